Source: an optimization exercise on an open RTL-to-GDS flow (aim: small area). Production flows keep margins and buffers that such runs may drop. RTL that was checked went through simulation tests only; none was proved equivalent to the original. The runs stand in the order in which they began. Some may have run side by side, so a run need not build on the results above it, and the first need not be the original design. Some runs may be left out. An edit can pass the tests and still lose a function that they never use. Only the layout flow was run in runs 3 to 10 and 14; the RTL was not checked for function there. No activity file was given, so power comes from the tool's default toggle rates. The clock port is modelled as an ideal driver; clocking choices that lean on that would not hold on a real chip.

===== flow/constraint.sdc =====
create_clock -name core_clock -period 5.0 [get_ports {clk}]
set_input_delay 1.0000 -clock core_clock [delete_from_list [all_inputs] [get_ports {clk}]]
set_output_delay 1.0000 -clock core_clock [all_outputs]
set_load 0.01 [all_outputs]

===== flow/run.sh =====
#!/bin/bash
# synth_recipe.tcl (not shown) runs the flow's synth.tcl, then flattens the netlist and writes it again
# the make line also repeats each setting of config.mk as NAME=value (left out here)
make -C /OpenROAD-flow-scripts/flow DESIGN_CONFIG=/design/flow/config.mk WORK_HOME=/design/flow/orfs CLKGATE_MAP_FILE= SYNTH_SCRIPT=/design/flow/synth_recipe.tcl finish

===== flow/design.v =====
`timescale 1ns / 1ps
module Comparator #(parameter WORD_WIDTH = 8)
						 (input [2*WORD_WIDTH-1: 0] A, B,
						  output reg equal);
	integer i;
	always @(*) begin
			equal = 1'b1;
			for (i = 0; i < WORD_WIDTH; i=i+1)
				equal = equal & (!A[WORD_WIDTH + i] || !B[WORD_WIDTH + i] || A[i] == B[i]);
	end
endmodule
`timescale 1ns / 1ps
module TCAM #(parameter WORD_WIDTH = 16, parameter MEMORY_SIZE = 32)
				 (input [WORD_WIDTH-1: 0] A, K,
				  input [$clog2(MEMORY_SIZE)-1: 0] write_addr,
				  input read, write, reset, clk,
				  output reg [MEMORY_SIZE-1: 0] matched);
	reg [2*WORD_WIDTH-1: 0] memory [MEMORY_SIZE-1: 0];
	wire [MEMORY_SIZE-1: 0] equal;
	genvar i;
	integer j;
	generate
		for (i = 0 ; i < MEMORY_SIZE; i=i+1)
			Comparator #(.WORD_WIDTH(WORD_WIDTH)) comparator (memory[i], {K, A}, equal[i]);
	endgenerate
	always @(posedge clk or negedge reset) begin
		if (!reset) begin
			for (j = 0; j < MEMORY_SIZE; j=j+1)
				memory[j] <= {{WORD_WIDTH{1'b1}}, {WORD_WIDTH{1'b0}}};
		end else if (read)	;
			 else if (write)	begin
				memory[write_addr] <= {K, A};
			 end
	end
	always @(posedge clk) begin
		if (reset && read) matched <= equal;
	end
endmodule

===== flow/config.mk =====
export PLATFORM = sky130hd
export DESIGN_NAME = TCAM
export DESIGN_NICKNAME = TCAM
export VERILOG_FILES = /design/flow/design.v
export SDC_FILE = /design/flow/constraint.sdc
export NUM_CORES = 4
export LEC_CHECK = 0
export CAP_MARGIN = 20
export CORE_MARGIN = 2
export CORE_UTILIZATION = 45
export SLEW_MARGIN = 20

==> results.ini, run 1 <==
[synthesis]
synthTopCellsByArea = dfstp_2 (28%), dfrtp_1 (26%), mux2_2 (23%)
netlist-cell-type-count = 30
yosysTopAreaCellShare_pct = 27.7
synth_top_flop_cell = dfstp_2
synth.largest_area_cell = dfstp_2
synth_cells = 3638
synth_common_cells = mux2_2 (1001), nand3_1 (515), dfrtp_1 (512), dfstp_2 (512), xor2_1 (512)
seq_area_frac_synth_pct = 56.0
synth_edf_count = 32
post-synth-top-count-cell = mux2_2
avgSynthCellArea_um2 = 13.4
ys_seq_elements = 1056
syn-num-nets = 3679
synth_area_um2 = 48600
async_flop_share_pct = 97.0
yosys_warnings = 4

[cells_and_area]
diodes = 0
drive_gt1_share_pct = 49.7
nFillCells = 9349
multi_input_area_um2 = 19900
synthToLayoutAreaGrowth_pct = 11.3
utilization_pct = 50.5
seq_area_um2 = 27200
nets = 3635

[setup_path]
crit_path_start = read
worstPathRequired_ns = 5.57
cp-start-kind = input port
r2r_setup_slack_ns = 3.17
critPathSlowestCell = or3_1
worstPathMaxFanout = 24
endpoint_kind = register
r2r-end = matched[0]
crit_chain = clkdlybuf4s50_1, and3b_1, nand3b_1, or3_1, buf_4, mux2_2
crit_type = in2reg
r2r-start = memory[0][3]
max_stage_delay_ns = 0.91
reg2regPathDepth = 4
arrival_ns = 3.74

[clock_network]
clockBufferDepth = 3
cts_buffers = 113
cts_tree = built
cts-root-buf = clkbuf_16
clk-insertion-delay-late_ns = 0.68
ctsHoldBuffers = 0
cts_resized = 0
htreeDepth = 3
postCtsSetupRepairBufs = 0
cts.sinks = 1056
clk_pin_slew_ns = 0.06

[floorplan]
die_h_um = 333
core_area_um2 = 107000
io-pin-count = 73
dieArea_um2 = 111000
rows = 120
start_util_pct = 45.4
die_w_um = 333

[sta]
clock-skew-final_ns = 0.0179
maxSlewHeadroom_pct = 31.1
fin_tns_setup_ns = 0
setup_viol_count_final = 0
worst_slew_pin_slew_ns = 1.03
rsz0062_at_grt = false
hold_viol = 0
maxSlewViolCount = 0
fin_crit_sh_pct = 63.4
clock.fmax_ghz = 0.315
min_period_ns = 3.17
setup_ws_ns = 1.83
hold_ws_ns = 0.234

[run]
max_cap_violations = 0

[worst_hold_path]
hp-class = in2async

[placement]
gp_congestion = 0.740
pre_cts_slack_ns = 1.15
portBuffers = 72
dpl.hpwl_mm = 65.5

[global_routing]
grtUsageTotal_pct = 20.4
grt_overflow_total = 0
grt_pass1_vias = 28111
grt_max_degree = 177
grt_pass1_wl_mm = 173
grt_antenna_before_repair = 2

[route]
drtPass1Iterations = 5
postRouteAntennaNets = 0
vias = 27683
drtIter0Drc = 1606
avgViaCountPerCell = 5.43
drc_errors = 0
routedWlPerCell_um = 22.0
wirelength_mm = 112

[power_and_ir_drop]
pwr_density_cell_nw_per_um2 = 403
ir_drop_mv = 0.310
cellLeakagePower_uw = 0.0241

[status]
status = timing/DRC/antenna clean

==> report_power, final <==
part	switching [uW]	internal (uW)
clock	3430	4820
combinational	1360	1380
sequential	621	10200
total	5410	16400
==> cell families (layout without fill, tap and decap cells) <==
group                  after synthesis  count (layout)  synth area share [%]
AND/OR/NAND/NOR                    722             722                  7.97
multiplexers                      1024            1024                  23.7
XOR/XNOR                           512             512                  9.22
buffers and inverters              324             379                  3.08
flip-flops                        1056            1056                  56.0
==> layout by cell type (no fill, tap or decap), types with 7 or more instances in the layout <==
master / count
mux2_2: 1001
nand3_1: 515
xor2_1: 512
dfrtp_1: 512
dfstp_2: 512
nand4_1: 128
clkbuf_16: 116
buf_4: 114
clkdlybuf4s50_1: 39
clkbuf_1: 33
nor4_1: 32
edfxtp_1: 32
clkinv_2: 25
clkbuf_8: 25
mux2_1: 23
nand2_1: 14
buf_12: 11
nor2_2: 8
clkinv_1: 7
==> state kept, by name, summed over array words and instances, names as in the netlist <==
register  count
memory     1024
matched      32
==> critical path, delay by kind of cell <==
kind | cells | cell delay, ns
and+or+nand+nor | 3 | 1.64
buffers and inverters | 2 | 0.82
muxes | 1 | 0.27
==> final cells by class <==
cell class / instances / share of cell area [%]
clock buffers: 174 / 6.23
clock inverters: 40 / 0.578
multi-input cells: 2258 / 36.9
flip-flops and latches: 1056 / 50.3
well taps: 1403 / 3.25
repair buffers: 165 / 2.74
==> stage by stage <==
stage / area (um^2) / std cells / total power (uW)
3_3_place_gp: 50400 / 4882 / 13600
2_1_floorplan: 48600 / 3638 / 12700
4_1_cts: 54100 / 5096 / 22100
6_report: 54100 / 5096 / 21800
3_5_place_dp: 50400 / 4882 / 13700
5_1_grt: 54100 / 5096 / 22800
==> worst max path at each step <==
stage                     endpoint  slack, ns  cells after the start
global route        memory[12][11]       1.76                      6
finish              memory[12][11]       1.83                      6
CTS                  memory[12][6]       1.90                      6
global placement     memory[12][7]       1.16                      6
floorplan           memory[20][10]       2.44                      5
detailed placement   memory[12][6]       1.15                      6
==> routing by layer <==
| layer | part of all wire [%] | GRT usage, % |
|---|---|---|
| met5 | 0 | 0 |
| met4 | 2.1 | 4.88 |
| met3 | 2.6 | 2.62 |
| met2 | 48 | 33.4 |
| met1 | 48 | 28.9 |
==> inputs of run 2 (changes only) <==
==> flow/design.v (replaced) <==
`timescale 1ns / 1ps
module Comparator #(parameter WORD_WIDTH = 16)
						 (input [WORD_WIDTH-1: 0] hit,
						  output equal);
	assign equal = &hit;
endmodule
`timescale 1ns / 1ps
module TCAM #(parameter WORD_WIDTH = 16, parameter MEMORY_SIZE = 32)
				 (input [WORD_WIDTH-1: 0] A, K,
				  input [$clog2(MEMORY_SIZE)-1: 0] write_addr,
				  input read, write, reset, clk,
				  output reg [MEMORY_SIZE-1: 0] matched);
	wire wr = write & ~read;
	wire [WORD_WIDTH-1: 0] dx = K & ~A;
	wire [WORD_WIDTH-1: 0] dy = K & A;
	wire [WORD_WIDTH-1: 0] ka1 = K & A;
	wire [WORD_WIDTH-1: 0] ka0 = K & ~A;
	wire [MEMORY_SIZE-1: 0] equal;
	genvar i, b;
	generate
		for (i = 0; i < MEMORY_SIZE; i = i + 1) begin : entry
			reg [WORD_WIDTH-1: 0] mx, my;
			wire [WORD_WIDTH-1: 0] mx_d, my_d, hit;
			wire sel  = wr & (write_addr == i);
			wire ldx = sel | ~reset;
			wire kpx = ~sel | ~reset;
			wire ldy = sel & reset;
			wire kpy = ~sel & reset;
			for (b = 0; b < WORD_WIDTH; b = b + 1) begin : col
				BitCell bitcell (.ldx(ldx), .kpx(kpx), .ldy(ldy), .kpy(kpy),
				              .dx(dx[b]), .dy(dy[b]), .qx(mx[b]), .qy(my[b]),
				              .ka1(ka1[b]), .ka0(ka0[b]),
				              .nx(mx_d[b]), .ny(my_d[b]), .hit(hit[b]));
			end
			always @(posedge clk) begin
				mx <= mx_d;
				my <= my_d;
			end
			Comparator #(.WORD_WIDTH(WORD_WIDTH)) comparator (.hit(hit), .equal(equal[i]));
		end
	endgenerate
	always @(posedge clk) begin
		if (reset && read) matched <= equal;
	end
endmodule
module BitCell (input ldx, kpx, ldy, kpy, dx, dy, qx, qy, ka1, ka0,
                output nx, ny, hit);
	assign nx = (ldx | qx) & (kpx | dx);
	assign ny = (ldy & dy) | (kpy & qy);
	assign hit = ~((qx & ka1) | (qy & ka0));
endmodule
--- a/flow/config.mk
+++ b/flow/config.mk
@@ -11 +11,3 @@
 export SLEW_MARGIN = 20
+export SYNTH_HIERARCHICAL = 1
+export SYNTH_MINIMUM_KEEP_SIZE = 0
==> run 2 against run 1 <==
  * Still clean
  * Fmax is 6.6% lower
  * Power fell by 19%
  * Sequential share of layout area shrank 0.97 points
  * Flip-flop and latch count unchanged
  * Clock power shrank 3.6%
  * Setup slack got worse by 0.22 ns
  * Die area fell by 24%
  * First-iteration DRC count rose by 95%
  * Area after synthesis shrank 24%
  * Critical endpoint is now entry[20].my[13]
  * Highest routed layer is now met5
==> results.ini, run 2 <==
[route]
drc_errors = 0  ; unchanged
vias = 30115  ; was 27683
routedWlPerCell_um = 28.1  ; was 22.0 um
drtPass1Iterations = 6  ; was 5
drtIter0Drc = 3138  ; was 1606
postRouteAntennaNets = 0  ; unchanged
wirelength_mm = 123  ; was 112 mm
avgViaCountPerCell = 6.86  ; was 5.43

[global_routing]
grt_antenna_before_repair = 4  ; was 2
grtUsageTotal_pct = 28.3  ; was 20.4%
grt_pass1_wl_mm = 185  ; was 173 mm
grt_overflow_total = 0  ; unchanged
grt_max_degree = 65  ; was 177
grt_pass1_vias = 29637  ; was 28111

[setup_path]
endpoint_kind = register  ; unchanged
critPathTopFamily = simple AND/OR/NAND/NOR gates  ; unchanged
worstPathRequired_ns = 5.58  ; was 5.57 ns
r2r_setup_slack_ns = 3.47  ; was 3.17 ns
arrival_ns = 3.98  ; was 3.74 ns
r2r-end = matched[25]  ; was matched[0]
crit_chain = clkdlybuf4s50_1, or4b_1, nor2_1, a22o_1  ; was clkdlybuf4s50_1, and3b_1, nand3b_1, or3_1, buf_4, mux2_2
max_stage_delay_ns = 0.90  ; was 0.91 ns
cp-start-kind = input port  ; unchanged
critPathSlowestCell = nor2_1  ; was or3_1
worst-path-buf-inv = 1  ; was 2
crit_type = in2reg  ; unchanged
r2r-start = entry[25].mx[14]  ; was memory[0][3]
worstPathMaxFanout = 27  ; was 24
reg2regPathDepth = 3  ; was 4
cp.depth = 4  ; was 6

[sta]
fin_crit_sh_pct = 67.9  ; was 63.4%
clock-skew-final_ns = 0.0196  ; was 0.0179 ns
fin_tns_setup_ns = 0  ; unchanged
min_period_ns = 3.40  ; was 3.17 ns
maxSlewHeadroom_pct = 24.7  ; was 31.1%
maxSlewViolCount = 0  ; unchanged
clock.fmax_ghz = 0.294  ; was 0.315 GHz
rsz0062_at_grt = false  ; unchanged
hold_viol = 0  ; unchanged
worst_slew_pin_slew_ns = 1.13  ; was 1.03 ns
setup_viol_count_final = 0  ; unchanged

[power_and_ir_drop]
cellLeakagePower_uw = 0.0149  ; was 0.0241 uW
sw_frac_of_total_pct = 23.3  ; was 24.8%
seqPwrFrac_pct = 48.2  ; was 49.5%
ir_drop_mv = 0.325  ; was 0.310 mV
p_comb_share_pct = 6.7  ; was 12.6%
clkPwrFrac_pct = 45.1  ; was 37.9%
switchingPower_uw = 4110  ; was 5410 uW
p_int_uw = 13500  ; was 16400 uW
pwr_density_cell_nw_per_um2 = 406  ; was 403 nW/um^2

[cells_and_area]
multi_input_area_um2 = 15400  ; was 19900 um^2
mostFrequentLayoutCells = dfxtp_1 (1024), o22a_1 (512), a22oi_1 (512), a22o_1 (512), nand4_1 (129)  ; was mux2_2 (1001), nand3_1 (515), xor2_1 (512), dfrtp_1 (512), dfstp_2 (512)
seq_area_um2 = 21500  ; was 27200 um^2
top_regs = entry.mx (512), entry.my (512), matched (32)  ; was memory (1024), matched (32)
diodes = 0  ; unchanged
utilization_pct = 53.8  ; was 50.5%
nets = 3282  ; was 3635
drive_gt1_share_pct = 11.1  ; was 49.7%
stdcell_area_um2 = 43500  ; was 54100 um^2
final_common_cell = dfxtp_1  ; was mux2_2
synthToLayoutAreaGrowth_pct = 18.1  ; was 11.3%
nFillCells = 6732  ; was 9349

[worst_hold_path]
hp-class = reg2reg  ; was in2async
whs_endpoint = entry[13].mx[4]
min_path_cells = 1
hold_start = entry[13].mx[4]

[run]
max_cap_violations = 0  ; unchanged

[clock_network]
clk_pin_slew_ns = 0.06  ; about the same
cts_buffers = 107  ; was 113
postCtsSetupRepairBufs = 0  ; unchanged
cts-root-buf = clkbuf_16  ; unchanged
cts.sinks = 1056  ; unchanged
cts_resized = 0  ; unchanged
cts_tree = built  ; unchanged
clk-insertion-delay-late_ns = 0.66  ; was 0.68 ns
clockBufferDepth = 3  ; unchanged
ctsHoldBuffers = 0  ; unchanged
htreeDepth = 3  ; unchanged

[synthesis]
yosys_warnings = 7  ; was 4
synth.largest_area_cell = dfxtp_1  ; was dfstp_2
yosys.area_share.simple_pct = 5.40  ; was 7.97%
netlist-cell-type-count = 31  ; was 30
ys_seq_elements = 1056  ; unchanged
synth_top_flop_cell = dfxtp_1  ; was dfstp_2
synth_area_um2 = 36800  ; was 48600 um^2
seq_area_frac_synth_pct = 58.3  ; was 56.0%
synth_common_cells = dfxtp_1 (1024), a22o_1 (512), a22oi_1 (512), o22a_1 (512), nand4_1 (129)  ; was mux2_2 (1001), nand3_1 (515), dfrtp_1 (512), dfstp_2 (512), xor2_1 (512)
synth_compound_area_share_pct = 35.9  ; was 0%
yosysTopAreaCellShare_pct = 55.7  ; was 27.7%
synth_edf_count = 32  ; unchanged
async_flop_share_pct = 0  ; was 97.0%
synth_cells = 2980  ; was 3638
syn-num-nets = 3021  ; was 3679
synthMuxAreaShare_pct = 0  ; was 23.7%
avgSynthCellArea_um2 = 12.4  ; was 13.4 um^2
synthXorXnorAreaFrac_pct = 0  ; was 9.22%
synth-adder-area-share_pct = 0  ; unchanged
post-synth-top-count-cell = dfxtp_1  ; was mux2_2
synthTopCellsByArea = dfxtp_1 (56%), a22o_1 (12%), o22a_1 (12%)  ; was dfstp_2 (28%), dfrtp_1 (26%), mux2_2 (23%)
synth_top_family_by_area = compound AO/OA/AOI/OAI gates  ; was multiplexers

[floorplan]
die_w_um = 290  ; was 333 um
start_util_pct = 45.6  ; was 45.4%
dieArea_um2 = 84100  ; was 111000 um^2
core_area_um2 = 80800  ; was 107000 um^2
rows = 104  ; was 120
io-pin-count = 73  ; unchanged
die_h_um = 290  ; was 333 um

[status]
status = timing/DRC/antenna clean  ; unchanged

[placement]
portBuffers = 72  ; unchanged
gp_congestion = 0.813  ; was 0.740
dpl.hpwl_mm = 68.6  ; was 65.5 mm
placed_area_um2 = 39900  ; was 50400 um^2

run 2: area by class of cell:
| class | count | area share, % |
|---|---|---|
| Sequential cell | 1056 | 49.4 |
| Multi-Input combinational cell | 1890 | 35.5 |
| Clock buffer | 174 | 7.60 |
| Clock inverter | 26 | 0.544 |
| Tap cell | 1060 | 3.05 |
| Timing Repair Buffer | 186 | 3.94 |
run 2: logic make-up after synthesis:
| family | count (synthesis) |
|---|---|
| AOI/OAI and AO/OA | 1600 |
| DFF | 1056 |
| and+or+nand+nor | 290 |
| buffers and inverters | 34 |
run 2: worst max-delay path by stage:
| stage | slack, ns | to | startpoint |
|---|---|---|---|
| 2_1_floorplan | 1.18 | matched[0] | A[14] |
| 3_3_place_gp | 0.98 | entry[27].mx[15] | write_addr[3] |
| 3_5_place_dp | 0.81 | entry[27].mx[13] | write_addr[3] |
| 4_1_cts | 1.52 | entry[27].mx[13] | write_addr[3] |
| 5_1_grt | 1.51 | entry[30].mx[7] | write_addr[1] |
| 6_report | 1.60 | entry[20].my[13] | write_addr[1] |
run 2: power groups by stage:
stage / clock (uW) / sequential (uW) / combinational [uW]
after floorplan: 0 / 8700 / 613
after global placement: 0 / 8700 / 1140
after detailed placement: 0 / 8700 / 1160
after CTS: 8070 / 8520 / 1160
after global routing: 8410 / 8520 / 1230
final: 7960 / 8520 / 1180
run 2: per-stage QoR:
step	instances	power, uW	hold slack, ns	worst slack (ns)
2_1_floorplan	2980	9320	0.443	1.18
3_3_place_gp	4189	9840	0.453	0.976
3_5_place_dp	4192	9860	0.455	0.810
4_1_cts	4392	17700	0.474	1.52
5_1_grt	4392	18200	0.481	1.51
6_report	4392	17700	0.471	1.60
run 2: modules after synthesis, one instance, submodules excluded, a selection:
| module | cells inside | flip-flops and latches |
|---|---|---|
| TCAM | 1284 | 1056 |
| BitCell | 3 | 0 |
run 2: metal layers:
layer  share of wire, %  GRT usage [%]
met5              0.037              0
met4                3.1           10.5
met3                7.5           3.78
met2                 46           45.3
met1                 43           39.0
==> inputs of run 3 (changes only) <==
--- a/flow/design.v
+++ b/flow/design.v
@@ -2,5 +2,25 @@
 module Comparator #(parameter WORD_WIDTH = 16)
-						 (input [WORD_WIDTH-1: 0] hit,
+						 (input [WORD_WIDTH-1: 0] mx, my, ka1, ka0,
 						  output equal);
+	localparam NP = 2 * WORD_WIDTH;
+	localparam N3 = NP / 3;
+	localparam NR = NP - 3 * N3;
+	wire [NP-1: 0] f = {my, mx};
+	wire [NP-1: 0] k = {ka0, ka1};
+	wire [N3: 0] hit;
+	genvar g;
+	generate
+		for (g = 0; g < N3; g = g + 1) begin : grp
+			NoHit #(.N(3)) nh (.f(f[3*g +: 3]), .k(k[3*g +: 3]), .y(hit[g]));
+		end
+		if (NR > 0) begin : rest
+			NoHit #(.N(NR)) nh (.f(f[NP-1: 3*N3]), .k(k[NP-1: 3*N3]), .y(hit[N3]));
+		end else begin : none
+			assign hit[N3] = 1'b1;
+		end
+	endgenerate
 	assign equal = &hit;
+endmodule
+module NoHit #(parameter N = 3) (input [N-1: 0] f, k, output y);
+	assign y = ~|(f & k);
 endmodule
@@ -22,3 +42,3 @@
 			reg [WORD_WIDTH-1: 0] mx, my;
-			wire [WORD_WIDTH-1: 0] mx_d, my_d, hit;
+			wire [WORD_WIDTH-1: 0] mx_d, my_d;
 			wire sel  = wr & (write_addr == i);
@@ -29,6 +49,5 @@
 			for (b = 0; b < WORD_WIDTH; b = b + 1) begin : col
-				BitCell bitcell (.ldx(ldx), .kpx(kpx), .ldy(ldy), .kpy(kpy),
-				              .dx(dx[b]), .dy(dy[b]), .qx(mx[b]), .qy(my[b]),
-				              .ka1(ka1[b]), .ka0(ka0[b]),
-				              .nx(mx_d[b]), .ny(my_d[b]), .hit(hit[b]));
+				FlagHold hold (.ldx(ldx), .kpx(kpx), .ldy(ldy), .kpy(kpy),
+				               .dx(dx[b]), .dy(dy[b]), .qx(mx[b]), .qy(my[b]),
+				               .nx(mx_d[b]), .ny(my_d[b]));
 			end
@@ -38,3 +57,3 @@
 			end
-			Comparator #(.WORD_WIDTH(WORD_WIDTH)) comparator (.hit(hit), .equal(equal[i]));
+			Comparator #(.WORD_WIDTH(WORD_WIDTH)) comparator (.mx(mx), .my(my), .ka1(ka1), .ka0(ka0), .equal(equal[i]));
 		end
@@ -45,7 +64,6 @@
 endmodule
-module BitCell (input ldx, kpx, ldy, kpy, dx, dy, qx, qy, ka1, ka0,
-                output nx, ny, hit);
+module FlagHold (input ldx, kpx, ldy, kpy, dx, dy, qx, qy,
+                 output nx, ny);
 	assign nx = (ldx | qx) & (kpx | dx);
 	assign ny = (ldy & dy) | (kpy & qy);
-	assign hit = ~((qx & ka1) | (qy & ka0));
 endmodule
==> run 3 against run 2 <==
  * Still clean on timing, DRC and antenna
  * Final cell count is 4.2% lower
  * Clock power increased by 2%
  * Via count is 0.24% lower
  * Largest cell class unchanged
  * Highest routed layer is now met4
==> results.ini, run 3 <==
[cells_and_area]
nFillCells = 6793  ; was 6732
diodes = 0  ; unchanged
seq_area_um2 = 21500  ; unchanged
final_common_cell = dfxtp_1  ; unchanged
nets = 3098  ; was 3282
synthToLayoutAreaGrowth_pct = 18.7  ; was 18.1%
top_regs = entry.mx (512), entry.my (512), matched (32)  ; unchanged
drive_gt1_share_pct = 12.6  ; was 11.1%
layout.cells.non_filler = 4206  ; was 4392
multi_input_area_um2 = 14800  ; was 15400 um^2
mostFrequentLayoutCells = dfxtp_1 (1024), o22a_1 (512), a22o_1 (512)  ; was dfxtp_1 (1024), o22a_1 (512), a22oi_1 (512), a22o_1 (512), nand4_1 (129)

[sta]
setup_viol_count_final = 0  ; unchanged
maxSlewHeadroom_pct = 19.9  ; was 24.7%
maxSlewViolCount = 0  ; unchanged
fin_crit_sh_pct = 71.5  ; was 67.9%
fin_tns_setup_ns = 0  ; unchanged
rsz0062_at_grt = false  ; unchanged
min_period_ns = 3.57  ; was 3.40 ns
hold_ws_ns = 0.472  ; was 0.471 ns
worst_slew_pin_slew_ns = 1.20  ; was 1.13 ns
hold_viol = 0  ; unchanged
clock-skew-final_ns = 0.0177  ; was 0.0196 ns
clock.fmax_ghz = 0.280  ; was 0.294 GHz

[synthesis]
netlist-cell-type-count = 33  ; was 31
async_flop_share_pct = 0  ; unchanged
yosys_warnings = 7  ; unchanged
synth_top_flop_cell = dfxtp_1  ; unchanged
syn-num-nets = 2829  ; was 3021
ys_seq_elements = 1056  ; unchanged
synth.largest_area_cell = dfxtp_1  ; unchanged
synth_cells = 2788  ; was 2980
synth_edf_count = 32  ; unchanged
seq_area_frac_synth_pct = 59.2  ; was 58.3%
yosysTopAreaCellShare_pct = 56.6  ; was 55.7%
synthTopCellsByArea = dfxtp_1 (57%), a22o_1 (12%), o22a_1 (12%)  ; was dfxtp_1 (56%), a22o_1 (12%), o22a_1 (12%)
post-synth-top-count-cell = dfxtp_1  ; unchanged
avgSynthCellArea_um2 = 13.0  ; was 12.4 um^2
synth_common_cells = dfxtp_1 (1024), a22o_1 (512), o22a_1 (512), a222oi_1 (320), nand4_1 (65)  ; was dfxtp_1 (1024), a22o_1 (512), a22oi_1 (512), o22a_1 (512), nand4_1 (129)
synth_area_um2 = 36200  ; was 36800 um^2

[clock_network]
htreeDepth = 3  ; unchanged
cts.sinks = 1056  ; unchanged
ctsHoldBuffers = 0  ; unchanged
clk-insertion-delay-late_ns = 0.67  ; was 0.66 ns
cts-root-buf = clkbuf_16  ; unchanged
cts_resized = 0  ; unchanged
postCtsSetupRepairBufs = 0  ; unchanged
clk_pin_slew_ns = 0.06  ; about the same
clockBufferDepth = 3  ; unchanged
cts_tree = built  ; unchanged
cts_buffers = 106  ; was 107

[setup_path]
worstPathRequired_ns = 5.61  ; was 5.58 ns
crit_type = in2reg  ; unchanged
crit_path_start = write_addr[2]  ; was write_addr[1]
cp-start-kind = input port  ; unchanged
worstPathMaxFanout = 27  ; unchanged
arrival_ns = 4.18  ; was 3.98 ns
endpoint_kind = register  ; unchanged
r2r-start = entry[22].mx[0]  ; was entry[25].mx[14]

[route]
vias = 30043  ; was 30115
drtPass1Iterations = 9  ; was 6
wirelength_mm = 129  ; was 123 mm
postRouteAntennaNets = 0  ; unchanged
routed.top_layer = met4  ; was met5
avgViaCountPerCell = 7.14  ; was 6.86
drt-met1-wl_mm = 54.3  ; was 53.6 mm
dr_wl_met3_mm = 12.4  ; was 9.26 mm
drtIter0Drc = 4534  ; was 3138
routedWlPerCell_um = 30.8  ; was 28.1 um
wl_met2_mm = 58.7  ; was 56.6 mm
drc_errors = 0  ; unchanged

[power_and_ir_drop]
cellLeakagePower_uw = 0.0148  ; was 0.0149 uW
pwr_density_cell_nw_per_um2 = 414  ; was 406 nW/um^2
ir_drop_mv = 0.262  ; was 0.325 mV

[floorplan]
die_h_um = 288  ; was 290 um
start_util_pct = 45.2  ; was 45.6%
core_area_um2 = 80200  ; was 80800 um^2
dieArea_um2 = 82800  ; was 84100 um^2
rows = 104  ; unchanged
io-pin-count = 73  ; unchanged
die_w_um = 288  ; was 290 um

[worst_hold_path]
hold_start = entry[12].my[0]  ; was entry[13].mx[4]
hp-class = reg2reg  ; unchanged

[global_routing]
grt_pass1_wl_mm = 191  ; was 185 mm
grtUsageTotal_pct = 30.3  ; was 28.3%
grt_max_degree = 69  ; was 65
grt_pass1_vias = 29495  ; was 29637
grt_overflow_total = 0  ; unchanged
grt_antenna_before_repair = 0  ; was 4

[run]
max_cap_violations = 0  ; unchanged

[status]
status = timing/DRC/antenna clean  ; unchanged

[placement]
place_inst = 4008  ; was 4192
gp_congestion = 0.780  ; was 0.813
portBuffers = 72  ; unchanged
dpl.hpwl_mm = 69.3  ; was 68.6 mm

==> run 3: cell count changes after synthesis, sizes merged <==
cell | before | now
nor3 | 0 | 32
nand4 | 129 | 65
a22oi | 512 | 32
nor4 | 33 | 1
nand3 | 0 | 32
a222oi | 0 | 320
==> run 3: worst max-delay path, cell delays in order <==
cell and delay, ns:
clkdlybuf4s50_1 1.23, nand4b_1 0.64, nor2_1 1.01, a22o_1 0.28
==> run 3: cell type report <==
type,count,area share [%]
multi-input cells,1698,34.5
well taps,1060,3.08
clock inverters,31,0.916
clock buffers,166,7.42
repair buffers,195,4.19
flip-flops and latches,1056,49.9
==> run 3: metal layers <==
metal	vias to the layer above	GRT usage (%)
li1	12820	-
met1	15404	41.7
met2	1554	48.1
met3	265	5.13
met4	0	10.7
met5	-	0
==> run 3: cells by family (layout without fill, tap and decap cells) <==
family,count (synthesis),count (layout),synth area share [%]
AO/OA/AOI/OAI,1440,1440,35.8
buffers and inverters,34,392,0.414
flip-flops,1056,1056,59.2
AND/OR/NAND/NOR,258,258,4.60
==> run 3: final timing paths <==
kind | slack (ns) | endpoint | cells after the start
worst min-delay path | 0.47 | entry[12].my[0] | 1
worst min register to register | 0.47 | entry[12].my[0] | 1
worst max-delay path | 1.43 | entry[14].my[6] | 4
worst max register to register | 3.41 | matched[22] | 3
==> run 3: report_power, final <==
group	internal (uW)	switching (uW)	leakage, uW	total [uW]
sequential	8500	21.4	0.00858	8520
clock	4790	3330	0.00176	8120
combinational	305	855	0.00451	1160
==> run 3: through the flow <==
step	setup WS (ns)	power, uW	area [um^2]	utilization [%]
2_1_floorplan	0.324	9230	36200	-
4_1_cts	1.62	17900	43000	53.6
3_5_place_dp	0.910	9830	39400	49.2
3_3_place_gp	1.06	9810	39400	49.2
5_1_grt	1.30	18300	43000	53.7
6_report	1.43	17800	43000	53.7
==> run 3: Yosys stat by module (local to each module, per instance), a selection <==
module,flops+latches,cells
TCAM,1056,1284
FlagHold,0,2
==> inputs of run 4 (changes only) <==
--- a/flow/config.mk
+++ b/flow/config.mk
@@ -9,3 +9,5 @@
 export CORE_MARGIN = 2
-export CORE_UTILIZATION = 45
+export CORE_UTILIZATION = 60
+export CTS_CLUSTER_DIAMETER = 150
+export CTS_CLUSTER_SIZE = 30
 export SLEW_MARGIN = 20
==> run 4 against run 3 <==
  * Core utilization up 14 points
  * Clock power down 49%
  * Flip-flop and latch count unchanged
  * Final cell count down 10%
  * Power down 22%
  * Clock skew up 0.012 ns
  * Fmax up 2.6%
  * Die area down 25%
  * Sequential share of layout area up 3.3 points
  * Count of clock-buffer cells in the layout down 100
  * Area after synthesis unchanged
  * Critical path type unchanged
  * Largest cell class unchanged
==> results.ini, run 4 <==
[clock_network]
ctsHoldBuffers = 0  ; unchanged
clk_pin_slew_ns = 0.11  ; was 0.06 ns
cts_resized = 0  ; unchanged
postCtsSetupRepairBufs = 0  ; unchanged
clk-insertion-delay-late_ns = 0.62  ; was 0.67 ns
cts_tree = built  ; unchanged
cts_buffers = 41  ; was 106
cts-root-buf = clkbuf_16  ; unchanged
clockBufferDepth = 3  ; unchanged
cts.sinks = 1056  ; unchanged
htreeDepth = 2  ; was 3

[sta]
clock.fmax_ghz = 0.287  ; was 0.280 GHz
rsz0062_at_grt = false  ; unchanged
setup_viol_count_final = 0  ; unchanged
worst_slew_pin_slew_ns = 1.10  ; was 1.20 ns
maxSlewViolCount = 0  ; unchanged
maxSlewHeadroom_pct = 26.1  ; was 19.9%
fin_crit_sh_pct = 69.7  ; was 71.5%
min_period_ns = 3.49  ; was 3.57 ns
hold_viol = 0  ; unchanged
fin_tns_setup_ns = 0  ; unchanged
clock-skew-final_ns = 0.0299  ; was 0.0177 ns

[route]
drc_errors = 0  ; unchanged
vias = 29746  ; was 30043
postRouteAntennaNets = 0  ; unchanged
routedWlPerCell_um = 32.3  ; was 30.8 um
avgViaCountPerCell = 7.88  ; was 7.14
wirelength_mm = 122  ; was 129 mm
drtPass1Iterations = 7  ; was 9
drtIter0Drc = 4689  ; was 4534

[placement]
dpl.hpwl_mm = 64.5  ; was 69.3 mm
placed_area_um2 = 39100  ; was 39400 um^2
portBuffers = 72  ; unchanged
gp_congestion = 0.792  ; was 0.780

[synthesis]
synth_cells = 2788  ; unchanged
post-synth-top-count-cell = dfxtp_1  ; unchanged
synth_common_cells = dfxtp_1 (1024), a22o_1 (512), o22a_1 (512), a222oi_1 (320), nand4_1 (65)  ; unchanged
synth_area_um2 = 36200  ; unchanged
seq_area_frac_synth_pct = 59.2  ; unchanged
synth.largest_area_cell = dfxtp_1  ; unchanged
avgSynthCellArea_um2 = 13.0  ; unchanged
netlist-cell-type-count = 33  ; unchanged
ys_seq_elements = 1056  ; unchanged
async_flop_share_pct = 0  ; unchanged
synthTopCellsByArea = dfxtp_1 (57%), a22o_1 (12%), o22a_1 (12%)  ; unchanged
syn-num-nets = 2829  ; unchanged
yosysTopAreaCellShare_pct = 56.6  ; unchanged
yosys_warnings = 7  ; unchanged
synth_top_flop_cell = dfxtp_1  ; unchanged
synth_edf_count = 32  ; unchanged

[cells_and_area]
nFillCells = 4399  ; was 6793
stdcell_area_um2 = 40300  ; was 43000 um^2
top_regs = entry.mx (512), entry.my (512), matched (32)  ; unchanged
synthToLayoutAreaGrowth_pct = 11.3  ; was 18.7%
drive_gt1_share_pct = 8.68  ; was 12.6%
utilization_pct = 67.2  ; was 53.7%
final_common_cell = dfxtp_1  ; unchanged
mostFrequentLayoutCells = dfxtp_1 (1024), o22a_1 (512), a22o_1 (512)  ; unchanged
diodes = 0  ; unchanged
nets = 3012  ; was 3098

[floorplan]
core_area_um2 = 60000  ; was 80200 um^2
dieArea_um2 = 62400  ; was 82800 um^2
start_util_pct = 60.4  ; was 45.2%
die_h_um = 250  ; was 288 um
rows = 90  ; was 104
die_w_um = 250  ; was 288 um
io-pin-count = 73  ; unchanged

[setup_path]
cp-start-kind = input port  ; unchanged
reg2regPathDepth = 3  ; unchanged
crit_type = in2reg  ; unchanged
worstPathMaxFanout = 27  ; unchanged
r2r-start = entry[16].mx[15]  ; was entry[22].mx[0]
r2r_setup_slack_ns = 3.57  ; was 3.41 ns
arrival_ns = 4.06  ; was 4.18 ns
endpoint_kind = register  ; unchanged
r2r-end = matched[16]  ; was matched[22]
worstPathRequired_ns = 5.57  ; was 5.61 ns

[power_and_ir_drop]
sw_frac_of_total_pct = 24.8  ; was 23.6%
seqPwrFrac_pct = 61.6  ; was 47.9%
p_int_uw = 10400  ; was 13600 uW
clkPwrFrac_pct = 30.1  ; was 45.6%
ir_drop_mv = 0.312  ; was 0.262 mV
switchingPower_uw = 3430  ; was 4210 uW
cellLeakagePower_uw = 0.0136  ; was 0.0148 uW
p_comb_share_pct = 8.3  ; was 6.5%
pwr_density_cell_nw_per_um2 = 343  ; was 414 nW/um^2

[worst_hold_path]
whs_endpoint = entry[26].my[3]  ; was entry[12].my[0]
hold_start = entry[26].my[3]  ; was entry[12].my[0]
hp-class = reg2reg  ; unchanged
min_path_cells = 1  ; unchanged

[global_routing]
grt_pass1_vias = 28603  ; was 29495
grt_max_degree = 65  ; was 69
grt_antenna_before_repair = 0  ; unchanged
grt_overflow_total = 0  ; unchanged
grt_pass1_wl_mm = 180  ; was 191 mm
grtUsageTotal_pct = 37.5  ; was 30.3%

[status]
status = timing/DRC/antenna clean  ; unchanged

[run]
max_cap_violations = 0  ; unchanged

[run 4: cell counts after synthesis]
No cell type changed its count.
[run 4: kinds of logic (layout without fill, tap and decap cells)]
group	after synthesis	after routing	share of synthesized area (%)
buffers and inverters	34	241	0.414
and+or+nand+nor	258	258	4.60
AOI/OAI and AO/OA	1440	1440	35.8
DFF	1056	1056	59.2
[run 4: power groups by stage]
| stage | combinational, uW | clock, uW | sequential (uW) |
|---|---|---|---|
| 4_1_cts | 1110 | 4170 | 8510 |
| 3_5_place_dp | 1100 | 0 | 8700 |
| 6_report | 1150 | 4150 | 8510 |
| 3_3_place_gp | 1090 | 0 | 8700 |
| 2_1_floorplan | 529 | 0 | 8700 |
| 5_1_grt | 1160 | 4460 | 8520 |
[run 4: Yosys stat by module, one instance, submodules excluded, excerpt]
module	area (um^2)	times used
FlagHold	17.5	512
TCAM	22800	1
[run 4: critical path, stage by stage]
cell and delay [ns]:
clkdlybuf4s50_1 0.90, or4b_1 0.94, nor2_1 0.91, a22o_1 0.29
[run 4: area by class of cell]
type	instances	area (um^2)	area share, %
flip-flops and latches	1056	21500	53.2
multi-input cells	1698	14900	36.8
clock buffers	66	1120	2.78
well taps	782	978	2.43
clock inverters	1	30.0	0.0745
repair buffers	174	1880	4.67
[run 4: how the worst max path moves through the flow]
stage,start,to,cells after the start
after floorplan,A[14],matched[0],4
after global placement,read,entry[2].mx[14],5
after detailed placement,write_addr[3],entry[11].mx[6],4
after CTS,write_addr[3],entry[11].mx[6],4
after global routing,write_addr[1],entry[17].my[14],4
final,write_addr[2],entry[1].my[9],4
[run 4: metal layers]
layer / wire (um) / up-vias / track usage [%]
met3: 12600 / 342 / 5.66
met2: 57700 / 1794 / 61.7
li1: - / 12598 / -
met4: 4590 / 0 / 14.9
met5: 0 / - / 0
met1: 47000 / 15012 / 49.7
[run 4: through the flow]
stage | std cells | total power [uW] | setup slack (ns) | hold slack, ns
detailed placement | 3708 | 9810 | 0.875 | 0.453
finish | 3777 | 13800 | 1.51 | 0.485
global placement | 3708 | 9790 | 1.09 | 0.451
CTS | 3775 | 13800 | 1.52 | 0.484
floorplan | 2788 | 9230 | 0.324 | 0.439
global route | 3777 | 14100 | 1.41 | 0.494
==> inputs of run 5 (changes only) <==
==> flow/flow/run.sh (new file) <==
#!/bin/bash
# Standard ORFS layout with a few of its own settings changed:
#  - port buffers are buf_1 cells
#  - CTS clusters sinks into larger groups and inserts no dummy loads
#  - after global routing, cells on paths with slack are downsized
bash standard.sh \
  BUFFER_PORTS_ARGS="-buffer_cell sky130_fd_sc_hd__buf_1" \
  RECOVER_POWER=100 \
  CTS_ARGS="-sink_clustering_enable -repair_clock_nets -sink_clustering_size 30 -sink_clustering_max_diameter 150 -dont_use_dummy_load" \
  finish > standard.log 2>&1
==> flow/standard.sh (new file) <==
#!/bin/bash
# synth_recipe.tcl (not shown) runs the flow's synth.tcl, then flattens the netlist and writes it again
# the make line also repeats each setting of config.mk as NAME=value (left out here)
make -C /OpenROAD-flow-scripts/flow DESIGN_CONFIG=/design/flow/config.mk WORK_HOME=/design/flow/orfs CLKGATE_MAP_FILE= SYNTH_SCRIPT=/design/flow/synth_recipe.tcl "${@:-finish}"
removed: flow/run.sh
==> run 5 against run 4 <==
  * Sequential power about the same
  * Routed wire length up 1.3%
  * Setup slack worse by 0.54 ns
  * Register-to-register slack worse by 0.42 ns
  * Clock skew up 0.024 ns
  * The layout now fails its checks (max-capacitance violations, max-slew violations)
  * Critical path type unchanged
  * Critical endpoint is now matched[11]
  * Global-route usage up 0.53 points
  * Area after synthesis unchanged
  * Largest power group unchanged
==> results.ini, run 5 <==
[status]
status = complete, but fails checks  ; was timing/DRC/antenna clean
failed_checks = max-capacitance violations, max-slew violations

[synthesis]
yosys_warnings = 7  ; unchanged
yosysTopAreaCellShare_pct = 56.6  ; unchanged
ys_seq_elements = 1056  ; unchanged
async_flop_share_pct = 0  ; unchanged
seq_area_frac_synth_pct = 59.2  ; unchanged
synth.largest_area_cell = dfxtp_1  ; unchanged
post-synth-top-count-cell = dfxtp_1  ; unchanged
synth_cells = 2788  ; unchanged
avgSynthCellArea_um2 = 13.0  ; unchanged
synthTopCellsByArea = dfxtp_1 (57%), a22o_1 (12%), o22a_1 (12%)  ; unchanged
netlist-cell-type-count = 33  ; unchanged
synth_common_cells = dfxtp_1 (1024), a22o_1 (512), o22a_1 (512), a222oi_1 (320), nand4_1 (65)  ; unchanged
synth_top_flop_cell = dfxtp_1  ; unchanged
synth_area_um2 = 36200  ; unchanged
synth_edf_count = 32  ; unchanged
syn-num-nets = 2829  ; unchanged

[sta]
worst_slew_pin_slew_ns = 3.11  ; was 1.10 ns
rsz0062_at_grt = false  ; unchanged
maxSlewViolCount = 92  ; was 0
min_period_ns = 4.02  ; was 3.49 ns
clock.fmax_ghz = 0.248  ; was 0.287 GHz
maxSlewHeadroom_pct = -108  ; was 26.1%
hold_viol = 0  ; unchanged
fin_crit_sh_pct = 80.5  ; was 69.7%
clock-skew-final_ns = 0.0544  ; was 0.0299 ns
setup_viol_count_final = 0  ; unchanged
fin_tns_setup_ns = 0  ; unchanged

[floorplan]
die_h_um = 250  ; unchanged
io-pin-count = 73  ; unchanged
dieArea_um2 = 62400  ; unchanged
die_w_um = 250  ; unchanged
start_util_pct = 60.4  ; unchanged
rows = 90  ; unchanged
core_area_um2 = 60000  ; unchanged

[route]
drtPass1Iterations = 10  ; was 7
wirelength_mm = 123  ; was 122 mm
avgViaCountPerCell = 7.95  ; was 7.88
drtIter0Drc = 5007  ; was 4689
drc_errors = 0  ; unchanged
postRouteAntennaNets = 0  ; unchanged
routedWlPerCell_um = 33.0  ; was 32.3 um
vias = 29724  ; was 29746

[clock_network]
cts_resized = 0  ; unchanged
cts.sinks = 1056  ; unchanged
clk-insertion-delay-late_ns = 0.61  ; was 0.62 ns
cts_tree = built  ; unchanged
clk_pin_slew_ns = 0.11  ; about the same
htreeDepth = 2  ; unchanged
cts-root-buf = clkbuf_16  ; unchanged
clockBufferDepth = 3  ; unchanged
ctsHoldBuffers = 0  ; unchanged
cts_buffers = 41  ; unchanged
postCtsSetupRepairBufs = 0  ; unchanged

[global_routing]
grtUsageTotal_pct = 38.0  ; was 37.5%
grt_overflow_total = 0  ; unchanged
grt_max_degree = 65  ; unchanged
grt_antenna_before_repair = 2  ; was 0
grt_pass1_vias = 28682  ; was 28603
grt_pass1_wl_mm = 182  ; was 180 mm

[setup_path]
crit_type = in2reg  ; unchanged
arrival_ns = 4.41  ; was 4.06 ns
crit_path_start = A[2]  ; was write_addr[2]
r2r-start = entry[0].my[5]  ; was entry[16].mx[15]
worstPathMaxFanout = 45  ; was 27
r2r-end = matched[0]  ; was matched[16]
r2r_setup_slack_ns = 3.15  ; was 3.57 ns
reg2regPathDepth = 3  ; unchanged
setup.worst_path.end = matched[11]  ; was entry[1].my[9]
cp-start-kind = input port  ; unchanged
worstPathRequired_ns = 5.39  ; was 5.57 ns
endpoint_kind = register  ; unchanged

[placement]
dpl.hpwl_mm = 65.8  ; was 64.5 mm
portBuffers = 72  ; unchanged
gp_congestion = 0.808  ; was 0.792

[cells_and_area]
top_regs = entry.mx (512), entry.my (512), matched (32)  ; unchanged
drive_gt1_share_pct = 7.68  ; was 8.68%
mostFrequentLayoutCells = dfxtp_1 (1024), o22a_1 (512), a22o_1 (512)  ; unchanged
nets = 2999  ; was 3012
synthToLayoutAreaGrowth_pct = 8.60  ; was 11.3%
final_common_cell = dfxtp_1  ; unchanged

[worst_hold_path]
hp-class = reg2reg  ; unchanged

[power_and_ir_drop]
cellLeakagePower_uw = 0.0132  ; was 0.0136 uW
pwr_density_cell_nw_per_um2 = 346  ; was 343 nW/um^2
ir_drop_mv = 0.263  ; was 0.312 mV
power_uw = 13600  ; was 13800 uW

[run]
max_cap_violations = 3  ; was 0

-- run 5: cell types whose count changed in the layout (fill, tap and decap cells not counted), moves of 3 or more --
cell / delta
buf_1: +68
buf_12: -15
buf_4: -3
clkbuf_1: -19
clkdlybuf4s50_1: -71
nor3_1: +25
nor3_2: -25
o21ai_1: -12
o21ai_2: +10
-- run 5: area by class of cell --
type | count | area (um^2)
repair buffers | 161 | 1140
fillers | 4603 | 20700
diodes | 1 | 2.50
well taps | 782 | 978
clock buffers | 41 | 1030
multi-input cells | 1698 | 14800
flip-flops and latches | 1056 | 21500
-- run 5: how the worst min path moves through the flow --
stage / from / endpoint / depth (start not counted)
detailed placement: entry[9].my[8] / entry[9].my[8] / 1
CTS: entry[26].mx[7] / entry[26].mx[7] / 1
global route: entry[26].mx[7] / entry[26].mx[7] / 1
finish: entry[26].mx[7] / entry[26].mx[7] / 1
floorplan: entry[0].my[11] / entry[0].my[11] / 1
global placement: entry[23].my[2] / entry[23].my[2] / 1
-- run 5: metrics by stage --
step           area (um^2)  util (%)  std cells  setup slack, ns  hold WS [ns]
2_1_floorplan        36200         -       2788            0.324         0.439
6_report             39400      65.6       3739            0.975         0.482
4_1_cts              39400      65.6       3731             2.21         0.481
3_3_place_gp         38400      63.9       3690            0.986         0.451
5_1_grt              39400      65.6       3738             1.04         0.490
3_5_place_dp         38400      63.9       3690             1.57         0.452
-- run 5: critical path, cell delays in order --
cell	delay (ns)
buf_1	0.14
and2_1	2.28
buf_4	0.53
a222oi_1	0.17
nand4_1	0.17
nor3_1	0.08
-- run 5: logic make-up (layout without fill, tap and decap cells) --
group | count (synthesis) | count (layout) | share of synthesized area (%)
other cells | 0 | 1 | 0
simple gates | 258 | 258 | 4.60
buf+inv | 34 | 202 | 0.414
compound gates | 1440 | 1440 | 35.8
flops | 1056 | 1056 | 59.2
-- run 5: report_power, final --
group	internal, uW	switching (uW)	total, uW	leakage, uW
combinational	266	837	1100	0.00415
sequential	8490	22.4	8510	0.00858
clock	1490	2520	4010	0.000505
total	10200	3380	13600	0.0132
-- run 5: layer usage --
metal / vias up / track usage, % / wire length (um)
li1: 12521 / - / -
met1: 15045 / 50.4 / 47600
met4: 4 / 18.5 / 5760
met2: 1802 / 61.2 / 57200
met3: 352 / 5.50 / 12900
met5: - / 0 / 27
-- run 5: per-module statistics from Yosys (local to each module, per instance), excerpt --
| module | flops+latches | times used |
|---|---|---|
| FlagHold | 0 | 512 |
| TCAM | 1056 | 1 |
==> inputs of run 6 (changes only) <==
==> flow/design.v (replaced) <==
`timescale 1ns / 1ps
module Comparator #(parameter WORD_WIDTH = 16)
						 (input [WORD_WIDTH-1: 0] miss,
						  input rd, nrd, q,
						  output d);
	assign d = (rd & ~|miss) | (nrd & q);
endmodule
`timescale 1ns / 1ps
module TCAM #(parameter WORD_WIDTH = 16, parameter MEMORY_SIZE = 32)
				 (input [WORD_WIDTH-1: 0] A, K,
				  input [$clog2(MEMORY_SIZE)-1: 0] write_addr,
				  input read, write, reset, clk,
				  output [MEMORY_SIZE-1: 0] matched);
	wire wr = write & ~read;
	wire [WORD_WIDTH-1: 0] nk1 = ~(K & A);
	wire [WORD_WIDTH-1: 0] nk0 = ~(K & ~A);
	wire [WORD_WIDTH-1: 0] wx = nk0 & {WORD_WIDTH{reset}};
	wire [WORD_WIDTH-1: 0] wy = nk1 | {WORD_WIDTH{~reset}};
	wire rd = reset & read;
	genvar i, b;
	generate
		for (i = 0; i < MEMORY_SIZE; i = i + 1) begin : entry
			reg [WORD_WIDTH-1: 0] nx, ny;
			wire [WORD_WIDTH-1: 0] nx_d, ny_d, miss;
			wire ld = ~reset | (wr & (write_addr == i));
			wire kp = ~ld;
			for (b = 0; b < WORD_WIDTH; b = b + 1) begin : col
				BitCell bitcell (.ld(ld), .kp(kp), .wx(wx[b]), .wy(wy[b]),
				                 .qx(nx[b]), .qy(ny[b]), .nk1(nk1[b]), .nk0(nk0[b]),
				                 .nx(nx_d[b]), .ny(ny_d[b]), .miss(miss[b]));
			end
			always @(posedge clk) begin
				nx <= nx_d;
				ny <= ny_d;
			end
			Comparator #(.WORD_WIDTH(WORD_WIDTH)) comparator (.miss(miss), .rd(rd), .nrd(~rd),
			                                                  .q(matched[i]), .d(match_d[i]));
		end
	endgenerate
	wire [MEMORY_SIZE-1: 0] match_d;
	reg [MEMORY_SIZE-1: 0] match_q;
	assign matched = match_q;
	always @(posedge clk)
		match_q <= match_d;
endmodule
module BitCell (input ld, kp, wx, wy, qx, qy, nk1, nk0,
                output nx, ny, miss);
	assign nx = (ld & wx) | (kp & qx);
	assign ny = (ld & wy) | (kp & qy);
	assign miss = ~((qx | nk1) & (qy | nk0));
endmodule
--- a/flow/config.mk
+++ b/flow/config.mk
@@ -9,5 +9,3 @@
 export CORE_MARGIN = 2
-export CORE_UTILIZATION = 60
-export CTS_CLUSTER_DIAMETER = 150
-export CTS_CLUSTER_SIZE = 30
+export CORE_UTILIZATION = 50
 export SLEW_MARGIN = 20
==> run 6 against run 5 <==
  * Still fails the layout checks on max-capacitance violations, max-slew violations
  * Sequential share of layout area fell by 1.7 points
  * Combinational power is 110% higher
  * Count of clock-buffer cells in the layout unchanged
  * Sequential power is 14% higher
  * Fmax shrank 0.26%
  * Critical path depth did not move
  * Cell area rose by 1.7%
  * Clock power up 2%
  * Critical endpoint is now entry[20].nx[9]
==> results.ini, run 6 <==
[synthesis]
syn-num-nets = 3061  ; was 2829
netlist-cell-type-count = 22  ; was 33
post-synth-top-count-cell = dfxtp_1  ; unchanged
yosys_warnings = 7  ; unchanged
synth_common_cells = dfxtp_1 (1056), a22o_1 (1024), o22ai_1 (512), nor4_1 (96), nand2_1 (51)  ; was dfxtp_1 (1024), a22o_1 (512), o22a_1 (512), a222oi_1 (320), nand4_1 (65)
synth_top_flop_cell = dfxtp_1  ; unchanged
synth_edf_count = 0  ; was 32
synth_cells = 3020  ; was 2788
seq_area_frac_synth_pct = 58.6  ; was 59.2%
yosysTopAreaCellShare_pct = 58.6  ; was 56.6%
synthTopCellsByArea = dfxtp_1 (59%), a22o_1 (25%), o22ai_1 (8.9%)  ; was dfxtp_1 (57%), a22o_1 (12%), o22a_1 (12%)
async_flop_share_pct = 0  ; unchanged
ys_seq_elements = 1056  ; unchanged
avgSynthCellArea_um2 = 11.9  ; was 13.0 um^2
synth.largest_area_cell = dfxtp_1  ; unchanged
synth_area_um2 = 36100  ; was 36200 um^2

[route]
vias = 31208  ; was 29724
avgViaCountPerCell = 7.43  ; was 7.95
wirelength_mm = 139  ; was 123 mm
postRouteAntennaNets = 0  ; unchanged
drtIter0Drc = 4046  ; was 5007
drc_errors = 0  ; unchanged
routedWlPerCell_um = 33.0  ; about the same
drtPass1Iterations = 7  ; was 10

[sta]
rsz0062_at_grt = false  ; unchanged
maxSlewHeadroom_pct = -70.9  ; was -108%
fin_crit_sh_pct = 80.7  ; was 80.5%
fin_tns_setup_ns = 0  ; unchanged
maxSlewViolCount = 344  ; was 92
clock.fmax_ghz = 0.248  ; about the same
worst_slew_pin_slew_ns = 2.56  ; was 3.11 ns
setup_ws_ns = 0.965  ; was 0.975 ns
clock-skew-final_ns = 0.0602  ; was 0.0544 ns
setup_viol_count_final = 0  ; unchanged
hold_viol = 0  ; unchanged
min_period_ns = 4.04  ; was 4.02 ns

[setup_path]
arrival_ns = 4.60  ; was 4.41 ns
worst-path-buf-inv = 3  ; was 2
worstPathMaxFanout = 13  ; was 45
reg2regPathDepth = 4  ; was 3
critPathSlowestCell = and2_0  ; was and2_1
worstPathRequired_ns = 5.56  ; was 5.39 ns
cp-start-kind = input port  ; unchanged
crit_chain = buf_1, nand2b_1, clkbuf_1, and2_0, buf_4, a22o_1  ; was buf_1, and2_1, buf_4, a222oi_1, nand4_1, nor3_1
endpoint_kind = register  ; unchanged
cp.depth = 6  ; unchanged
max_stage_delay_ns = 1.10  ; was 2.28 ns
critPathTopFamily = simple AND/OR/NAND/NOR gates  ; unchanged
crit_type = in2reg  ; unchanged

[global_routing]
grtUsageTotal_pct = 35.8  ; was 38.0%
grt_pass1_wl_mm = 200  ; was 182 mm
grt_antenna_before_repair = 3  ; was 2
grt_pass1_vias = 29235  ; was 28682
grt_overflow_total = 0  ; unchanged
grt_max_degree = 33  ; was 65

[clock_network]
clockBufferDepth = 3  ; unchanged
cts.sinks = 1056  ; unchanged
htreeDepth = 2  ; unchanged
cts-root-buf = clkbuf_16  ; unchanged
postCtsSetupRepairBufs = 0  ; unchanged
cts_resized = 0  ; unchanged
cts_tree = built  ; unchanged
cts_buffers = 41  ; unchanged
clk_pin_slew_ns = 0.11  ; about the same
ctsHoldBuffers = 0  ; unchanged
clk-insertion-delay-late_ns = 0.62  ; was 0.61 ns

[floorplan]
die_h_um = 273  ; was 250 um
die_w_um = 273  ; was 250 um
dieArea_um2 = 74300  ; was 62400 um^2
core_area_um2 = 71500  ; was 60000 um^2
start_util_pct = 50.5  ; was 60.4%
io-pin-count = 73  ; unchanged
rows = 98  ; was 90

[power_and_ir_drop]
ir_drop_mv = 0.284  ; was 0.263 mV
pwr_density_cell_nw_per_um2 = 401  ; was 346 nW/um^2
cellLeakagePower_uw = 0.0155  ; was 0.0132 uW

[cells_and_area]
synthToLayoutAreaGrowth_pct = 10.9  ; was 8.60%
drive_gt1_share_pct = 8.30  ; was 7.68%
top_regs = entry.nx (512), entry.ny (512), match_q (32)  ; was entry.mx (512), entry.my (512), matched (32)
nets = 3295  ; was 2999
nFillCells = 6148  ; was 4603
diodes = 0  ; was 1
final_common_cell = dfxtp_1  ; unchanged
mostFrequentLayoutCells = dfxtp_1 (1056), a22o_1 (1024), o22ai_1 (512)  ; was dfxtp_1 (1024), o22a_1 (512), a22o_1 (512)

[placement]
dpl.hpwl_mm = 79.7  ; was 65.8 mm
portBuffers = 72  ; unchanged
pre_cts_slack_ns = 1.38  ; was 1.57 ns
gp_congestion = 0.845  ; was 0.808

[status]
status = complete, but fails checks  ; unchanged
failed_checks = max-capacitance violations, max-slew violations  ; unchanged

[run]
max_cap_violations = 15  ; was 3

[worst_hold_path]
min_path_cells = 2  ; was 1
hp-class = reg2reg  ; unchanged

run 6: worst paths after layout:
kind,from,slack (ns),to
setup / recovery,A[9],0.96,entry[20].nx[9]
hold / removal,match_q[2],0.46,match_q[2]
setup reg to reg,entry[12].ny[1],3.28,match_q[12]
hold reg to reg,match_q[2],0.46,match_q[2]
run 6: Yosys stat by module (local to each module, per instance), excerpt:
module   cells inside  copies in the design
BitCell             3                   512
TCAM             1228                     1
run 6: worst register-to-register path, stage by stage, from the launching register on:
cell	delay, ns
dfxtp_1	0.36
o22ai_1	0.10
nor4_1	0.71
nand4_1	0.18
o41ai_1	0.26
run 6: where the power goes:
| part | total [uW] | switching (uW) | internal, uW |
|---|---|---|---|
| clock | 4080 | 2580 | 1490 |
| combinational | 2310 | 1370 | 943 |
| sequential | 9670 | 450 | 9220 |
| total | 16100 | 4400 | 11700 |
run 6: metal layers:
layer  GRT usage, %  wire, um  up-vias
li1               -         -    13165
met5              0        30        -
met3           8.02     14400      389
met4           15.9      6890        4
met2           55.2     61300     1980
met1           48.2     56000    15670
run 6: per-stage QoR:
step                power (uW)  util (%)  std cells  instance area [um^2]  hold WS [ns]
floorplan                11100         -       3020                 36100         0.441
global placement         12000      54.6       4143                 39100         0.435
detailed placement       12100      54.8       4150                 39200         0.437
CTS                      16000      56.2       4191                 40200         0.472
global route             16500      56.0       4202                 40000         0.484
finish                   16100      56.0       4202                 40000         0.461
run 6: cell families (layout without fill, tap and decap cells):
logic type      count (synthesis)  count (layout)  share of synthesized area (%)
buf+inv                        65             297                          0.787
compound gates               1632            1632                           36.6
simple gates                  267             267                           4.01
flops                        1056            1056                           58.6
run 6: cell type report:
type	instances	area [um^2]	area share (%)
multi-input cells	1899	15100	37.6
flip-flops and latches	1056	21100	52.8
inverters	33	124	0.309
repair buffers	223	1490	3.72
clock buffers	41	1030	2.56
well taps	950	1190	2.97
==> inputs of run 7 (changes only) <==
==> flow/flow/run.sh (replaced) <==
#!/bin/bash
# Standard ORFS layout with a few of its own settings changed:
#  - port buffers are buf_1 cells
#  - CTS clusters sinks into larger groups and inserts no dummy loads
bash standard.sh \
  BUFFER_PORTS_ARGS="-buffer_cell sky130_fd_sc_hd__buf_1" \
  CTS_ARGS="-sink_clustering_enable -repair_clock_nets -sink_clustering_size 30 -sink_clustering_max_diameter 150 -dont_use_dummy_load" \
  finish > standard.log 2>&1
==> run 7 against run 6 <==
  * The run now finishes clean
  * Die area unchanged
  * Power about the same
  * Non-clock buffer count unchanged
  * First-iteration DRC count increased by 0.12%
  * Global-route usage unchanged
  * Core utilization increased by 0.47 points
  * Critical path type unchanged
  * Largest power group unchanged
  * Highest routed layer unchanged
==> results.ini, run 7 <==
[cells_and_area]
mostFrequentLayoutCells = dfxtp_1 (1056), a22o_1 (1024), o22ai_1 (512)  ; unchanged
seq_area_um2 = 21100  ; unchanged
multi_input_area_um2 = 15300  ; was 15100 um^2
final_common_cell = dfxtp_1  ; unchanged
nFillCells = 6076  ; was 6148
layout.cells.non_filler = 4202  ; unchanged
synthToLayoutAreaGrowth_pct = 11.9  ; was 10.9%
drive_gt1_share_pct = 10.7  ; was 8.30%
top_regs = entry.nx (512), entry.ny (512), match_q (32)  ; unchanged
nets = 3295  ; unchanged
diodes = 0  ; unchanged

[sta]
fin_tns_setup_ns = 0  ; unchanged
hold_viol = 0  ; unchanged
maxSlewHeadroom_pct = 27.1  ; was -70.9%
worst_slew_pin_slew_ns = 1.09  ; was 2.56 ns
clock.fmax_ghz = 0.343  ; was 0.248 GHz
setup_ws_ns = 2.08  ; was 0.965 ns
maxSlewViolCount = 0  ; was 344
min_period_ns = 2.92  ; was 4.04 ns
clock-skew-final_ns = 0.0583  ; was 0.0602 ns
rsz0062_at_grt = false  ; unchanged
fin_crit_sh_pct = 58.3  ; was 80.7%
setup_viol_count_final = 0  ; unchanged

[synthesis]
synth_top_flop_cell = dfxtp_1  ; unchanged
yosys_warnings = 7  ; unchanged
syn-num-nets = 3061  ; unchanged
yosysTopAreaCellShare_pct = 58.6  ; unchanged
synth.largest_area_cell = dfxtp_1  ; unchanged
ys_seq_elements = 1056  ; unchanged
post-synth-top-count-cell = dfxtp_1  ; unchanged
synthTopCellsByArea = dfxtp_1 (59%), a22o_1 (25%), o22ai_1 (8.9%)  ; unchanged
synth_edf_count = 0  ; unchanged
synth_common_cells = dfxtp_1 (1056), a22o_1 (1024), o22ai_1 (512), nor4_1 (96), nand2_1 (51)  ; unchanged
netlist-cell-type-count = 22  ; unchanged
async_flop_share_pct = 0  ; unchanged
avgSynthCellArea_um2 = 11.9  ; unchanged
synth_area_um2 = 36100  ; unchanged
seq_area_frac_synth_pct = 58.6  ; unchanged
synth_cells = 3020  ; unchanged

[floorplan]
die_w_um = 273  ; unchanged
io-pin-count = 73  ; unchanged
dieArea_um2 = 74300  ; unchanged
rows = 98  ; unchanged
core_area_um2 = 71500  ; unchanged
die_h_um = 273  ; unchanged
start_util_pct = 50.5  ; unchanged

[power_and_ir_drop]
cellLeakagePower_uw = 0.0158  ; was 0.0155 uW
clkPwrFrac_pct = 25.3  ; was 25.4%
p_comb_share_pct = 14.5  ; was 14.4%
seqPwrFrac_pct = 60.2  ; about the same
power_uw = 16100  ; about the same
ir_drop_mv = 0.288  ; was 0.284 mV
switchingPower_uw = 4400  ; about the same
sw_frac_of_total_pct = 27.4  ; about the same
p_int_uw = 11700  ; about the same
pwr_density_cell_nw_per_um2 = 398  ; was 401 nW/um^2

[setup_path]
max_stage_delay_ns = 0.90  ; was 1.10 ns
arrival_ns = 3.43  ; was 4.60 ns
endpoint_kind = register  ; unchanged
crit_chain = clkbuf_4, nand3_2, buf_4, a22o_1  ; was buf_1, nand2b_1, clkbuf_1, and2_0, buf_4, a22o_1
worstPathRequired_ns = 5.51  ; was 5.56 ns
worstPathMaxFanout = 29  ; was 13
crit_type = in2reg  ; unchanged
cp-start-kind = input port  ; unchanged
critPathSlowestCell = nand3_2  ; was and2_0

[route]
vias = 31178  ; was 31208
wirelength_mm = 138  ; was 139 mm
avgViaCountPerCell = 7.42  ; was 7.43
postRouteAntennaNets = 0  ; unchanged
drtPass1Iterations = 5  ; was 7
drtIter0Drc = 4051  ; was 4046
routedWlPerCell_um = 32.9  ; was 33.0 um
drc_errors = 0  ; unchanged

[global_routing]
grt_max_degree = 33  ; unchanged
grt_pass1_wl_mm = 200  ; unchanged
grtUsageTotal_pct = 35.8  ; unchanged
grt_overflow_total = 0  ; unchanged
grt_antenna_before_repair = 3  ; unchanged
grt_pass1_vias = 29235  ; unchanged

[clock_network]
cts-root-buf = clkbuf_16  ; unchanged
cts.sinks = 1056  ; unchanged
clk_pin_slew_ns = 0.11  ; about the same
clk-insertion-delay-late_ns = 0.62  ; about the same
cts_buffers = 41  ; unchanged
htreeDepth = 2  ; unchanged
postCtsSetupRepairBufs = 0  ; unchanged
cts_resized = 0  ; unchanged
clockBufferDepth = 3  ; unchanged
cts_tree = built  ; unchanged
ctsHoldBuffers = 0  ; unchanged

[placement]
dpl.hpwl_mm = 79.7  ; unchanged
portBuffers = 72  ; unchanged
gp_congestion = 0.845  ; unchanged
pre_cts_slack_ns = 1.38  ; unchanged
place_inst = 4150  ; unchanged

[run]
max_cap_violations = 0  ; was 15

[worst_hold_path]
hp-class = reg2reg  ; unchanged

[status]
status = timing/DRC/antenna clean  ; was complete, but fails checks

## run 7: power by group through the flow
stage	Clock (uW)	Sequential (uW)	Combinational, uW
after global placement	0	9800	2170
after global routing	4380	9750	2430
after detailed placement	0	9830	2240
final	4070	9670	2330
after CTS	4100	9650	2250
after floorplan	0	9720	1430
## run 7: layout make-up
| type | instances | share of cell area (%) |
|---|---|---|
| Multi-Input combinational cell | 1899 | 37.9 |
| Sequential cell | 1056 | 52.4 |
| Tap cell | 950 | 2.94 |
| Timing Repair Buffer | 223 | 3.90 |
| Inverter | 33 | 0.307 |
| Clock buffer | 41 | 2.54 |
## run 7: kinds of logic (layout without fill, tap and decap cells)
logic type,count (synthesis),in the layout,synth area share (%)
AO/OA/AOI/OAI,1632,1632,36.6
buffers and inverters,65,297,0.787
flip-flops,1056,1056,58.6
AND/OR/NAND/NOR,267,267,4.01
## run 7: per-stage QoR
stage / utilization [%] / instance area, um^2 / hold slack (ns)
after floorplan: - / 36100 / 0.441
after global placement: 54.6 / 39100 / 0.435
final: 56.5 / 40400 / 0.468
after CTS: 56.2 / 40200 / 0.472
after detailed placement: 54.8 / 39200 / 0.437
after global routing: 56.5 / 40400 / 0.484
## run 7: worst paths after layout
path,from,cells past startpoint,to,slack (ns)
max,reset,4,entry[29].ny[3],2.08
min,match_q[2],2,match_q[2],0.47
max reg2reg,entry[12].nx[1],4,match_q[12],3.33
min reg2reg,match_q[2],2,match_q[2],0.47
## run 7: worst max-delay path: cells and delay by family
kind | cells | cell delay, ns
AO/OA/AOI/OAI | 1 | 0.28
AND/OR/NAND/NOR | 1 | 0.90
buffers and inverters | 2 | 1.17
## run 7: per-layer routing
metal / global-route usage [%] / up-vias / wire length (um)
li1: - / 13158 / -
met1: 48.2 / 15675 / 55800
met2: 55.2 / 1933 / 60900
met3: 8.02 / 408 / 14500
met4: 15.9 / 4 / 7150
met5: 0 / - / 30
## run 7: modules after synthesis, one instance, submodules excluded, a selection
module   flip-flops and latches  copies in the design  area [um^2]  cells
TCAM                       1056                     1        22200   1228
BitCell                       0                   512         23.8      3
==> inputs of run 8 (changes only) <==
--- a/flow/design.v
+++ b/flow/design.v
@@ -5,3 +5,18 @@
 						  output d);
-	assign d = (rd & ~|miss) | (nrd & q);
+	localparam NG = (WORD_WIDTH + 3) / 4;
+	wire [4*NG-1: 0] m = {{(4*NG-WORD_WIDTH){1'b0}}, miss};
+	wire [NG-1: 0] none;
+	genvar g;
+	generate
+		for (g = 0; g < NG; g = g + 1) begin : grp
+			NoMiss nm (.miss(m[4*g +: 4]), .none(none[g]));
+		end
+	endgenerate
+	ResultHold hold (.none(none), .rd(rd), .nrd(nrd), .q(q), .d(d));
+endmodule
+module NoMiss (input [3: 0] miss, output none);
+	assign none = ~|miss;
+endmodule
+module ResultHold #(parameter N = 4) (input [N-1: 0] none, input rd, nrd, q, output d);
+	assign d = (rd & &none) | (nrd & q);
 endmodule
==> flow/flow/run.sh (replaced) <==
#!/bin/bash
# The standard ORFS layout with a few changes:
#  - after the standard synthesis, combinational cells are reset to drive
#    strength 1 (flow/downsize.py); the placer's repair sizes up what needs it
#  - port buffers are buf_1 cells
#  - CTS clusters sinks into larger groups and inserts no dummy loads
# Each step's output goes to a log of its own here; ORFS keeps its own logs
# under orfs/logs.
set -euo pipefail
R=orfs/results/$FLOW_PLATFORM/TCAM/base
LIB=$FLOW_HOME/platforms/$FLOW_PLATFORM/lib/sky130_fd_sc_hd__tt_025C_1v80.lib

bash standard.sh synth > synth.log 2>&1
python3 flow/downsize.py "$LIB" "$R/1_2_yosys.v" > downsize.log 2>&1
rm -f "$R/1_synth.odb" "$R/1_synth.sdc"
bash standard.sh \
  BUFFER_PORTS_ARGS="-buffer_cell sky130_fd_sc_hd__buf_1" \
  CTS_ARGS="-sink_clustering_enable -repair_clock_nets -sink_clustering_size 30 -sink_clustering_max_diameter 80 -dont_use_dummy_load" \
  finish > standard.log 2>&1
==> flow/flow/downsize.py (new file) <==
#!/usr/bin/env python3
"""Replace each combinational cell of a mapped netlist by the drive-strength-1
variant of the same cell, where the library has one. Flip-flops are left
alone. The placer's repair steps size cells up again where slew, load or
timing need it.

usage: downsize.py LIBERTY NETLIST  (the netlist is rewritten in place)
"""
import re
import sys

lib, path = sys.argv[1], sys.argv[2]
cells = set(re.findall(r'cell\s*\(\s*"?(\w+)"?\s*\)', open(lib).read()))
keep = re.compile(r'sky130_fd_sc_hd__(s?e?df|dl|clk|conb|tap|fill|decap|diode)')
count = {}


def sub(m):
    name, base = m.group(0), m.group(1)
    if keep.match(name):
        return name
    small = base + '_1'
    if small == name or small not in cells:
        return name
    count[name] = count.get(name, 0) + 1
    return small


text = open(path).read()
text = re.sub(r'\b(sky130_fd_sc_hd__\w+?)_\d+\b(?=\s)', sub, text)
open(path, 'w').write(text)
for k in sorted(count):
    print(f'{k}: {count[k]} replaced')
--- a/flow/config.mk
+++ b/flow/config.mk
@@ -9,3 +9,3 @@
 export CORE_MARGIN = 2
-export CORE_UTILIZATION = 50
+export CORE_UTILIZATION = 55
 export SLEW_MARGIN = 20
==> run 8 against run 7 <==
  * Sequential share of layout area up 0.88 points
  * Highest routed layer is now met4
  * Sequential power about the same
  * Final cell count down 4.4%
  * Via count about the same
  * Largest cell class unchanged
  * Clock power up 1%
  * Area after synthesis down 1.1%
  * Still clean
==> results.ini, run 8 <==
[status]
status = timing/DRC/antenna clean  ; unchanged

[power_and_ir_drop]
clkPwrFrac_pct = 25.7  ; was 25.3%
seqPwrFrac_pct = 60.2  ; about the same
ir_drop_mv = 0.294  ; was 0.288 mV
pwr_density_cell_nw_per_um2 = 405  ; was 398 nW/um^2
sw_frac_of_total_pct = 27.1  ; was 27.4%
p_int_uw = 11700  ; about the same
p_comb_share_pct = 14.2  ; was 14.5%
switchingPower_uw = 4360  ; was 4400 uW
cellLeakagePower_uw = 0.0155  ; was 0.0158 uW

[floorplan]
rows = 93  ; was 98
die_w_um = 259  ; was 273 um
die_h_um = 259  ; was 273 um
dieArea_um2 = 66900  ; was 74300 um^2
io-pin-count = 73  ; unchanged
start_util_pct = 55.5  ; was 50.5%
core_area_um2 = 64300  ; was 71500 um^2

[global_routing]
grtUsageTotal_pct = 38.3  ; was 35.8%
grt_max_degree = 63  ; was 33
grt_antenna_before_repair = 1  ; was 3
grt_overflow_total = 0  ; unchanged
grt_pass1_vias = 28545  ; was 29235
grt_pass1_wl_mm = 192  ; was 200 mm

[worst_hold_path]
min_path_cells = 1  ; was 2
hold_start = entry[22].ny[15]  ; was match_q[2]
whs_endpoint = entry[22].ny[15]  ; was match_q[2]
hp-class = reg2reg  ; unchanged

[sta]
worst_slew_pin_slew_ns = 1.22  ; was 1.09 ns
min_period_ns = 3.12  ; was 2.92 ns
rsz0062_at_grt = false  ; unchanged
maxSlewViolCount = 0  ; unchanged
maxSlewHeadroom_pct = 18.4  ; was 27.1%
fin_tns_setup_ns = 0  ; unchanged
setup_ws_ns = 1.88  ; was 2.08 ns
hold_viol = 0  ; unchanged
clock.fmax_ghz = 0.321  ; was 0.343 GHz
setup_viol_count_final = 0  ; unchanged
hold_ws_ns = 0.478  ; was 0.468 ns
fin_crit_sh_pct = 62.4  ; was 58.3%
clock-skew-final_ns = 0.0309  ; was 0.0583 ns

[clock_network]
ctsHoldBuffers = 0  ; unchanged
cts_resized = 0  ; unchanged
cts.sinks = 1056  ; unchanged
cts_tree = built  ; unchanged
clk-insertion-delay-late_ns = 0.63  ; was 0.62 ns
htreeDepth = 2  ; unchanged
postCtsSetupRepairBufs = 0  ; unchanged
cts_buffers = 43  ; was 41
clockBufferDepth = 3  ; unchanged
cts-root-buf = clkbuf_16  ; unchanged
clk_pin_slew_ns = 0.09  ; was 0.11 ns

[cells_and_area]
nets = 3205  ; was 3295
mostFrequentLayoutCells = dfxtp_1 (1056), a22o_1 (1024), o22ai_1 (512)  ; unchanged
final_common_cell = dfxtp_1  ; unchanged
top_regs = entry.nx (512), entry.ny (512), match_q (32)  ; unchanged
nFillCells = 5138  ; was 6076
multi_input_area_um2 = 15100  ; was 15300 um^2
seq_area_um2 = 21100  ; unchanged
drive_gt1_share_pct = 8.92  ; was 10.7%
synthToLayoutAreaGrowth_pct = 11.2  ; was 11.9%

[setup_path]
critPathTopFamily = buffers and inverters  ; unchanged
worstPathRequired_ns = 5.50  ; was 5.51 ns
cp-start-kind = input port  ; unchanged
worst-path-buf-inv = 4  ; was 2
crit_top_cell = buf_4
cp.depth = 7  ; was 4
reg2regPathDepth = 4  ; unchanged
critPathSlowestCell = buf_4  ; was nand3_2
r2r_setup_slack_ns = 3.57  ; was 3.33 ns
crit_type = in2reg  ; unchanged
crit_chain = clkbuf_4, nand2_2, buf_4, inv_1, buf_4, and3_1, a32o_1  ; was clkbuf_4, nand3_2, buf_4, a22o_1
arrival_ns = 3.62  ; was 3.43 ns
r2r-end = match_q[22]  ; was match_q[12]
endpoint_kind = register  ; unchanged
max_stage_delay_ns = 0.63  ; was 0.90 ns
r2r-start = entry[22].nx[1]  ; was entry[12].nx[1]
worstPathMaxFanout = 33  ; was 29

[placement]
gp_congestion = 0.848  ; was 0.845
dpl.hpwl_mm = 71.3  ; was 79.7 mm
pre_cts_slack_ns = 1.26  ; was 1.38 ns
portBuffers = 72  ; unchanged

[route]
drc_errors = 0  ; unchanged
drtIter0Drc = 4615  ; was 4051
avgViaCountPerCell = 7.76  ; was 7.42
routedWlPerCell_um = 33.4  ; was 32.9 um
vias = 31175  ; was 31178
drtPass1Iterations = 5  ; unchanged
postRouteAntennaNets = 0  ; unchanged
wirelength_mm = 134  ; was 138 mm

[synthesis]
syn-num-nets = 2997  ; was 3061
avgSynthCellArea_um2 = 12.1  ; was 11.9 um^2
yosys_warnings = 7  ; unchanged
synth_cells = 2956  ; was 3020
synth_area_um2 = 35700  ; was 36100 um^2

[run]
max_cap_violations = 0  ; unchanged

==> run 8: power by group through the flow <==
stage / sequential [uW] / clock (uW) / combinational [uW]
2_1_floorplan: 9720 / 0 / 1410
3_3_place_gp: 9800 / 0 / 2110
3_5_place_dp: 9830 / 0 / 2170
4_1_cts: 9650 / 4140 / 2180
5_1_grt: 9750 / 4400 / 2370
6_report: 9670 / 4120 / 2280
==> run 8: cell type report <==
type,count,share of cell area (%)
clock buffer,43,2.71
sequential,1056,53.3
tap,855,2.69
multi-input combinational,1867,38.0
antenna,1,0.00630
inverter,1,0.00946
timing repair buffer,195,3.31
==> run 8: per-layer routing <==
metal | vias up | global-route usage (%) | part of all wire, %
li1 | 12989 | - | -
met1 | 15557 | 56.0 | 41
met2 | 2273 | 53.2 | 40
met3 | 356 | 11.1 | 14
met4 | 0 | 14.5 | 4.3
met5 | - | 0 | 0
==> run 8: worst max path at each step <==
stage / start / end
floorplan: read / entry[18].ny[0]
global placement: read / entry[0].ny[6]
detailed placement: read / entry[0].ny[5]
CTS: read / entry[0].ny[5]
global route: reset / match_q[22]
finish: reset / match_q[22]
==> run 8: metrics by stage <==
step	cell area [um^2]	cells	util [%]	power, uW
floorplan	35700	2956	-	11100
global placement	38400	3959	59.6	11900
detailed placement	38400	3959	59.7	12000
CTS	39500	4002	61.3	16000
global route	39700	4017	61.7	16500
finish	39700	4018	61.7	16100
==> inputs of run 9 (changes only) <==
==> flow/design.v (replaced) <==
`timescale 1ns / 1ps
module Comparator #(parameter WORD_WIDTH = 16)
						 (input [WORD_WIDTH-1: 0] mx, my, ka1, ka0,
						  output equal);
	localparam NP = 2 * WORD_WIDTH;
	localparam N3 = NP / 3;
	localparam NR = NP - 3 * N3;
	wire [NP-1: 0] f = {my, mx};
	wire [NP-1: 0] k = {ka0, ka1};
	wire [N3: 0] hit;
	genvar g;
	generate
		for (g = 0; g < N3; g = g + 1) begin : grp
			NoHit #(.N(3)) nh (.f(f[3*g +: 3]), .k(k[3*g +: 3]), .y(hit[g]));
		end
		if (NR > 0) begin : rest
			NoHit #(.N(NR)) nh (.f(f[NP-1: 3*N3]), .k(k[NP-1: 3*N3]), .y(hit[N3]));
		end else begin : none
			assign hit[N3] = 1'b1;
		end
	endgenerate
	assign equal = &hit;
endmodule
module NoHit #(parameter N = 3) (input [N-1: 0] f, k, output y);
	assign y = ~|(f & k);
endmodule
`timescale 1ns / 1ps
module TCAM #(parameter WORD_WIDTH = 16, parameter MEMORY_SIZE = 32)
				 (input [WORD_WIDTH-1: 0] A, K,
				  input [$clog2(MEMORY_SIZE)-1: 0] write_addr,
				  input read, write, reset, clk,
				  output reg [MEMORY_SIZE-1: 0] matched);
	wire wr = write & ~read;
	wire [WORD_WIDTH-1: 0] dx = K & ~A;
	wire [WORD_WIDTH-1: 0] dy = K & A;
	wire [WORD_WIDTH-1: 0] ka1 = K & A;
	wire [WORD_WIDTH-1: 0] ka0 = K & ~A;
	wire [MEMORY_SIZE-1: 0] equal;
	genvar i, b;
	generate
		for (i = 0; i < MEMORY_SIZE; i = i + 1) begin : entry
			reg [WORD_WIDTH-1: 0] mx, my;
			wire [WORD_WIDTH-1: 0] mx_d, my_d;
			wire sel  = wr & (write_addr == i);
			wire ldx = sel | ~reset;
			wire kpx = ~sel | ~reset;
			wire ldy = sel & reset;
			wire kpy = ~sel & reset;
			for (b = 0; b < WORD_WIDTH; b = b + 1) begin : col
				FlagHold hold (.ldx(ldx), .kpx(kpx), .ldy(ldy), .kpy(kpy),
				               .dx(dx[b]), .dy(dy[b]), .qx(mx[b]), .qy(my[b]),
				               .nx(mx_d[b]), .ny(my_d[b]));
			end
			always @(posedge clk) begin
				mx <= mx_d;
				my <= my_d;
			end
			Comparator #(.WORD_WIDTH(WORD_WIDTH)) comparator (.mx(mx), .my(my), .ka1(ka1), .ka0(ka0), .equal(equal[i]));
		end
	endgenerate
	always @(posedge clk) begin
		if (reset && read) matched <= equal;
	end
endmodule
module FlagHold (input ldx, kpx, ldy, kpy, dx, dy, qx, qy,
                 output nx, ny);
	assign nx = (ldx | qx) & (kpx | dx);
	assign ny = (ldy & dy) | (kpy & qy);
endmodule
==> run 9 against run 8 <==
  * Setup slack got worse by 0.15 ns
  * Flip-flop and latch count is the same
  * Largest power group unchanged
  * Power down 14%
==> results.ini, run 9 <==
[status]
status = timing/DRC/antenna clean  ; unchanged

[route]
drtPass1Iterations = 7  ; was 5
wirelength_mm = 126  ; was 134 mm
postRouteAntennaNets = 0  ; unchanged
drc_errors = 0  ; unchanged
vias = 29725  ; was 31175
drtIter0Drc = 4530  ; was 4615
avgViaCountPerCell = 7.79  ; was 7.76
routedWlPerCell_um = 33.0  ; was 33.4 um

[placement]
dpl.hpwl_mm = 65.3  ; was 71.3 mm
place_inst = 3768  ; was 3959
gp_congestion = 0.802  ; was 0.848
pre_cts_slack_ns = 1.34  ; was 1.26 ns
portBuffers = 72  ; unchanged

[setup_path]
max_stage_delay_ns = 0.84  ; was 0.63 ns
worst-path-buf-inv = 2  ; was 4
crit_chain = buf_1, buf_4, nor4bb_1, nand2_1, o22a_1  ; was clkbuf_4, nand2_2, buf_4, inv_1, buf_4, and3_1, a32o_1
critPathSlowestCell = nor4bb_1  ; was buf_4
arrival_ns = 3.78  ; was 3.62 ns
endpoint_kind = register  ; unchanged
critPathTopFamily = simple AND/OR/NAND/NOR gates  ; was buffers and inverters
worstPathMaxFanout = 16  ; was 33
crit_type = in2reg  ; unchanged
cp-start-kind = input port  ; unchanged
worstPathRequired_ns = 5.51  ; was 5.50 ns

[clock_network]
clk_pin_slew_ns = 0.10  ; was 0.09 ns
cts_resized = 0  ; unchanged
clk-insertion-delay-late_ns = 0.64  ; was 0.63 ns
cts_buffers = 44  ; was 43
clockBufferDepth = 3  ; unchanged
ctsHoldBuffers = 0  ; unchanged
htreeDepth = 2  ; unchanged
cts-root-buf = clkbuf_16  ; unchanged
cts_tree = built  ; unchanged
cts.sinks = 1056  ; unchanged
postCtsSetupRepairBufs = 0  ; unchanged

[cells_and_area]
top_regs = entry.mx (512), entry.my (512), matched (32)  ; was entry.nx (512), entry.ny (512), match_q (32)
nFillCells = 5193  ; was 5138
layout.cells.non_filler = 3814  ; was 4018
multi_input_area_um2 = 14600  ; was 15100 um^2
synthToLayoutAreaGrowth_pct = 9.52  ; was 11.2%
final_common_cell = dfxtp_1  ; unchanged
drive_gt1_share_pct = 6.63  ; was 8.92%
nets = 3001  ; was 3205
mostFrequentLayoutCells = dfxtp_1 (1024), o22a_1 (512), a22o_1 (512)  ; was dfxtp_1 (1056), a22o_1 (1024), o22ai_1 (512)
seq_area_um2 = 21500  ; was 21100 um^2

[power_and_ir_drop]
cellLeakagePower_uw = 0.0133  ; was 0.0155 uW
pwr_density_cell_nw_per_um2 = 350  ; was 405 nW/um^2
ir_drop_mv = 0.311  ; was 0.294 mV

[synthesis]
synth_area_um2 = 35900  ; was 35700 um^2
yosys_warnings = 7  ; unchanged
synth_edf_count = 32
seq_area_frac_synth_pct = 59.2
synthTopCellsByArea = dfxtp_1 (57%), a22o_1 (12%), o22a_1 (12%)
ys_seq_elements = 1056
yosysTopAreaCellShare_pct = 56.6
synth.largest_area_cell = dfxtp_1
synth_cells = 2788  ; was 2956
synth_common_cells = dfxtp_1 (1024), a22o_1 (512), o22a_1 (512), a222oi_1 (320), nand4_1 (65)
avgSynthCellArea_um2 = 12.9  ; was 12.1 um^2
syn-num-nets = 2829  ; was 2997
async_flop_share_pct = 0
netlist-cell-type-count = 33
post-synth-top-count-cell = dfxtp_1
synth_top_flop_cell = dfxtp_1
yosys_area_um2 = 36200

[global_routing]
grt_pass1_vias = 28535  ; was 28545
grt_max_degree = 65  ; was 63
grt_pass1_wl_mm = 183  ; was 192 mm
grtUsageTotal_pct = 35.9  ; was 38.3%
grt_overflow_total = 0  ; unchanged
grt_antenna_before_repair = 0  ; was 1

[floorplan]
start_util_pct = 55.7  ; was 55.5%
core_area_um2 = 64500  ; was 64300 um^2
dieArea_um2 = 67300  ; was 66900 um^2
die_w_um = 260  ; was 259 um
rows = 93  ; unchanged
io-pin-count = 73  ; unchanged
die_h_um = 260  ; was 259 um

[sta]
rsz0062_at_grt = false  ; unchanged
fin_crit_sh_pct = 65.4  ; was 62.4%
maxSlewHeadroom_pct = 18.5  ; was 18.4%
hold_viol = 0  ; unchanged
worst_slew_pin_slew_ns = 1.22  ; about the same
fin_tns_setup_ns = 0  ; unchanged
clock-skew-final_ns = 0.0329  ; was 0.0309 ns
setup_ws_ns = 1.73  ; was 1.88 ns
setup_viol_count_final = 0  ; unchanged
min_period_ns = 3.27  ; was 3.12 ns
maxSlewViolCount = 0  ; unchanged
clock.fmax_ghz = 0.306  ; was 0.321 GHz

[worst_hold_path]
hp-class = reg2reg  ; unchanged

[run]
max_cap_violations = 0  ; unchanged

## run 9: worst reg2reg max path, delay by kind of cell (launching register included)
| kind | cells | cell delay, ns |
|---|---|---|
| and+or+nand+nor | 2 | 0.64 |
| AOI/OAI and AO/OA | 1 | 0.49 |
| DFF | 1 | 0.33 |
## run 9: logic make-up after synthesis
kind of cell,Yosys count,synth area share (%)
buf+inv,34,0.414
flops,1056,59.2
compound gates,1440,35.8
simple gates,258,4.60
## run 9: routing by layer
| layer | part of all wire (%) | GRT usage (%) | routed length [um] |
|---|---|---|---|
| met5 | 0 | 0 | 0 |
| met4 | 3.7 | 13.9 | 4610 |
| met3 | 11 | 6.70 | 13500 |
| met2 | 46 | 57.3 | 57600 |
| met1 | 40 | 48.3 | 50100 |
## run 9: worst paths after layout
path         cells after the start             from  slack, ns               end
max                              5    write_addr[0]       1.73  entry[19].mx[12]
min reg2reg                      1  entry[26].my[5]       0.48   entry[26].my[5]
min                              1  entry[26].my[5]       0.48   entry[26].my[5]
max reg2reg                      3  entry[16].mx[0]       3.30       matched[16]
## run 9: final cells by class
class / instances / share of cell area [%]
multi-input cells: 1698 / 37.1
diodes: 1 / 0.00636
well taps: 855 / 2.72
clock buffers: 44 / 2.80
flip-flops and latches: 1056 / 54.6
repair buffers: 160 / 2.82
## run 9: report_power, final
part,switching [uW],leakage [uW],internal (uW)
clock,2550,0.000542,1590
sequential,22.0,0.00858,8490
combinational,844,0.00414,260
total,3420,0.0133,10300
## run 9: per-module statistics from Yosys (local to each module, per instance), a selection
module,cell area (um^2),cells inside,times used,flops+latches
FlagHold,17.5,2,512,0
TCAM,22800,1284,1,1056
## run 9: through the flow
step,hold WS (ns),util (%),cell area [um^2],power (uW)
after floorplan,0.439,-,35900,9210
after global placement,0.451,59.1,38100,9740
after detailed placement,0.453,59.1,38100,9760
after CTS,0.481,60.8,39200,13700
after global routing,0.493,61.0,39300,14100
final,0.479,61.0,39300,13800
==> inputs of run 10 (changes only) <==
==> flow/design.v (replaced) <==
`timescale 1ns / 1ps
module Comparator #(parameter WORD_WIDTH = 16)
						 (input [WORD_WIDTH-1: 0] miss,
						  input rd, nrd, q,
						  output d);
	localparam NG = (WORD_WIDTH + 3) / 4;
	wire [4*NG-1: 0] m = {{(4*NG-WORD_WIDTH){1'b0}}, miss};
	wire [NG-1: 0] none;
	genvar g;
	generate
		for (g = 0; g < NG; g = g + 1) begin : grp
			NoMiss nm (.miss(m[4*g +: 4]), .none(none[g]));
		end
	endgenerate
	ResultHold hold (.none(none), .rd(rd), .nrd(nrd), .q(q), .d(d));
endmodule
module NoMiss (input [3: 0] miss, output none);
	assign none = ~|miss;
endmodule
module ResultHold #(parameter N = 4) (input [N-1: 0] none, input rd, nrd, q, output d);
	assign d = (rd & &none) | (nrd & q);
endmodule
`timescale 1ns / 1ps
module TCAM #(parameter WORD_WIDTH = 16, parameter MEMORY_SIZE = 32)
				 (input [WORD_WIDTH-1: 0] A, K,
				  input [$clog2(MEMORY_SIZE)-1: 0] write_addr,
				  input read, write, reset, clk,
				  output [MEMORY_SIZE-1: 0] matched);
	wire wr = write & ~read;
	wire [WORD_WIDTH-1: 0] nk1 = ~(K & A);
	wire [WORD_WIDTH-1: 0] nk0 = ~(K & ~A);
	wire [WORD_WIDTH-1: 0] wx = nk0 & {WORD_WIDTH{reset}};
	wire [WORD_WIDTH-1: 0] wy = nk1 | {WORD_WIDTH{~reset}};
	wire rd = reset & read;
	genvar i, b;
	generate
		for (i = 0; i < MEMORY_SIZE; i = i + 1) begin : entry
			reg [WORD_WIDTH-1: 0] nx, ny;
			wire [WORD_WIDTH-1: 0] nx_d, ny_d, miss;
			wire ld = ~reset | (wr & (write_addr == i));
			wire kp = ~ld;
			for (b = 0; b < WORD_WIDTH; b = b + 1) begin : col
				BitCell bitcell (.ld(ld), .kp(kp), .wx(wx[b]), .wy(wy[b]),
				                 .qx(nx[b]), .qy(ny[b]), .nk1(nk1[b]), .nk0(nk0[b]),
				                 .nx(nx_d[b]), .ny(ny_d[b]), .miss(miss[b]));
			end
			always @(posedge clk) begin
				nx <= nx_d;
				ny <= ny_d;
			end
			Comparator #(.WORD_WIDTH(WORD_WIDTH)) comparator (.miss(miss), .rd(rd), .nrd(~rd),
			                                                  .q(matched[i]), .d(match_d[i]));
		end
	endgenerate
	wire [MEMORY_SIZE-1: 0] match_d;
	reg [MEMORY_SIZE-1: 0] match_q;
	assign matched = match_q;
	always @(posedge clk)
		match_q <= match_d;
endmodule
module BitCell (input ld, kp, wx, wy, qx, qy, nk1, nk0,
                output nx, ny, miss);
	assign nx = (ld & wx) | (kp & qx);
	assign ny = (ld & wy) | (kp & qy);
	assign miss = ~((qx | nk1) & (qy | nk0));
endmodule
--- a/flow/config.mk
+++ b/flow/config.mk
@@ -7,6 +7,6 @@
 export LEC_CHECK = 0
-export CAP_MARGIN = 20
+export CAP_MARGIN = 5
 export CORE_MARGIN = 2
 export CORE_UTILIZATION = 55
-export SLEW_MARGIN = 20
+export SLEW_MARGIN = 5
 export SYNTH_HIERARCHICAL = 1
==> run 10 against run 9 <==
  * Non-clock buffer count rose by 20
  * Fmax rose by 2.4%
  * Synthesized cell count rose by 6.0%
  * Sequential share of layout area fell by 1.0 points
  * Register-to-register slack improved by 0.21 ns
  * Clock power barely moved
  * Setup slack improved by 0.076 ns
  * Critical path type unchanged
  * Critical endpoint is now entry[0].ny[5]
  * Highest routed layer unchanged
==> results.ini, run 10 <==
[status]
status = timing/DRC/antenna clean  ; unchanged

[clock_network]
postCtsSetupRepairBufs = 0  ; unchanged
clockBufferDepth = 3  ; unchanged
htreeDepth = 2  ; unchanged
cts_resized = 0  ; unchanged
clk-insertion-delay-late_ns = 0.62  ; was 0.64 ns
ctsHoldBuffers = 0  ; unchanged
cts-root-buf = clkbuf_16  ; unchanged
cts_tree = built  ; unchanged
cts_buffers = 43  ; was 44
cts.sinks = 1056  ; unchanged
clk_pin_slew_ns = 0.09  ; was 0.10 ns

[sta]
maxSlewViolCount = 0  ; unchanged
fin_crit_sh_pct = 63.9  ; was 65.4%
clock-skew-final_ns = 0.0309  ; was 0.0329 ns
clock.fmax_ghz = 0.313  ; was 0.306 GHz
setup_viol_count_final = 0  ; unchanged
min_period_ns = 3.19  ; was 3.27 ns
maxSlewHeadroom_pct = 6.80  ; was 18.5%
rsz0062_at_grt = false  ; unchanged
hold_viol = 0  ; unchanged
worst_slew_pin_slew_ns = 1.39  ; was 1.22 ns
fin_tns_setup_ns = 0  ; unchanged

[placement]
dpl.hpwl_mm = 71.1  ; was 65.3 mm
place_inst = 3959  ; was 3768
gp_congestion = 0.848  ; was 0.802
portBuffers = 72  ; unchanged
placed_area_um2 = 38400  ; was 38100 um^2

[global_routing]
grt_overflow_total = 0  ; unchanged
grt_pass1_wl_mm = 192  ; was 183 mm
grt_pass1_vias = 28511  ; was 28535
grt_antenna_before_repair = 0  ; unchanged
grtUsageTotal_pct = 38.3  ; was 35.9%
grt_max_degree = 63  ; was 65

[run]
max_cap_violations = 0  ; unchanged

[setup_path]
reg2regPathDepth = 4  ; was 3
endpoint_kind = register  ; unchanged
worstPathRequired_ns = 5.56  ; was 5.51 ns
r2r-end = match_q[19]  ; was matched[16]
cp-start-kind = input port  ; unchanged
r2r_setup_slack_ns = 3.51  ; was 3.30 ns
worstPathMaxFanout = 32  ; was 16
arrival_ns = 3.76  ; was 3.78 ns
r2r-start = entry[19].nx[1]  ; was entry[16].mx[0]
crit_type = in2reg  ; unchanged

[cells_and_area]
final_common_cell = dfxtp_1  ; unchanged
layout.cells.non_filler = 4003  ; was 3814
stdcell_area_um2 = 39500  ; was 39300 um^2
synthToLayoutAreaGrowth_pct = 10.6  ; was 9.52%
nFillCells = 5148  ; was 5193
mostFrequentLayoutCells = dfxtp_1 (1056), a22o_1 (1024), o22ai_1 (512)  ; was dfxtp_1 (1024), o22a_1 (512), a22o_1 (512)
top_regs = entry.nx (512), entry.ny (512), match_q (32)  ; was entry.mx (512), entry.my (512), matched (32)
nets = 3190  ; was 3001
drive_gt1_share_pct = 7.94  ; was 6.63%

[synthesis]
avgSynthCellArea_um2 = 12.1  ; was 12.9 um^2
syn-num-nets = 2997  ; was 2829
yosys_warnings = 7  ; unchanged
synth_area_um2 = 35700  ; was 35900 um^2
synth_cells = 2956  ; was 2788

[route]
routedWlPerCell_um = 33.4  ; was 33.0 um
vias = 31049  ; was 29725
drtPass1Iterations = 5  ; was 7
drtIter0Drc = 4253  ; was 4530
avgViaCountPerCell = 7.76  ; was 7.79
wirelength_mm = 134  ; was 126 mm
drc_errors = 0  ; unchanged
postRouteAntennaNets = 0  ; unchanged

[floorplan]
dieArea_um2 = 66900  ; was 67300 um^2
core_area_um2 = 64300  ; was 64500 um^2
die_h_um = 259  ; was 260 um
io-pin-count = 73  ; unchanged
die_w_um = 259  ; was 260 um
rows = 93  ; unchanged
start_util_pct = 55.5  ; was 55.7%

[worst_hold_path]
whs_endpoint = entry[26].ny[13]  ; was entry[26].my[5]
hp-class = reg2reg  ; unchanged
min_path_cells = 1  ; unchanged
hold_start = entry[26].ny[13]  ; was entry[26].my[5]

[power_and_ir_drop]
power_uw = 16000  ; was 13800 uW
cellLeakagePower_uw = 0.0154  ; was 0.0133 uW
ir_drop_mv = 0.279  ; was 0.311 mV
pwr_density_cell_nw_per_um2 = 407  ; was 350 nW/um^2

-- run 10: layer usage --
metal,track usage (%),routed length [um],up-vias
met4,14.5,6060,0
met3,10.9,19300,376
met2,52.6,53000,2188
met1,56.6,55500,15534
li1,-,-,12951
met5,0,0,-
-- run 10: stage by stage --
step,setup WS (ns),hold WS (ns),utilization (%)
2_1_floorplan,1.04,0.441,-
3_3_place_gp,1.38,0.453,59.6
3_5_place_dp,1.25,0.454,59.6
4_1_cts,1.88,0.478,61.3
5_1_grt,1.70,0.485,61.3
6_report,1.81,0.477,61.3
-- run 10: worst max path at each step --
stage | startpoint | end | slack [ns] | cells past startpoint
2_1_floorplan | read | entry[18].ny[0] | 1.04 | 5
3_5_place_dp | read | entry[0].ny[5] | 1.25 | 5
6_report | read | entry[0].ny[5] | 1.81 | 5
4_1_cts | read | entry[0].ny[5] | 1.88 | 5
5_1_grt | read | entry[0].ny[5] | 1.70 | 5
3_3_place_gp | read | entry[0].ny[6] | 1.38 | 5
-- run 10: power by group --
part	internal, uW	total, uW	switching, uW
Clock	1560	4110	2550
Combinational	924	2270	1340
Sequential	9220	9670	447
Total	11700	16000	4340
-- run 10: layout make-up --
class                      count  area [um^2]  area share, %
clock buffer                  43         1080           2.73
antenna                        1         2.50        0.00634
sequential                  1056        21100           53.6
inverter                       1         3.75        0.00951
multi-input combinational   1867        15100           38.2
timing repair buffer         180         1110           2.81
tap                          855         1070           2.71
-- run 10: worst max-delay path: stages --
cell and delay, ns:
buf_1 0.11, or3b_2 0.85, buf_4 0.35, o31ai_4 1.08, a22o_1 0.31
==> inputs of run 11 (changes only) <==
==> flow/design.v (replaced) <==
`timescale 1ns / 1ps
module Comparator #(parameter WORD_WIDTH = 16)
						 (input [WORD_WIDTH-1: 0] mx, my, ka1, ka0,
						  input rd, nrd, q,
						  output d);
	localparam NP = 2 * WORD_WIDTH;
	localparam N3 = NP / 3;
	localparam NR = NP - 3 * N3;
	localparam NH = N3 + (NR > 0);
	localparam NA = (NH + 3) / 4;
	wire [NP-1: 0] f = {my, mx};
	wire [NP-1: 0] k = {ka0, ka1};
	wire [4*NA-1: 0] hit;
	wire [NA-1: 0] any;
	genvar g;
	generate
		for (g = 0; g < N3; g = g + 1) begin : grp
			NoHit #(.N(3)) nh (.f(f[3*g +: 3]), .k(k[3*g +: 3]), .y(hit[g]));
		end
		if (NR > 0) begin : rest
			NoHit #(.N(NR)) nh (.f(f[NP-1: 3*N3]), .k(k[NP-1: 3*N3]), .y(hit[N3]));
		end
		if (4*NA > NH) begin : pad
			assign hit[4*NA-1: NH] = {(4*NA-NH){1'b1}};
		end
		for (g = 0; g < NA; g = g + 1) begin : tree
			if (g < NA - 1 || NH % 4 == 0) begin : full
				AnyHit #(.N(4)) ah (.nohit(hit[4*g +: 4]), .any(any[g]));
			end else begin : part
				AnyHit #(.N(NH % 4)) ah (.nohit(hit[4*g +: (NH % 4)]), .any(any[g]));
			end
		end
	endgenerate
	ResultHold #(.N(NA)) hold (.any(any), .rd(rd), .nrd(nrd), .q(q), .d(d));
endmodule
module NoHit #(parameter N = 3) (input [N-1: 0] f, k, output y);
	assign y = ~|(f & k);
endmodule
module AnyHit #(parameter N = 4) (input [N-1: 0] nohit, output any);
	assign any = ~&nohit;
endmodule
module ResultHold #(parameter N = 3) (input [N-1: 0] any, input rd, nrd, q, output d);
	assign d = (rd & ~|any) | (nrd & q);
endmodule
`timescale 1ns / 1ps
module TCAM #(parameter WORD_WIDTH = 16, parameter MEMORY_SIZE = 32)
				 (input [WORD_WIDTH-1: 0] A, K,
				  input [$clog2(MEMORY_SIZE)-1: 0] write_addr,
				  input read, write, reset, clk,
				  output [MEMORY_SIZE-1: 0] matched);
	wire wr = write & ~read;
	wire [WORD_WIDTH-1: 0] dx = K & ~A;
	wire [WORD_WIDTH-1: 0] dy = K & A;
	wire [WORD_WIDTH-1: 0] ka1 = K & A;
	wire [WORD_WIDTH-1: 0] ka0 = K & ~A;
	wire rd = reset & read;
	wire [MEMORY_SIZE-1: 0] match_d;
	reg [MEMORY_SIZE-1: 0] match_q;
	assign matched = match_q;
	genvar i, b;
	generate
		for (i = 0; i < MEMORY_SIZE; i = i + 1) begin : entry
			reg [WORD_WIDTH-1: 0] mx, my;
			wire [WORD_WIDTH-1: 0] mx_d, my_d;
			wire sel  = wr & (write_addr == i);
			wire ldx = sel | ~reset;
			wire kpx = ~sel | ~reset;
			wire ldy = sel & reset;
			wire kpy = ~sel & reset;
			for (b = 0; b < WORD_WIDTH; b = b + 1) begin : col
				FlagHold hold (.ldx(ldx), .kpx(kpx), .ldy(ldy), .kpy(kpy),
				               .dx(dx[b]), .dy(dy[b]), .qx(mx[b]), .qy(my[b]),
				               .nx(mx_d[b]), .ny(my_d[b]));
			end
			always @(posedge clk) begin
				mx <= mx_d;
				my <= my_d;
			end
			Comparator #(.WORD_WIDTH(WORD_WIDTH)) comparator (.mx(mx), .my(my), .ka1(ka1), .ka0(ka0),
			                                                  .rd(rd), .nrd(~rd), .q(matched[i]), .d(match_d[i]));
		end
	endgenerate
	always @(posedge clk)
		match_q <= match_d;
endmodule
module FlagHold (input ldx, kpx, ldy, kpy, dx, dy, qx, qy,
                 output nx, ny);
	assign nx = (ldx | qx) & (kpx | dx);
	assign ny = (ldy & dy) | (kpy & qy);
endmodule
--- a/flow/config.mk
+++ b/flow/config.mk
@@ -7,6 +7,6 @@
 export LEC_CHECK = 0
-export CAP_MARGIN = 5
+export CAP_MARGIN = 0
 export CORE_MARGIN = 2
 export CORE_UTILIZATION = 55
-export SLEW_MARGIN = 5
+export SLEW_MARGIN = 0
 export SYNTH_HIERARCHICAL = 1
==> run 11 against run 10 <==
  * Global-route usage fell by 1.5 points
  * Area after synthesis rose by 0.72%
  * Synthesized cell count fell by 3.5%
  * Worst hold slack worse by 0.012 ns
  * Highest routed layer is now met5
  * Routed wire length shrank 3.9%
  * Die area up 0.70%
  * Count of clock-buffer cells in the layout is 2 higher
  * Core utilization down 0.77 points
  * Largest cell class unchanged
  * First-iteration DRC count is 14% higher
  * Register-to-register slack is essentially flat
==> results.ini, run 11 <==
[status]
status = timing/DRC/antenna clean  ; unchanged

[sta]
setup_viol_count_final = 0  ; unchanged
min_period_ns = 3.42  ; was 3.19 ns
rsz0062_at_grt = false  ; unchanged
clock-skew-final_ns = 0.0317  ; was 0.0309 ns
maxSlewHeadroom_pct = 20.4  ; was 6.80%
fin_tns_setup_ns = 0  ; unchanged
fin_crit_sh_pct = 68.3  ; was 63.9%
hold_viol = 0  ; unchanged
maxSlewViolCount = 0  ; unchanged
worst_slew_pin_slew_ns = 1.19  ; was 1.39 ns
clock.fmax_ghz = 0.293  ; was 0.313 GHz

[clock_network]
clk_pin_slew_ns = 0.12  ; was 0.09 ns
cts-root-buf = clkbuf_16  ; unchanged
cts_buffers = 45  ; was 43
cts_tree = built  ; unchanged
ctsHoldBuffers = 0  ; unchanged
cts_resized = 0  ; unchanged
clk-insertion-delay-late_ns = 0.63  ; was 0.62 ns
postCtsSetupRepairBufs = 0  ; unchanged
cts.sinks = 1056  ; unchanged
htreeDepth = 2  ; unchanged
clockBufferDepth = 3  ; unchanged

[cells_and_area]
mostFrequentLayoutCells = dfxtp_1 (1056), o22a_1 (512), a22o_1 (512)  ; was dfxtp_1 (1056), a22o_1 (1024), o22ai_1 (512)
final_common_cell = dfxtp_1  ; unchanged
synthToLayoutAreaGrowth_pct = 8.79  ; was 10.6%
multi_input_area_um2 = 14700  ; was 15100 um^2
top_regs = entry.mx (512), entry.my (512), match_q (32)  ; was entry.nx (512), entry.ny (512), match_q (32)
nFillCells = 5180  ; was 5148
stdcell_area_um2 = 39100  ; was 39500 um^2
nets = 3042  ; was 3190
drive_gt1_share_pct = 4.80  ; was 7.94%
seq_area_um2 = 21100  ; unchanged

[route]
drc_errors = 0  ; unchanged
wirelength_mm = 129  ; was 134 mm
routedWlPerCell_um = 33.4  ; about the same
avgViaCountPerCell = 7.80  ; was 7.76
postRouteAntennaNets = 0  ; unchanged
drtIter0Drc = 4829  ; was 4253
drtPass1Iterations = 10  ; was 5
vias = 30071  ; was 31049

[power_and_ir_drop]
power_uw = 13700  ; was 16000 uW
cellLeakagePower_uw = 0.0134  ; was 0.0154 uW
ir_drop_mv = 0.252  ; was 0.279 mV
pwr_density_cell_nw_per_um2 = 350  ; was 407 nW/um^2

[worst_hold_path]
hp-class = reg2reg  ; unchanged
hold_start = match_q[10]  ; was entry[26].ny[13]
min_path_cells = 2  ; was 1

[floorplan]
core_area_um2 = 64600  ; was 64300 um^2
io-pin-count = 73  ; unchanged
dieArea_um2 = 67400  ; was 66900 um^2
die_w_um = 260  ; was 259 um
die_h_um = 260  ; was 259 um
rows = 93  ; unchanged
start_util_pct = 55.7  ; was 55.5%

[global_routing]
grtUsageTotal_pct = 36.8  ; was 38.3%
grt_antenna_before_repair = 4  ; was 0
grt_overflow_total = 0  ; unchanged
grt_max_degree = 65  ; was 63
grt_pass1_vias = 28999  ; was 28511
grt_pass1_wl_mm = 188  ; was 192 mm

[setup_path]
r2r-start = entry[5].mx[0]  ; was entry[19].nx[1]
crit_path_start = write_addr[3]  ; was read
crit_type = in2reg  ; unchanged
worstPathRequired_ns = 5.58  ; was 5.56 ns
reg2regPathDepth = 3  ; was 4
worstPathMaxFanout = 27  ; was 32
arrival_ns = 3.99  ; was 3.76 ns
cp-start-kind = input port  ; unchanged
endpoint_kind = register  ; unchanged

[synthesis]
avgSynthCellArea_um2 = 12.6  ; was 12.1 um^2
synth_area_um2 = 35900  ; was 35700 um^2
syn-num-nets = 2894  ; was 2997
yosys_warnings = 7  ; unchanged
synth_cells = 2853  ; was 2956

[placement]
portBuffers = 72  ; unchanged
placed_area_um2 = 38000  ; was 38400 um^2
dpl.hpwl_mm = 64.4  ; was 71.1 mm
gp_congestion = 0.779  ; was 0.848

[run]
max_cap_violations = 0  ; unchanged

run 11: power breakdown:
group	leakage (uW)	internal, uW	total (uW)	switching [uW]
sequential	0.00853	8440	8470	21.7
combinational	0.00428	238	1070	837
clock	0.000555	1620	4170	2540
total	0.0134	10300	13700	3400
run 11: area by class of cell:
cell class	instances	share of cell area, %
sequential	1056	54.1
multi-input combinational	1730	37.7
clock buffer	45	2.88
tap	855	2.74
timing repair buffer	135	2.35
inverter	33	0.317
antenna	1	0.00640
run 11: routing by layer:
layer | part of all wire, % | global-route usage (%) | wire length (um)
met2 | 47 | 60.6 | 60100
met3 | 10 | 5.33 | 12800
met1 | 39 | 48.1 | 49700
met5 | 0.027 | 0 | 35
met4 | 4.6 | 16.4 | 5920
run 11: final timing paths:
check,to,slack (ns)
worst min-delay path,match_q[10],0.47
worst max register to register,match_q[5],3.50
worst max-delay path,entry[11].mx[9],1.58
worst min register to register,match_q[10],0.47
run 11: critical path, cell delays in order:
cell and delay (ns):
buf_1 0.72, nand4b_1 0.85, o21ai_1 1.16, o22a_1 0.25
run 11: per-stage QoR:
step / utilization (%) / std cells / worst slack [ns] / hold WS [ns]
finish: 60.6 / 3855 / 1.58 / 0.465
global route: 60.6 / 3854 / 1.43 / 0.485
CTS: 60.6 / 3854 / 1.79 / 0.463
detailed placement: 58.8 / 3809 / 1.11 / 0.442
global placement: 58.8 / 3809 / 1.30 / 0.438
floorplan: - / 2853 / 1.18 / 0.439
==> inputs of run 12 (changes only) <==
--- a/flow/config.mk
+++ b/flow/config.mk
@@ -7,6 +7,6 @@
 export LEC_CHECK = 0
-export CAP_MARGIN = 0
+export CAP_MARGIN = 5
 export CORE_MARGIN = 2
-export CORE_UTILIZATION = 55
-export SLEW_MARGIN = 0
+export CORE_UTILIZATION = 65
+export SLEW_MARGIN = 5
 export SYNTH_HIERARCHICAL = 1
==> run 12 against run 11 <==
  * Still clean on timing, DRC and antenna
  * Register-to-register slack gained 0.03 ns
  * Area after synthesis is the same
  * Routed wire length shrank 4.5%
  * Non-clock buffer count grew 14
  * Critical path type unchanged
  * Critical endpoint is now entry[3].mx[15]
  * Largest cell class unchanged
==> results.ini, run 12 <==
[global_routing]
grt_overflow_total = 0  ; unchanged
grt_pass1_wl_mm = 180  ; was 188 mm
grt_antenna_before_repair = 3  ; was 4
grt_pass1_vias = 29022  ; was 28999
grtUsageTotal_pct = 41.5  ; was 36.8%
grt_max_degree = 65  ; unchanged

[route]
postRouteAntennaNets = 0  ; unchanged
drtPass1Iterations = 8  ; was 10
drtIter0Drc = 5342  ; was 4829
avgViaCountPerCell = 8.20  ; was 7.80
wirelength_mm = 123  ; was 129 mm
vias = 30495  ; was 30071
drc_errors = 0  ; unchanged
routedWlPerCell_um = 33.0  ; was 33.4 um

[sta]
fin_tns_setup_ns = 0  ; unchanged
hold_viol = 0  ; unchanged
maxSlewHeadroom_pct = 11.0  ; was 20.4%
fin_crit_sh_pct = 69.4  ; was 68.3%
min_period_ns = 3.47  ; was 3.42 ns
clock.fmax_ghz = 0.288  ; was 0.293 GHz
maxSlewViolCount = 0  ; unchanged
setup_viol_count_final = 0  ; unchanged
rsz0062_at_grt = false  ; unchanged
worst_slew_pin_slew_ns = 1.33  ; was 1.19 ns
clock-skew-final_ns = 0.0352  ; was 0.0317 ns

[floorplan]
core_area_um2 = 54900  ; was 64600 um^2
rows = 86  ; was 93
start_util_pct = 65.5  ; was 55.7%
die_h_um = 239  ; was 260 um
dieArea_um2 = 57200  ; was 67400 um^2
die_w_um = 239  ; was 260 um
io-pin-count = 73  ; unchanged

[setup_path]
cp-start-kind = input port  ; unchanged
setup.worst_path.end = entry[3].mx[15]  ; was entry[11].mx[9]
r2r-start = entry[17].mx[0]  ; was entry[5].mx[0]
critPathSlowestCell = o21ai_1  ; unchanged
worstPathMaxFanout = 27  ; unchanged
reg2regPathDepth = 3  ; unchanged
endpoint_kind = register  ; unchanged
crit_type = in2reg  ; unchanged
worstPathRequired_ns = 5.58  ; about the same
r2r-end = match_q[17]  ; was match_q[5]
max_stage_delay_ns = 1.18  ; was 1.16 ns
crit_path_start = write_addr[0]  ; was write_addr[3]
crit_chain = buf_1, nand4bb_1, o21ai_1, o22a_1  ; was buf_1, nand4b_1, o21ai_1, o22a_1
arrival_ns = 4.05  ; was 3.99 ns
r2r_setup_slack_ns = 3.53  ; was 3.50 ns

[power_and_ir_drop]
ir_drop_mv = 0.380  ; was 0.252 mV
cellLeakagePower_uw = 0.0134  ; about the same
pwr_density_cell_nw_per_um2 = 349  ; was 350 nW/um^2

[cells_and_area]
layout.cells.non_filler = 3718  ; was 3855
final_common_cell = dfxtp_1  ; unchanged
mostFrequentLayoutCells = dfxtp_1 (1056), o22a_1 (512), a22o_1 (512)  ; unchanged
nFillCells = 3931  ; was 5180
top_regs = entry.mx (512), entry.my (512), match_q (32)  ; unchanged
drive_gt1_share_pct = 5.18  ; was 4.80%
synthToLayoutAreaGrowth_pct = 8.43  ; was 8.79%
nets = 3054  ; was 3042

[clock_network]
postCtsSetupRepairBufs = 0  ; unchanged
clockBufferDepth = 3  ; unchanged
clk_pin_slew_ns = 0.11  ; was 0.12 ns
cts.sinks = 1056  ; unchanged
cts_buffers = 43  ; was 45
ctsHoldBuffers = 0  ; unchanged
cts-root-buf = clkbuf_16  ; unchanged
cts_tree = built  ; unchanged
htreeDepth = 2  ; unchanged
clk-insertion-delay-late_ns = 0.63  ; about the same
cts_resized = 0  ; unchanged

[placement]
portBuffers = 72  ; unchanged
place_inst = 3672  ; was 3809
gp_congestion = 0.811  ; was 0.779
dpl.hpwl_mm = 62.6  ; was 64.4 mm

[status]
status = timing/DRC/antenna clean  ; unchanged

[synthesis]
avgSynthCellArea_um2 = 12.6  ; unchanged
syn-num-nets = 2894  ; unchanged
synth_area_um2 = 35900  ; unchanged
synth_cells = 2853  ; unchanged
yosys_warnings = 7  ; unchanged

[worst_hold_path]
min_path_cells = 2  ; unchanged
hp-class = reg2reg  ; unchanged

[run]
max_cap_violations = 0  ; unchanged

run 12: how the worst min path moves through the flow:
stage	startpoint	end	slack [ns]
global route	match_q[4]	match_q[4]	0.48
CTS	match_q[1]	match_q[1]	0.46
detailed placement	match_q[1]	match_q[1]	0.44
global placement	match_q[24]	match_q[24]	0.44
finish	match_q[1]	match_q[1]	0.47
floorplan	entry[0].my[11]	entry[0].my[11]	0.44
run 12: metal layers:
layer,vias up,track usage [%],part of all wire [%]
li1,12718,-,-
met1,15199,56.2,38
met2,2132,64.9,45
met3,446,7.21,13
met4,0,19.7,5.0
met5,-,0,0
run 12: layout make-up:
type | instances | area (um^2) | area share [%]
Sequential cell | 1056 | 21100 | 54.2
Timing Repair Buffer | 149 | 1020 | 2.63
Clock buffer | 43 | 1080 | 2.76
Inverter | 33 | 124 | 0.318
Antenna cell | 3 | 7.51 | 0.0193
Multi-Input combinational cell | 1730 | 14700 | 37.8
Tap cell | 704 | 881 | 2.26
run 12: critical path, delay by kind of cell:
kind,cells,cell delay [ns]
AOI/OAI and AO/OA,2,1.42
buffers and inverters,1,0.78
and+or+nand+nor,1,0.84
run 12: where the power goes:
part           leakage [uW]  switching, uW  total (uW)  internal [uW]
sequential          0.00853           21.9        8470           8450
clock              0.000530           2530        4090           1560
combinational       0.00436            819        1060            239
run 12: metrics by stage:
step | cell area, um^2 | worst slack (ns) | hold WS [ns] | power (uW) | util (%)
2_1_floorplan | 35900 | 1.18 | 0.439 | 9160 | -
3_3_place_gp | 37900 | 1.25 | 0.439 | 9640 | 69.1
3_5_place_dp | 37900 | 1.11 | 0.440 | 9660 | 69.1
4_1_cts | 39000 | 1.76 | 0.460 | 13500 | 71.0
5_1_grt | 39000 | 1.46 | 0.480 | 13900 | 71.0
6_report | 39000 | 1.53 | 0.467 | 13600 | 71.0
==> inputs of run 13 (changes only) <==
--- a/flow/config.mk
+++ b/flow/config.mk
@@ -7,6 +7,6 @@
 export LEC_CHECK = 0
-export CAP_MARGIN = 5
+export CAP_MARGIN = 0
 export CORE_MARGIN = 2
 export CORE_UTILIZATION = 65
-export SLEW_MARGIN = 5
+export SLEW_MARGIN = 0
 export SYNTH_HIERARCHICAL = 1
==> run 13 against run 12 <==
  * Clock power barely moved
  * Core utilization did not move
  * Still clean
  * Global-route usage did not move
  * Largest power group unchanged
  * Area after synthesis did not move
  * Critical endpoint unchanged
==> results.ini, run 13 <==
[status]
status = timing/DRC/antenna clean  ; unchanged

[cells_and_area]
mostFrequentLayoutCells = dfxtp_1 (1056), o22a_1 (512), a22o_1 (512)  ; unchanged
stdcell_area_um2 = 39000  ; unchanged
drive_gt1_share_pct = 5.18  ; unchanged
top_regs = entry.mx (512), entry.my (512), match_q (32)  ; unchanged
synthToLayoutAreaGrowth_pct = 8.43  ; unchanged
nets = 3054  ; unchanged
final_common_cell = dfxtp_1  ; unchanged

[route]
drtPass1Iterations = 8  ; unchanged
wirelength_mm = 123  ; unchanged
drc_errors = 0  ; unchanged
routedWlPerCell_um = 33.0  ; unchanged
avgViaCountPerCell = 8.20  ; unchanged
vias = 30495  ; unchanged
drtIter0Drc = 5342  ; unchanged
postRouteAntennaNets = 0  ; unchanged

[run]
max_cap_violations = 0  ; unchanged

[worst_hold_path]
hold_start = match_q[1]  ; unchanged
whs_endpoint = match_q[1]  ; unchanged
hp-class = reg2reg  ; unchanged
min_path_cells = 2  ; unchanged

[setup_path]
arrival_ns = 4.05  ; about the same
crit_path_start = write_addr[0]  ; unchanged
worstPathMaxFanout = 27  ; unchanged
endpoint_kind = register  ; unchanged
r2r-start = entry[17].mx[0]  ; unchanged
worstPathRequired_ns = 5.58  ; about the same
r2r-end = match_q[17]  ; unchanged
r2r_setup_slack_ns = 3.53  ; about the same
reg2regPathDepth = 3  ; unchanged
cp-start-kind = input port  ; unchanged
crit_type = in2reg  ; unchanged

[clock_network]
postCtsSetupRepairBufs = 0  ; unchanged
cts_tree = built  ; unchanged
clk_pin_slew_ns = 0.11  ; about the same
cts.sinks = 1056  ; unchanged
htreeDepth = 2  ; unchanged
ctsHoldBuffers = 0  ; unchanged
cts_buffers = 43  ; unchanged
clk-insertion-delay-late_ns = 0.63  ; about the same
cts-root-buf = clkbuf_16  ; unchanged
cts_resized = 0  ; unchanged
clockBufferDepth = 3  ; unchanged

[floorplan]
rows = 86  ; unchanged
dieArea_um2 = 57200  ; unchanged
die_h_um = 239  ; unchanged
die_w_um = 239  ; unchanged
core_area_um2 = 54900  ; unchanged
io-pin-count = 73  ; unchanged
start_util_pct = 65.5  ; unchanged

[placement]
dpl.hpwl_mm = 62.6  ; unchanged
placed_area_um2 = 37900  ; unchanged
portBuffers = 72  ; unchanged
gp_congestion = 0.811  ; unchanged
pre_cts_slack_ns = 1.11  ; unchanged

[power_and_ir_drop]
pwr_density_cell_nw_per_um2 = 349  ; unchanged
ir_drop_mv = 0.380  ; unchanged
cellLeakagePower_uw = 0.0134  ; unchanged

[synthesis]
avgSynthCellArea_um2 = 12.6  ; unchanged
synth_area_um2 = 35900  ; unchanged
syn-num-nets = 2894  ; unchanged
yosys_warnings = 7  ; unchanged
synth_cells = 2853  ; unchanged

[sta]
worst_slew_pin_slew_ns = 1.33  ; unchanged
hold_ws_ns = 0.467  ; unchanged
min_period_ns = 3.47  ; unchanged
clock.fmax_ghz = 0.288  ; unchanged
setup_viol_count_final = 0  ; unchanged
setup_ws_ns = 1.53  ; unchanged
maxSlewViolCount = 0  ; unchanged
fin_crit_sh_pct = 69.4  ; unchanged
rsz0062_at_grt = false  ; unchanged
fin_tns_setup_ns = 0  ; unchanged
clock-skew-final_ns = 0.0352  ; unchanged
maxSlewHeadroom_pct = 11.0  ; unchanged
hold_viol = 0  ; unchanged

[global_routing]
grt_pass1_vias = 29022  ; unchanged
grt_overflow_total = 0  ; unchanged
grt_antenna_before_repair = 3  ; unchanged
grt_max_degree = 65  ; unchanged
grt_pass1_wl_mm = 180  ; unchanged
grtUsageTotal_pct = 41.5  ; unchanged

## run 13: layout make-up
cell class	count	area, um^2
clock buffer	43	1080
antenna	3	7.51
timing repair buffer	149	1020
tap	704	881
sequential	1056	21100
inverter	33	124
multi-input combinational	1730	14700
fill	3931	15900
## run 13: worst max-delay path by stage
stage	endpoint	slack [ns]	depth (start not counted)
after floorplan	match_q[0]	1.18	4
after global placement	entry[19].mx[10]	1.25	4
after detailed placement	entry[3].mx[15]	1.11	4
after CTS	entry[3].mx[15]	1.76	4
after global routing	entry[19].mx[1]	1.46	4
final	entry[3].mx[15]	1.53	4
## run 13: critical path, cell delays in order
cell and delay [ns]:
buf_1 0.78, nand4bb_1 0.84, o21ai_1 1.18, o22a_1 0.24
## run 13: routing by layer
layer	vias up	global-route usage, %	routed length [um]
met5	-	0	0
met4	0	19.7	6100
met3	446	7.21	15400
met2	2132	64.9	55200
met1	15199	56.2	46200
li1	12718	-	-
## run 13: power breakdown
group	switching (uW)	total (uW)	internal [uW]
sequential	21.9	8470	8450
clock	2530	4090	1560
combinational	819	1060	239
total	3370	13600	10200
## run 13: stage by stage
| stage | utilization [%] | cells | power (uW) |
|---|---|---|---|
| floorplan | - | 2853 | 9160 |
| global route | 71.0 | 3715 | 13900 |
| global placement | 69.1 | 3672 | 9640 |
| finish | 71.0 | 3718 | 13600 |
| detailed placement | 69.1 | 3672 | 9660 |
| CTS | 71.0 | 3715 | 13500 |
==> inputs of run 14 (changes only) <==
--- a/flow/design.v
+++ b/flow/design.v
@@ -3,3 +3,3 @@
 						 (input [WORD_WIDTH-1: 0] mx, my, ka1, ka0,
-						  input rd, nrd, q,
+						  input valid, match_rst, rd, nrd, q,
 						  output d);
@@ -33,3 +33,4 @@
 	endgenerate
-	ResultHold #(.N(NA)) hold (.any(any), .rd(rd), .nrd(nrd), .q(q), .d(d));
+	wire match = valid ? ~|any : match_rst;
+	ResultHold hold (.match(match), .rd(rd), .nrd(nrd), .q(q), .d(d));
 endmodule
@@ -41,4 +42,4 @@
 endmodule
-module ResultHold #(parameter N = 3) (input [N-1: 0] any, input rd, nrd, q, output d);
-	assign d = (rd & ~|any) | (nrd & q);
+module ResultHold (input match, rd, nrd, q, output d);
+	assign d = (rd & match) | (nrd & q);
 endmodule
@@ -51,6 +52,5 @@
 	wire wr = write & ~read;
-	wire [WORD_WIDTH-1: 0] dx = K & ~A;
-	wire [WORD_WIDTH-1: 0] dy = K & A;
 	wire [WORD_WIDTH-1: 0] ka1 = K & A;
 	wire [WORD_WIDTH-1: 0] ka0 = K & ~A;
+	wire match_rst = ~|ka1;
 	wire rd = reset & read;
@@ -63,12 +63,8 @@
 			reg [WORD_WIDTH-1: 0] mx, my;
+			reg valid;
 			wire [WORD_WIDTH-1: 0] mx_d, my_d;
-			wire sel  = wr & (write_addr == i);
-			wire ldx = sel | ~reset;
-			wire kpx = ~sel | ~reset;
-			wire ldy = sel & reset;
-			wire kpy = ~sel & reset;
+			wire ld = wr & (write_addr == i);
 			for (b = 0; b < WORD_WIDTH; b = b + 1) begin : col
-				FlagHold hold (.ldx(ldx), .kpx(kpx), .ldy(ldy), .kpy(kpy),
-				               .dx(dx[b]), .dy(dy[b]), .qx(mx[b]), .qy(my[b]),
-				               .nx(mx_d[b]), .ny(my_d[b]));
+				FlagHold hold (.ld(ld), .kp(~ld), .dx(ka0[b]), .dy(ka1[b]),
+				               .qx(mx[b]), .qy(my[b]), .nx(mx_d[b]), .ny(my_d[b]));
 			end
@@ -78,3 +74,8 @@
 			end
+			always @(posedge clk or negedge reset) begin
+				if (!reset) valid <= 1'b0;
+				else if (ld) valid <= 1'b1;
+			end
 			Comparator #(.WORD_WIDTH(WORD_WIDTH)) comparator (.mx(mx), .my(my), .ka1(ka1), .ka0(ka0),
+			                                                  .valid(valid), .match_rst(match_rst),
 			                                                  .rd(rd), .nrd(~rd), .q(matched[i]), .d(match_d[i]));
@@ -85,6 +86,5 @@
 endmodule
-module FlagHold (input ldx, kpx, ldy, kpy, dx, dy, qx, qy,
-                 output nx, ny);
-	assign nx = (ldx | qx) & (kpx | dx);
-	assign ny = (ldy & dy) | (kpy & qy);
+module FlagHold (input ld, kp, dx, dy, qx, qy, output nx, ny);
+	assign nx = (ld & dx) | (kp & qx);
+	assign ny = (ld & dy) | (kp & qy);
 endmodule
==> run 14 against run 13 <==
  * Sequential share of layout area is 0.68 points higher
  * Power is 17% higher
  * Count of clock-buffer cells in the layout fell by 1
  * Area after synthesis grew 1.7%
  * Setup slack gained 0.57 ns
  * Largest cell class unchanged
  * Sequential power increased by 17%
  * Flip-flop and latch count is 32 higher
  * Via count decreased by 1.9%
==> results.ini, run 14 <==
[synthesis]
avgSynthCellArea_um2 = 13.0  ; was 12.6 um^2
synth.largest_area_cell = dfxtp_1
syn-num-nets = 2852  ; was 2894
ys_seq_elements = 1088
synth_common_cells = a22o_1 (1056), dfxtp_1 (1056), a222oi_1 (320), nand4_1 (64)
yosys_area_um2 = 36700
async_flop_share_pct = 2.94
yosysTopAreaCellShare_pct = 57.5
synth_top_flop_cell = dfxtp_1
yosys_warnings = 7  ; unchanged
synthTopCellsByArea = dfxtp_1 (58%), a22o_1 (25%), a222oi_1 (8.7%)
seq_area_frac_synth_pct = 59.7
netlist-cell-type-count = 25
synth_area_um2 = 36600  ; was 35900 um^2
synth_edf_count = 0
synth_cells = 2811  ; was 2853

[cells_and_area]
top_regs = entry.mx (512), entry.my (512)  ; was entry.mx (512), entry.my (512), match_q (32)
mostFrequentLayoutCells = a22o_1 (1056), dfxtp_1 (1056), a222oi_1 (320)  ; was dfxtp_1 (1056), o22a_1 (512), a22o_1 (512)
synthToLayoutAreaGrowth_pct = 9.29  ; was 8.43%
layout.cells.non_filler = 3761  ; was 3718
nets = 3055  ; was 3054
drive_gt1_share_pct = 6.08  ; was 5.18%
nFillCells = 3905  ; was 3931

[setup_path]
r2r_setup_slack_ns = 3.38  ; was 3.53 ns
worst-path-buf-inv = 3  ; was 1
worstPathRequired_ns = 5.51  ; was 5.58 ns
max_stage_delay_ns = 0.53  ; was 1.18 ns
crit_chain = buf_1, nand3b_1, nor3_2, buf_4, inv_1, a22o_1  ; was buf_1, nand4bb_1, o21ai_1, o22a_1
crit_type = in2reg  ; unchanged
endpoint_kind = register  ; unchanged
critPathTopFamily = buffers and inverters  ; was compound AO/OA/AOI/OAI gates
worstPathMaxFanout = 34  ; was 27
cp-start-kind = input port  ; unchanged
arrival_ns = 3.41  ; was 4.05 ns
critPathSlowestCell = nand3b_1  ; was o21ai_1

[worst_hold_path]
hp-class = reg2reg  ; unchanged

[route]
drc_errors = 0  ; unchanged
postRouteAntennaNets = 0  ; unchanged
vias = 29918  ; was 30495
drtPass1Iterations = 10  ; was 8
drtIter0Drc = 5263  ; was 5342
routedWlPerCell_um = 31.3  ; was 33.0 um
wirelength_mm = 118  ; was 123 mm
avgViaCountPerCell = 7.95  ; was 8.20

[floorplan]
rows = 86  ; unchanged
die_h_um = 241  ; was 239 um
start_util_pct = 66.1  ; was 65.5%
die_w_um = 241  ; was 239 um
core_area_um2 = 55300  ; was 54900 um^2
io-pin-count = 73  ; unchanged
dieArea_um2 = 58200  ; was 57200 um^2

[global_routing]
grt_pass1_wl_mm = 176  ; was 180 mm
grt_max_degree = 65  ; unchanged
grtUsageTotal_pct = 39.3  ; was 41.5%
grt_pass1_vias = 28547  ; was 29022
grt_antenna_before_repair = 3  ; unchanged
grt_overflow_total = 0  ; unchanged

[sta]
rsz0062_at_grt = false  ; unchanged
maxSlewViolCount = 0  ; unchanged
clock.fmax_ghz = 0.345  ; was 0.288 GHz
maxSlewHeadroom_pct = 13.5  ; was 11.0%
min_period_ns = 2.89  ; was 3.47 ns
hold_viol = 0  ; unchanged
clock-skew-final_ns = 0.0184  ; was 0.0352 ns
worst_slew_pin_slew_ns = 1.30  ; was 1.33 ns
fin_crit_sh_pct = 57.9  ; was 69.4%
fin_tns_setup_ns = 0  ; unchanged
setup_viol_count_final = 0  ; unchanged

[placement]
dpl.hpwl_mm = 59.9  ; was 62.6 mm
gp_congestion = 0.811  ; about the same
place_inst = 3718  ; was 3672
portBuffers = 72  ; unchanged

[clock_network]
cts.sinks = 1088  ; was 1056
postCtsSetupRepairBufs = 0  ; unchanged
cts_buffers = 42  ; was 43
cts_tree = built  ; unchanged
clk-insertion-delay-late_ns = 0.63  ; about the same
cts-root-buf = clkbuf_16  ; unchanged
ctsHoldBuffers = 0  ; unchanged
cts_resized = 0  ; unchanged
clk_pin_slew_ns = 0.11  ; about the same
clockBufferDepth = 3  ; unchanged
htreeDepth = 2  ; unchanged

[power_and_ir_drop]
cellLeakagePower_uw = 0.0156  ; was 0.0134 uW
pwr_density_cell_nw_per_um2 = 397  ; was 349 nW/um^2
ir_drop_mv = 0.418  ; was 0.380 mV

[status]
status = timing/DRC/antenna clean  ; unchanged

[run]
max_cap_violations = 0  ; unchanged

==> run 14: kinds of logic (layout without fill, tap and decap cells) <==
kind of cell    after synthesis  after routing  share of synthesized area (%)
compound gates             1408           1408                           35.0
buf+inv                      35            236                          0.364
flops                      1088           1088                           59.7
mux                          32             32                          0.981
other cells                   0              1                              0
simple gates                248            248                           3.94
==> run 14: final cells by class <==
class	count	area, um^2	area share [%]
Antenna cell	1	2.50	0.00626
Clock buffer	42	1050	2.63
Inverter	33	124	0.310
Multi-Input combinational cell	1688	14700	36.9
Sequential cell	1088	21900	54.9
Tap cell	748	936	2.34
Timing Repair Buffer	161	1160	2.92
==> run 14: path summary, 6_finish.rpt <==
check	start	end	cells past startpoint
worst min register to register	match_q[21]	match_q[21]	1
min in group asynchronous	reset	entry[23].valid	2
worst max-delay path	write	entry[13].my[12]	6
worst min-delay path	match_q[21]	match_q[21]	1
worst max register to register	entry[16].mx[3]	match_q[16]	5
max in group asynchronous	reset	entry[7].valid	2
==> run 14: through the flow <==
| step | setup slack (ns) | instance area [um^2] | util, % | hold WS [ns] | power [uW] |
|---|---|---|---|---|---|
| floorplan | 0.322 | 36600 | - | 0.439 | 11100 |
| global placement | 1.67 | 38900 | 70.3 | 0.451 | 11800 |
| CTS | 2.23 | 39900 | 72.2 | 0.484 | 15800 |
| detailed placement | 1.56 | 38900 | 70.3 | 0.452 | 11900 |
| finish | 2.11 | 40000 | 72.2 | 0.482 | 15900 |
| global route | 2.05 | 39900 | 72.2 | 0.494 | 16300 |
==> run 14: power breakdown <==
part           internal (uW)  switching [uW]
Combinational            858             993
Clock                   1520            2550
Sequential              9460             478
Total                  11800            4020
==> run 14: per-module statistics from Yosys, one instance, submodules excluded, excerpt <==
module      times used  cells inside
ResultHold          32             1
FlagHold           512             2
TCAM                 1          1243
==> run 14: routing by layer <==
layer / part of all wire [%] / GRT usage, %
met1: 39 / 55.9
met2: 44 / 59.5
met3: 13 / 7.95
met4: 3.8 / 14.3
met5: 0.021 / 0
==> inputs of run 15 (changes only) <==
--- a/flow/design.v
+++ b/flow/design.v
@@ -3,3 +3,3 @@
 						 (input [WORD_WIDTH-1: 0] mx, my, ka1, ka0,
-						  input valid, match_rst, rd, nrd, q,
+						  input rd, nrd, q,
 						  output d);
@@ -33,4 +33,3 @@
 	endgenerate
-	wire match = valid ? ~|any : match_rst;
-	ResultHold hold (.match(match), .rd(rd), .nrd(nrd), .q(q), .d(d));
+	ResultHold #(.N(NA)) hold (.any(any), .rd(rd), .nrd(nrd), .q(q), .d(d));
 endmodule
@@ -42,4 +41,4 @@
 endmodule
-module ResultHold (input match, rd, nrd, q, output d);
-	assign d = (rd & match) | (nrd & q);
+module ResultHold #(parameter N = 3) (input [N-1: 0] any, input rd, nrd, q, output d);
+	assign d = (rd & ~|any) | (nrd & q);
 endmodule
@@ -52,5 +51,6 @@
 	wire wr = write & ~read;
+	wire [WORD_WIDTH-1: 0] dx = K & ~A;
+	wire [WORD_WIDTH-1: 0] dy = K & A;
 	wire [WORD_WIDTH-1: 0] ka1 = K & A;
 	wire [WORD_WIDTH-1: 0] ka0 = K & ~A;
-	wire match_rst = ~|ka1;
 	wire rd = reset & read;
@@ -63,8 +63,12 @@
 			reg [WORD_WIDTH-1: 0] mx, my;
-			reg valid;
 			wire [WORD_WIDTH-1: 0] mx_d, my_d;
-			wire ld = wr & (write_addr == i);
+			wire sel  = wr & (write_addr == i);
+			wire ldx = sel | ~reset;
+			wire kpx = ~sel | ~reset;
+			wire ldy = sel & reset;
+			wire kpy = ~sel & reset;
 			for (b = 0; b < WORD_WIDTH; b = b + 1) begin : col
-				FlagHold hold (.ld(ld), .kp(~ld), .dx(ka0[b]), .dy(ka1[b]),
-				               .qx(mx[b]), .qy(my[b]), .nx(mx_d[b]), .ny(my_d[b]));
+				FlagHold hold (.ldx(ldx), .kpx(kpx), .ldy(ldy), .kpy(kpy),
+				               .dx(dx[b]), .dy(dy[b]), .qx(mx[b]), .qy(my[b]),
+				               .nx(mx_d[b]), .ny(my_d[b]));
 			end
@@ -74,8 +78,3 @@
 			end
-			always @(posedge clk or negedge reset) begin
-				if (!reset) valid <= 1'b0;
-				else if (ld) valid <= 1'b1;
-			end
 			Comparator #(.WORD_WIDTH(WORD_WIDTH)) comparator (.mx(mx), .my(my), .ka1(ka1), .ka0(ka0),
-			                                                  .valid(valid), .match_rst(match_rst),
 			                                                  .rd(rd), .nrd(~rd), .q(matched[i]), .d(match_d[i]));
@@ -86,5 +85,6 @@
 endmodule
-module FlagHold (input ld, kp, dx, dy, qx, qy, output nx, ny);
-	assign nx = (ld & dx) | (kp & qx);
-	assign ny = (ld & dy) | (kp & qy);
+module FlagHold (input ldx, kpx, ldy, kpy, dx, dy, qx, qy,
+                 output nx, ny);
+	assign nx = (ldx | qx) & (kpx | dx);
+	assign ny = (ldy & dy) | (kpy & qy);
 endmodule
--- a/flow/config.mk
+++ b/flow/config.mk
@@ -9,3 +9,4 @@
 export CORE_MARGIN = 2
-export CORE_UTILIZATION = 65
+export CORE_UTILIZATION = 60
+export PLACE_DENSITY = 0.85
 export SLEW_MARGIN = 0
==> run 15 against run 14 <==
  * Still clean on timing, DRC and antenna
  * Routed wire length increased by 3.9%
  * Critical path depth is 2 lower
  * Setup slack lost 0.48 ns
  * Synthesized cell count increased by 1.5%
  * Combinational power down 43%
  * Clock skew about the same
  * Sequential power shrank 15%
  * Non-clock buffer count shrank 16
  * Via count increased by 3.5%
  * Fmax fell by 14%
  * Flip-flop and latch count decreased by 32
  * Cell area shrank 2.4%
==> results.ini, run 15 <==
[cells_and_area]
drive_gt1_share_pct = 4.99  ; was 6.08%
nets = 3048  ; was 3055
nFillCells = 4189  ; was 3905
top_regs = entry.mx (512), entry.my (512), match_q (32)  ; was entry.mx (512), entry.my (512)
seq_area_um2 = 21100  ; was 21900 um^2
multi_input_area_um2 = 14700  ; about the same
utilization_pct = 65.9  ; was 72.2%
mostFrequentLayoutCells = dfxtp_1 (1056), o22a_1 (512), a22o_1 (512)  ; was a22o_1 (1056), dfxtp_1 (1056), a222oi_1 (320)
layout.cells.non_filler = 3780  ; was 3761
final_common_cell = dfxtp_1
synthToLayoutAreaGrowth_pct = 8.46  ; was 9.29%

[setup_path]
crit_chain = buf_1, nand4bb_1, o21ai_1, o22a_1  ; was buf_1, nand3b_1, nor3_2, buf_4, inv_1, a22o_1
max_stage_delay_ns = 1.14  ; was 0.53 ns
worst-path-buf-inv = 1  ; was 3
worstPathRequired_ns = 5.57  ; was 5.51 ns
worstPathMaxFanout = 27  ; was 34
critPathTopFamily = compound AO/OA/AOI/OAI gates  ; was buffers and inverters
endpoint_kind = register  ; unchanged
cp-start-kind = input port  ; unchanged
critPathSlowestCell = o21ai_1  ; was nand3b_1
arrival_ns = 3.95  ; was 3.41 ns
crit_type = in2reg  ; unchanged

[power_and_ir_drop]
seqPwrFrac_pct = 62.6  ; was 62.7%
p_int_uw = 10200  ; was 11800 uW
cellLeakagePower_uw = 0.0134  ; was 0.0156 uW
p_comb_share_pct = 7.8  ; was 11.7%
pwr_density_cell_nw_per_um2 = 347  ; was 397 nW/um^2
sw_frac_of_total_pct = 24.7  ; was 25.4%
clkPwrFrac_pct = 29.5  ; was 25.7%
ir_drop_mv = 0.227  ; was 0.418 mV
switchingPower_uw = 3350  ; was 4020 uW

[route]
vias = 30967  ; was 29918
routedWlPerCell_um = 32.3  ; was 31.3 um
avgViaCountPerCell = 8.19  ; was 7.95
wirelength_mm = 122  ; was 118 mm
drc_errors = 0  ; unchanged
drtPass1Iterations = 8  ; was 10
postRouteAntennaNets = 0  ; unchanged
drtIter0Drc = 6057  ; was 5263

[floorplan]
dieArea_um2 = 61900  ; was 58200 um^2
start_util_pct = 60.8  ; was 66.1%
io-pin-count = 73  ; unchanged
die_h_um = 249  ; was 241 um
core_area_um2 = 59100  ; was 55300 um^2
die_w_um = 249  ; was 241 um
rows = 89  ; was 86

[global_routing]
grt_pass1_vias = 30157  ; was 28547
grt_overflow_total = 0  ; unchanged
grtUsageTotal_pct = 37.4  ; was 39.3%
grt_antenna_before_repair = 3  ; unchanged
grt_pass1_wl_mm = 182  ; was 176 mm
grt_max_degree = 65  ; unchanged

[placement]
portBuffers = 72  ; unchanged
dpl.hpwl_mm = 62.4  ; was 59.9 mm
gp_congestion = 0.829  ; was 0.811
place_inst = 3737  ; was 3718

[sta]
maxSlewHeadroom_pct = 20.2  ; was 13.5%
rsz0062_at_grt = false  ; unchanged
maxSlewViolCount = 0  ; unchanged
hold_viol = 0  ; unchanged
fin_crit_sh_pct = 67.4  ; was 57.9%
fin_tns_setup_ns = 0  ; unchanged
min_period_ns = 3.37  ; was 2.89 ns
setup_viol_count_final = 0  ; unchanged
worst_slew_pin_slew_ns = 1.19  ; was 1.30 ns
clock-skew-final_ns = 0.0181  ; was 0.0184 ns
clock.fmax_ghz = 0.297  ; was 0.345 GHz

[synthesis]
syn-num-nets = 2894  ; was 2852
avgSynthCellArea_um2 = 12.6  ; was 13.0 um^2
synth_area_um2 = 35900  ; was 36600 um^2
yosys_warnings = 7  ; unchanged
synth_cells = 2853  ; was 2811

[clock_network]
clk-insertion-delay-late_ns = 0.62  ; was 0.63 ns
cts_resized = 0  ; unchanged
cts_buffers = 41  ; was 42
htreeDepth = 2  ; unchanged
cts-root-buf = clkbuf_16  ; unchanged
clk_pin_slew_ns = 0.11  ; about the same
postCtsSetupRepairBufs = 0  ; unchanged
ctsHoldBuffers = 0  ; unchanged
clockBufferDepth = 3  ; unchanged
cts.sinks = 1056  ; was 1088
cts_tree = built  ; unchanged

[status]
status = timing/DRC/antenna clean  ; unchanged

[run]
max_cap_violations = 0  ; unchanged

[worst_hold_path]
hp-class = reg2reg  ; unchanged

[run 15: power groups by stage]
stage	Combinational [uW]	Clock (uW)	Sequential, uW
floorplan	503	0	8660
global placement	973	0	8660
global route	1050	4270	8480
CTS	993	3970	8470
detailed placement	990	0	8660
finish	1060	3990	8470
[run 15: layout make-up]
| class | instances | area share [%] |
|---|---|---|
| Antenna cell | 2 | 0.0128 |
| Clock buffer | 41 | 2.63 |
| Inverter | 33 | 0.318 |
| Multi-Input combinational cell | 1730 | 37.8 |
| Sequential cell | 1056 | 54.2 |
| Tap cell | 773 | 2.48 |
| Timing Repair Buffer | 145 | 2.55 |
[run 15: tightest hold or removal path, cell delays in order (launching register included)]
cell and delay [ns]:
dfxtp_1 0.33, nand2_1 0.05, o41ai_1 0.06
[run 15: per-stage QoR]
step / total power [uW] / area [um^2] / setup WS (ns) / hold slack, ns
after detailed placement: 9650 / 38000 / 1.21 / 0.452
final: 13500 / 39000 / 1.63 / 0.470
after global routing: 13800 / 39000 / 1.51 / 0.489
after global placement: 9630 / 38000 / 1.39 / 0.442
after floorplan: 9160 / 35900 / 1.18 / 0.439
after CTS: 13400 / 39000 / 1.85 / 0.473
[run 15: path summary, 6_finish.rpt]
kind | to | cells past startpoint | startpoint | slack [ns]
setup / recovery | entry[28].mx[3] | 4 | write_addr[3] | 1.63
hold / removal | match_q[5] | 2 | match_q[5] | 0.47
setup reg to reg | match_q[14] | 3 | entry[14].mx[9] | 3.52
hold reg to reg | match_q[5] | 2 | match_q[5] | 0.47
[run 15: metal layers]
layer,wire length [um],global-route usage (%)
met3,17500,8.34
met2,53200,57.6
met4,7970,22.3
met1,43500,48.6
met5,16,0
==> inputs of run 16 (changes only) <==
--- a/flow/design.v
+++ b/flow/design.v
@@ -51,2 +51,13 @@
 	wire wr = write & ~read;
+	wire [3: 0] pa;
+	wire [MEMORY_SIZE/4-1: 0] pb;
+	genvar j;
+	generate
+		for (j = 0; j < 4; j = j + 1) begin : pdec_a
+			assign pa[j] = wr & (write_addr[1: 0] == j);
+		end
+		for (j = 0; j < MEMORY_SIZE/4; j = j + 1) begin : pdec_b
+			assign pb[j] = (write_addr[$clog2(MEMORY_SIZE)-1: 2] == j);
+		end
+	endgenerate
 	wire [WORD_WIDTH-1: 0] dx = K & ~A;
@@ -64,7 +75,5 @@
 			wire [WORD_WIDTH-1: 0] mx_d, my_d;
-			wire sel  = wr & (write_addr == i);
-			wire ldx = sel | ~reset;
-			wire kpx = ~sel | ~reset;
-			wire ldy = sel & reset;
-			wire kpy = ~sel & reset;
+			wire ldx, kpx, ldy, kpy;
+			RowCtl row (.pa(pa[i % 4]), .pb(pb[i / 4]), .reset(reset), .nrst(~reset),
+			            .ldx(ldx), .kpx(kpx), .ldy(ldy), .kpy(kpy));
 			for (b = 0; b < WORD_WIDTH; b = b + 1) begin : col
@@ -85,2 +94,9 @@
 endmodule
+module RowCtl (input pa, pb, reset, nrst, output ldx, kpx, ldy, kpy);
+	wire sel = pa & pb;
+	assign ldx = sel | nrst;
+	assign kpx = ~(sel & reset);
+	assign ldy = sel & reset;
+	assign kpy = ~(sel | nrst);
+endmodule
 module FlagHold (input ldx, kpx, ldy, kpy, dx, dy, qx, qy,
==> run 16 against run 15 <==
  * Now fails the layout checks on max-capacitance violations, max-slew violations
  * Fmax up 2.8%
  * Critical path depth unchanged
  * Clock skew up 0.0034 ns
  * Largest cell class unchanged
  * Largest power group unchanged
  * Count of clock-buffer cells in the layout unchanged
  * Final cell count down 0.87%
  * Synthesized cell count down 1.9%
  * Via count down 1.2%
==> results.ini, run 16 <==
[cells_and_area]
mostFrequentLayoutCells = dfxtp_1 (1056), o22a_1 (512), a22o_1 (512)  ; unchanged
nets = 3017  ; was 3048
top_regs = entry.mx (512), entry.my (512), match_q (32)  ; unchanged
final_common_cell = dfxtp_1  ; unchanged
nFillCells = 4244  ; was 4189
drive_gt1_share_pct = 4.88  ; was 4.99%
synthToLayoutAreaGrowth_pct = 8.65  ; was 8.46%
diodes = 0  ; was 2
stdcell_area_um2 = 38800  ; was 39000 um^2

[power_and_ir_drop]
ir_drop_mv = 0.362  ; was 0.227 mV
switchingPower_uw = 3330  ; was 3350 uW
seqPwrFrac_pct = 62.8  ; was 62.6%
sw_frac_of_total_pct = 24.6  ; was 24.7%
p_comb_share_pct = 7.7  ; was 7.8%
p_int_uw = 10200  ; about the same
pwr_density_cell_nw_per_um2 = 348  ; was 347 nW/um^2
cellLeakagePower_uw = 0.0137  ; was 0.0134 uW
clkPwrFrac_pct = 29.5  ; about the same

[setup_path]
r2r_setup_slack_ns = 3.54  ; was 3.52 ns
cp-start-kind = input port  ; unchanged
worstPathRequired_ns = 5.51  ; was 5.57 ns
endpoint_kind = register  ; unchanged
reg2regPathDepth = 3  ; unchanged
r2r-start = entry[5].mx[15]  ; was entry[14].mx[9]
worstPathMaxFanout = 16  ; was 27
arrival_ns = 3.79  ; was 3.95 ns
crit_path_start = write_addr[4]  ; was write_addr[3]
crit_type = in2reg  ; unchanged

[placement]
placed_area_um2 = 37800  ; was 38000 um^2
dpl.hpwl_mm = 60.6  ; was 62.4 mm
gp_congestion = 0.803  ; was 0.829
portBuffers = 72  ; unchanged

[clock_network]
cts.sinks = 1056  ; unchanged
cts-root-buf = clkbuf_16  ; unchanged
clk_pin_slew_ns = 0.11  ; about the same
clockBufferDepth = 3  ; unchanged
postCtsSetupRepairBufs = 0  ; unchanged
clk-insertion-delay-late_ns = 0.62  ; about the same
cts_buffers = 41  ; unchanged
cts_tree = built  ; unchanged
htreeDepth = 2  ; unchanged
cts_resized = 0  ; unchanged
ctsHoldBuffers = 0  ; unchanged

[run]
max_cap_violations = 1  ; was 0

[global_routing]
grtUsageTotal_pct = 37.3  ; was 37.4%
grt_antenna_before_repair = 1  ; was 3
grt_overflow_total = 0  ; unchanged
grt_max_degree = 65  ; unchanged
grt_pass1_wl_mm = 177  ; was 182 mm
grt_pass1_vias = 29676  ; was 30157

[sta]
worst_slew_pin_slew_ns = 1.52  ; was 1.19 ns
maxSlewViolCount = 17  ; was 0
min_period_ns = 3.28  ; was 3.37 ns
clock-skew-final_ns = 0.0215  ; was 0.0181 ns
fin_crit_sh_pct = 65.6  ; was 67.4%
maxSlewHeadroom_pct = -1.94  ; was 20.2%
fin_tns_setup_ns = 0  ; unchanged
rsz0062_at_grt = false  ; unchanged
setup_viol_count_final = 0  ; unchanged
clock.fmax_ghz = 0.305  ; was 0.297 GHz
hold_viol = 0  ; unchanged

[route]
drc_errors = 0  ; unchanged
vias = 30606  ; was 30967
wirelength_mm = 119  ; was 122 mm
routedWlPerCell_um = 31.7  ; was 32.3 um
drtIter0Drc = 6167  ; was 6057
drtPass1Iterations = 8  ; unchanged
postRouteAntennaNets = 0  ; unchanged
avgViaCountPerCell = 8.17  ; was 8.19

[synthesis]
synth_area_um2 = 35700  ; was 35900 um^2
avgSynthCellArea_um2 = 12.8  ; was 12.6 um^2
syn-num-nets = 2840  ; was 2894
synth_cells = 2799  ; was 2853
yosys_warnings = 7  ; unchanged

[worst_hold_path]
hold_start = match_q[29]  ; was match_q[5]
hp-class = reg2reg  ; unchanged
min_path_cells = 2  ; unchanged

[floorplan]
die_w_um = 248  ; was 249 um
die_h_um = 248  ; was 249 um
core_area_um2 = 58900  ; was 59100 um^2
io-pin-count = 73  ; unchanged
start_util_pct = 60.6  ; was 60.8%
rows = 89  ; unchanged
dieArea_um2 = 61500  ; was 61900 um^2

[status]
status = complete, but fails checks  ; was timing/DRC/antenna clean
failed_checks = max-capacitance violations, max-slew violations

==> run 16: area by class of cell <==
class / count / area (um^2) / share of cell area [%]
flip-flops and latches: 1056 / 21100 / 54.5
well taps: 773 / 967 / 2.49
inverters: 33 / 125 / 0.322
clock buffers: 41 / 1030 / 2.64
multi-input cells: 1710 / 14600 / 37.7
repair buffers: 134 / 912 / 2.35
==> run 16: through the flow <==
| stage | std cells | util (%) | setup slack, ns | hold slack [ns] | power, uW |
|---|---|---|---|---|---|
| after floorplan | 2799 | - | 0.311 | 0.439 | 9140 |
| after global placement | 3706 | 64.1 | 1.58 | 0.446 | 9610 |
| after detailed placement | 3706 | 64.1 | 1.28 | 0.445 | 9630 |
| after CTS | 3747 | 65.9 | 1.95 | 0.471 | 13400 |
| after global routing | 3747 | 65.9 | 1.77 | 0.480 | 13800 |
| final | 3747 | 65.9 | 1.72 | 0.472 | 13500 |
==> run 16: critical path, cell delays in order <==
cell	delay (ns)
buf_1	0.24
nor3b_2	1.23
nand3_1	0.89
o22a_1	0.40
==> run 16: final timing paths <==
path,end
min,match_q[29]
min reg2reg,match_q[29]
max reg2reg,match_q[5]
max,entry[18].mx[3]
==> run 16: power by group through the flow <==
stage / logic [uW] / registers [uW] / clock network, uW
after floorplan: 488 / 8660 / 0
after global placement: 955 / 8660 / 0
after detailed placement: 974 / 8660 / 0
after CTS: 976 / 8470 / 3970
after global routing: 1040 / 8480 / 4250
final: 1040 / 8470 / 3990
==> run 16: per-layer routing <==
layer | routed length, um | vias to the layer above | global-route usage, %
li1 | - | 12600 | -
met3 | 16900 | 537 | 7.42
met1 | 43800 | 15004 | 50.3
met5 | 0 | - | 0
met4 | 6120 | 0 | 18.2
met2 | 52000 | 2465 | 57.4
==> inputs of run 17 (changes only) <==
--- a/flow/design.v
+++ b/flow/design.v
@@ -3,3 +3,3 @@
 						 (input [WORD_WIDTH-1: 0] mx, my, ka1, ka0,
-						  input rd, nrd, q,
+						  input valid, match_rst, rd, nrd, q,
 						  output d);
@@ -33,3 +33,4 @@
 	endgenerate
-	ResultHold #(.N(NA)) hold (.any(any), .rd(rd), .nrd(nrd), .q(q), .d(d));
+	ResultHold #(.N(NA)) hold (.any(any), .valid(valid), .match_rst(match_rst),
+	                           .rd(rd), .nrd(nrd), .q(q), .d(d));
 endmodule
@@ -41,4 +42,6 @@
 endmodule
-module ResultHold #(parameter N = 3) (input [N-1: 0] any, input rd, nrd, q, output d);
-	assign d = (rd & ~|any) | (nrd & q);
+module ResultHold #(parameter N = 3) (input [N-1: 0] any, input valid, match_rst, rd, nrd, q,
+                                      output d);
+	wire match = valid ? ~|any : match_rst;
+	assign d = (rd & match) | (nrd & q);
 endmodule
@@ -62,6 +65,5 @@
 	endgenerate
-	wire [WORD_WIDTH-1: 0] dx = K & ~A;
-	wire [WORD_WIDTH-1: 0] dy = K & A;
 	wire [WORD_WIDTH-1: 0] ka1 = K & A;
 	wire [WORD_WIDTH-1: 0] ka0 = K & ~A;
+	wire match_rst = ~|ka1;
 	wire rd = reset & read;
@@ -74,10 +76,9 @@
 			reg [WORD_WIDTH-1: 0] mx, my;
+			reg valid;
 			wire [WORD_WIDTH-1: 0] mx_d, my_d;
-			wire ldx, kpx, ldy, kpy;
-			RowCtl row (.pa(pa[i % 4]), .pb(pb[i / 4]), .reset(reset), .nrst(~reset),
-			            .ldx(ldx), .kpx(kpx), .ldy(ldy), .kpy(kpy));
+			wire ld, kp;
+			RowCtl row (.pa(pa[i % 4]), .pb(pb[i / 4]), .ld(ld), .kp(kp));
 			for (b = 0; b < WORD_WIDTH; b = b + 1) begin : col
-				FlagHold hold (.ldx(ldx), .kpx(kpx), .ldy(ldy), .kpy(kpy),
-				               .dx(dx[b]), .dy(dy[b]), .qx(mx[b]), .qy(my[b]),
-				               .nx(mx_d[b]), .ny(my_d[b]));
+				FlagHold hold (.ld(ld), .kp(kp), .dx(ka0[b]), .dy(ka1[b]),
+				               .qx(mx[b]), .qy(my[b]), .nx(mx_d[b]), .ny(my_d[b]));
 			end
@@ -87,3 +88,8 @@
 			end
+			always @(posedge clk or negedge reset) begin
+				if (!reset) valid <= 1'b0;
+				else if (ld) valid <= 1'b1;
+			end
 			Comparator #(.WORD_WIDTH(WORD_WIDTH)) comparator (.mx(mx), .my(my), .ka1(ka1), .ka0(ka0),
+			                                                  .valid(valid), .match_rst(match_rst),
 			                                                  .rd(rd), .nrd(~rd), .q(matched[i]), .d(match_d[i]));
@@ -94,13 +100,9 @@
 endmodule
-module RowCtl (input pa, pb, reset, nrst, output ldx, kpx, ldy, kpy);
-	wire sel = pa & pb;
-	assign ldx = sel | nrst;
-	assign kpx = ~(sel & reset);
-	assign ldy = sel & reset;
-	assign kpy = ~(sel | nrst);
+module RowCtl (input pa, pb, output ld, kp);
+	assign ld = pa & pb;
+	assign kp = ~(pa & pb);
 endmodule
-module FlagHold (input ldx, kpx, ldy, kpy, dx, dy, qx, qy,
-                 output nx, ny);
-	assign nx = (ldx | qx) & (kpx | dx);
-	assign ny = (ldy & dy) | (kpy & qy);
+module FlagHold (input ld, kp, dx, dy, qx, qy, output nx, ny);
+	assign nx = (ld & dx) | (kp & qx);
+	assign ny = (ld & dy) | (kp & qy);
 endmodule
==> run 17 against run 16 <==
  * Area after synthesis grew 2.5%
  * Sequential power grew 17%
  * Worst hold slack gained 0.0011 ns
  * The run now finishes clean
  * Non-clock buffer count shrank 8
  * Sequential share of layout area grew 0.83 points
  * Critical path type unchanged
  * Fmax grew 1.3%
  * Setup slack gained 0.043 ns
  * First-iteration DRC count shrank 4.0%
  * Clock skew grew 0.0099 ns
==> results.ini, run 17 <==
[cells_and_area]
final_common_cell = dfxtp_1  ; unchanged
nFillCells = 4372  ; was 4244
synthToLayoutAreaGrowth_pct = 8.32  ; was 8.65%
drive_gt1_share_pct = 4.51  ; was 4.88%
top_regs = entry.mx (512), entry.my (512)  ; was entry.mx (512), entry.my (512), match_q (32)
nets = 3080  ; was 3017
multi_input_area_um2 = 14800  ; was 14600 um^2
seq_area_um2 = 21900  ; was 21100 um^2
mostFrequentLayoutCells = dfxtp_1 (1056), a22o_1 (1024), a222oi_1 (320)  ; was dfxtp_1 (1056), o22a_1 (512), a22o_1 (512)
stdcell_area_um2 = 39700  ; was 38800 um^2

[synthesis]
seq_area_frac_synth_pct = 59.6
synth_area_um2 = 36600  ; was 35700 um^2
ys_seq_elements = 1088
synth_top_flop_cell = dfxtp_1
yosysTopAreaCellShare_pct = 57.5
synth.largest_area_cell = dfxtp_1
avgSynthCellArea_um2 = 12.8  ; about the same
synth_edf_count = 0
syn-num-nets = 2909  ; was 2840
synth_common_cells = dfxtp_1 (1056), a22o_1 (1024), a222oi_1 (320), nand3_1 (64), nand4_1 (64)
yosys_warnings = 7  ; unchanged
netlist-cell-type-count = 26
synth_cells = 2868  ; was 2799
yosys_area_um2 = 36800
synthTopCellsByArea = dfxtp_1 (57%), a22o_1 (24%), a222oi_1 (8.7%)
async_flop_share_pct = 2.94
post-synth-top-count-cell = dfxtp_1

[global_routing]
grt_overflow_total = 0  ; unchanged
grt_max_degree = 65  ; unchanged
grtUsageTotal_pct = 35.8  ; was 37.3%
grt_pass1_wl_mm = 177  ; about the same
grt_pass1_vias = 29125  ; was 29676
grt_antenna_before_repair = 1  ; unchanged

[sta]
clock-skew-final_ns = 0.0314  ; was 0.0215 ns
min_period_ns = 3.24  ; was 3.28 ns
setup_ws_ns = 1.76  ; was 1.72 ns
maxSlewViolCount = 0  ; was 17
worst_slew_pin_slew_ns = 1.26  ; was 1.52 ns
fin_tns_setup_ns = 0  ; unchanged
fin_crit_sh_pct = 64.7  ; was 65.6%
clock.fmax_ghz = 0.309  ; was 0.305 GHz
setup_viol_count_final = 0  ; unchanged
hold_ws_ns = 0.473  ; was 0.472 ns
maxSlewHeadroom_pct = 15.8  ; was -1.94%
rsz0062_at_grt = false  ; unchanged
hold_viol = 0  ; unchanged

[floorplan]
core_area_um2 = 60400  ; was 58900 um^2
dieArea_um2 = 63000  ; was 61500 um^2
rows = 90  ; was 89
die_w_um = 251  ; was 248 um
start_util_pct = 60.7  ; was 60.6%
io-pin-count = 73  ; unchanged
die_h_um = 251  ; was 248 um

[clock_network]
cts.sinks = 1088  ; was 1056
cts_buffers = 43  ; was 41
htreeDepth = 2  ; unchanged
postCtsSetupRepairBufs = 0  ; unchanged
cts-root-buf = clkbuf_16  ; unchanged
cts_resized = 0  ; unchanged
ctsHoldBuffers = 0  ; unchanged
cts_tree = built  ; unchanged
clk_pin_slew_ns = 0.10  ; was 0.11 ns
clk-insertion-delay-late_ns = 0.64  ; was 0.62 ns
clockBufferDepth = 3  ; unchanged

[placement]
dpl.hpwl_mm = 57.9  ; was 60.6 mm
portBuffers = 72  ; unchanged
placed_area_um2 = 38600  ; was 37800 um^2
pre_cts_slack_ns = 1.27  ; was 1.28 ns
gp_congestion = 0.806  ; was 0.803

[route]
drtIter0Drc = 5921  ; was 6167
wirelength_mm = 117  ; was 119 mm
avgViaCountPerCell = 7.95  ; was 8.17
postRouteAntennaNets = 0  ; unchanged
routedWlPerCell_um = 30.7  ; was 31.7 um
vias = 30386  ; was 30606
drtPass1Iterations = 8  ; unchanged
drc_errors = 0  ; unchanged

[power_and_ir_drop]
seqPwrFrac_pct = 62.8  ; about the same
p_comb_share_pct = 11.3  ; was 7.7%
pwr_density_cell_nw_per_um2 = 399  ; was 348 nW/um^2
cellLeakagePower_uw = 0.0153  ; was 0.0137 uW
sw_frac_of_total_pct = 25.5  ; was 24.6%
ir_drop_mv = 0.293  ; was 0.362 mV
switchingPower_uw = 4030  ; was 3330 uW
clkPwrFrac_pct = 25.8  ; was 29.5%
p_int_uw = 11800  ; was 10200 uW

[setup_path]
worstPathRequired_ns = 5.52  ; was 5.51 ns
endpoint_kind = register  ; unchanged
arrival_ns = 3.75  ; was 3.79 ns
crit_chain = buf_1, nor3b_1, nand2_1, a22o_1  ; was buf_1, nor3b_2, nand3_1, o22a_1
critPathSlowestCell = nor3b_1  ; was nor3b_2
crit_type = in2reg  ; unchanged
worstPathMaxFanout = 32  ; was 16
cp-start-kind = input port  ; unchanged
max_stage_delay_ns = 1.04  ; was 1.23 ns

[worst_hold_path]
hp-class = reg2reg  ; unchanged

[status]
status = timing/DRC/antenna clean  ; was complete, but fails checks

[run]
max_cap_violations = 0  ; was 1

-- run 17: path summary, 6_finish.rpt --
path,from,endpoint,slack (ns),cells after the start
worst min register to register,entry[10].my[15],entry[10].my[15],0.47,1
worst max-delay path,write_addr[4],entry[19].my[5],1.76,4
max in group asynchronous,reset,entry[10].valid,3.69,2
worst min-delay path,entry[10].my[15],entry[10].my[15],0.47,1
worst max register to register,entry[4].my[2],match_q[4],3.50,5
min in group asynchronous,reset,entry[1].valid,0.72,2
-- run 17: power by group through the flow --
stage                     clock network [uW]  registers, uW  logic, uW
final                                   4090           9950       1800
after global routing                    4410          10000       1890
after CTS                               4110           9920       1750
after detailed placement                   0          10100       1730
after global placement                     0          10100       1670
after floorplan                            0          10000       1110
-- run 17: routing by layer --
| layer | vias up | routed length (um) | global-route usage, % |
|---|---|---|---|
| met1 | 14940 | 44100 | 49.0 |
| met4 | 0 | 5980 | 16.9 |
| met2 | 2250 | 51300 | 54.2 |
| li1 | 12751 | - | - |
| met5 | - | 0 | 0 |
| met3 | 445 | 15800 | 7.77 |
-- run 17: cell type report --
cell class              instances  area share, %
repair buffers                126           1.99
flip-flops and latches       1088           55.3
inverters                      33          0.312
clock buffers                  43           2.71
multi-input cells            1747           37.2
well taps                     782           2.47
diodes                          1        0.00631
-- run 17: cell families after synthesis --
logic type | count (synthesis) | share of synthesized area (%)
AO/OA/AOI/OAI | 1440 | 35.4
AND/OR/NAND/NOR | 307 | 4.65
buffers and inverters | 33 | 0.337
flip-flops | 1088 | 59.6
-- run 17: critical path: cells and delay by family --
kind,cells,cell delay [ns]
AO/OA/AOI/OAI,1,0.47
AND/OR/NAND/NOR,2,2.03
buffers and inverters,1,0.25
-- run 17: per-module statistics from Yosys (local to each module, per instance), a selection --
module    cell area, um^2  times used  cells inside
FlagHold             17.5         512             2
RowCtl               10.0          32             2
TCAM                22500           1          1172
-- run 17: through the flow --
step	std cells	utilization [%]	power [uW]
floorplan	2868	-	11100
global placement	3776	63.9	11700
detailed placement	3776	63.9	11800
CTS	3819	65.7	15800
global route	3819	65.7	16300
finish	3820	65.7	15800
==> inputs of run 18 (changes only) <==
==> flow/design.v: back to that of run 16 <==
--- a/flow/config.mk
+++ b/flow/config.mk
@@ -7,3 +7,3 @@
 export LEC_CHECK = 0
-export CAP_MARGIN = 0
+export CAP_MARGIN = 10
 export CORE_MARGIN = 2
@@ -11,3 +11,3 @@
 export PLACE_DENSITY = 0.85
-export SLEW_MARGIN = 0
+export SLEW_MARGIN = 10
 export SYNTH_HIERARCHICAL = 1
==> run 18 against run 17 <==
  * Clock power shrank 2%
  * Register-to-register slack gained 0.05 ns
  * Non-clock buffer count grew 8
  * Still clean on timing, DRC and antenna
==> results.ini, run 18 <==
[setup_path]
critPathSlowestCell = and4bb_2  ; was nor3b_1
critPathTopFamily = simple AND/OR/NAND/NOR gates  ; unchanged
endpoint_kind = register  ; unchanged
max_stage_delay_ns = 1.04  ; about the same
crit_type = in2reg  ; unchanged
crit_path_start = read  ; was write_addr[4]
worst-path-buf-inv = 1  ; unchanged
worstPathMaxFanout = 32  ; unchanged
worstPathRequired_ns = 5.51  ; was 5.52 ns
r2r-start = entry[5].mx[0]  ; was entry[4].my[2]
cp-start-kind = input port  ; unchanged
crit_chain = buf_1, and4bb_2, nand3_1, o22a_1  ; was buf_1, nor3b_1, nand2_1, a22o_1
arrival_ns = 3.43  ; was 3.75 ns

[cells_and_area]
nFillCells = 4243  ; was 4372
diodes = 0  ; was 1
utilization_pct = 65.9  ; was 65.7%
final_common_cell = dfxtp_1  ; unchanged
nets = 3017  ; was 3080
drive_gt1_share_pct = 4.94  ; was 4.51%
synthToLayoutAreaGrowth_pct = 8.69  ; was 8.32%
top_regs = entry.mx (512), entry.my (512), match_q (32)  ; was entry.mx (512), entry.my (512)
mostFrequentLayoutCells = dfxtp_1 (1056), o22a_1 (512), a22o_1 (512)  ; was dfxtp_1 (1056), a22o_1 (1024), a222oi_1 (320)

[clock_network]
cts_resized = 0  ; unchanged
ctsHoldBuffers = 0  ; unchanged
cts-root-buf = clkbuf_16  ; unchanged
clk_pin_slew_ns = 0.11  ; was 0.10 ns
clk-insertion-delay-late_ns = 0.62  ; was 0.64 ns
cts.sinks = 1056  ; was 1088
clockBufferDepth = 3  ; unchanged
postCtsSetupRepairBufs = 0  ; unchanged
htreeDepth = 2  ; unchanged
cts_buffers = 41  ; was 43
cts_tree = built  ; unchanged

[floorplan]
rows = 89  ; was 90
io-pin-count = 73  ; unchanged
core_area_um2 = 58900  ; was 60400 um^2
die_h_um = 248  ; was 251 um
start_util_pct = 60.6  ; was 60.7%
die_w_um = 248  ; was 251 um
dieArea_um2 = 61500  ; was 63000 um^2

[power_and_ir_drop]
power_uw = 13500  ; was 15800 uW
pwr_density_cell_nw_per_um2 = 348  ; was 399 nW/um^2
sw_frac_of_total_pct = 24.6  ; was 25.5%
p_int_uw = 10200  ; was 11800 uW
p_comb_share_pct = 7.7  ; was 11.3%
cellLeakagePower_uw = 0.0137  ; was 0.0153 uW
seqPwrFrac_pct = 62.8  ; about the same
ir_drop_mv = 0.359  ; was 0.293 mV
clkPwrFrac_pct = 29.5  ; was 25.8%
switchingPower_uw = 3320  ; was 4030 uW

[global_routing]
grt_antenna_before_repair = 1  ; unchanged
grt_pass1_wl_mm = 177  ; about the same
grt_overflow_total = 0  ; unchanged
grt_max_degree = 65  ; unchanged
grtUsageTotal_pct = 37.3  ; was 35.8%
grt_pass1_vias = 29676  ; was 29125

[route]
postRouteAntennaNets = 0  ; unchanged
avgViaCountPerCell = 8.16  ; was 7.95
wirelength_mm = 119  ; was 117 mm
drc_errors = 0  ; unchanged
drtIter0Drc = 5793  ; was 5921
drtPass1Iterations = 14  ; was 8
routedWlPerCell_um = 31.7  ; was 30.7 um
vias = 30581  ; was 30386

[synthesis]
synth_area_um2 = 35700  ; was 36600 um^2
syn-num-nets = 2840  ; was 2909
yosys_warnings = 7  ; unchanged
synth_cells = 2799  ; was 2868
avgSynthCellArea_um2 = 12.8  ; about the same

[placement]
portBuffers = 72  ; unchanged
dpl.hpwl_mm = 60.6  ; was 57.9 mm
gp_congestion = 0.803  ; was 0.806

[sta]
worst_slew_pin_slew_ns = 1.25  ; was 1.26 ns
clock-skew-final_ns = 0.0208  ; was 0.0314 ns
maxSlewViolCount = 0  ; unchanged
rsz0062_at_grt = false  ; unchanged
setup_viol_count_final = 0  ; unchanged
min_period_ns = 2.92  ; was 3.24 ns
fin_tns_setup_ns = 0  ; unchanged
hold_viol = 0  ; unchanged
maxSlewHeadroom_pct = 16.4  ; was 15.8%
clock.fmax_ghz = 0.343  ; was 0.309 GHz
fin_crit_sh_pct = 58.3  ; was 64.7%

[worst_hold_path]
hp-class = reg2reg  ; unchanged
hold_start = match_q[29]  ; was entry[10].my[15]

[status]
status = timing/DRC/antenna clean  ; unchanged

[run]
max_cap_violations = 0  ; unchanged

==> run 18: worst paths after layout <==
kind                     to  slack [ns]  cells after the start
max reg2reg      match_q[5]        3.55                      3
max          entry[2].mx[7]        2.08                      4
min             match_q[29]        0.47                      2
min reg2reg     match_q[29]        0.47                      2
==> run 18: cell type report <==
cell class	instances	area, um^2	share of cell area (%)
timing repair buffer	134	912	2.35
multi-input combinational	1710	14600	37.7
inverter	33	125	0.322
clock buffer	41	1030	2.64
sequential	1056	21100	54.5
tap	773	967	2.49
==> run 18: tightest hold or removal path: cells and delay by family (launching register included) <==
kind            cells  cell delay, ns
compound gates      1            0.05
simple gates        1            0.05
flops               1            0.33
==> run 18: power by group through the flow <==
stage	Sequential [uW]	Clock (uW)	Combinational, uW
3_3_place_gp	8660	0	955
5_1_grt	8480	4250	1040
2_1_floorplan	8660	0	488
6_report	8470	3990	1040
3_5_place_dp	8660	0	974
4_1_cts	8470	3970	976
==> run 18: routing by layer <==
metal	vias to the layer above	track usage (%)	share of wire, %
met4	0	18.2	5.2
li1	12604	-	-
met5	-	0	0
met2	2449	57.4	44
met1	14992	50.3	36
met3	536	7.42	14
==> run 18: per-stage QoR <==
stage	instance area [um^2]	cells	setup slack [ns]	hold slack [ns]
4_1_cts	38800	3747	1.95	0.471
6_report	38800	3747	2.08	0.470
5_1_grt	38800	3747	2.11	0.480
3_5_place_dp	37800	3706	1.28	0.445
2_1_floorplan	35700	2799	0.311	0.439
3_3_place_gp	37800	3706	1.58	0.446
==> inputs of run 19 (changes only) <==
==> flow/design.v: back to that of run 17 <==
==> run 19 against run 18 <==
  * Sequential power up 17%
  * Worst hold slack better by 0.0097 ns
  * Clock power up 3%
  * Largest cell class unchanged
  * Largest power group unchanged
==> results.ini, run 19 <==
[sta]
maxSlewHeadroom_pct = 16.6  ; was 16.4%
fin_crit_sh_pct = 64.0  ; was 58.3%
hold_viol = 0  ; unchanged
rsz0062_at_grt = false  ; unchanged
setup_viol_count_final = 0  ; unchanged
worst_slew_pin_slew_ns = 1.25  ; about the same
fin_tns_setup_ns = 0  ; unchanged
hold_ws_ns = 0.479  ; was 0.470 ns
clock-skew-final_ns = 0.0306  ; was 0.0208 ns
maxSlewViolCount = 0  ; unchanged
min_period_ns = 3.20  ; was 2.92 ns
clock.fmax_ghz = 0.313  ; was 0.343 GHz

[cells_and_area]
mostFrequentLayoutCells = dfxtp_1 (1056), a22o_1 (1024), a222oi_1 (320)  ; was dfxtp_1 (1056), o22a_1 (512), a22o_1 (512)
final_common_cell = dfxtp_1  ; unchanged
top_regs = entry.mx (512), entry.my (512)  ; was entry.mx (512), entry.my (512), match_q (32)
layout.cells.non_filler = 3821  ; was 3747
drive_gt1_share_pct = 4.54  ; was 4.94%
nets = 3080  ; was 3017
synthToLayoutAreaGrowth_pct = 8.34  ; was 8.69%
stdcell_area_um2 = 39700  ; was 38800 um^2

[synthesis]
synth_cells = 2868  ; was 2799
seq_area_frac_synth_pct = 59.6
synth_area_um2 = 36600  ; was 35700 um^2
yosysTopAreaCellShare_pct = 57.5
synth-adder-area-share_pct = 0
yosys.area_share.simple_pct = 4.65
synthTopCellsByArea = dfxtp_1 (57%), a22o_1 (24%), a222oi_1 (8.7%)
yosys_area_um2 = 36800
synthMuxAreaShare_pct = 0
synth_top_flop_cell = dfxtp_1
synth_edf_count = 0
synth.largest_area_cell = dfxtp_1
ys_seq_elements = 1088
post-synth-top-count-cell = dfxtp_1
synth_common_cells = dfxtp_1 (1056), a22o_1 (1024), a222oi_1 (320), nand3_1 (64), nand4_1 (64)
avgSynthCellArea_um2 = 12.8  ; about the same
synthXorXnorAreaFrac_pct = 0
netlist-cell-type-count = 26
synth_compound_area_share_pct = 35.4
synth_top_family_by_area = compound AO/OA/AOI/OAI gates
syn-num-nets = 2909  ; was 2840
yosys_warnings = 7  ; unchanged
async_flop_share_pct = 2.94

[power_and_ir_drop]
pwr_density_cell_nw_per_um2 = 400  ; was 348 nW/um^2
clkPwrFrac_pct = 25.9  ; was 29.5%
switchingPower_uw = 4050  ; was 3320 uW
seqPwrFrac_pct = 62.7  ; was 62.8%
cellLeakagePower_uw = 0.0153  ; was 0.0137 uW
power_uw = 15900  ; was 13500 uW
ir_drop_mv = 0.293  ; was 0.359 mV
p_comb_share_pct = 11.4  ; was 7.7%
sw_frac_of_total_pct = 25.6  ; was 24.6%
p_int_uw = 11800  ; was 10200 uW

[placement]
place_inst = 3776  ; was 3706
portBuffers = 72  ; unchanged
placed_area_um2 = 38600  ; was 37800 um^2
gp_congestion = 0.806  ; was 0.803
dpl.hpwl_mm = 57.9  ; was 60.6 mm

[floorplan]
rows = 90  ; was 89
core_area_um2 = 60400  ; was 58900 um^2
die_w_um = 251  ; was 248 um
start_util_pct = 60.7  ; was 60.6%
dieArea_um2 = 63000  ; was 61500 um^2
io-pin-count = 73  ; unchanged
die_h_um = 251  ; was 248 um

[worst_hold_path]
hp-class = reg2reg  ; unchanged
min_path_cells = 1  ; was 2
whs_endpoint = entry[6].my[3]  ; was match_q[29]
hold_start = entry[6].my[3]  ; was match_q[29]

[status]
status = timing/DRC/antenna clean  ; unchanged

[setup_path]
cp-start-kind = input port  ; unchanged
r2r-start = entry[4].my[2]  ; was entry[5].mx[0]
r2r_setup_slack_ns = 3.52  ; was 3.55 ns
worstPathMaxFanout = 32  ; unchanged
worstPathRequired_ns = 5.52  ; was 5.51 ns
arrival_ns = 3.72  ; was 3.43 ns
crit_chain = buf_1, and4b_1, nand2_1, a22o_1  ; was buf_1, and4bb_2, nand3_1, o22a_1
crit_type = in2reg  ; unchanged
r2r-end = match_q[4]  ; was match_q[5]
critPathSlowestCell = and4b_1  ; was and4bb_2
max_stage_delay_ns = 1.09  ; was 1.04 ns
endpoint_kind = register  ; unchanged
reg2regPathDepth = 5  ; was 3

[clock_network]
cts-root-buf = clkbuf_16  ; unchanged
clockBufferDepth = 3  ; unchanged
clk_pin_slew_ns = 0.10  ; was 0.11 ns
ctsHoldBuffers = 0  ; unchanged
htreeDepth = 2  ; unchanged
cts_buffers = 43  ; was 41
cts.sinks = 1088  ; was 1056
cts_resized = 0  ; unchanged
cts_tree = built  ; unchanged
clk-insertion-delay-late_ns = 0.64  ; was 0.62 ns
postCtsSetupRepairBufs = 0  ; unchanged

[global_routing]
grtUsageTotal_pct = 35.8  ; was 37.3%
grt_pass1_vias = 29125  ; was 29676
grt_pass1_wl_mm = 177  ; about the same
grt_overflow_total = 0  ; unchanged
grt_antenna_before_repair = 1  ; unchanged
grt_max_degree = 65  ; unchanged

[run]
max_cap_violations = 0  ; unchanged

[route]
routedWlPerCell_um = 30.7  ; was 31.7 um
vias = 30321  ; was 30581
avgViaCountPerCell = 7.94  ; was 8.16
wirelength_mm = 117  ; was 119 mm
postRouteAntennaNets = 0  ; unchanged
drtIter0Drc = 6073  ; was 5793
drc_errors = 0  ; unchanged
drtPass1Iterations = 10  ; was 14

run 19: cell count changes in the layout (fill, tap and decap cells not counted), sizes merged, moves of 8 or more:
cell	change
o21ai	+32
a32oi	+32
o22a	-512
dfrtp	+32
and2	+31
o41ai	-32
and3	-32
or2	+32
nor2	+33
a21oi	-32
buf	-8
a22o	+512
a21o	-32
run 19: layout make-up:
cell class / count / area (um^2)
flip-flops and latches: 1088 / 21900
fillers: 4372 / 20700
multi-input cells: 1747 / 14800
clock buffers: 43 / 1080
well taps: 782 / 978
repair buffers: 126 / 790
inverters: 33 / 124
diodes: 2 / 5.00
run 19: critical path, delay by kind of cell:
kind            cells  cell delay, ns
compound gates      1            0.48
buf+inv             1            0.17
simple gates        2            2.05
run 19: metal layers:
| metal | vias to the layer above | part of all wire, % | track usage (%) |
|---|---|---|---|
| met1 | 14855 | 38 | 49.0 |
| met4 | 0 | 4.8 | 16.9 |
| li1 | 12741 | - | - |
| met3 | 439 | 14 | 7.77 |
| met2 | 2286 | 44 | 54.2 |
| met5 | - | 0 | 0 |
run 19: Yosys stat by module, one instance, submodules excluded, excerpt:
module    flops+latches  copies in the design  cells inside  cell area, um^2
TCAM               1088                     1          1172            22500
FlagHold              0                   512             2             17.5
RowCtl                0                    32             2             10.0
run 19: how the worst max path moves through the flow:
| stage | depth (start not counted) | slack (ns) | start | to |
|---|---|---|---|---|
| after floorplan | 5 | 0.88 | K[4] | match_q[0] |
| after global placement | 4 | 1.45 | write_addr[4] | entry[16].my[9] |
| after detailed placement | 4 | 1.27 | write_addr[4] | entry[16].my[6] |
| after CTS | 4 | 1.89 | write_addr[4] | entry[19].my[15] |
| after global routing | 4 | 1.76 | read | entry[3].my[8] |
| final | 4 | 1.80 | read | entry[11].my[13] |
run 19: power groups by stage:
stage | sequential, uW | combinational [uW] | clock (uW)
floorplan | 10000 | 1110 | 0
global placement | 10100 | 1670 | 0
detailed placement | 10100 | 1730 | 0
CTS | 9920 | 1750 | 4110
global route | 10000 | 1890 | 4410
finish | 9950 | 1800 | 4110
run 19: kinds of logic after synthesis:
group | after synthesis
compound gates | 1440
buf+inv | 33
flops | 1088
simple gates | 307
run 19: per-stage QoR:
stage / setup slack [ns] / util (%)
after detailed placement: 1.27 / 63.9
after CTS: 1.89 / 65.7
final: 1.80 / 65.7
after global placement: 1.45 / 63.9
after floorplan: 0.875 / -
after global routing: 1.76 / 65.7
==> inputs of run 20 (changes only) <==
--- a/flow/design.v
+++ b/flow/design.v
@@ -3,3 +3,3 @@
 						 (input [WORD_WIDTH-1: 0] mx, my, ka1, ka0,
-						  input valid, match_rst, rd, nrd, q,
+						  input rd, nrd, q,
 						  output d);
@@ -33,4 +33,5 @@
 	endgenerate
-	ResultHold #(.N(NA)) hold (.any(any), .valid(valid), .match_rst(match_rst),
-	                           .rd(rd), .nrd(nrd), .q(q), .d(d));
+	wire match;
+	NoneHit #(.N(NA)) none (.any(any), .match(match));
+	ResultHold hold (.match(match), .rd(rd), .nrd(nrd), .q(q), .d(d));
 endmodule
@@ -42,5 +43,6 @@
 endmodule
-module ResultHold #(parameter N = 3) (input [N-1: 0] any, input valid, match_rst, rd, nrd, q,
-                                      output d);
-	wire match = valid ? ~|any : match_rst;
+module NoneHit #(parameter N = 3) (input [N-1: 0] any, output match);
+	assign match = ~|any;
+endmodule
+module ResultHold (input match, rd, nrd, q, output d);
 	assign d = (rd & match) | (nrd & q);
@@ -65,5 +67,6 @@
 	endgenerate
+	wire [WORD_WIDTH-1: 0] dx = K & ~A;
+	wire [WORD_WIDTH-1: 0] dy = K & A;
 	wire [WORD_WIDTH-1: 0] ka1 = K & A;
 	wire [WORD_WIDTH-1: 0] ka0 = K & ~A;
-	wire match_rst = ~|ka1;
 	wire rd = reset & read;
@@ -76,9 +79,10 @@
 			reg [WORD_WIDTH-1: 0] mx, my;
-			reg valid;
 			wire [WORD_WIDTH-1: 0] mx_d, my_d;
-			wire ld, kp;
-			RowCtl row (.pa(pa[i % 4]), .pb(pb[i / 4]), .ld(ld), .kp(kp));
+			wire ldx, kpx, ldy, kpy;
+			RowCtl row (.pa(pa[i % 4]), .pb(pb[i / 4]), .reset(reset), .nrst(~reset),
+			            .ldx(ldx), .kpx(kpx), .ldy(ldy), .kpy(kpy));
 			for (b = 0; b < WORD_WIDTH; b = b + 1) begin : col
-				FlagHold hold (.ld(ld), .kp(kp), .dx(ka0[b]), .dy(ka1[b]),
-				               .qx(mx[b]), .qy(my[b]), .nx(mx_d[b]), .ny(my_d[b]));
+				FlagHold hold (.ldx(ldx), .kpx(kpx), .ldy(ldy), .kpy(kpy),
+				               .dx(dx[b]), .dy(dy[b]), .qx(mx[b]), .qy(my[b]),
+				               .nx(mx_d[b]), .ny(my_d[b]));
 			end
@@ -88,8 +92,3 @@
 			end
-			always @(posedge clk or negedge reset) begin
-				if (!reset) valid <= 1'b0;
-				else if (ld) valid <= 1'b1;
-			end
 			Comparator #(.WORD_WIDTH(WORD_WIDTH)) comparator (.mx(mx), .my(my), .ka1(ka1), .ka0(ka0),
-			                                                  .valid(valid), .match_rst(match_rst),
 			                                                  .rd(rd), .nrd(~rd), .q(matched[i]), .d(match_d[i]));
@@ -100,9 +99,13 @@
 endmodule
-module RowCtl (input pa, pb, output ld, kp);
-	assign ld = pa & pb;
-	assign kp = ~(pa & pb);
+module RowCtl (input pa, pb, reset, nrst, output ldx, kpx, ldy, kpy);
+	wire sel = pa & pb;
+	assign ldx = sel | nrst;
+	assign kpx = ~(sel & reset);
+	assign ldy = sel & reset;
+	assign kpy = ~(sel | nrst);
 endmodule
-module FlagHold (input ld, kp, dx, dy, qx, qy, output nx, ny);
-	assign nx = (ld & dx) | (kp & qx);
-	assign ny = (ld & dy) | (kp & qy);
+module FlagHold (input ldx, kpx, ldy, kpy, dx, dy, qx, qy,
+                 output nx, ny);
+	assign nx = (ldx | qx) & (kpx | dx);
+	assign ny = (ldy & dy) | (kpy & qy);
 endmodule
--- a/flow/flow/run.sh
+++ b/flow/flow/run.sh
@@ -6,2 +6,4 @@
 #  - CTS clusters sinks into larger groups and inserts no dummy loads
+#  - after global routing, cells on paths with slack are downsized, and
+#    the slew and load limits repaired again (flow/post_grt.tcl)
 # Each step's output goes to a log of its own here; ORFS keeps its own logs
@@ -17,2 +19,4 @@
   BUFFER_PORTS_ARGS="-buffer_cell sky130_fd_sc_hd__buf_1" \
+  RECOVER_POWER=100 \
+  POST_GLOBAL_ROUTE_TCL="$PWD/flow/post_grt.tcl" \
   CTS_ARGS="-sink_clustering_enable -repair_clock_nets -sink_clustering_size 30 -sink_clustering_max_diameter 80 -dont_use_dummy_load" \
==> flow/flow/post_grt.tcl (new file) <==
# After the power-recovery downsizing at the end of global routing, repair
# any slew or load limit that the downsizing broke, then legalize and reroute
# the touched nets.
log_cmd global_route -start_incremental
repair_design_helper
log_cmd detailed_placement
log_cmd global_route -end_incremental
log_cmd estimate_parasitics -global_routing
==> run 20 against run 19 <==
  * Still clean on timing, DRC and antenna
  * Synthesized cell count down 3.5%
  * Count of clock-buffer cells in the layout down 2
  * Clock skew up 0.0057 ns
  * Area after synthesis down 2.7%
  * Global-route usage up 1.4 points
  * Largest cell class unchanged
==> results.ini, run 20 <==
[status]
status = timing/DRC/antenna clean  ; unchanged

[cells_and_area]
multi_input_area_um2 = 14700  ; was 14800 um^2
nFillCells = 4253  ; was 4372
mostFrequentLayoutCells = dfxtp_1 (1056), a22o_1 (544), o22a_1 (512)  ; was dfxtp_1 (1056), a22o_1 (1024), a222oi_1 (320)
top_regs = entry.mx (512), entry.my (512), match_q (32)  ; was entry.mx (512), entry.my (512)
seq_area_um2 = 21100  ; was 21900 um^2
drive_gt1_share_pct = 5.22  ; was 4.54%
final_common_cell = dfxtp_1  ; unchanged
nets = 2994  ; was 3080
stdcell_area_um2 = 38800  ; was 39700 um^2
synthToLayoutAreaGrowth_pct = 9.00  ; was 8.34%

[power_and_ir_drop]
clkPwrFrac_pct = 29.4  ; was 25.9%
switchingPower_uw = 3300  ; was 4050 uW
ir_drop_mv = 0.259  ; was 0.293 mV
p_comb_share_pct = 7.7  ; was 11.4%
cellLeakagePower_uw = 0.0137  ; was 0.0153 uW
sw_frac_of_total_pct = 24.5  ; was 25.6%
pwr_density_cell_nw_per_um2 = 347  ; was 400 nW/um^2
p_int_uw = 10200  ; was 11800 uW
seqPwrFrac_pct = 62.8  ; was 62.7%

[synthesis]
syn-num-nets = 2808  ; was 2909
synth_area_um2 = 35600  ; was 36600 um^2
synth_top_flop_cell = dfxtp_1  ; unchanged
synth_edf_count = 0  ; unchanged
synth_common_cells = dfxtp_1 (1056), a22o_1 (544), o22a_1 (512), a222oi_1 (320)  ; was dfxtp_1 (1056), a22o_1 (1024), a222oi_1 (320), nand3_1 (64), nand4_1 (64)
async_flop_share_pct = 0  ; was 2.94%
yosysTopAreaCellShare_pct = 58.8  ; was 57.5%
ys_seq_elements = 1056  ; was 1088
post-synth-top-count-cell = dfxtp_1  ; unchanged
seq_area_frac_synth_pct = 58.8  ; was 59.6%
synthTopCellsByArea = dfxtp_1 (59%), a22o_1 (13%), o22a_1 (12%)  ; was dfxtp_1 (57%), a22o_1 (24%), a222oi_1 (8.7%)
netlist-cell-type-count = 22  ; was 26
synth_cells = 2767  ; was 2868
yosys_warnings = 7  ; unchanged
yosys_area_um2 = 36000  ; was 36800 um^2
synth.largest_area_cell = dfxtp_1  ; unchanged
avgSynthCellArea_um2 = 12.9  ; was 12.8 um^2

[route]
postRouteAntennaNets = 0  ; unchanged
wirelength_mm = 118  ; was 117 mm
routedWlPerCell_um = 31.6  ; was 30.7 um
drc_errors = 0  ; unchanged
vias = 30211  ; was 30321
avgViaCountPerCell = 8.11  ; was 7.94
drtPass1Iterations = 12  ; was 10
drtIter0Drc = 5811  ; was 6073

[clock_network]
cts_buffers = 41  ; was 43
clockBufferDepth = 3  ; unchanged
clk_pin_slew_ns = 0.11  ; was 0.10 ns
clk-insertion-delay-late_ns = 0.63  ; was 0.64 ns
postCtsSetupRepairBufs = 0  ; unchanged
cts_tree = built  ; unchanged
htreeDepth = 2  ; unchanged
cts-root-buf = clkbuf_16  ; unchanged
cts_resized = 0  ; unchanged
ctsHoldBuffers = 0  ; unchanged
cts.sinks = 1056  ; was 1088

[sta]
worst_slew_pin_slew_ns = 1.28  ; was 1.25 ns
maxSlewViolCount = 0  ; unchanged
fin_tns_setup_ns = 0  ; unchanged
setup_viol_count_final = 0  ; unchanged
hold_viol = 0  ; unchanged
clock-skew-final_ns = 0.0363  ; was 0.0306 ns
fin_crit_sh_pct = 61.6  ; was 64.0%
min_period_ns = 3.08  ; was 3.20 ns
clock.fmax_ghz = 0.324  ; was 0.313 GHz
maxSlewHeadroom_pct = 14.2  ; was 16.6%

[floorplan]
die_w_um = 248  ; was 251 um
dieArea_um2 = 61400  ; was 63000 um^2
io-pin-count = 73  ; unchanged
core_area_um2 = 58900  ; was 60400 um^2
die_h_um = 248  ; was 251 um
rows = 89  ; was 90
start_util_pct = 60.5  ; was 60.7%

[worst_hold_path]
min_path_cells = 1  ; unchanged
hold_start = match_q[29]  ; was entry[6].my[3]
hp-class = reg2reg  ; unchanged

[placement]
placed_area_um2 = 37800  ; was 38600 um^2
gp_congestion = 0.821  ; was 0.806
dpl.hpwl_mm = 59.9  ; was 57.9 mm
portBuffers = 72  ; unchanged

[setup_path]
crit_path_start = write_addr[4]  ; was read
critPathSlowestCell = nor3b_2  ; was and4b_1
max_stage_delay_ns = 0.99  ; was 1.09 ns
crit_chain = buf_1, nor3b_2, nand3_1, o22a_1  ; was buf_1, and4b_1, nand2_1, a22o_1
r2r-start = entry[3].mx[12]  ; was entry[4].my[2]
reg2regPathDepth = 4  ; was 5
worstPathMaxFanout = 16  ; was 32
worstPathRequired_ns = 5.49  ; was 5.52 ns
endpoint_kind = register  ; unchanged
cp-start-kind = input port  ; unchanged
crit_type = in2reg  ; unchanged
arrival_ns = 3.57  ; was 3.72 ns

[global_routing]
grt_overflow_total = 0  ; unchanged
grt_pass1_vias = 29672  ; was 29125
grt_antenna_before_repair = 2  ; was 1
grtUsageTotal_pct = 37.2  ; was 35.8%
grt_max_degree = 65  ; unchanged
grt_pass1_wl_mm = 177  ; about the same

[run]
max_cap_violations = 0  ; unchanged

## run 20: path summary, 6_finish.rpt
path	end	slack, ns
worst max-delay path	entry[17].mx[3]	1.92
worst min-delay path	match_q[29]	0.47
worst max register to register	match_q[3]	3.28
worst min register to register	match_q[29]	0.47
## run 20: logic make-up (layout without fill, tap and decap cells)
logic type      after synthesis  after routing  synth area share (%)
compound gates             1472           1472                  36.9
buf+inv                       1            185                0.0104
simple gates                238            238                  4.36
other cells                   0              1                     0
flops                      1056           1056                  58.8
## run 20: final cells by class
cell class / instances / share of cell area, %
antenna: 1 / 0.00644
clock buffer: 41 / 2.64
inverter: 1 / 0.0129
multi-input combinational: 1710 / 37.8
sequential: 1056 / 54.4
tap: 773 / 2.49
timing repair buffer: 143 / 2.63
## run 20: metal layers
| layer | part of all wire (%) | routed length, um | vias to the layer above | track usage [%] |
|---|---|---|---|---|
| li1 | - | - | 12566 | - |
| met1 | 37 | 43400 | 14717 | 50.6 |
| met2 | 43 | 50900 | 2424 | 56.2 |
| met3 | 14 | 17000 | 500 | 8.04 |
| met4 | 5.4 | 6290 | 4 | 18.6 |
| met5 | 0.024 | 28 | - | 0 |
## run 20: critical path: cells and delay by family
family	cells	cell delay, ns
simple gates	2	1.77
compound gates	1	0.40
buf+inv	1	0.38
## run 20: per-stage QoR
step	instances	hold WS (ns)	power, uW	utilization [%]	worst slack (ns)
2_1_floorplan	2767	0.439	9140	-	0.311
3_5_place_dp	3680	0.453	9630	64.1	1.44
4_1_cts	3721	0.481	13400	65.8	2.04
6_report	3725	0.474	13500	65.9	1.92
3_3_place_gp	3680	0.451	9610	64.1	1.52
## run 20: power by group through the flow
stage	Clock [uW]	Combinational, uW	Sequential, uW
floorplan	0	485	8660
global placement	0	950	8660
detailed placement	0	975	8660
CTS	3960	978	8470
finish	3960	1040	8470
## run 20: modules after synthesis, one instance, submodules excluded, a selection
module / cells inside / times used
FlagHold: 2 / 512
ResultHold: 1 / 32
RowCtl: 4 / 32
TCAM: 1103 / 1
==> inputs of run 21 (changes only) <==
--- a/flow/flow/run.sh
+++ b/flow/flow/run.sh
@@ -6,4 +6,2 @@
 #  - CTS clusters sinks into larger groups and inserts no dummy loads
-#  - after global routing, cells on paths with slack are downsized, and
-#    the slew and load limits repaired again (flow/post_grt.tcl)
 # Each step's output goes to a log of its own here; ORFS keeps its own logs
@@ -19,5 +17,3 @@
   BUFFER_PORTS_ARGS="-buffer_cell sky130_fd_sc_hd__buf_1" \
-  RECOVER_POWER=100 \
-  POST_GLOBAL_ROUTE_TCL="$PWD/flow/post_grt.tcl" \
-  CTS_ARGS="-sink_clustering_enable -repair_clock_nets -sink_clustering_size 30 -sink_clustering_max_diameter 80 -dont_use_dummy_load" \
+  CTS_ARGS="-sink_clustering_enable -repair_clock_nets -sink_clustering_size 32 -sink_clustering_max_diameter 100 -dont_use_dummy_load" \
   finish > standard.log 2>&1
removed: flow/flow/post_grt.tcl
==> run 21 against run 20 <==
  * Synthesized cell count unchanged
  * Flip-flop and latch count unchanged
  * Largest power group unchanged
  * Critical path depth unchanged
==> results.ini, run 21 <==
[route]
avgViaCountPerCell = 8.14  ; was 8.11
drc_errors = 0  ; unchanged
routedWlPerCell_um = 31.6  ; about the same
postRouteAntennaNets = 0  ; unchanged
vias = 30263  ; was 30211
drtPass1Iterations = 10  ; was 12
wirelength_mm = 117  ; was 118 mm
drtIter0Drc = 6062  ; was 5811

[setup_path]
max_stage_delay_ns = 1.02  ; was 0.99 ns
critPathTopFamily = simple AND/OR/NAND/NOR gates  ; unchanged
crit_path_start = write_addr[4]  ; unchanged
setup.worst_path.end = entry[17].mx[3]  ; unchanged
arrival_ns = 3.63  ; was 3.57 ns
endpoint_kind = register  ; unchanged
r2r_setup_slack_ns = 3.29  ; was 3.28 ns
crit_chain = buf_1, nor3b_2, nand3_1, o22a_1  ; unchanged
cp-start-kind = input port  ; unchanged
crit_type = in2reg  ; unchanged
worstPathMaxFanout = 16  ; unchanged
r2r-start = entry[14].mx[15]  ; was entry[3].mx[12]
worst-path-buf-inv = 1  ; unchanged
worstPathRequired_ns = 5.50  ; was 5.49 ns
cp.depth = 4  ; unchanged
r2r-end = match_q[14]  ; was match_q[3]
reg2regPathDepth = 4  ; unchanged
critPathSlowestCell = nor3b_2  ; unchanged

[clock_network]
clockBufferDepth = 3  ; unchanged
cts_buffers = 38  ; was 41
cts_resized = 0  ; unchanged
cts-root-buf = clkbuf_16  ; unchanged
ctsHoldBuffers = 0  ; unchanged
htreeDepth = 2  ; unchanged
clk-insertion-delay-late_ns = 0.63  ; about the same
cts.sinks = 1056  ; unchanged
postCtsSetupRepairBufs = 0  ; unchanged
cts_tree = built  ; unchanged
clk_pin_slew_ns = 0.12  ; was 0.11 ns

[sta]
fin_tns_setup_ns = 0  ; unchanged
clock-skew-final_ns = 0.0274  ; was 0.0363 ns
maxSlewViolCount = 0  ; unchanged
maxSlewHeadroom_pct = 13.1  ; was 14.2%
hold_viol = 0  ; unchanged
rsz0062_at_grt = false
clock.fmax_ghz = 0.319  ; was 0.324 GHz
worst_slew_pin_slew_ns = 1.30  ; was 1.28 ns
fin_crit_sh_pct = 62.6  ; was 61.6%
setup_viol_count_final = 0  ; unchanged
min_period_ns = 3.13  ; was 3.08 ns

[cells_and_area]
multi_input_area_um2 = 14700  ; unchanged
seq_area_um2 = 21100  ; unchanged
nFillCells = 4239  ; was 4253
diodes = 0  ; was 1
final_common_cell = dfxtp_1  ; unchanged
mostFrequentLayoutCells = dfxtp_1 (1056), a22o_1 (544), o22a_1 (512)  ; unchanged
layout.cells.non_filler = 3719  ; was 3725
nets = 2989  ; was 2994
drive_gt1_share_pct = 5.09  ; was 5.22%
top_regs = entry.mx (512), entry.my (512), match_q (32)  ; unchanged
stdcell_area_um2 = 38700  ; was 38800 um^2
synthToLayoutAreaGrowth_pct = 8.66  ; was 9.00%

[floorplan]
die_h_um = 248  ; unchanged
core_area_um2 = 58900  ; unchanged
dieArea_um2 = 61400  ; unchanged
die_w_um = 248  ; unchanged
start_util_pct = 60.5  ; unchanged
io-pin-count = 73  ; unchanged
rows = 89  ; unchanged

[worst_hold_path]
hold_start = match_q[29]  ; unchanged
min_path_cells = 1  ; unchanged
hp-class = reg2reg  ; unchanged

[synthesis]
netlist-cell-type-count = 22  ; unchanged
async_flop_share_pct = 0  ; unchanged
synth_common_cells = dfxtp_1 (1056), a22o_1 (544), o22a_1 (512), a222oi_1 (320)  ; unchanged
synth.largest_area_cell = dfxtp_1  ; unchanged
avgSynthCellArea_um2 = 12.9  ; unchanged
ys_seq_elements = 1056  ; unchanged
seq_area_frac_synth_pct = 58.8  ; unchanged
synth_top_flop_cell = dfxtp_1  ; unchanged
yosys_warnings = 7  ; unchanged
post-synth-top-count-cell = dfxtp_1  ; unchanged
synth_cells = 2767  ; unchanged
synthTopCellsByArea = dfxtp_1 (59%), a22o_1 (13%), o22a_1 (12%)  ; unchanged
yosys_area_um2 = 36000  ; unchanged
yosysTopAreaCellShare_pct = 58.8  ; unchanged
synth_area_um2 = 35600  ; unchanged
syn-num-nets = 2808  ; unchanged
synth_edf_count = 0  ; unchanged

[power_and_ir_drop]
pwr_density_cell_nw_per_um2 = 345  ; was 347 nW/um^2
p_comb_share_pct = 7.8  ; was 7.7%
ir_drop_mv = 0.222  ; was 0.259 mV
clkPwrFrac_pct = 28.8  ; was 29.4%
sw_frac_of_total_pct = 24.5  ; about the same
switchingPower_uw = 3280  ; was 3300 uW
power_uw = 13400  ; was 13500 uW
seqPwrFrac_pct = 63.4  ; was 62.8%
cellLeakagePower_uw = 0.0136  ; was 0.0137 uW
p_int_uw = 10100  ; was 10200 uW

[placement]
place_inst = 3680  ; unchanged
dpl.hpwl_mm = 59.9  ; unchanged
gp_congestion = 0.821  ; unchanged
portBuffers = 72  ; unchanged
placed_area_um2 = 37800  ; unchanged

[global_routing]
grt_pass1_wl_mm = 176  ; was 177 mm
grt_max_degree = 65  ; unchanged
grt_antenna_before_repair = 0  ; was 2
grt_pass1_vias = 29556  ; was 29672
grt_overflow_total = 0  ; unchanged
grtUsageTotal_pct = 37.1  ; was 37.2%

[run]
max_cap_violations = 0  ; unchanged

[status]
status = timing/DRC/antenna clean  ; unchanged

-- run 21: cell families after synthesis --
family,Yosys count,share of synthesized area [%]
AOI/OAI and AO/OA,1472,36.9
and+or+nand+nor,238,4.36
buffers and inverters,1,0.0104
DFF,1056,58.8
-- run 21: per-stage QoR --
stage / hold WS (ns) / util (%) / setup WS [ns]
global route: 0.494 / 65.7 / 1.85
CTS: 0.484 / 65.7 / 2.08
detailed placement: 0.453 / 64.1 / 1.44
finish: 0.478 / 65.7 / 1.87
global placement: 0.451 / 64.1 / 1.52
floorplan: 0.439 / - / 0.311
-- run 21: how the worst min path moves through the flow --
| stage | to | slack (ns) |
|---|---|---|
| 2_1_floorplan | entry[0].my[11] | 0.44 |
| 3_3_place_gp | match_q[3] | 0.45 |
| 3_5_place_dp | entry[21].my[8] | 0.45 |
| 4_1_cts | match_q[21] | 0.48 |
| 5_1_grt | entry[30].my[3] | 0.49 |
| 6_report | match_q[29] | 0.48 |
-- run 21: modules after synthesis, one instance, submodules excluded, a selection --
module,flops+latches,area (um^2),cells inside,times used
RowCtl,0,23.8,4,32
ResultHold,0,8.76,1,32
FlagHold,0,17.5,2,512
TCAM,1056,21500,1103,1
-- run 21: power by group through the flow --
stage	registers [uW]	clock network, uW	logic, uW
after floorplan	8660	0	485
after global placement	8660	0	950
after detailed placement	8660	0	975
after CTS	8470	3830	977
after global routing	8480	4100	1040
final	8470	3840	1040
-- run 21: metal layers --
| layer | GRT usage, % | vias up | routed length [um] | part of all wire, % |
|---|---|---|---|---|
| li1 | - | 12567 | - | - |
| met2 | 56.3 | 2447 | 50700 | 43 |
| met3 | 7.92 | 480 | 17500 | 15 |
| met5 | 0 | - | 0 | 0 |
| met1 | 50.8 | 14769 | 43300 | 37 |
| met4 | 17.5 | 0 | 6040 | 5.1 |
-- run 21: area by class of cell --
class / instances / share of cell area, %
clock buffers: 38 / 2.46
inverters: 1 / 0.0129
multi-input cells: 1710 / 37.9
flip-flops and latches: 1056 / 54.6
well taps: 773 / 2.50
repair buffers: 141 / 2.52

## static timing again, ports no longer ideal
How much do the figures lean on ideal ports? The routed layouts below were timed once more, with nothing changed but the port constraints. Step 1, drivers: a clkbuf_16 drives clk and a buf_2 each remaining input, both assumed. Step 2 also shifts input and output timing later by t, the mid clock arrival at the registers, as if the neighbouring blocks saw the same clock. Three values: no drivers, after step 1, after step 2; two values: the first two.
run | t, ns | setup slack, ns | latest minus earliest clock arrival (ns)
run 1 | 0.741 | 1.828 / 1.873 / 1.132 | 0.022 / 0.022
run 2 | 0.724 | 1.604 / 1.615 / 0.891 | 0.022 / 0.022
run 3 | 0.733 | 1.425 / 1.426 / 0.693 | 0.028 / 0.028
run 4 | 0.677 | 1.515 / 1.560 / 0.882 | 0.041 / 0.041
run 5 | 0.659 | 0.975 / 1.016 / 0.356 | 0.080 / 0.079
run 6 | 0.672 | 0.965 / 0.998 / 0.326 | 0.088 / 0.088
run 7 | 0.669 | 2.084 / 2.067 / 1.398 | 0.088 / 0.087
run 8 | 0.689 | 1.880 / 1.925 / 1.237 | 0.043 / 0.043
run 9 | 0.686 | 1.729 / 1.726 / 1.040 | 0.049 / 0.049
run 10 | 0.682 | 1.806 / 1.849 / 1.166 | 0.049 / 0.049
run 11 | 0.681 | 1.584 / 1.535 / 0.854 | 0.039 / 0.038
run 12 | 0.680 | 1.531 / 1.480 / 0.800 | 0.043 / 0.044
run 13 | 0.680 | 1.531 / 1.480 / 0.800 | 0.043 / 0.044
run 14 | 0.680 | 2.105 / 2.149 / 1.469 | 0.030 / 0.030
run 15 | 0.681 | 1.628 / 1.567 / 0.886 | 0.024 / 0.024
run 16 | 0.676 | 1.720 / 1.758 / 1.082 | 0.032 / 0.032
run 17 | 0.686 | 1.763 / 1.775 / 1.089 | 0.037 / 0.036
run 18 | 0.675 | 2.083 / 2.114 / 1.438 | 0.035 / 0.035
run 19 | 0.683 | 1.800 / 1.836 / 1.153 | 0.036 / 0.036
run 20 | 0.669 | 1.918 / 1.949 / 1.279 | 0.063 / 0.063
run 21 | 0.674 | 1.870 / 1.893 / 1.219 | 0.035 / 0.035
For run 15, which loses most, drivers alone change the setup slack by -0.061 ns; drivers and shift together by -0.742 ns.
